Source: an optimization exercise on an open RTL-to-GDS flow (aim: small area). Production flows keep margins and buffers that such runs may drop. Only simulation tests tie the RTL to the original design; equivalence was not proved. The runs stand in the order in which they began. Some may have run side by side, so a run need not build on the results above it, and the first need not be the original design. Not every run is shown, and edits may drop behaviour that the tests do not exercise. The clock cells of runs 7 to 10 and 12 come from the design's own scripts or RTL, not from TritonCTS. The flow treats the clock pin as an ideal source. Dropping or thinning the clock tree relies on that and would not hold on a real chip. Power is estimated from default activity; no workload was simulated.

### flow/design.v
module clk100hz (input logic clk, reset,
                output logic tick100);
localparam int W = 4;
logic [W-1:0] q;
assign tick100 = (q == '0);
always_ff @(posedge clk or posedge reset)
begin
    if (reset)
        q <= '0;
    else
        q <= q - 1'b1;
end
endmodule
module clk1hz(input logic clk, reset,
            output logic tick1);
localparam int W = 10;
logic [W-1:0] q;
assign tick1 = (q == '0);
always_ff @(posedge clk or posedge reset)
begin
    if (reset)
        q <= '0;
    else
        q <= q - 1'b1;
end
endmodule
module d_ff(output logic [3:0] q,
            input logic clk, reset, enable,
            input logic [3:0] d);
always_ff @ (posedge clk or posedge reset)
begin
    if (reset)
        q <= 4'b0000;
    else begin
    if (enable)
            q <= d;
            end
end
endmodule
module alpha_shift(input logic clk, reset, direction,
                input logic [3:0] q0, q1, q2, q3, q4, q5, q6, q7, q8,
                output logic [3:0] y, 
                output logic [2:0] x);
logic tick100, tick1;
clk100hz DUT1 (
    .clk(clk),
    .reset(reset),
    .tick100(tick100)
);
clk1hz DUT2 (
    .clk(clk),
    .reset(reset),
    .tick1(tick1)
);
logic [2:0] ff0_q, ff0_d, ff1_q, ff1_d, ff2_q, ff2_d, ff3_q, ff3_d, ff4_q, ff4_d, ff5_q, ff5_d;
logic [2:0] ff6_q, ff6_d, ff7_q, ff7_d, ff8_q, ff8_d, ff9_q, ff9_d;
logic [2:0] ff10_q, ff10_d, ff11_q, ff11_d, ff12_q, ff12_d, ff13_q, ff13_d, ff14_q, ff14_d, ff15_q, ff15_d;
always_comb ff0_d = 3'd0;
always_ff@(posedge clk or posedge reset)
begin
    if (reset) begin
        ff0_q <= 3'd0;
    end
    else if (tick100) begin
        ff0_q <= ff0_d;
    end
end
always_comb ff1_d = ff1_q + 1;
always_ff@(posedge clk or posedge reset)
begin
    if (reset) begin
        ff1_q <= 3'd0;
    end
    else if (tick100) begin
        if (ff1_q == 3'd1) begin
            ff1_q <= 3'd0; end
        else begin
            ff1_q <= ff1_d; end
    end
end
always_comb ff2_d = ff2_q + 1;
always_ff@(posedge clk or posedge reset)
begin
    if (reset) begin
        ff2_q <= 3'd0;
    end
    else if (tick100) begin
        if (ff2_q == 3'd2) begin
            ff2_q <= 3'd0; end
        else begin
            ff2_q <= ff2_d; end
    end
end
always_comb ff3_d = ff3_q + 1;
always_ff@(posedge clk or posedge reset)
begin
    if (reset) begin
        ff3_q <= 3'd0;
    end
    else if (tick100) begin
        if (ff3_q == 3'd3) begin
            ff3_q <= 3'd0; end
        else begin
            ff3_q <= ff3_d; end
    end
end
always_comb ff4_d = ff4_q + 1;
always_ff@(posedge clk or posedge reset)
begin
    if (reset) begin
        ff4_q <= 3'd0;
    end
    else if (tick100) begin
        if (ff4_q == 3'd4) begin
            ff4_q <= 3'd0; end
        else begin
            ff4_q <= ff4_d; end
    end
end
always_comb ff5_d = ff5_q + 1;
always_ff@(posedge clk or posedge reset)
begin
    if (reset) begin
        ff5_q <= 3'd0;
    end
    else if (tick100) begin
        if (ff5_q == 3'd5) begin
            ff5_q <= 3'd0; end
        else begin
            ff5_q <= ff5_d; end
    end
end
always_comb ff6_d = ff6_q + 1;
always_ff@(posedge clk or posedge reset)
begin
    if (reset) begin
        ff6_q <= 3'd0;
    end
    else if (tick100) begin
        if (ff6_q == 3'd6) begin
            ff6_q <= 3'd0; end
        else begin
            ff6_q <= ff6_d; end
    end
end
always_comb ff7_d = ff7_q + 1;
always_ff@(posedge clk or posedge reset)
begin
    if (reset) begin
        ff7_q <= 3'd0;
    end
    else if (tick100) begin
        ff7_q <= ff7_d; end
end
always_comb ff8_d = ff8_q + 1;
always_ff@(posedge clk or posedge reset)
begin
    if (reset) begin
        ff8_q <= 3'd0;
    end
    else if (tick100) begin
        ff8_q <= ff8_d; end
end
always_comb ff9_d = ff9_q + 1;
always_ff@(posedge clk or posedge reset)
begin
    if (reset) begin
        ff9_q <= 3'd1;
    end
    else if (tick100) begin
        if (ff9_q == 3'd7) begin
            ff9_q <= 3'd1; end
        else begin
            ff9_q <= ff9_d; end
    end
end
always_comb ff10_d = ff10_q + 1;
always_ff@(posedge clk or posedge reset)
begin
    if (reset) begin
        ff10_q <= 3'd2;
    end
    else if (tick100) begin
        if (ff10_q == 3'd7) begin
            ff10_q <= 3'd2; end
        else begin
            ff10_q <= ff10_d; end
    end
end
always_comb ff11_d = ff11_q + 1;
always_ff@(posedge clk or posedge reset)
begin
    if (reset) begin
        ff11_q <= 3'd3;
    end
    else if (tick100) begin
        if (ff11_q == 3'd7) begin
            ff11_q <= 3'd3; end
        else begin
            ff11_q <= ff11_d; end
    end
end
always_comb ff12_d = ff12_q + 1;
always_ff@(posedge clk or posedge reset)
begin
    if (reset) begin
        ff12_q <= 3'd4;
    end
    else if (tick100) begin
        if (ff12_q == 3'd7) begin
            ff12_q <= 3'd4; end
        else begin
            ff12_q <= ff12_d; end
    end
end
always_comb ff13_d = ff13_q + 1;
always_ff@(posedge clk or posedge reset)
begin
    if (reset) begin
        ff13_q <= 3'd5;
    end
    else if (tick100) begin
        if (ff13_q == 3'd7) begin
            ff13_q <= 3'd5; end
        else begin
            ff13_q <= ff13_d; end
    end
end
always_comb ff14_d = ff14_q + 1;
always_ff@(posedge clk or posedge reset)
begin
    if (reset) begin
        ff14_q <= 3'd6;
    end
    else if (tick100) begin
        if (ff14_q == 3'd7) begin
            ff14_q <= 3'd6; end
        else begin
            ff14_q <= ff14_d; end
    end
end
always_comb ff15_d = 3'd7;
always_ff@(posedge clk or posedge reset)
begin
    if (reset) begin
        ff15_q <= 3'd7;
    end
    else if (tick100) begin
        ff15_q <= ff15_d;
    end
end
logic [3:0] m0,m1,m2,m3,m4,m5,m6,m7,m8,m9,m10,m11,m12,m13,m14,m15;
always_comb begin
    case(ff0_q)
        3'b000: m0 = q0;
        default: m0 = 4'b0000;
    endcase
end
always_comb begin
    case(ff1_q)
        3'b000: m1 = q1;
        3'b001: m1 = q0;
        default: m1 = 4'b0000;
    endcase
end
always_comb begin
    case(ff2_q)
        3'b000: m2 = q2;
        3'b001: m2 = q1;
        3'b010: m2 = q0;
        default: m2 = 4'b0000;
    endcase
end
always_comb begin
    case(ff3_q)
        3'b000: m3 = q3;
        3'b001: m3 = q2;
        3'b010: m3 = q1;
        3'b011: m3 = q0;
        default: m3 = 4'b0000;
    endcase
end
always_comb begin
    case(ff4_q)
        3'b000: m4 = q4;
        3'b001: m4 = q3;
        3'b010: m4 = q2;
        3'b011: m4 = q1;
        3'b100: m4 = q0;
        default: m4 = 4'b0000;
    endcase
end
always_comb begin
    case(ff5_q)
        3'b000: m5 = q5;
        3'b001: m5 = q4;
        3'b010: m5 = q3;
        3'b011: m5 = q2;
        3'b100: m5 = q1;
        3'b101: m5 = q0;
        default: m5 = 4'b0000;
    endcase
end
always_comb begin
    case(ff6_q)
        3'b000: m6 = q6;
        3'b001: m6 = q5;
        3'b010: m6 = q4;
        3'b011: m6 = q3;
        3'b100: m6 = q2;
        3'b101: m6 = q1;
        3'b110: m6 = q0;
        default: m6 = 4'b0000;
    endcase
end
always_comb begin
    case(ff7_q)
        3'b000: m7 = q7;
        3'b001: m7 = q6;
        3'b010: m7 = q5;
        3'b011: m7 = q4;
        3'b100: m7 = q3;
        3'b101: m7 = q2;
        3'b110: m7 = q1;
        3'b111: m7 = q0;
        default: m7 = 4'b0000;
    endcase
end
always_comb begin
    case(ff8_q)
        3'b000: m8 = q8;
        3'b001: m8 = q7;
        3'b010: m8 = q6;
        3'b011: m8 = q5;
        3'b100: m8 = q4;
        3'b101: m8 = q3;
        3'b110: m8 = q2;
        3'b111: m8 = q1;
        default: m8 = 4'b0000;
    endcase
end
always_comb begin
    case(ff9_q)
        3'b001: m9 = q8;
        3'b010: m9 = q7;
        3'b011: m9 = q6;
        3'b100: m9 = q5;
        3'b101: m9 = q4;
        3'b110: m9 = q3;
        3'b111: m9 = q2;
        default: m9 = 4'b0000;
    endcase
end
always_comb begin
    case(ff10_q)
        3'b010: m10 = q8;
        3'b011: m10 = q7;
        3'b100: m10 = q6;
        3'b101: m10 = q5;
        3'b110: m10 = q4;
        3'b111: m10 = q3;
        default: m10 = 4'b0000;
    endcase
end
always_comb begin
    case(ff11_q)
        3'b011: m11 = q8;
        3'b100: m11 = q7;
        3'b101: m11 = q6;
        3'b110: m11 = q5;
        3'b111: m11 = q4;
        default: m11 = 4'b0000;
    endcase
end
always_comb begin
    case(ff12_q)
        3'b100: m12 = q8;
        3'b101: m12 = q7;
        3'b110: m12 = q6;
        3'b111: m12 = q5;
        default: m12 = 4'b0000;
    endcase
end
always_comb begin
    case(ff13_q)
        3'b101: m13 = q8;
        3'b110: m13 = q7;
        3'b111: m13 = q6;
        default: m13 = 4'b0000;
    endcase
end
always_comb begin
    case(ff14_q)
        3'b110: m14 = q8;
        3'b111: m14 = q7;
        default: m14 = 4'b0000;
    endcase
end
always_comb begin
    case(ff15_q)
        3'b111: m15 = q8;
        default: m15 = 4'b0000;
    endcase
end
logic [3:0] counter_d, counter_q;
always_comb counter_d = counter_q + 1;
always_ff@(posedge clk or posedge reset)
begin
    if (reset) begin
        counter_q <= 4'd0;
    end
    else if (tick1) begin
        counter_q <= counter_d; end
end
logic [3:0] sub_d, sub_q;
always_comb sub_d = sub_q - 1;
always_ff@(posedge clk or posedge reset)
begin
    if (reset) begin
        sub_q <= 4'd15;
    end
    else if (tick1) begin
        if (sub_q == 4'd0) begin
            sub_q <= 4'd15; end
        else begin
            sub_q <= sub_d; end 
    end
end
logic [3:0] s;
always_comb begin
    if (direction) s = sub_q;
    else s = counter_q;
end
always_comb begin
    case(s)
        4'b0000:y = m0;
        4'b0001:y = m1;
        4'b0010:y = m2;
        4'b0011:y = m3;
        4'b0100:y = m4;
        4'b0101:y = m5;
        4'b0110:y = m6;
        4'b0111:y = m7;
        4'b1000:y = m8;
        4'b1001:y = m9;
        4'b1010:y = m10;
        4'b1011:y = m11;
        4'b1100:y = m12;
        4'b1101:y = m13;
        4'b1110:y = m14;
        4'b1111:y = m15;
        default: y = 4'b0000;
    endcase
end 
always_comb begin
    case(s)
        4'b0000:x = ff0_q;
        4'b0001:x = ff1_q;
        4'b0010:x = ff2_q;
        4'b0011:x = ff3_q;
        4'b0100:x = ff4_q;
        4'b0101:x = ff5_q;
        4'b0110:x = ff6_q;
        4'b0111:x = ff7_q;
        4'b1000:x = ff8_q;
        4'b1001:x = ff9_q;
        4'b1010:x = ff10_q;
        4'b1011:x = ff11_q;
        4'b1100:x = ff12_q;
        4'b1101:x = ff13_q;
        4'b1110:x = ff14_q;
        4'b1111:x = ff15_q;
        default: x = 3'b000;
    endcase
end 
endmodule
module lab8 (input logic [3:0] num, 
        input [3:0] sel,
        input logic write, reset, clk, direction,
        output logic an0, an1, an2, an3, an4, an5, an6, an7,
        output logic segA, segB, segC, segD, segE, segF, segG);
logic tick100, tick1;
logic en0, en1, en2, en3, en4, en5, en6, en7, en8;
logic [3:0] q0, q1, q2, q3, q4, q5, q6, q7, q8;
logic [4:0] lion;
logic [8:0] cubs;
logic [3:0] y;
logic [2:0] x;
clk100hz DUT1 (
    .clk(clk),
    .reset(reset),
    .tick100(tick100)
);
clk1hz DUT2 (
    .clk(clk),
    .reset(reset),
    .tick1(tick1)
);
always_comb
begin
    lion[4] = write;
    lion[3] = sel[3];
    lion[2] = sel[2];
    lion[1] = sel[1];
    lion[0] = sel[0];
end
always_comb
begin
    en0 = cubs[8];
    en1 = cubs[7];
    en2 = cubs[6];
    en3 = cubs[5];
    en4 = cubs[4];
    en5 = cubs[3];
    en6 = cubs[2];
    en7 = cubs[1];
    en8 = cubs[0];
end
always_comb begin
    if (!lion[4]) cubs = 9'b000000000;
    else case(lion)
        5'b10000: cubs = 9'b100000000;
        5'b10001: cubs = 9'b010000000;
        5'b10010: cubs = 9'b001000000;
        5'b10011: cubs = 9'b000100000;
        5'b10100: cubs = 9'b000010000;
        5'b10101: cubs = 9'b000001000;
        5'b10110: cubs = 9'b000000100;
        5'b10111: cubs = 9'b000000010;
        5'b11000: cubs = 9'b000000001;
        default: cubs = 9'b000000000;
    endcase
end
d_ff ff0 (
    .q (q0),
    .clk (clk),
    .reset (reset),
    .enable (en0 & tick100),
    .d (num)
);
d_ff ff1 (
    .q (q1),
    .clk (clk),
    .reset (reset),
    .enable (en1 & tick100),
    .d (num)
);
d_ff ff2 (
    .q (q2),
    .clk (clk),
    .reset (reset),
    .enable (en2 & tick100),
    .d (num)
);
d_ff ff3 (
    .q (q3),
    .clk (clk),
    .reset (reset),
    .enable (en3 & tick100),
    .d (num)
);
d_ff ff4 (
    .q (q4),
    .clk (clk),
    .reset (reset),
    .enable (en4 & tick100),
    .d (num)
);
d_ff ff5 (
    .q (q5),
    .clk (clk),
    .reset (reset),
    .enable (en5 & tick100),
    .d (num)
);
d_ff ff6 (
    .q (q6),
    .clk (clk),
    .reset (reset),
    .enable (en6 & tick100),
    .d (num)
);
d_ff ff7 (
    .q (q7),
    .clk (clk),
    .reset (reset),
    .enable (en7 & tick100),
    .d (num)
);
d_ff ff8 (
    .q (q8),
    .clk (clk),
    .reset (reset),
    .enable (en8 & tick100),
    .d (num)
);
alpha_shift CAT (
    .clk(clk),
    .reset(reset),
    .direction(direction),
    .y(y),
    .x(x),
    .q0(q0),
    .q1(q1),
    .q2(q2),
    .q3(q3),
    .q4(q4),
    .q5(q5),
    .q6(q6),
    .q7(q7),
    .q8(q8)
);
logic [3:0] bb;
always_comb begin
    case (sel)
        4'b0000:bb = q0;
        4'b0001:bb = q1;
        4'b0010:bb = q2;
        4'b0011:bb = q3;
        4'b0100:bb = q4;
        4'b0101:bb = q5;
        4'b0110:bb = q6;
        4'b0111:bb = q7;
        4'b1000:bb = q8;
        default: bb = 4'b0000;
    endcase
end
logic [3:0] h;
always_comb begin
    case(write)
        1'b0 : h = y;
        1'b1 : h = bb;
    endcase
end
logic [2:0] d;
logic [2:0] amma;
always_comb begin
    amma[2] = sel[2];
    amma[1] = sel[1];
    amma[0] = sel[0];
end
always_comb begin
    if (write) d = amma;
    else d = x;
end
logic [6:0] sara;
always_comb
begin
    segA = sara[6];
    segB = sara[5];
    segC = sara[4];
    segD = sara[3];
    segE = sara[2];
    segF = sara[1];
    segG = sara[0];
end
always_comb begin
    case (h)
        4'b0000: sara = 7'b0000001;
        4'b0001: sara = 7'b1001111;
        4'b0010: sara = 7'b0010010;
        4'b0011: sara = 7'b0000110;
        4'b0100: sara = 7'b1001100;
        4'b0101: sara = 7'b0100100;
        4'b0110: sara = 7'b0100000;
        4'b0111: sara = 7'b0001111;
        4'b1000: sara = 7'b0000000;
        4'b1001: sara = 7'b0000100;
        4'b1010: sara = 7'b0001000;
        4'b1011: sara = 7'b1100000;
        4'b1100: sara = 7'b0110001;
        4'b1101: sara = 7'b1000010;
        4'b1110: sara = 7'b0110000;
        4'b1111: sara = 7'b0111000;
    endcase
end
logic [7:0] zulfi;
always_comb
begin
    an0 = zulfi[7];
    an1 = zulfi[6];
    an2 = zulfi[5];
    an3 = zulfi[4];
    an4 = zulfi[3];
    an5 = zulfi[2];
    an6 = zulfi[1];
    an7 = zulfi[0];
end
always_comb begin
    case (d)
        3'b000: zulfi = 8'b01111111;
        3'b001: zulfi = 8'b10111111;
        3'b010: zulfi = 8'b11011111;
        3'b011: zulfi = 8'b11101111;
        3'b100: zulfi = 8'b11110111;
        3'b101: zulfi = 8'b11111011;
        3'b110: zulfi = 8'b11111101;
        3'b111: zulfi = 8'b11111110;
        default: zulfi = 8'b00000000;
    endcase
end
endmodule
### flow/run.sh
#!/bin/bash
# synth_recipe.tcl (not shown) runs the flow's synth.tcl, then flattens the netlist and writes it again
# the make line also repeats each setting of config.mk as NAME=value (left out here)
make -C /OpenROAD-flow-scripts/flow DESIGN_CONFIG=/design/flow/config.mk WORK_HOME=/design/flow/orfs CLKGATE_MAP_FILE= SYNTH_SCRIPT=/design/flow/synth_recipe.tcl finish
### flow/config.mk
export PLATFORM = sky130hd
export DESIGN_NAME = lab8
export DESIGN_NICKNAME = lab8
export VERILOG_FILES = /design/flow/design.v
export SDC_FILE = /design/flow/constraint.sdc
export NUM_CORES = 4
export LEC_CHECK = 0
export CAP_MARGIN = 20
export CORE_MARGIN = 2
export CORE_UTILIZATION = 30
export SLEW_MARGIN = 20
### flow/constraint.sdc
create_clock -name core_clock -period 10.0 [get_ports {clk}]
set_input_delay 2.0000 -clock core_clock [delete_from_list [all_inputs] [get_ports {clk}]]
set_output_delay 2.0000 -clock core_clock [all_outputs]
set_load 0.01 [all_outputs]
==> parameters.txt, run 1 <==
Parameter                              Value

Cells and area
  Commonest non-fill, non-tap cell in the layout    dfrtp_1
  Fraction of final layout cells with drive strength greater than 1    0.131
  Register Area    0.00262 sq mm
  Area growth from synthesis to final layout    7.40%
  Net total in the final layout    985
  Antenna Cells    0
  Most frequent cells in the layout    dfrtp_1, nand2_1, ha_1
  Filler cell count in the final layout    2,950
  Area of combinational cells with multiple inputs    0.00554 sq mm
  Final Instance Area    0.00943 sq mm
  Final standard cell count with taps included and fillers excluded    1,298

Logic synthesis
  Net count after synthesis    1,038
  Count of flip-flops with a built-in enable after synthesis    0
  Synth top area cells    dfrtp_1, ha_1, mux2_2
  Synthesized flop and latch total    104
  YS warnings    5
  Proportion of synthesized flip-flops having asynchronous set or reset    1.00
  Most used flip-flop cell after synthesis    dfrtp_1
  Synthesized instance count    962
  Cell type with the highest aggregate area in the netlist    dfrtp_1
  Sequential fraction of the synthesis area    0.298
  Number of distinct standard cells referenced by the synthesized netlist    86
  Syn avg cell area    9.12 sq um
  Combined area of all synthesized cells    0.00878 sq mm
  Area share of the largest cell type after synthesis    0.259

Run
  Reported max-cap violation count    0

Floorplanning
  Initial core utilization    0.305
  Vert. Die Dim    175 microns
  Width of the chip    175 microns
  Std-Cell Core Area    0.0288 sq mm
  Boundary pin count    27
  Die area    0.0306 sq mm
  Placement Rows    62

Global routing
  Total grt overflow    0
  Total global-route track usage    0.191
  Number of antenna violations at the first check in global routing    0
  Via count of the first global-routing pass    7,415
  Wire length of the first global-routing pass    45.3 mm
  Pin count of the biggest net entering global routing    66

Run status
  Outcome  no timing/DRC/antenna violations

Detailed routing
  Post-route ant nets    0
  Vias    7,846
  Detailed Routing Iterations Pass 1    9
  WL/cell    22.9 microns
  # DRC    0
  Via density per instance    6.04
  Final WL    29.7 mm
  Initial drt markers    1,143

Setup path
  Arrival time of the worst setup path    6280 ps
  Crit path kind    in -> out
  Sort of element at the end of the critical path    output pin
  Startpoint Class    input port
  Crit path required time    8000 ps
  Max Fanout on Critical Path    25

Place
  Global placement routability congestion    0.982
  Cell total after placement    1,282
  HPWL after DPL    20.8 mm
  Area after DPL    0.00912 sq mm
  Count of input and output buffers    26

Clock network
  Clock transition at the registers of the reported paths    90 ps
  TritonCTS clock tree    done
  CTS Hold Buffers Added    0
  CTS resizes    0
  Clock buffer depth    2
  Clk latency of the worst-skew pair    360 ps
  Clock Root Buffer    clkbuf_16
  Max H-tree Level    3
  CTS Buf Count    9
  Number of clock sinks seen by CTS    104
  # Post-CTS Setup Buffers    0

Timing
  Max-slew headroom at the worst pin    0.341
  Final setup violating endpoints    0
  Highest attainable clock frequency    121 MHz
  Pin slew with the least headroom to its limit    989 ps
  Number of failing hold endpoints at the final stage    0
  Period minus WS final    8280 ps
  Unrepaired setup endpoints after global routing    false
  Setup TNS    0 ps
  Final critical-path share of the clock period    0.828
  Max Transition Viols Final    0
  Worst clock skew on the final layout    9.34 ps

Power and ir drop
  Leakage power of the design    3.89 nW
  Total power divided by cell area    98.6 mW/mm^2
  Worst voltage drop across the vdd grid    0.0000756 V
  Overall Power    929 uW

Worst hold path
  Worst hold-check path type    reg -> reg
[through the flow]
step	hold WS, ps	utilization	setup slack, ps
2_1_floorplan	412	-	3660
3_3_place_gp	426	0.317	1920
3_5_place_dp	446	0.317	1830
4_1_cts	459	0.327	1800
5_1_grt	472	0.327	1440
6_report	448	0.327	1720
[Yosys cell counts, drive strengths merged (11+ instances only)]
library cell  instances
ha                   64
inv                  55
nor2                 42
mux2                 61
buf                  30
a221oi               22
a22o                 33
dfrtp                91
a222oi               27
mux2i                23
nand2                74
o21ai                52
nor3                 17
nand2b               11
a21oi                38
a22oi                24
nand3                25
xnor2                11
clkbuf               62
dfstp                13
[worst max-delay path, stage by stage]
cell             delay, ps
clkdlybuf4s50_1        780
or3b_2                 640
nand2_2                300
o211ai_1               240
o21ai_0                370
nor4_1                 120
a21oi_1                800
or3b_1                 420
o211a_1                130
clkdlybuf4s50_1        470
[state kept, by name, indices dropped and copies added (netlist names), 4 cells and up]
name / count
CAT.DUT1.q: 4
CAT.DUT2.q: 10
CAT.counter_q: 4
CAT.sub_q: 4
DUT1.q: 4
ff0.q: 4
ff1.q: 4
ff2.q: 4
ff3.q: 4
ff4.q: 4
ff5.q: 4
ff6.q: 4
ff7.q: 4
ff8.q: 4
[routing by layer]
metal | up-vias | track usage | part of all wire
li1 | 3514 | - | -
met5 | - | 0 | 0
met1 | 3845 | 0.257 | 0.43
met2 | 404 | 0.287 | 0.44
met3 | 83 | 0.0498 | 0.092
met4 | 0 | 0.0885 | 0.037
[final timing paths]
kind	start	end	slack (ps)	cells past startpoint
min	DUT1.q[0]	DUT1.q[0]	450	1
max in group asynchronous	reset	ff3.q[3]	6720	3
min in group asynchronous	reset	CAT.DUT2.q[1]	2010	2
min reg2reg	DUT1.q[0]	DUT1.q[0]	450	1
max	direction	segA	1720	10
max reg2reg	DUT1.q[0]	ff2.q[3]	7340	6
[logic make-up after synthesis]
family                     Yosys count  synth area share
adders and majority gates           64            0.0912
AOI/OAI and AO/OA                  286             0.245
and+or+nand+nor                    250             0.154
buffers and inverters              147            0.0707
muxes                               90             0.120
xor gates and xnor gates            21            0.0210
DFF                                104             0.298
[cell type report]
cell class	instances	area share
flip-flops and latches	104	0.278
clock inverters	7	0.00850
well taps	384	0.0510
multi-input cells	711	0.587
inverters	55	0.0222
clock buffers	9	0.0239
repair buffers	28	0.0292
[power breakdown]
group	switching (mW)	internal [mW]	total, mW
Combinational	0.0543	0.0455	0.0998
Clock	0.196	0.180	0.377
Sequential	0.0275	0.425	0.453
Total	0.278	0.651	0.929
==> run 2: changes to the inputs <==
==> flow/design.v (replaced) <==
module lab8 (input logic [3:0] num,
        input [3:0] sel,
        input logic write, reset, clk, direction,
        output logic an0, an1, an2, an3, an4, an5, an6, an7,
        output logic segA, segB, segC, segD, segE, segF, segG);
logic [9:0] D;
always_ff @(posedge clk or posedge reset)
    if (reset) D <= '0;
    else       D <= D - 1'b1;
wire tick100 = (D[3:0] == 4'd0);
wire tick1   = tick100 & (D[9:4] == 6'd0);
logic [1:0] r3;
logic [2:0] r5, r7;
always_ff @(posedge clk or posedge reset)
    if (reset) begin
        r3 <= '0; r5 <= '0; r7 <= '0;
    end else if (tick100) begin
        r3 <= (r3 == 2'd2) ? 2'd0 : r3 + 1'b1;
        r5 <= (r5 == 3'd4) ? 3'd0 : r5 + 1'b1;
        r7 <= (r7 == 3'd6) ? 3'd0 : r7 + 1'b1;
    end
logic [3:0] C;
always_ff @(posedge clk or posedge reset)
    if (reset)      C <= '0;
    else if (tick1) C <= C + 1'b1;
logic [3:0] Q [0:8];
always_ff @(posedge clk or posedge reset)
    if (reset) begin
        for (int i = 0; i < 9; i++) Q[i] <= '0;
    end else if (tick100 & write) begin
        for (int i = 0; i < 8; i++)
            if (sel == 4'(i)) Q[i] <= num;
        if (sel[3]) Q[8] <= num;
    end
wire [2:0] t8 = 3'd0 - D[6:4];                   
logic [2:0] m6;                                   
always_comb
    case ({r3, t8[0]})
        3'b000: m6 = 3'd0;
        3'b001: m6 = 3'd3;
        3'b010: m6 = 3'd4;
        3'b011: m6 = 3'd1;
        3'b100: m6 = 3'd2;
        3'b101: m6 = 3'd5;
        default: m6 = 3'd0;
    endcase
wire [2:0] u = C[2:0] ^ {3{C[3]}};
wire s3 = C[3] ^ direction;
logic [2:0] r;
always_comb
    case (u)
        3'd0: r = 3'd0;
        3'd1: r = {2'b0, t8[0]};
        3'd2: r = {1'b0, r3};
        3'd3: r = {1'b0, t8[1:0]};
        3'd4: r = r5;
        3'd5: r = m6;
        3'd6: r = r7;
        default: r = t8;
    endcase
wire [2:0] v = u - r;
logic [2:0] d, idx;
logic idx8;
always_comb
    if (write) begin
        d = sel[2:0]; idx = sel[2:0]; idx8 = sel[3];
    end else if (!s3) begin
        d = r; idx = v; idx8 = 1'b0;
    end else begin
        d = ~v; idx = 3'd0 - r; idx8 = (r == 3'd0);
    end
wire [3:0] h = idx8 ? Q[8] : Q[idx];
logic [6:0] seg;
always_comb
    case (h)
        4'h0: seg = 7'b0000001;
        4'h1: seg = 7'b1001111;
        4'h2: seg = 7'b0010010;
        4'h3: seg = 7'b0000110;
        4'h4: seg = 7'b1001100;
        4'h5: seg = 7'b0100100;
        4'h6: seg = 7'b0100000;
        4'h7: seg = 7'b0001111;
        4'h8: seg = 7'b0000000;
        4'h9: seg = 7'b0000100;
        4'hA: seg = 7'b0001000;
        4'hB: seg = 7'b1100000;
        4'hC: seg = 7'b0110001;
        4'hD: seg = 7'b1000010;
        4'hE: seg = 7'b0110000;
        default: seg = 7'b0111000;
    endcase
assign {segA, segB, segC, segD, segE, segF, segG} = seg;
wire [7:0] an = ~(8'd1 << d);
assign {an7, an6, an5, an4, an3, an2, an1, an0} = an;
endmodule
--- a/flow/config.mk
+++ b/flow/config.mk
@@ -5,7 +5,8 @@
 export SDC_FILE = /design/flow/constraint.sdc
 export NUM_CORES = 4
 export LEC_CHECK = 0
+export ABC_AREA = 1
 export CAP_MARGIN = 20
 export CORE_MARGIN = 2
-export CORE_UTILIZATION = 30
+export CORE_UTILIZATION = 60
 export SLEW_MARGIN = 20
==> parameters.txt, run 2 <==
Parameter                              Value

Run status
  Outcome  no timing/DRC/antenna violations (unchanged)

Cells and area
  Antenna Cells    0 (unchanged)
  Commonest non-fill, non-tap cell in the layout    nand2_1 (was dfrtp_1)
  Fraction of final layout cells with drive strength greater than 1    0.139 (was 0.131)
  Top reg by flops    Q (was CAT.DUT2.q)
  Filler cell count in the final layout    496 (was 2,950)
  Most frequent cells in the layout    nand2_1, dfrtp_1, inv_1 (was dfrtp_1, nand2_1, ha_1)
  Largest register FFs    36 (was 10)
  Largest registers ranked by flip-flop count    Q: 36 flops, D: 10 flops, C: 4 flops
  Net total in the final layout    562 (was 985)
  Area growth from synthesis to final layout    15.7% (was 7.40%)

Floorplanning
  Width of the chip    83.2 microns (was 175 microns)
  Boundary pin count    27 (unchanged)
  Vert. Die Dim    83.2 microns (was 175 microns)
  Placement Rows    28 (was 62)
  Die area    0.00693 sq mm (was 0.0306 sq mm)
  Std-Cell Core Area    0.00599 sq mm (was 0.0288 sq mm)
  Initial core utilization    0.629 (was 0.305)

Place
  Count of input and output buffers    26 (unchanged)
  Global placement routability congestion    0.890 (was 0.982)
  HPWL after DPL    6.13 mm (was 20.8 mm)

Logic synthesis
  Most frequent cell after synthesis    nand2_1 (was dfrtp_1)
  Synthesized flop and latch total    58 (was 104)
  Synthesized-area fraction occupied by and/or/nand/nor cells    0.345 (was 0.154)
  Complex-gate fraction of the synthesized area    0.115 (was 0.245)
  Proportion of synthesized flip-flops having asynchronous set or reset    1.00 (unchanged)
  Post-Synth Adder-Cell Area    0.0585 (was 0.0912)
  Sequential fraction of the synthesis area    0.385 (was 0.298)
  Cell type with the highest aggregate area in the netlist    dfrtp_1 (unchanged)
  Number of distinct standard cells referenced by the synthesized netlist    39 (was 86)
  YS warnings    2 (was 5)
  Synth top area cells    dfrtp_1, nand2_1, inv_1 (was dfrtp_1, ha_1, mux2_2)
  Count of flip-flops with a built-in enable after synthesis    0 (unchanged)
  Most used flip-flop cell after synthesis    dfrtp_1 (unchanged)
  Area share of the largest cell type after synthesis    0.385 (was 0.259)
  Synthesized instance count    496 (was 962)
  Multiplexer share of the synthesized area    0 (was 0.120)
  Dominant combinational cell family by area after synthesis    simple AND/OR/NAND/NOR gates (was compound AO/OA/AOI/OAI gates)
  Combined area of all synthesized cells    0.00377 sq mm (was 0.00878 sq mm)
  Net count after synthesis    525 (was 1,038)
  XOR/XNOR Fraction of Synth Area    0.0256 (was 0.0210)
  Most instantiated cells after synthesis    nand2_1, dfrtp_1, inv_1 (was dfrtp_1, nand2_1, ha_1)
  Syn avg cell area    7.60 sq um (was 9.12 sq um)

Power and ir drop
  Total power divided by cell area    142 mW/mm^2 (was 98.6 mW/mm^2)
  Worst voltage drop across the vdd grid    0.000118 V (was 0.0000756 V)
  Overall Power    619 uW (was 929 uW)
  Leakage power of the design    2.19 nW (was 3.89 nW)

Clock network
  Max H-tree Level    3 (unchanged)
  # Post-CTS Setup Buffers    0 (unchanged)
  Clock transition at the registers of the reported paths    70 ps (was 90 ps)
  CTS Hold Buffers Added    0 (unchanged)
  CTS resizes    0 (unchanged)
  Number of clock sinks seen by CTS    58 (was 104)
  CTS Buf Count    9 (unchanged)
  Clock buffer depth    2 (unchanged)
  TritonCTS clock tree    done (unchanged)
  Clock Root Buffer    clkbuf_8 (was clkbuf_16)
  Clk latency of the worst-skew pair    340 ps (was 360 ps)

Timing
  Setup TNS    0 ps (unchanged)
  Highest attainable clock frequency    140 MHz (was 121 MHz)
  Pin slew with the least headroom to its limit    860 ps (was 989 ps)
  Final critical-path share of the clock period    0.716 (was 0.828)
  Worst clock skew on the final layout    13.3 ps (was 9.34 ps)
  Final setup violating endpoints    0 (unchanged)
  Period minus WS final    7160 ps (was 8280 ps)
  Unrepaired setup endpoints after global routing    false (unchanged)
  Number of failing hold endpoints at the final stage    0 (unchanged)
  Max Transition Viols Final    0 (unchanged)
  Max-slew headroom at the worst pin    0.422 (was 0.341)

Detailed routing
  Final WL    8.37 mm (was 29.7 mm)
  Initial drt markers    384 (was 1,143)
  Detailed Routing Iterations Pass 1    6 (was 9)
  Vias    3,276 (was 7,846)
  # DRC    0 (unchanged)
  Post-route ant nets    0 (unchanged)
  Via density per instance    5.34 (was 6.04)
  WL/cell    13.7 microns (was 22.9 microns)

Worst hold path
  Worst hold-check path type    reg -> reg (unchanged)
  Hold-critical path depth    1 (unchanged)

Global routing
  Number of antenna violations at the first check in global routing    0 (unchanged)
  Wire length of the first global-routing pass    14.1 mm (was 45.3 mm)
  Via count of the first global-routing pass    3,052 (was 7,415)
  Total grt overflow    0 (unchanged)
  Pin count of the biggest net entering global routing    59 (was 66)
  Total global-route track usage    0.253 (was 0.191)

Setup path
  Sort of element at the end of the critical path    output pin (unchanged)
  Crit path kind    reg -> out (was in -> out)
  Max Fanout on Critical Path    15 (was 25)
  Arrival time of the worst setup path    5160 ps (was 6280 ps)
  Crit path required time    8000 ps (about the same)
  Register-to-Register Setup Slack    7760 ps (was 7340 ps)
  Number of cells traversed by the worst register-to-register path    8 (was 6)
  Startpoint Class    register (was input port)

Run
  Reported max-cap violation count    0 (unchanged)
==> run 2: cell count changes in the layout (fill, tap and decap cells not counted), sizes merged, moves of 27 or more <==
cell | before | now
nand2 | 74 | 153
mux2 | 61 | 0
ha | 64 | 16
a22o | 33 | 0
dfrtp | 91 | 58
a222oi | 27 | 0
==> run 2: final cells by class <==
cell class                      instances  area (sq um)  share of cell area
Clock buffer                            9           124              0.0284
Clock inverter                          7           116              0.0267
Inverter                               62           243              0.0557
Multi-Input combinational cell        373          2050               0.470
Sequential cell                        58          1450               0.333
Tap cell                               75          93.8              0.0215
Timing Repair Buffer                   29           283              0.0649
==> run 2: final timing paths <==
kind	startpoint	endpoint
max	D[4]	segA
min	D[0]	D[0]
max reg2reg	D[0]	Q[5][1]
min reg2reg	D[0]	D[0]
max in group asynchronous	reset	Q[4][1]
min in group asynchronous	reset	r5[1]
==> run 2: kinds of logic (layout without fill, tap and decap cells) <==
family	after synthesis	in the layout
buffers and inverters	65	107
adder cells (fa/ha/maj)	17	17
XOR/XNOR	11	11
AO/OA/AOI/OAI	73	73
AND/OR/NAND/NOR	272	272
flip-flops	58	58
==> run 2: stage by stage <==
stage	instance area, sq um	cells	setup slack [ps]	hold WS, ps	utilization
floorplan	3770	496	4050	397	-
global placement	4120	597	2900	412	0.687
detailed placement	4120	597	2860	424	0.688
CTS	4360	613	2840	433	0.728
global route	4360	613	2410	456	0.728
finish	4360	613	2840	428	0.728
==> run 2: worst max-delay path: stages, from the launching register on <==
cell,delay (ps)
dfrtp_1,470
inv_1,150
ha_1,340
and3_1,200
a2111oi_1,780
fa_1,330
xor2_1,190
nand3_1,140
nand2_2,120
nand2_4,70
nand2_4,90
nand2_4,120
nand2_1,180
nand2_1,90
nor2_2,120
nand2_2,90
a21boi_0,240
ha_1,280
nand3_1,120
nand2_1,80
nand2_1,50
nand2_1,50
clkdlybuf4s50_1,520
==> run 2: power by group <==
group | total [mW] | switching (mW) | internal (mW)
clock network | 0.264 | 0.0990 | 0.165
registers | 0.249 | 0.00521 | 0.244
logic | 0.105 | 0.0628 | 0.0424
==> run 2: metal layers <==
metal,vias to the layer above,track usage,part of all wire
met5,-,0,0
met1,1491,0.358,0.48
li1,1672,-,-
met4,0,0.0671,0.016
met2,100,0.407,0.46
met3,13,0.0408,0.046
==> run 3: changes to the inputs <==
==> flow/flow/run.sh (new file) <==
#!/bin/bash
# Own layout flow: the standard flow (standard.sh, ORFS) with
#  - synthesis through flow/synth.tcl (area-only ABC script, no adder
#    extraction, smallest drive strengths), registers unchanged;
#  - port buffers of the smallest buffer cell;
#  - a clock tree of small clock buffers without dummy loads.
# Each step's full output goes to a log file in this folder.
set -euo pipefail
W=$(pwd)
export MYFLOW=$W/flow
sed "s#SYNTH_SCRIPT=[^ ]*#SYNTH_SCRIPT=$W/flow/synth.tcl#" standard.sh > own_standard.sh
grep -q "SYNTH_SCRIPT=$W/flow/synth.tcl" own_standard.sh
KNOBS=(
  "ADDER_MAP_FILE="
  "BUFFER_PORTS_ARGS=-buffer_cell sky130_fd_sc_hd__buf_1"
  "CTS_ARGS=-sink_clustering_enable -repair_clock_nets -dont_use_dummy_load -root_buf sky130_fd_sc_hd__clkbuf_4 -buf_list sky130_fd_sc_hd__clkbuf_4 -sink_clustering_size 20 -sink_clustering_max_diameter 60"
)
bash own_standard.sh "${KNOBS[@]}" synth > log_synth.txt 2>&1
bash own_standard.sh "${KNOBS[@]}" floorplan > log_floorplan.txt 2>&1
bash own_standard.sh "${KNOBS[@]}" place > log_place.txt 2>&1
bash own_standard.sh "${KNOBS[@]}" cts > log_cts.txt 2>&1
bash own_standard.sh "${KNOBS[@]}" finish > log_finish.txt 2>&1
test -f out/final.def
==> flow/flow/area.abc (new file) <==
strash; &get -n; &deepsyn -T 20; &put; dch -f; map -a; topo
==> flow/flow/downsize.tcl (new file) <==
chtype -map sky130_fd_sc_hd__a2111o_2 sky130_fd_sc_hd__a2111o_1
chtype -map sky130_fd_sc_hd__a2111o_4 sky130_fd_sc_hd__a2111o_1
chtype -map sky130_fd_sc_hd__a2111oi_1 sky130_fd_sc_hd__a2111oi_0
chtype -map sky130_fd_sc_hd__a2111oi_2 sky130_fd_sc_hd__a2111oi_0
chtype -map sky130_fd_sc_hd__a2111oi_4 sky130_fd_sc_hd__a2111oi_0
chtype -map sky130_fd_sc_hd__a211o_2 sky130_fd_sc_hd__a211o_1
chtype -map sky130_fd_sc_hd__a211o_4 sky130_fd_sc_hd__a211o_1
chtype -map sky130_fd_sc_hd__a211oi_2 sky130_fd_sc_hd__a211oi_1
chtype -map sky130_fd_sc_hd__a211oi_4 sky130_fd_sc_hd__a211oi_1
chtype -map sky130_fd_sc_hd__a21bo_4 sky130_fd_sc_hd__a21bo_1
chtype -map sky130_fd_sc_hd__a21boi_2 sky130_fd_sc_hd__a21boi_0
chtype -map sky130_fd_sc_hd__a21boi_4 sky130_fd_sc_hd__a21boi_0
chtype -map sky130_fd_sc_hd__a21o_2 sky130_fd_sc_hd__a21o_1
chtype -map sky130_fd_sc_hd__a21o_4 sky130_fd_sc_hd__a21o_1
chtype -map sky130_fd_sc_hd__a21oi_2 sky130_fd_sc_hd__a21oi_1
chtype -map sky130_fd_sc_hd__a21oi_4 sky130_fd_sc_hd__a21oi_1
chtype -map sky130_fd_sc_hd__a221o_2 sky130_fd_sc_hd__a221o_1
chtype -map sky130_fd_sc_hd__a221o_4 sky130_fd_sc_hd__a221o_1
chtype -map sky130_fd_sc_hd__a221oi_2 sky130_fd_sc_hd__a221oi_1
chtype -map sky130_fd_sc_hd__a221oi_4 sky130_fd_sc_hd__a221oi_1
chtype -map sky130_fd_sc_hd__a22o_2 sky130_fd_sc_hd__a22o_1
chtype -map sky130_fd_sc_hd__a22o_4 sky130_fd_sc_hd__a22o_1
chtype -map sky130_fd_sc_hd__a22oi_2 sky130_fd_sc_hd__a22oi_1
chtype -map sky130_fd_sc_hd__a22oi_4 sky130_fd_sc_hd__a22oi_1
chtype -map sky130_fd_sc_hd__a2bb2o_2 sky130_fd_sc_hd__a2bb2o_1
chtype -map sky130_fd_sc_hd__a2bb2o_4 sky130_fd_sc_hd__a2bb2o_1
chtype -map sky130_fd_sc_hd__a2bb2oi_2 sky130_fd_sc_hd__a2bb2oi_1
chtype -map sky130_fd_sc_hd__a2bb2oi_4 sky130_fd_sc_hd__a2bb2oi_1
chtype -map sky130_fd_sc_hd__a311o_2 sky130_fd_sc_hd__a311o_1
chtype -map sky130_fd_sc_hd__a311o_4 sky130_fd_sc_hd__a311o_1
chtype -map sky130_fd_sc_hd__a311oi_2 sky130_fd_sc_hd__a311oi_1
chtype -map sky130_fd_sc_hd__a311oi_4 sky130_fd_sc_hd__a311oi_1
chtype -map sky130_fd_sc_hd__a31o_4 sky130_fd_sc_hd__a31o_1
chtype -map sky130_fd_sc_hd__a31oi_2 sky130_fd_sc_hd__a31oi_1
chtype -map sky130_fd_sc_hd__a31oi_4 sky130_fd_sc_hd__a31oi_1
chtype -map sky130_fd_sc_hd__a32o_2 sky130_fd_sc_hd__a32o_1
chtype -map sky130_fd_sc_hd__a32o_4 sky130_fd_sc_hd__a32o_1
chtype -map sky130_fd_sc_hd__a32oi_2 sky130_fd_sc_hd__a32oi_1
chtype -map sky130_fd_sc_hd__a32oi_4 sky130_fd_sc_hd__a32oi_1
chtype -map sky130_fd_sc_hd__a41o_2 sky130_fd_sc_hd__a41o_1
chtype -map sky130_fd_sc_hd__a41o_4 sky130_fd_sc_hd__a41o_1
chtype -map sky130_fd_sc_hd__a41oi_2 sky130_fd_sc_hd__a41oi_1
chtype -map sky130_fd_sc_hd__a41oi_4 sky130_fd_sc_hd__a41oi_1
chtype -map sky130_fd_sc_hd__and2_2 sky130_fd_sc_hd__and2_0
chtype -map sky130_fd_sc_hd__and2_4 sky130_fd_sc_hd__and2_0
chtype -map sky130_fd_sc_hd__and2b_2 sky130_fd_sc_hd__and2b_1
chtype -map sky130_fd_sc_hd__and2b_4 sky130_fd_sc_hd__and2b_1
chtype -map sky130_fd_sc_hd__and3_2 sky130_fd_sc_hd__and3_1
chtype -map sky130_fd_sc_hd__and3_4 sky130_fd_sc_hd__and3_1
chtype -map sky130_fd_sc_hd__and3b_2 sky130_fd_sc_hd__and3b_1
chtype -map sky130_fd_sc_hd__and3b_4 sky130_fd_sc_hd__and3b_1
chtype -map sky130_fd_sc_hd__and4_2 sky130_fd_sc_hd__and4_1
chtype -map sky130_fd_sc_hd__and4_4 sky130_fd_sc_hd__and4_1
chtype -map sky130_fd_sc_hd__and4b_2 sky130_fd_sc_hd__and4b_1
chtype -map sky130_fd_sc_hd__and4b_4 sky130_fd_sc_hd__and4b_1
chtype -map sky130_fd_sc_hd__and4bb_4 sky130_fd_sc_hd__and4bb_1
chtype -map sky130_fd_sc_hd__fa_2 sky130_fd_sc_hd__fa_1
chtype -map sky130_fd_sc_hd__fa_4 sky130_fd_sc_hd__fa_1
chtype -map sky130_fd_sc_hd__ha_2 sky130_fd_sc_hd__ha_1
chtype -map sky130_fd_sc_hd__ha_4 sky130_fd_sc_hd__ha_1
chtype -map sky130_fd_sc_hd__inv_4 sky130_fd_sc_hd__inv_1
chtype -map sky130_fd_sc_hd__inv_6 sky130_fd_sc_hd__inv_1
chtype -map sky130_fd_sc_hd__inv_8 sky130_fd_sc_hd__inv_1
chtype -map sky130_fd_sc_hd__inv_12 sky130_fd_sc_hd__inv_1
chtype -map sky130_fd_sc_hd__inv_16 sky130_fd_sc_hd__inv_1
chtype -map sky130_fd_sc_hd__maj3_2 sky130_fd_sc_hd__maj3_1
chtype -map sky130_fd_sc_hd__maj3_4 sky130_fd_sc_hd__maj3_1
chtype -map sky130_fd_sc_hd__mux2_4 sky130_fd_sc_hd__mux2_1
chtype -map sky130_fd_sc_hd__mux2_8 sky130_fd_sc_hd__mux2_1
chtype -map sky130_fd_sc_hd__mux2i_2 sky130_fd_sc_hd__mux2i_1
chtype -map sky130_fd_sc_hd__mux2i_4 sky130_fd_sc_hd__mux2i_1
chtype -map sky130_fd_sc_hd__mux4_4 sky130_fd_sc_hd__mux4_2
chtype -map sky130_fd_sc_hd__mux4_1 sky130_fd_sc_hd__mux4_2
chtype -map sky130_fd_sc_hd__nand2_2 sky130_fd_sc_hd__nand2_1
chtype -map sky130_fd_sc_hd__nand2_4 sky130_fd_sc_hd__nand2_1
chtype -map sky130_fd_sc_hd__nand2_8 sky130_fd_sc_hd__nand2_1
chtype -map sky130_fd_sc_hd__nand2b_2 sky130_fd_sc_hd__nand2b_1
chtype -map sky130_fd_sc_hd__nand2b_4 sky130_fd_sc_hd__nand2b_1
chtype -map sky130_fd_sc_hd__nand3_2 sky130_fd_sc_hd__nand3_1
chtype -map sky130_fd_sc_hd__nand3_4 sky130_fd_sc_hd__nand3_1
chtype -map sky130_fd_sc_hd__nand3b_2 sky130_fd_sc_hd__nand3b_1
chtype -map sky130_fd_sc_hd__nand3b_4 sky130_fd_sc_hd__nand3b_1
chtype -map sky130_fd_sc_hd__nand4_2 sky130_fd_sc_hd__nand4_1
chtype -map sky130_fd_sc_hd__nand4_4 sky130_fd_sc_hd__nand4_1
chtype -map sky130_fd_sc_hd__nand4b_2 sky130_fd_sc_hd__nand4b_1
chtype -map sky130_fd_sc_hd__nand4b_4 sky130_fd_sc_hd__nand4b_1
chtype -map sky130_fd_sc_hd__nand4bb_2 sky130_fd_sc_hd__nand4bb_1
chtype -map sky130_fd_sc_hd__nand4bb_4 sky130_fd_sc_hd__nand4bb_1
chtype -map sky130_fd_sc_hd__nor2_2 sky130_fd_sc_hd__nor2_1
chtype -map sky130_fd_sc_hd__nor2_4 sky130_fd_sc_hd__nor2_1
chtype -map sky130_fd_sc_hd__nor2_8 sky130_fd_sc_hd__nor2_1
chtype -map sky130_fd_sc_hd__nor2b_2 sky130_fd_sc_hd__nor2b_1
chtype -map sky130_fd_sc_hd__nor2b_4 sky130_fd_sc_hd__nor2b_1
chtype -map sky130_fd_sc_hd__nor3_2 sky130_fd_sc_hd__nor3_1
chtype -map sky130_fd_sc_hd__nor3_4 sky130_fd_sc_hd__nor3_1
chtype -map sky130_fd_sc_hd__nor3b_2 sky130_fd_sc_hd__nor3b_1
chtype -map sky130_fd_sc_hd__nor3b_4 sky130_fd_sc_hd__nor3b_1
chtype -map sky130_fd_sc_hd__nor4_2 sky130_fd_sc_hd__nor4_1
chtype -map sky130_fd_sc_hd__nor4_4 sky130_fd_sc_hd__nor4_1
chtype -map sky130_fd_sc_hd__nor4b_2 sky130_fd_sc_hd__nor4b_1
chtype -map sky130_fd_sc_hd__nor4b_4 sky130_fd_sc_hd__nor4b_1
chtype -map sky130_fd_sc_hd__nor4bb_2 sky130_fd_sc_hd__nor4bb_1
chtype -map sky130_fd_sc_hd__nor4bb_4 sky130_fd_sc_hd__nor4bb_1
chtype -map sky130_fd_sc_hd__o2111a_2 sky130_fd_sc_hd__o2111a_1
chtype -map sky130_fd_sc_hd__o2111a_4 sky130_fd_sc_hd__o2111a_1
chtype -map sky130_fd_sc_hd__o2111ai_2 sky130_fd_sc_hd__o2111ai_1
chtype -map sky130_fd_sc_hd__o2111ai_4 sky130_fd_sc_hd__o2111ai_1
chtype -map sky130_fd_sc_hd__o211a_4 sky130_fd_sc_hd__o211a_1
chtype -map sky130_fd_sc_hd__o211ai_2 sky130_fd_sc_hd__o211ai_1
chtype -map sky130_fd_sc_hd__o211ai_4 sky130_fd_sc_hd__o211ai_1
chtype -map sky130_fd_sc_hd__o21a_2 sky130_fd_sc_hd__o21a_1
chtype -map sky130_fd_sc_hd__o21a_4 sky130_fd_sc_hd__o21a_1
chtype -map sky130_fd_sc_hd__o21ai_2 sky130_fd_sc_hd__o21ai_0
chtype -map sky130_fd_sc_hd__o21ai_4 sky130_fd_sc_hd__o21ai_0
chtype -map sky130_fd_sc_hd__o21ba_4 sky130_fd_sc_hd__o21ba_1
chtype -map sky130_fd_sc_hd__o21bai_2 sky130_fd_sc_hd__o21bai_1
chtype -map sky130_fd_sc_hd__o21bai_4 sky130_fd_sc_hd__o21bai_1
chtype -map sky130_fd_sc_hd__o221a_4 sky130_fd_sc_hd__o221a_1
chtype -map sky130_fd_sc_hd__o221ai_2 sky130_fd_sc_hd__o221ai_1
chtype -map sky130_fd_sc_hd__o221ai_4 sky130_fd_sc_hd__o221ai_1
chtype -map sky130_fd_sc_hd__o22a_2 sky130_fd_sc_hd__o22a_1
chtype -map sky130_fd_sc_hd__o22a_4 sky130_fd_sc_hd__o22a_1
chtype -map sky130_fd_sc_hd__o22ai_2 sky130_fd_sc_hd__o22ai_1
chtype -map sky130_fd_sc_hd__o22ai_4 sky130_fd_sc_hd__o22ai_1
chtype -map sky130_fd_sc_hd__o2bb2a_2 sky130_fd_sc_hd__o2bb2a_1
chtype -map sky130_fd_sc_hd__o2bb2a_4 sky130_fd_sc_hd__o2bb2a_1
chtype -map sky130_fd_sc_hd__o2bb2ai_2 sky130_fd_sc_hd__o2bb2ai_1
chtype -map sky130_fd_sc_hd__o2bb2ai_4 sky130_fd_sc_hd__o2bb2ai_1
chtype -map sky130_fd_sc_hd__o311a_2 sky130_fd_sc_hd__o311a_1
chtype -map sky130_fd_sc_hd__o311a_4 sky130_fd_sc_hd__o311a_1
chtype -map sky130_fd_sc_hd__o311ai_2 sky130_fd_sc_hd__o311ai_0
chtype -map sky130_fd_sc_hd__o311ai_4 sky130_fd_sc_hd__o311ai_0
chtype -map sky130_fd_sc_hd__o31a_2 sky130_fd_sc_hd__o31a_1
chtype -map sky130_fd_sc_hd__o31a_4 sky130_fd_sc_hd__o31a_1
chtype -map sky130_fd_sc_hd__o31ai_2 sky130_fd_sc_hd__o31ai_1
chtype -map sky130_fd_sc_hd__o31ai_4 sky130_fd_sc_hd__o31ai_1
chtype -map sky130_fd_sc_hd__o32a_2 sky130_fd_sc_hd__o32a_1
chtype -map sky130_fd_sc_hd__o32a_4 sky130_fd_sc_hd__o32a_1
chtype -map sky130_fd_sc_hd__o32ai_2 sky130_fd_sc_hd__o32ai_1
chtype -map sky130_fd_sc_hd__o32ai_4 sky130_fd_sc_hd__o32ai_1
chtype -map sky130_fd_sc_hd__o41a_2 sky130_fd_sc_hd__o41a_1
chtype -map sky130_fd_sc_hd__o41a_4 sky130_fd_sc_hd__o41a_1
chtype -map sky130_fd_sc_hd__o41ai_2 sky130_fd_sc_hd__o41ai_1
chtype -map sky130_fd_sc_hd__o41ai_4 sky130_fd_sc_hd__o41ai_1
chtype -map sky130_fd_sc_hd__or2_4 sky130_fd_sc_hd__or2_0
chtype -map sky130_fd_sc_hd__or2b_2 sky130_fd_sc_hd__or2b_1
chtype -map sky130_fd_sc_hd__or2b_4 sky130_fd_sc_hd__or2b_1
chtype -map sky130_fd_sc_hd__or3_2 sky130_fd_sc_hd__or3_1
chtype -map sky130_fd_sc_hd__or3_4 sky130_fd_sc_hd__or3_1
chtype -map sky130_fd_sc_hd__or3b_4 sky130_fd_sc_hd__or3b_1
chtype -map sky130_fd_sc_hd__or4_2 sky130_fd_sc_hd__or4_1
chtype -map sky130_fd_sc_hd__or4_4 sky130_fd_sc_hd__or4_1
chtype -map sky130_fd_sc_hd__or4b_4 sky130_fd_sc_hd__or4b_1
chtype -map sky130_fd_sc_hd__or4bb_2 sky130_fd_sc_hd__or4bb_1
chtype -map sky130_fd_sc_hd__or4bb_4 sky130_fd_sc_hd__or4bb_1
chtype -map sky130_fd_sc_hd__sdlclkp_2 sky130_fd_sc_hd__sdlclkp_1
chtype -map sky130_fd_sc_hd__sdlclkp_4 sky130_fd_sc_hd__sdlclkp_1
chtype -map sky130_fd_sc_hd__xnor2_2 sky130_fd_sc_hd__xnor2_1
chtype -map sky130_fd_sc_hd__xnor2_4 sky130_fd_sc_hd__xnor2_1
chtype -map sky130_fd_sc_hd__xnor3_2 sky130_fd_sc_hd__xnor3_1
chtype -map sky130_fd_sc_hd__xnor3_4 sky130_fd_sc_hd__xnor3_1
chtype -map sky130_fd_sc_hd__xor2_2 sky130_fd_sc_hd__xor2_1
chtype -map sky130_fd_sc_hd__xor2_4 sky130_fd_sc_hd__xor2_1
chtype -map sky130_fd_sc_hd__xor3_2 sky130_fd_sc_hd__xor3_1
chtype -map sky130_fd_sc_hd__xor3_4 sky130_fd_sc_hd__xor3_1
==> flow/flow/synth.tcl (new file) <==
proc abc {args} {
    set i [lsearch -exact $args -script]
    if {$i >= 0} {
        set args [lreplace $args $i [expr {$i + 1}] -script $::env(MYFLOW)/area.abc]
    }
    yosys abc {*}$args
}
source $::env(MYFLOW)/../synth_recipe.tcl
source $::env(MYFLOW)/downsize.tcl
opt_clean -purge
tee -o $::env(REPORTS_DIR)/synth_stat_own.txt stat -liberty [string trim $::env(LIB_FILES)]
# left out here: write 1_2_yosys.v
==> flow/standard.sh (new file) <==
#!/bin/bash
# synth_recipe.tcl (not shown) runs the flow's synth.tcl, then flattens the netlist and writes it again
# the make line also repeats each setting of config.mk as NAME=value (left out here)
make -C /OpenROAD-flow-scripts/flow DESIGN_CONFIG=/design/flow/config.mk WORK_HOME=/design/flow/orfs CLKGATE_MAP_FILE= SYNTH_SCRIPT=/design/flow/synth_recipe.tcl "${@:-finish}"
--- a/flow/config.mk
+++ b/flow/config.mk
@@ -5,7 +5,6 @@
 export SDC_FILE = /design/flow/constraint.sdc
 export NUM_CORES = 4
 export LEC_CHECK = 0
-export ABC_AREA = 1
 export CAP_MARGIN = 20
 export CORE_MARGIN = 2
 export CORE_UTILIZATION = 60
removed: flow/run.sh
==> parameters.txt, run 3 <==
Parameter                              Value

Run status
  Outcome  no timing/DRC/antenna violations (unchanged)

Cells and area
  Top reg by flops    Q (unchanged)
  Area growth from synthesis to final layout    8.50% (was 15.7%)
  Commonest non-fill, non-tap cell in the layout    nand2_1 (unchanged)
  Area of combinational cells with multiple inputs    0.00135 sq mm (was 0.00205 sq mm)
  Largest registers ranked by flip-flop count    Q: 36 flops, D: 10 flops, C: 4 flops (unchanged)
  Register Area    0.00145 sq mm (unchanged)
  Largest register FFs    36 (unchanged)
  Filler cell count in the final layout    478 (was 496)
  Antenna Cells    0 (unchanged)
  Final Instance Area    0.00332 sq mm (was 0.00436 sq mm)
  Most frequent cells in the layout    nand2_1, clkinv_1, nor2_1 (was nand2_1, dfrtp_1, inv_1)
  Fraction of final layout cells with drive strength greater than 1    0.0423 (was 0.139)
  Net total in the final layout    463 (was 562)

Setup path
  Register-to-Register Setup Slack    6800 ps (was 7760 ps)
  Startpoint Class    input port (was register)
  Arrival time of the worst setup path    5340 ps (was 5160 ps)
  Crit path max-delay family    simple AND/OR/NAND/NOR gates (unchanged)
  Crit-path slowest cell    nor2_1 (was a2111oi_1)
  Most prevalent standard cell on the critical path    clkinv_1 (was nand2_1)
  Cells traversed along the worst timing path    buf_1, or2_2, nand2_1, clkinv_1, o21ai_0, xor2_1, nand2_1, nand2_1, clkinv_1, nor2_1, clkinv_1, o22ai_1, o21ai_0, o21ai_0, o311ai_0, o21ai_0, clkinv_1, nor2_1, clkinv_1, a21oi_1, nand2_1, nand3_1, buf_1 (was inv_1, ha_1, and3_1, a2111oi_1, fa_1, xor2_1, nand3_1, nand2_2, nand2_4, nand2_4, nand2_4, nand2_1, nand2_1, nor2_2, nand2_2, a21boi_0, ha_1, nand3_1, nand2_1, nand2_1, nand2_1, clkdlybuf4s50_1)
  Max Fanout on Critical Path    7 (was 15)
  Critical path buffer and inverter count    7 (was 2)
  Biggest cell delay along the critical path    380 ps (was 780 ps)
  Crit path kind    in -> out (was reg -> out)
  Crit path required time    8000 ps (about the same)
  Sort of element at the end of the critical path    output pin (unchanged)

Logic synthesis
  Number of distinct standard cells referenced by the synthesized netlist    25 (was 39)
  Combined area of all synthesized cells    0.00306 sq mm (was 0.00377 sq mm)
  Area share of the largest cell type after synthesis    0.474 (was 0.385)
  Most frequent cell after synthesis    nand2_1 (unchanged)
  Synthesized instance count    413 (was 496)
  Syn avg cell area    7.42 sq um (was 7.60 sq um)
  Synthesized flop and latch total    58 (unchanged)
  YS warnings    2 (unchanged)
  Sequential fraction of the synthesis area    0.474 (was 0.385)
  Synth top area cells    dfrtp_1, nand2_1, clkinv_1 (was dfrtp_1, nand2_1, inv_1)
  Most instantiated cells after synthesis    nand2_1, clkinv_1, nor2_1 (was nand2_1, dfrtp_1, inv_1)
  Count of flip-flops with a built-in enable after synthesis    0 (unchanged)
  Cell type with the highest aggregate area in the netlist    dfrtp_1 (unchanged)
  Net count after synthesis    425 (was 525)
  Proportion of synthesized flip-flops having asynchronous set or reset    1.00 (unchanged)
  Most used flip-flop cell after synthesis    dfrtp_1 (unchanged)

Detailed routing
  Vias    2,727 (was 3,276)
  Via density per instance    5.25 (was 5.34)
  Detailed Routing Iterations Pass 1    4 (was 6)
  Initial drt markers    175 (was 384)
  WL/cell    13.0 microns (was 13.7 microns)
  Final WL    6.76 mm (was 8.37 mm)
  Post-route ant nets    0 (unchanged)
  # DRC    0 (unchanged)

Floorplanning
  Width of the chip    75.5 microns (was 83.2 microns)
  Std-Cell Core Area    0.00501 sq mm (was 0.00599 sq mm)
  Placement Rows    26 (was 28)
  Boundary pin count    27 (unchanged)
  Vert. Die Dim    75.5 microns (was 83.2 microns)
  Die area    0.00569 sq mm (was 0.00693 sq mm)
  Initial core utilization    0.611 (was 0.629)

Power and ir drop
  Total power divided by cell area    133 mW/mm^2 (was 142 mW/mm^2)
  Worst voltage drop across the vdd grid    0.000107 V (was 0.000118 V)
  Leakage power of the design    1.40 nW (was 2.19 nW)

Global routing
  Via count of the first global-routing pass    2,250 (was 3,052)
  Pin count of the biggest net entering global routing    59 (unchanged)
  Wire length of the first global-routing pass    10.9 mm (was 14.1 mm)
  Number of antenna violations at the first check in global routing    0 (unchanged)
  Met1 usage    0.413 (was 0.358)
  Global-route met2 utilization    0.340 (was 0.407)
  Met3 track demand over resource    0.0542 (was 0.0408)
  GRT busiest layer    met1 (was met2)
  Total global-route track usage    0.260 (was 0.253)
  Total grt overflow    0 (unchanged)

Timing
  Worst clock skew on the final layout    44.5 ps (was 13.3 ps)
  Pin slew with the least headroom to its limit    716 ps (was 860 ps)
  Unrepaired setup endpoints after global routing    false (unchanged)
  Setup TNS    0 ps (unchanged)
  Max-slew headroom at the worst pin    0.522 (was 0.422)
  Final setup violating endpoints    0 (unchanged)
  Period minus WS final    7340 ps (was 7160 ps)
  Final critical-path share of the clock period    0.734 (was 0.716)
  Highest attainable clock frequency    136 MHz (was 140 MHz)
  Number of failing hold endpoints at the final stage    0 (unchanged)
  Max Transition Viols Final    0 (unchanged)

Worst hold path
  Worst hold-check path type    reg -> reg (unchanged)

Clock network
  CTS Buf Count    9 (unchanged)
  Max H-tree Level    3 (unchanged)
  Clock Root Buffer    clkbuf_4 (was clkbuf_8)
  Clock buffer depth    2 (unchanged)
  Number of clock sinks seen by CTS    58 (unchanged)
  CTS Hold Buffers Added    0 (unchanged)
  TritonCTS clock tree    done (unchanged)
  Clock transition at the registers of the reported paths    100 ps (was 70 ps)
  # Post-CTS Setup Buffers    0 (unchanged)
  Clk latency of the worst-skew pair    410 ps (was 340 ps)
  CTS resizes    0 (unchanged)

Place
  Count of input and output buffers    26 (unchanged)
  Area after DPL    0.00326 sq mm (was 0.00412 sq mm)
  Global placement routability congestion    0.968 (was 0.890)
  HPWL after DPL    5.09 mm (was 6.13 mm)

Run
  Reported max-cap violation count    0 (unchanged)
-- run 3: layer usage --
| metal | part of all wire | vias to the layer above |
|---|---|---|
| li1 | - | 1419 |
| met1 | 0.52 | 1219 |
| met2 | 0.41 | 75 |
| met3 | 0.058 | 14 |
| met4 | 0.019 | 0 |
| met5 | 0 | - |
-- run 3: worst paths after layout --
check                      startpoint      end  cells past startpoint
max                         direction     segD                     23
min                              D[0]     D[0]                      1
max reg2reg                      D[0]     C[3]                     17
min reg2reg                      D[0]     D[0]                      1
max in group asynchronous       reset  Q[8][2]                      3
min in group asynchronous       reset     D[0]                      3
-- run 3: power by group --
group	switching (mW)	internal [mW]
Combinational	0.0539	0.0256
Clock	0.0730	0.0416
Sequential	0.00476	0.245
Total	0.132	0.312
-- run 3: kinds of logic after synthesis --
logic type / Yosys count / synth area share
xor+xnor: 6 / 0.0172
mux: 5 / 0.0184
flops: 58 / 0.474
compound gates: 93 / 0.172
simple gates: 181 / 0.232
buf+inv: 70 / 0.0858
-- run 3: layout make-up --
class | count | area share
well taps | 70 | 0.0264
flip-flops and latches | 58 | 0.437
inverters | 70 | 0.0791
repair buffers | 27 | 0.0316
multi-input cells | 285 | 0.406
clock buffers | 9 | 0.0203
-- run 3: per-stage QoR --
stage / util / worst slack, ps / hold WS (ps) / instances / power, mW
floorplan: - / 3340 / 443 / 413 / 0.309
detailed placement: 0.650 / 2710 / 462 / 510 / 0.333
CTS: 0.663 / 2700 / 488 / 519 / 0.447
global route: 0.663 / 2170 / 514 / 519 / 0.470
finish: 0.663 / 2660 / 482 / 519 / 0.443
global placement: 0.650 / 2880 / 457 / 510 / 0.331
==> run 4: changes to the inputs <==
--- a/flow/design.v
+++ b/flow/design.v
@@ -23,15 +23,6 @@
 always_ff @(posedge clk or posedge reset)
     if (reset)      C <= '0;
     else if (tick1) C <= C + 1'b1;
-logic [3:0] Q [0:8];
-always_ff @(posedge clk or posedge reset)
-    if (reset) begin
-        for (int i = 0; i < 9; i++) Q[i] <= '0;
-    end else if (tick100 & write) begin
-        for (int i = 0; i < 8; i++)
-            if (sel == 4'(i)) Q[i] <= num;
-        if (sel[3]) Q[8] <= num;
-    end
 wire [2:0] t8 = 3'd0 - D[6:4];                   
 logic [2:0] m6;                                   
 always_comb
@@ -69,7 +60,8 @@
     end else begin
         d = ~v; idx = 3'd0 - r; idx8 = (r == 3'd0);
     end
-wire [3:0] h = idx8 ? Q[8] : Q[idx];
+logic [3:0] h;
+assign h = idx8 ? Q[8] : Q[idx];
 logic [6:0] seg;
 always_comb
     case (h)
@@ -93,4 +85,15 @@
 assign {segA, segB, segC, segD, segE, segF, segG} = seg;
 wire [7:0] an = ~(8'd1 << d);
 assign {an7, an6, an5, an4, an3, an2, an1, an0} = an;
+logic [3:0] Q [0:8];
+wire wr = tick100 & write;
+always_ff @(posedge clk or posedge reset)
+    if (reset) begin
+        for (int i = 0; i < 9; i++) Q[i] <= '0;
+    end else if (wr) begin
+        if (!an[0] && !sel[3]) Q[0] <= num;
+        for (int i = 1; i < 8; i++)
+            if (!an[i]) Q[i] <= num;
+        if (sel[3]) Q[8] <= num;
+    end
 endmodule
==> flow/flow/area1.abc (new file) <==
strash; &get -n; &fraig -x; &put; dc2; dc2; dc2; &get -n; &dch -f; &nf -R 1000; &put
==> flow/flow/area2.abc (new file) <==
strash; &get -n; &fraig -x; &put; dc2; dc2; dc2; &get -n; &dch -f; &nf -p -R 1000; &put
==> flow/flow/area3.abc (new file) <==
strash; &get -n; &fraig -x; &put; dc2; resub -K 8 -N 2; dc2; resub -K 10 -N 2; dc2; &get -n; &dch -f; &nf -R 1000; &put
==> flow/flow/area4.abc (new file) <==
strash; dch -f; map -a; topo; strash; dch -f; map -a; topo
==> flow/flow/area5.abc (new file) <==
strash; balance; resub -K 6; rewrite; resub -K 6 -N 2; refactor; resub -K 8; balance; resub -K 8 -N 2; rewrite; resub -K 10; rewrite -z; resub -K 10 -N 2; balance; resub -K 12; refactor -z; resub -K 12 -N 2; rewrite -z; balance; dch -f; map -a; topo
==> flow/flow/area6.abc (new file) <==
strash; dc2; dc2; dch -f; map -a; topo
==> flow/flow/synth.tcl (replaced) <==
proc abc {args} {
    # ORFS hands ABC the clock period in ns where ABC reads ps; give it the
    # period in ps so that the mapping aims at area, not at an unreachable delay.
    set i [lsearch -exact $args -D]
    if {$i >= 0} {
        set args [lreplace $args $i [expr {$i + 1}] -D [expr {int(1000 * ([info exists ::env(FLOW_PERIOD_NS)] ? $::env(FLOW_PERIOD_NS) : 10))}]]
    }
    set i [lsearch -exact $args -script]
    set args [lreplace $args $i [expr {$i + 1}]]
    set lib [string trim $::env(LIB_FILES)]
    # Map with each area script in turn and keep the smallest result.
    yosys design -save pre_abc
    set best ""
    set best_area 1e18
    foreach script [lsort [glob $::env(MYFLOW)/area*.abc]] {
        yosys design -load pre_abc
        yosys abc -script $script {*}$args
        set st [yosys tee -q -s result.string stat -liberty $lib]
        if {[regexp {Chip area for module[^:]*:\s*([0-9.]+)} $st -> area]} {
            puts "ABC script [file tail $script]: area $area"
            if {$area < $best_area} {
                set best_area $area
                set best $script
            }
        }
    }
    puts "ABC script chosen: [file tail $best] (area $best_area)"
    yosys design -load pre_abc
    yosys abc -script $best {*}$args
}
source $::env(MYFLOW)/../synth_recipe.tcl
source $::env(MYFLOW)/downsize.tcl
opt_clean -purge
tee -o $::env(REPORTS_DIR)/synth_stat_own.txt stat -liberty [string trim $::env(LIB_FILES)]
# left out here: write 1_2_yosys.v
removed: flow/flow/area.abc
==> parameters.txt, run 4 <==
Parameter                              Value

Detailed routing
  Routed length on met2    2.82 mm (was 2.75 mm)
  WL/cell    13.2 microns (was 13.0 microns)
  # DRC    0 (unchanged)
  Met1 Routed Length    3.19 mm (was 3.48 mm)
  Post-route ant nets    0 (unchanged)
  Via density per instance    5.50 (was 5.25)
  Detailed Routing Iterations Pass 1    5 (was 4)
  Vias    2,722 (was 2,727)
  Topmost layer with routed signal wires    met4 (unchanged)
  Initial drt markers    271 (was 175)
  Final WL    6.56 mm (was 6.76 mm)
  Met3 layer wire length in the routed design    394 microns (was 395 microns)

Global routing
  Pin count of the biggest net entering global routing    59 (unchanged)
  Number of antenna violations at the first check in global routing    0 (unchanged)
  Via count of the first global-routing pass    2,443 (was 2,250)
  Total grt overflow    0 (unchanged)
  Total global-route track usage    0.269 (was 0.260)
  Wire length of the first global-routing pass    11.2 mm (was 10.9 mm)

Timing
  Setup TNS    0 ps (unchanged)
  Pin slew with the least headroom to its limit    879 ps (was 716 ps)
  Unrepaired setup endpoints after global routing    false (unchanged)
  Final setup violating endpoints    0 (unchanged)
  Number of failing hold endpoints at the final stage    0 (unchanged)
  Period minus WS final    7320 ps (was 7340 ps)
  PnR worst setup slack    2680 ps (was 2660 ps)
  Final critical-path share of the clock period    0.732 (was 0.734)
  Highest attainable clock frequency    137 MHz (was 136 MHz)
  Max Transition Viols Final    0 (unchanged)
  Worst clock skew on the final layout    36.5 ps (was 44.5 ps)
  Max-slew headroom at the worst pin    0.406 (was 0.522)

Setup path
  Startpoint Class    register (was input port)
  Crit path required time    8000 ps (about the same)
  Worst reg2reg path endpoint    Q[4][2] (was C[3])
  Launching point of the worst reg2reg path    C[3] (was D[0])
  Most prevalent standard cell on the critical path    clkinv_1 (unchanged)
  Crit-path slowest cell    dfrtp_1 (was nor2_1)
  Arrival time of the worst setup path    5320 ps (was 5340 ps)
  Number of cells traversed by the worst register-to-register path    15 (was 17)
  Sort of element at the end of the critical path    output pin (unchanged)
  Max Fanout on Critical Path    8 (was 7)
  Biggest cell delay along the critical path    470 ps (was 380 ps)
  Crit path kind    reg -> out (was in -> out)
  Cells traversed along the worst timing path    xor2_1, clkinv_1, nor2_1, clkinv_1, nor4_1, a21oi_1, nand4_1, clkinv_1, nand2_1, nand2_1, o21ai_0, xor2_1, nand2_1, o211ai_1, o21ai_0, clkinv_1, a32o_1, a2111oi_0, o21bai_1, clkinv_1, o21ai_0, o211ai_1, a21oi_1, buf_1 (was buf_1, or2_2, nand2_1, clkinv_1, o21ai_0, xor2_1, nand2_1, nand2_1, clkinv_1, nor2_1, clkinv_1, o22ai_1, o21ai_0, o21ai_0, o311ai_0, o21ai_0, clkinv_1, nor2_1, clkinv_1, a21oi_1, nand2_1, nand3_1, buf_1)
  Register-to-Register Setup Slack    6210 ps (was 6800 ps)

Clock network
  # Post-CTS Setup Buffers    0 (unchanged)
  CTS Hold Buffers Added    0 (unchanged)
  Number of clock sinks seen by CTS    58 (unchanged)
  Clk latency of the worst-skew pair    410 ps (about the same)
  CTS Buf Count    9 (unchanged)
  Clock transition at the registers of the reported paths    90 ps (was 100 ps)
  Max H-tree Level    3 (unchanged)
  TritonCTS clock tree    done (unchanged)
  Clock buffer depth    2 (unchanged)
  Clock Root Buffer    clkbuf_4 (unchanged)
  CTS resizes    0 (unchanged)

Cells and area
  Net total in the final layout    442 (was 463)
  Fraction of final layout cells with drive strength greater than 1    0.0280 (was 0.0423)
  Filler cell count in the final layout    448 (was 478)
  Register Area    0.00145 sq mm (unchanged)
  Final Instance Area    0.00325 sq mm (was 0.00332 sq mm)
  Most frequent cells in the layout    nand2_1, nor2_1, dfrtp_1 (was nand2_1, clkinv_1, nor2_1)
  Top reg by flops    Q (unchanged)
  Antenna Cells    0 (unchanged)
  Area growth from synthesis to final layout    8.79% (was 8.50%)
  Largest register FFs    36 (unchanged)
  Final cell utilization of the core    0.684 (was 0.663)
  Largest registers ranked by flip-flop count    Q: 36 flops, D: 10 flops, C: 4 flops (unchanged)
  Commonest non-fill, non-tap cell in the layout    nand2_1 (unchanged)
  Area of combinational cells with multiple inputs    0.00137 sq mm (was 0.00135 sq mm)

Run
  Reported max-cap violation count    0 (unchanged)

Floorplanning
  Die area    0.00556 sq mm (was 0.00569 sq mm)
  Vert. Die Dim    74.6 microns (was 75.5 microns)
  Initial core utilization    0.628 (was 0.611)
  Boundary pin count    27 (unchanged)
  Width of the chip    74.6 microns (was 75.5 microns)
  Std-Cell Core Area    0.00475 sq mm (was 0.00501 sq mm)
  Placement Rows    25 (was 26)

Worst hold path
  Critical hold path startpoint    D[0] (unchanged)
  Worst hold-check path type    reg -> reg (unchanged)
  Hold-critical path endpoint    D[0] (unchanged)
  Hold-critical path depth    1 (unchanged)

Logic synthesis
  Net count after synthesis    404 (was 425)
  Most instantiated cells after synthesis    nand2_1, nor2_1, dfrtp_1 (was nand2_1, clkinv_1, nor2_1)
  Area share of the largest cell type after synthesis    0.486 (was 0.474)
  Count of flip-flops with a built-in enable after synthesis    0 (unchanged)
  Most frequent cell after synthesis    nand2_1 (unchanged)
  Proportion of synthesized flip-flops having asynchronous set or reset    1.00 (unchanged)
  Cell type with the highest aggregate area in the netlist    dfrtp_1 (unchanged)
  Synthesized instance count    392 (was 413)
  Synth top area cells    dfrtp_1, nand2_1, nor2_1 (was dfrtp_1, nand2_1, clkinv_1)
  Synthesized flop and latch total    58 (unchanged)
  Sequential fraction of the synthesis area    0.486 (was 0.474)
  YS warnings    2 (unchanged)
  Number of distinct standard cells referenced by the synthesized netlist    24 (was 25)
  Most used flip-flop cell after synthesis    dfrtp_1 (unchanged)
  Combined area of all synthesized cells    0.00299 sq mm (was 0.00306 sq mm)
  Syn avg cell area    7.62 sq um (was 7.42 sq um)

Place
  HPWL after DPL    4.92 mm (was 5.09 mm)
  Area after DPL    0.00318 sq mm (was 0.00326 sq mm)
  Worst slack, placed    2830 ps (was 2710 ps)
  Global placement routability congestion    0.893 (was 0.968)
  Count of input and output buffers    26 (unchanged)

Run status
  Outcome  no timing/DRC/antenna violations (unchanged)

Power and ir drop
  Leakage power of the design    1.40 nW (about the same)
  Worst voltage drop across the vdd grid    0.000100 V (was 0.000107 V)
  Total power divided by cell area    137 mW/mm^2 (was 133 mW/mm^2)
  Overall Power    445 uW (was 443 uW)
[run 4: worst max-delay path by stage]
stage	startpoint	endpoint	slack [ps]	depth (start not counted)
2_1_floorplan	direction	segF	3450	14
3_3_place_gp	direction	segF	2900	16
3_5_place_dp	direction	segF	2830	16
4_1_cts	C[3]	segF	2740	24
5_1_grt	C[3]	segF	1990	26
6_report	C[3]	segF	2680	24
[run 4: cell families (layout without fill, tap and decap cells)]
| group | count (synthesis) | count (layout) | share of synthesized area |
|---|---|---|---|
| flops | 58 | 58 | 0.486 |
| xor+xnor | 10 | 10 | 0.0293 |
| compound gates | 94 | 94 | 0.187 |
| buf+inv | 47 | 83 | 0.0590 |
| simple gates | 183 | 183 | 0.239 |
[run 4: report_power, final]
part           leakage, nW  switching [mW]  internal [mW]
logic                0.635          0.0495         0.0239
clock network       0.0414          0.0719         0.0417
registers            0.719         0.00891          0.249
total                 1.40           0.130          0.315
[run 4: critical path: cells and delay by family, from the launching register on]
family,cells,cell delay (ps)
AO/OA/AOI/OAI,10,2150
buffers and inverters,6,1120
AND/OR/NAND/NOR,6,790
flip-flops,1,470
XOR/XNOR,2,400
[run 4: metrics by stage]
step	instances	hold WS (ps)
floorplan	392	443
finish	495	473
global placement	486	456
detailed placement	486	457
CTS	495	478
global route	495	501
[run 4: metal layers]
| layer | vias to the layer above | global-route usage |
|---|---|---|
| met5 | - | 0 |
| met4 | 0 | 0.109 |
| met3 | 14 | 0.0556 |
| met2 | 92 | 0.402 |
| met1 | 1232 | 0.383 |
| li1 | 1384 | - |
[run 4: area by class of cell]
class	instances	share of cell area
repair buffers	27	0.0323
inverters	47	0.0543
well taps	67	0.0258
multi-input cells	287	0.420
clock buffers	9	0.0208
flip-flops and latches	58	0.446
==> run 5: changes to the inputs <==
--- a/flow/design.v
+++ b/flow/design.v
@@ -61,7 +61,7 @@
         d = ~v; idx = 3'd0 - r; idx8 = (r == 3'd0);
     end
 logic [3:0] h;
-assign h = idx8 ? Q[8] : Q[idx];
+assign h = reset ? 4'd0 : (idx8 ? Q[8] : Q[idx]);
 logic [6:0] seg;
 always_comb
     case (h)
@@ -87,13 +87,11 @@
 assign {an7, an6, an5, an4, an3, an2, an1, an0} = an;
 logic [3:0] Q [0:8];
 wire wr = tick100 & write;
-always_ff @(posedge clk or posedge reset)
-    if (reset) begin
-        for (int i = 0; i < 9; i++) Q[i] <= '0;
-    end else if (wr) begin
-        if (!an[0] && !sel[3]) Q[0] <= num;
-        for (int i = 1; i < 8; i++)
-            if (!an[i]) Q[i] <= num;
-        if (sel[3]) Q[8] <= num;
-    end
+wire [3:0] wdata = reset ? 4'd0 : num;
+always_ff @(posedge clk) begin
+    if (reset || (wr && !an[0] && !sel[3])) Q[0] <= wdata;
+    for (int i = 1; i < 8; i++)
+        if (reset || (wr && !an[i])) Q[i] <= wdata;
+    if (reset || (wr && sel[3])) Q[8] <= wdata;
+end
 endmodule
==> flow/flow/clock.tcl (new file) <==
# PRE_CTS_TCL hook: the clock tree by hand. The clock port drives
# MY_CLK_GROUPS buffers of type MY_CLK_BUF, each placed at the centre of a
# group of nearby flip-flops and driving their clock pins (groups by k-means
# on the flip-flops' places). TritonCTS is then skipped; the rest of ORFS's
# CTS step (placement legalisation, timing repair) runs as usual.
set db [ord::get_db]
set block [ord::get_db_block]
set master [$db findMaster $::env(MY_CLK_BUF)]
set k $::env(MY_CLK_GROUPS)
set clknet [[$block findBTerm clk] getNet]
set sinks {}
foreach it [$clknet getITerms] {
    set loc [[$it getInst] getLocation]
    lappend sinks [list $it [lindex $loc 0] [lindex $loc 1]]
}
set sinks [lsort -real -index 1 $sinks]
set n [llength $sinks]
# start: k groups by x order, then k-means
set centres {}
for {set g 0} {$g < $k} {incr g} {
    set s [lindex $sinks [expr {int(($g + 0.5) * $n / $k)}]]
    lappend centres [list [lindex $s 1] [lindex $s 2]]
}
for {set iter 0} {$iter < 20} {incr iter} {
    set members {}
    for {set g 0} {$g < $k} {incr g} { lappend members {} }
    foreach s $sinks {
        set best 0
        set bd 1e30
        for {set g 0} {$g < $k} {incr g} {
            set c [lindex $centres $g]
            set d [expr {abs([lindex $s 1] - [lindex $c 0]) + abs([lindex $s 2] - [lindex $c 1])}]
            if {$d < $bd} { set bd $d; set best $g }
        }
        lset members $best [concat [lindex $members $best] [list $s]]
    }
    set centres {}
    for {set g 0} {$g < $k} {incr g} {
        set sx 0.0; set sy 0.0; set m [llength [lindex $members $g]]
        foreach s [lindex $members $g] { set sx [expr {$sx + [lindex $s 1]}]; set sy [expr {$sy + [lindex $s 2]}] }
        if {$m > 0} { lappend centres [list [expr {$sx / $m}] [expr {$sy / $m}]] } else { lappend centres {0 0} }
    }
}
for {set g 0} {$g < $k} {incr g} {
    set ms [lindex $members $g]
    if {[llength $ms] == 0} { continue }
    set inst [odb::dbInst_create $block $master "clkbuf_own_$g"]
    set net [odb::dbNet_create $block "clknet_own_$g"]
    $net setSigType CLOCK
    [$inst findITerm A] connect $clknet
    [$inst findITerm X] connect $net
    foreach s $ms {
        set it [lindex $s 0]
        $it disconnect
        $it connect $net
    }
    set c [lindex $centres $g]
    $inst setLocation [expr {int([lindex $c 0])}] [expr {int([lindex $c 1])}]
    $inst setPlacementStatus PLACED
    puts "clock buffer clkbuf_own_$g drives [llength $ms] flip-flops"
}
$clknet setSigType CLOCK
global_connect
rename clock_tree_synthesis ""
proc clock_tree_synthesis {args} {
    puts "TritonCTS skipped: clock tree made by hand in clock.tcl"
    set_propagated_clock [all_clocks]
}
==> parameters.txt, run 5 <==
Parameter                              Value

Setup path
  Number of cells traversed by the worst register-to-register path    14 (was 15)
  Register-to-Register Setup Slack    5620 ps (was 6210 ps)
  Arrival time of the worst setup path    5350 ps (was 5320 ps)
  Crit path required time    8000 ps (about the same)
  Crit path kind    in -> out (was reg -> out)
  Startpoint Class    input port (was register)
  Max Fanout on Critical Path    5 (was 8)
  Sort of element at the end of the critical path    output pin (unchanged)

Global routing
  Number of antenna violations at the first check in global routing    0 (unchanged)
  Total global-route track usage    0.242 (was 0.269)
  Via count of the first global-routing pass    1,991 (was 2,443)
  Wire length of the first global-routing pass    9.48 mm (was 11.2 mm)
  Pin count of the biggest net entering global routing    34 (was 59)
  Total grt overflow    0 (unchanged)

Clock network
  Clk latency of the worst-skew pair    410 ps (about the same)
  TritonCTS clock tree    done (unchanged)
  # Post-CTS Setup Buffers    0 (unchanged)
  CTS resizes    0 (unchanged)
  Clock transition at the registers of the reported paths    70 ps (was 90 ps)
  CTS Hold Buffers Added    0 (unchanged)
  CTS Buf Count    9 (unchanged)
  Number of clock sinks seen by CTS    58 (unchanged)

Power and ir drop
  Total power divided by cell area    142 mW/mm^2 (was 137 mW/mm^2)
  Leakage power of the design    1.11 nW (was 1.40 nW)
  Overall Power    434 uW (was 445 uW)
  Worst voltage drop across the vdd grid    0.0000973 V (was 0.000100 V)

Floorplanning
  Boundary pin count    27 (unchanged)
  Std-Cell Core Area    0.00444 sq mm (was 0.00475 sq mm)
  Initial core utilization    0.633 (was 0.628)
  Vert. Die Dim    72.5 microns (was 74.6 microns)
  Width of the chip    72.5 microns (was 74.6 microns)
  Placement Rows    24 (was 25)
  Die area    0.00525 sq mm (was 0.00556 sq mm)

Worst hold path
  Worst hold-check path type    reg -> reg (unchanged)
  Hold-critical path depth    1 (unchanged)

Place
  Count of input and output buffers    26 (unchanged)
  HPWL after DPL    4.18 mm (was 4.92 mm)
  Worst slack, placed    2690 ps (was 2830 ps)
  Global placement routability congestion    0.954 (was 0.893)
  Area after DPL    0.00299 sq mm (was 0.00318 sq mm)

Cells and area
  Largest registers ranked by flip-flop count    Q: 36 flops, D: 10 flops, C: 4 flops (unchanged)
  Most frequent cells in the layout    edfxtp_1, nand2_1, nor2_1 (was nand2_1, nor2_1, dfrtp_1)
  Antenna Cells    0 (unchanged)
  Fraction of final layout cells with drive strength greater than 1    0.0396 (was 0.0280)
  Area growth from synthesis to final layout    8.67% (was 8.79%)
  Largest register FFs    36 (unchanged)
  Final Instance Area    0.00306 sq mm (was 0.00325 sq mm)
  Top reg by flops    Q (unchanged)
  Net total in the final layout    317 (was 442)

Logic synthesis
  Most instantiated cells after synthesis    edfxtp_1, nand2_1, nor2_1 (was nand2_1, nor2_1, dfrtp_1)
  Synthesized flop and latch total    58 (unchanged)
  Synthesized instance count    267 (was 392)
  Cell type with the highest aggregate area in the netlist    edfxtp_1 (was dfrtp_1)
  Combined area of all synthesized cells    0.00281 sq mm (was 0.00299 sq mm)
  Synth top area cells    edfxtp_1, dfrtp_1, nand2_1 (was dfrtp_1, nand2_1, nor2_1)
  Proportion of synthesized flip-flops having asynchronous set or reset    0.379 (was 1.00)
  Sequential fraction of the synthesis area    0.580 (was 0.486)
  YS warnings    2 (unchanged)
  Count of flip-flops with a built-in enable after synthesis    36 (was 0)
  Number of distinct standard cells referenced by the synthesized netlist    35 (was 24)
  Net count after synthesis    279 (was 404)
  Most used flip-flop cell after synthesis    edfxtp_1 (was dfrtp_1)
  Area share of the largest cell type after synthesis    0.384 (was 0.486)
  Syn avg cell area    10.5 sq um (was 7.62 sq um)

Timing
  Highest attainable clock frequency    136 MHz (was 137 MHz)
  Setup TNS    0 ps (unchanged)
  Worst clock skew on the final layout    29.8 ps (was 36.5 ps)
  Max-slew headroom at the worst pin    0.468 (was 0.406)
  Final critical-path share of the clock period    0.735 (was 0.732)
  Pin slew with the least headroom to its limit    792 ps (was 879 ps)
  Unrepaired setup endpoints after global routing    false (unchanged)
  Number of failing hold endpoints at the final stage    0 (unchanged)
  Max Transition Viols Final    0 (unchanged)
  PnR worst setup slack    2650 ps (was 2680 ps)
  Period minus WS final    7350 ps (was 7320 ps)
  Final worst hold slack    461 ps (was 473 ps)
  Final setup violating endpoints    0 (unchanged)

Run
  Reported max-cap violation count    0 (unchanged)

Detailed routing
  Detailed Routing Iterations Pass 1    6 (was 5)
  WL/cell    16.1 microns (was 13.2 microns)
  Final WL    5.72 mm (was 6.56 mm)
  Post-route ant nets    0 (unchanged)
  Initial drt markers    236 (was 271)
  Vias    2,192 (was 2,722)
  # DRC    0 (unchanged)
  Via density per instance    6.17 (was 5.50)

Run status
  Outcome  no timing/DRC/antenna violations (unchanged)
-- run 5: final cells by class, without the clock buffers --
class,count,area (sq um)
Sequential cell,58,1630
Fill cell,351,1390
Multi-Input combinational cell,202,1160
Timing Repair Buffer,27,105
Tap cell,52,65.1
Inverter,7,26.3
-- run 5: per-stage QoR --
stage	util	instances
2_1_floorplan	-	267
4_1_cts	0.688	355
3_3_place_gp	0.673	346
5_1_grt	0.688	355
6_report	0.688	355
3_5_place_dp	0.673	346
-- run 5: cells by family after synthesis --
family,count (synthesis),synth area share
simple gates,111,0.182
compound gates,69,0.160
flops,58,0.580
xor+xnor,21,0.0654
buf+inv,7,0.00934
mux,1,0.00356
-- run 5: worst paths after layout --
path,start,endpoint
max in group asynchronous,reset,r7[2]
min reg2reg,D[8],D[8]
min in group asynchronous,reset,C[0]
max,direction,segF
max reg2reg,C[3],Q[4][1]
min,D[8],D[8]
-- run 5: layer usage --
| layer | GRT usage | part of all wire | up-vias |
|---|---|---|---|
| met5 | 0 | 0 | - |
| met4 | 0.0967 | 0.017 | 0 |
| met3 | 0.0667 | 0.086 | 13 |
| met2 | 0.327 | 0.41 | 107 |
| met1 | 0.372 | 0.49 | 1008 |
| li1 | - | - | 1064 |
-- run 5: where the power goes --
part           switching [mW]  leakage [nW]  internal, mW  total [mW]
combinational          0.0349         0.450        0.0156      0.0505
sequential            0.00348         0.614         0.266       0.270
clock                  0.0720        0.0414        0.0417       0.114
-- run 5: worst max-delay path: stages --
cell and delay [ps]:
buf_1 80, xor2_1 270, nand2b_1 170, or3_1 360
nor3_1 200, a211oi_1 90, and2_0 240, nor2_1 300
a22oi_1 110, a41oi_1 290, o221a_1 310, clkinv_1 160
nor3_1 310, o32ai_1 140, a21oi_1 150, buf_1 160
==> run 6: changes to the inputs <==
--- a/flow/design.v
+++ b/flow/design.v
@@ -4,14 +4,14 @@
         output logic an0, an1, an2, an3, an4, an5, an6, an7,
         output logic segA, segB, segC, segD, segE, segF, segG);
 logic [9:0] D;
-always_ff @(posedge clk or posedge reset)
+always_ff @(posedge clk)
     if (reset) D <= '0;
     else       D <= D - 1'b1;
 wire tick100 = (D[3:0] == 4'd0);
 wire tick1   = tick100 & (D[9:4] == 6'd0);
 logic [1:0] r3;
 logic [2:0] r5, r7;
-always_ff @(posedge clk or posedge reset)
+always_ff @(posedge clk)
     if (reset) begin
         r3 <= '0; r5 <= '0; r7 <= '0;
     end else if (tick100) begin
@@ -20,7 +20,7 @@
         r7 <= (r7 == 3'd6) ? 3'd0 : r7 + 1'b1;
     end
 logic [3:0] C;
-always_ff @(posedge clk or posedge reset)
+always_ff @(posedge clk)
     if (reset)      C <= '0;
     else if (tick1) C <= C + 1'b1;
 wire [2:0] t8 = 3'd0 - D[6:4];                   
@@ -35,8 +35,8 @@
         3'b101: m6 = 3'd5;
         default: m6 = 3'd0;
     endcase
-wire [2:0] u = C[2:0] ^ {3{C[3]}};
-wire s3 = C[3] ^ direction;
+wire [2:0] u = reset ? 3'd0 : C[2:0] ^ {3{C[3]}};
+wire s3 = (C[3] & ~reset) ^ direction;
 logic [2:0] r;
 always_comb
     case (u)
==> flow/flow/area10.abc (new file) <==
strash; &get -n; &fraig -x; &put; dc2; dc2; &get -n; &synch2; &put; dc2; &get -n; &dch -f; &nf -R 1000; &put
==> flow/flow/area7.abc (new file) <==
strash; &get -n; &fraig -x; &put; dc2; resub -K 8 -N 2; dc2; resub -K 10 -N 2; dc2; resub -K 12 -N 2; dc2; &get -n; &dch -f; &nf -R 1000; &put
==> flow/flow/area8.abc (new file) <==
strash; &get -n; &fraig -x; &put; dc2; resub -K 8 -N 2; dc2; resub -K 10 -N 2; dc2; dch -f; map -a; topo
==> flow/flow/area9.abc (new file) <==
strash; balance; resub -K 6; rewrite; resub -K 6 -N 2; refactor; resub -K 8; balance; resub -K 8 -N 2; rewrite; resub -K 10; rewrite -z; resub -K 10 -N 2; balance; resub -K 12; refactor -z; resub -K 12 -N 2; rewrite -z; balance; &get -n; &dch -f; &nf -R 1000; &put
==> parameters.txt, run 6 <==
Parameter                              Value

Detailed routing
  Initial drt markers    176 (was 236)
  Via density per instance    6.22 (was 6.17)
  # DRC    0 (unchanged)
  Post-route ant nets    0 (unchanged)
  WL/cell    16.2 microns (was 16.1 microns)
  Detailed Routing Iterations Pass 1    5 (was 6)
  Vias    2,244 (was 2,192)
  Final WL    5.84 mm (was 5.72 mm)

Cells and area
  Antenna Cells    0 (unchanged)
  Final cell utilization of the core    0.684 (was 0.688)
  Top reg by flops    Q (unchanged)
  Net total in the final layout    323 (was 317)
  Most frequent cells in the layout    edfxtp_1, nand2_1, nor2_1 (unchanged)
  Largest register FFs    36 (unchanged)
  Fraction of final layout cells with drive strength greater than 1    0.0356 (was 0.0396)
  Largest registers ranked by flip-flop count    Q: 36 flops, D: 10 flops, C: 4 flops (unchanged)
  Area growth from synthesis to final layout    8.91% (was 8.67%)

Power and ir drop
  Worst voltage drop across the vdd grid    0.000108 V (was 0.0000973 V)
  Net switching fraction of the power    0.294 (was 0.254)
  Overall Power    510 uW (was 434 uW)
  Cell-internal power    360 uW (was 324 uW)
  Switching component of the power    150 uW (was 110 uW)
  Leakage power of the design    1.03 nW (was 1.11 nW)
  Part of the power in registers    0.580 (was 0.622)
  Relative contribution of the clock network to total power    0.218 (was 0.262)
  Power share of the combinational group    0.202 (was 0.116)
  Total power divided by cell area    170 mW/mm^2 (was 142 mW/mm^2)

Logic synthesis
  Cell type with the highest aggregate area in the netlist    edfxtp_1 (unchanged)
  Synth top area cells    edfxtp_1, dfxtp_1, nand2_1 (was edfxtp_1, dfrtp_1, nand2_1)
  Number of distinct standard cells referenced by the synthesized netlist    35 (unchanged)
  Most used flip-flop cell after synthesis    edfxtp_1 (unchanged)
  Net count after synthesis    284 (was 279)
  Synthesized instance count    272 (was 267)
  Synthesized flop and latch total    58 (unchanged)
  Most instantiated cells after synthesis    edfxtp_1, nand2_1, nor2_1 (unchanged)
  Syn avg cell area    10.1 sq um (was 10.5 sq um)
  Combined area of all synthesized cells    0.00275 sq mm (was 0.00281 sq mm)
  Proportion of synthesized flip-flops having asynchronous set or reset    0 (was 0.379)
  Area share of the largest cell type after synthesis    0.393 (was 0.384)
  Sequential fraction of the synthesis area    0.553 (was 0.580)
  Count of flip-flops with a built-in enable after synthesis    36 (unchanged)
  YS warnings    2 (unchanged)

Global routing
  Global-route met2 utilization    0.418 (was 0.327)
  Wire length of the first global-routing pass    9.55 mm (was 9.48 mm)
  GRT busiest layer    met2 (was met1)
  Pin count of the biggest net entering global routing    28 (was 34)
  Met3 track demand over resource    0.0802 (was 0.0667)
  Met1 usage    0.310 (was 0.372)
  Via count of the first global-routing pass    2,047 (was 1,991)
  Total grt overflow    0 (unchanged)
  Number of antenna violations at the first check in global routing    0 (unchanged)
  Total global-route track usage    0.252 (was 0.242)

Clock network
  CTS Hold Buffers Added    0 (unchanged)
  CTS resizes    0 (unchanged)
  Clock transition at the registers of the reported paths    70 ps (about the same)
  # Post-CTS Setup Buffers    0 (unchanged)
  Number of clock sinks seen by CTS    58 (unchanged)
  TritonCTS clock tree    done (unchanged)
  Clk latency of the worst-skew pair    390 ps (was 410 ps)
  CTS Buf Count    9 (unchanged)

Floorplanning
  Width of the chip    71.7 microns (was 72.5 microns)
  Std-Cell Core Area    0.00438 sq mm (was 0.00444 sq mm)
  Die area    0.00515 sq mm (was 0.00525 sq mm)
  Boundary pin count    27 (unchanged)
  Initial core utilization    0.628 (was 0.633)
  Placement Rows    24 (unchanged)
  Vert. Die Dim    71.7 microns (was 72.5 microns)

Setup path
  Worst reg2reg path endpoint    Q[7][1] (was Q[4][1])
  Number of cells traversed by the worst register-to-register path    13 (was 14)
  Most prevalent standard cell on the critical path    o21ai_0
  Biggest cell delay along the critical path    550 ps (was 360 ps)
  Arrival time of the worst setup path    7070 ps (was 5350 ps)
  Crit path required time    8000 ps (about the same)
  Sort of element at the end of the critical path    output pin (unchanged)
  Register-to-Register Setup Slack    6120 ps (was 5620 ps)
  Startpoint Class    input port (unchanged)
  Max Fanout on Critical Path    27 (was 5)
  Crit path kind    in -> out (unchanged)
  Crit-path slowest cell    o21ai_0 (was or3_1)
  Launching point of the worst reg2reg path    C[3] (unchanged)
  Cells traversed along the worst timing path    buf_1, buf_4, clkinv_1, nand2_1, nor2_1, o21ai_0, a21oi_1, a221oi_1, nand2_1, o21ai_0, o22ai_1, xnor2_1, o21ai_0, nor3b_1, a222oi_1, a31o_1, a31oi_1, clkinv_1, o21ai_0, nand3_1, o221ai_1, buf_1 (was buf_1, xor2_1, nand2b_1, or3_1, nor3_1, a211oi_1, and2_0, nor2_1, a22oi_1, a41oi_1, o221a_1, clkinv_1, nor3_1, o32ai_1, a21oi_1, buf_1)

Timing
  Number of failing hold endpoints at the final stage    0 (unchanged)
  Worst clock skew on the final layout    25.7 ps (was 29.8 ps)
  Max Transition Viols Final    0 (unchanged)
  Pin slew with the least headroom to its limit    811 ps (was 792 ps)
  Highest attainable clock frequency    110 MHz (was 136 MHz)
  Final worst hold slack    474 ps (was 461 ps)
  Final critical-path share of the clock period    0.907 (was 0.735)
  Max-slew headroom at the worst pin    0.455 (was 0.468)
  Period minus WS final    9070 ps (was 7350 ps)
  Setup TNS    0 ps (unchanged)
  Unrepaired setup endpoints after global routing    false (unchanged)
  PnR worst setup slack    927 ps (was 2650 ps)
  Final setup violating endpoints    0 (unchanged)

Place
  Worst slack, placed    1050 ps (was 2690 ps)
  Global placement routability congestion    0.962 (was 0.954)
  Count of input and output buffers    26 (unchanged)
  HPWL after DPL    4.27 mm (was 4.18 mm)

Run
  Reported max-cap violation count    0 (unchanged)

Worst hold path
  Hold-critical path depth    1 (unchanged)
  Hold-critical path endpoint    D[0] (was D[8])
  Worst hold-check path type    reg -> reg (unchanged)
  Critical hold path startpoint    D[0] (was D[8])

Run status
  Outcome  no timing/DRC/antenna violations (unchanged)
## run 6: cell types whose count changed after synthesis, moves of 4 or more
cell	before	now
a211oi_1	1	5
clkinv_1	7	2
dfrtp_1	22	0
dfxtp_1	0	22
nand2b_1	11	7
nand3_1	9	3
nor2b_1	5	13
o21a_1	1	5
## run 6: logic make-up after synthesis
group                     after synthesis  share of synthesized area
buffers and inverters                   2                    0.00273
and+or+nand+nor                       116                      0.201
xor gates and xnor gates               16                     0.0509
AOI/OAI and AO/OA                      80                      0.192
DFF                                    58                      0.553
## run 6: worst max-delay path, delay by kind of cell
family	cells	cell delay, ps
simple gates	5	1200
compound gates	11	2550
xor+xnor	1	160
buf+inv	5	1140
## run 6: how the worst max path moves through the flow
stage               startpoint    to  slack (ps)  cells after the start
finish                   reset  segD         930                     22
global route             reset  segD         270                     22
CTS                      reset  segD        1050                     22
detailed placement       reset  segD        1050                     22
global placement         reset  segD        1320                     22
floorplan                reset  segF        2390                     18
## run 6: metrics by stage
step | cell area (sq um) | cells
finish | 3000 | 361
global placement | 2930 | 352
global route | 3000 | 361
CTS | 3000 | 361
floorplan | 2750 | 272
detailed placement | 2930 | 352
## run 6: layout make-up, without the clock buffers
type                    instances  area, sq um
flip-flops and latches         58         1520
fillers                       350         1390
well taps                      52         65.1
inverters                       2         7.51
multi-input cells             212         1220
repair buffers                 28          113
## run 6: layer usage
metal	up-vias	routed length (microns)
met2	85	2880
met4	0	121
met3	11	342
li1	1108	-
met5	-	0
met1	1040	2490
## run 6: power by group through the flow
stage	Sequential [mW]	Clock, mW	Combinational (mW)
floorplan	0.296	0	0.0763
finish	0.296	0.111	0.103
CTS	0.296	0.114	0.103
detailed placement	0.301	0	0.102
global placement	0.301	0	0.101
global route	0.299	0.124	0.117
==> run 7: changes to the inputs <==
--- a/flow/flow/run.sh
+++ b/flow/flow/run.sh
@@ -3,7 +3,8 @@
 #  - synthesis through flow/synth.tcl (area-only ABC script, no adder
 #    extraction, smallest drive strengths), registers unchanged;
 #  - port buffers of the smallest buffer cell;
-#  - a clock tree of small clock buffers without dummy loads.
+#  - a clock tree made by hand (clock.tcl): the clock port drives four
+#    clock buffers, each driving a group of nearby flip-flops.
 # Each step's full output goes to a log file in this folder.
 set -euo pipefail
 W=$(pwd)
@@ -13,8 +14,10 @@
 KNOBS=(
   "ADDER_MAP_FILE="
   "BUFFER_PORTS_ARGS=-buffer_cell sky130_fd_sc_hd__buf_1"
-  "CTS_ARGS=-sink_clustering_enable -repair_clock_nets -dont_use_dummy_load -root_buf sky130_fd_sc_hd__clkbuf_4 -buf_list sky130_fd_sc_hd__clkbuf_4 -sink_clustering_size 20 -sink_clustering_max_diameter 60"
+  "PRE_CTS_TCL=$W/flow/clock.tcl"
 )
+export MY_CLK_BUF=sky130_fd_sc_hd__clkbuf_8
+export MY_CLK_GROUPS=4
 bash own_standard.sh "${KNOBS[@]}" synth > log_synth.txt 2>&1
 bash own_standard.sh "${KNOBS[@]}" floorplan > log_floorplan.txt 2>&1
 bash own_standard.sh "${KNOBS[@]}" place > log_place.txt 2>&1
removed: flow/flow/area10.abc
==> parameters.txt, run 7 <==
Parameter                              Value

Run status
  Outcome  no timing/DRC/antenna violations (unchanged)

Setup path
  Max Fanout on Critical Path    26 (was 27)
  Launching point of the worst reg2reg path    C[3] (unchanged)
  Arrival time of the worst setup path    6460 ps (was 7070 ps)
  Worst reg2reg path endpoint    Q[6][0] (was Q[7][1])
  Cells traversed along the worst timing path    buf_1, buf_4, or2_0, nor3_1, a221oi_1, nand2_1, o21ai_0, o22ai_1, xnor2_1, o21ai_0, nor3b_1, a222oi_1, a31o_1, a31oi_1, clkinv_1, o21ai_0, nand3_1, o221ai_1, buf_1 (was buf_1, buf_4, clkinv_1, nand2_1, nor2_1, o21ai_0, a21oi_1, a221oi_1, nand2_1, o21ai_0, o22ai_1, xnor2_1, o21ai_0, nor3b_1, a222oi_1, a31o_1, a31oi_1, clkinv_1, o21ai_0, nand3_1, o221ai_1, buf_1)
  Crit path kind    in -> out (unchanged)
  Startpoint Class    input port (unchanged)
  Sort of element at the end of the critical path    output pin (unchanged)
  Most prevalent standard cell on the critical path    o21ai_0 (unchanged)
  Number of cells traversed by the worst register-to-register path    13 (unchanged)
  Biggest cell delay along the critical path    560 ps (was 550 ps)
  Crit path required time    8000 ps (about the same)
  Register-to-Register Setup Slack    6270 ps (was 6120 ps)
  Crit-path slowest cell    o21ai_0 (unchanged)

Clock network
  CTS resizes    0 (unchanged)
  # Post-CTS Setup Buffers    0 (unchanged)
  Clock transition at the registers of the reported paths    100 ps (was 70 ps)
  Clk latency of the worst-skew pair    150 ps (was 390 ps)
  CTS Hold Buffers Added    0 (unchanged)

Worst hold path
  Worst hold-check path type    reg -> reg (unchanged)
  Hold-critical path endpoint    D[0] (unchanged)
  Critical hold path startpoint    D[0] (unchanged)
  Hold-critical path depth    1 (unchanged)

Logic synthesis
  Net count after synthesis    284 (unchanged)
  Cell type with the highest aggregate area in the netlist    edfxtp_1 (unchanged)
  Proportion of synthesized flip-flops having asynchronous set or reset    0 (unchanged)
  Sequential fraction of the synthesis area    0.553 (unchanged)
  Synthesized flop and latch total    58 (unchanged)
  Synthesized instance count    272 (unchanged)
  Syn avg cell area    10.1 sq um (unchanged)
  YS warnings    2 (unchanged)
  Synth top area cells    edfxtp_1, dfxtp_1, nand2_1 (unchanged)
  Most used flip-flop cell after synthesis    edfxtp_1 (unchanged)
  Combined area of all synthesized cells    0.00275 sq mm (unchanged)
  Area share of the largest cell type after synthesis    0.393 (unchanged)
  Count of flip-flops with a built-in enable after synthesis    36 (unchanged)
  Most instantiated cells after synthesis    edfxtp_1, nand2_1, nor2_1 (unchanged)
  Number of distinct standard cells referenced by the synthesized netlist    35 (unchanged)

Timing
  Worst clock skew on the final layout    35.1 ps (was 25.7 ps)
  Pin slew with the least headroom to its limit    760 ps (was 811 ps)
  Number of failing hold endpoints at the final stage    0 (unchanged)
  Final critical-path share of the clock period    0.846 (was 0.907)
  Setup TNS    0 ps (unchanged)
  Max Transition Viols Final    0 (unchanged)
  Final setup violating endpoints    0 (unchanged)
  Unrepaired setup endpoints after global routing    false (unchanged)
  Period minus WS final    8460 ps (was 9070 ps)
  Max-slew headroom at the worst pin    0.491 (was 0.455)
  Highest attainable clock frequency    118 MHz (was 110 MHz)

Cells and area
  Net total in the final layout    319 (was 323)
  Most frequent cells in the layout    edfxtp_1, nand2_1, nor2_1 (unchanged)
  Largest register FFs    36 (unchanged)
  Filler cell count in the final layout    359 (was 350)
  Top reg by flops    Q (unchanged)
  Largest registers ranked by flip-flop count    Q: 36 flops, D: 10 flops, C: 4 flops (unchanged)
  Antenna Cells    0 (unchanged)
  Area growth from synthesis to final layout    8.73% (was 8.91%)
  Fraction of final layout cells with drive strength greater than 1    0.0230 (was 0.0356)

Floorplanning
  Boundary pin count    27 (unchanged)
  Initial core utilization    0.628 (unchanged)
  Std-Cell Core Area    0.00438 sq mm (unchanged)
  Vert. Die Dim    71.7 microns (unchanged)
  Die area    0.00515 sq mm (unchanged)
  Width of the chip    71.7 microns (unchanged)
  Placement Rows    24 (unchanged)

Global routing
  Total global-route track usage    0.222 (was 0.252)
  Pin count of the biggest net entering global routing    27 (was 28)
  Via count of the first global-routing pass    1,961 (was 2,047)
  Wire length of the first global-routing pass    9.29 mm (was 9.55 mm)
  Number of antenna violations at the first check in global routing    0 (unchanged)
  Total grt overflow    0 (unchanged)

Detailed routing
  # DRC    0 (unchanged)
  Post-route ant nets    0 (unchanged)
  Final WL    5.59 mm (was 5.84 mm)
  Initial drt markers    124 (was 176)
  Via density per instance    6.01 (was 6.22)
  Detailed Routing Iterations Pass 1    4 (was 5)
  WL/cell    15.7 microns (was 16.2 microns)
  Vias    2,145 (was 2,244)

Place
  Count of input and output buffers    26 (unchanged)
  HPWL after DPL    4.32 mm (was 4.27 mm)
  Global placement routability congestion    0.993 (was 0.962)

Power and ir drop
  Total power divided by cell area    163 mW/mm^2 (was 170 mW/mm^2)
  Leakage power of the design    1.02 nW (was 1.03 nW)
  Worst voltage drop across the vdd grid    0.000120 V (was 0.000108 V)
  Overall Power    489 uW (was 510 uW)

Run
  Reported max-cap violation count    0 (unchanged)
==> run 7: cell counts after synthesis <==
Identical to the previous run, type by type.
==> run 7: worst max-delay path by stage <==
stage	slack [ps]	start	end	depth (start not counted)
6_report	1540	reset	segD	19
5_1_grt	940	reset	segA	19
4_1_cts	1610	reset	segD	19
2_1_floorplan	2390	reset	segF	18
3_5_place_dp	1620	reset	segD	19
3_3_place_gp	1800	reset	segD	19
==> run 7: kinds of logic after synthesis <==
| logic type | synth area share |
|---|---|
| xor gates and xnor gates | 0.0509 |
| AOI/OAI and AO/OA | 0.192 |
| and+or+nand+nor | 0.201 |
| buffers and inverters | 0.00273 |
| DFF | 0.553 |
==> run 7: power breakdown <==
part	internal (mW)	switching, mW
clock	0.0368	0.0534
sequential	0.279	0.0172
combinational	0.0400	0.0629
total	0.356	0.133
==> run 7: metal layers <==
layer | wire, microns | GRT usage
met5 | 0 | 0
met4 | 94 | 0.0335
met3 | 194 | 0.00985
met2 | 2830 | 0.414
met1 | 2470 | 0.293
==> run 7: cell type report <==
| class | instances | area [sq um] | area share |
|---|---|---|---|
| plain buffers | 4 | 55.1 | 0.0184 |
| inverters | 2 | 7.51 | 0.00251 |
| multi-input cells | 212 | 1220 | 0.409 |
| flip-flops and latches | 58 | 1520 | 0.508 |
| well taps | 52 | 65.1 | 0.0217 |
| repair buffers | 29 | 120 | 0.0401 |
==> run 7: critical path, delay by kind of cell <==
kind	cells	cell delay, ps
AO/OA/AOI/OAI	9	2400
XOR/XNOR	1	160
buffers and inverters	4	770
AND/OR/NAND/NOR	5	1140
==> run 7: metrics by stage <==
| stage | hold WS, ps | instances | worst slack, ps | util | area [sq um] |
|---|---|---|---|---|---|
| finish | 472 | 357 | 1540 | 0.683 | 2990 |
| global route | 501 | 357 | 943 | 0.683 | 2990 |
| CTS | 478 | 357 | 1610 | 0.683 | 2990 |
| detailed placement | 454 | 353 | 1620 | 0.670 | 2940 |
| global placement | 440 | 353 | 1800 | 0.670 | 2940 |
| floorplan | 428 | 272 | 2390 | - | 2750 |
==> run 8: changes to the inputs <==
--- a/flow/design.v
+++ b/flow/design.v
@@ -3,12 +3,12 @@
         input logic write, reset, clk, direction,
         output logic an0, an1, an2, an3, an4, an5, an6, an7,
         output logic segA, segB, segC, segD, segE, segF, segG);
-logic [9:0] D;
+logic [9:0] E;
 always_ff @(posedge clk)
-    if (reset) D <= '0;
-    else       D <= D - 1'b1;
-wire tick100 = (D[3:0] == 4'd0);
-wire tick1   = tick100 & (D[9:4] == 6'd0);
+    if (reset) E <= 10'b1111110000;
+    else       E <= E - 1'b1;
+wire tick100 = (E[3:0] == 4'd0);
+wire tick1   = tick100 & (E[9:4] == 6'b111111);
 logic [1:0] r3;
 logic [2:0] r5, r7;
 always_ff @(posedge clk)
@@ -23,7 +23,8 @@
 always_ff @(posedge clk)
     if (reset)      C <= '0;
     else if (tick1) C <= C + 1'b1;
-wire [2:0] t8 = 3'd0 - D[6:4];                   
+logic [3:0] Q [0:8];
+wire [2:0] t8 = ~E[6:4];                         
 logic [2:0] m6;                                   
 always_comb
     case ({r3, t8[0]})
@@ -60,8 +61,7 @@
     end else begin
         d = ~v; idx = 3'd0 - r; idx8 = (r == 3'd0);
     end
-logic [3:0] h;
-assign h = reset ? 4'd0 : (idx8 ? Q[8] : Q[idx]);
+wire [3:0] h = reset ? 4'd0 : (idx8 ? Q[8] : Q[{1'b0, idx}]);
 logic [6:0] seg;
 always_comb
     case (h)
@@ -85,7 +85,6 @@
 assign {segA, segB, segC, segD, segE, segF, segG} = seg;
 wire [7:0] an = ~(8'd1 << d);
 assign {an7, an6, an5, an4, an3, an2, an1, an0} = an;
-logic [3:0] Q [0:8];
 wire wr = tick100 & write;
 wire [3:0] wdata = reset ? 4'd0 : num;
 always_ff @(posedge clk) begin
--- a/flow/config.mk
+++ b/flow/config.mk
@@ -8,4 +8,5 @@
 export CAP_MARGIN = 20
 export CORE_MARGIN = 2
 export CORE_UTILIZATION = 60
+export GPL_TIMING_DRIVEN = 0
 export SLEW_MARGIN = 20
==> parameters.txt, run 8 <==
Parameter                              Value

Run status
  Outcome  no timing/DRC/antenna violations (unchanged)

Detailed routing
  WL/cell    16.5 microns (was 15.7 microns)
  Via density per instance    6.15 (was 6.01)
  Vias    2,176 (was 2,145)
  Post-route ant nets    0 (unchanged)
  Initial drt markers    244 (was 124)
  Final WL    5.84 mm (was 5.59 mm)
  Detailed Routing Iterations Pass 1    7 (was 4)
  # DRC    0 (unchanged)

Cells and area
  Area growth from synthesis to final layout    8.07% (was 8.73%)
  Antenna Cells    0 (unchanged)
  Final Instance Area    0.00295 sq mm (was 0.00299 sq mm)
  Most frequent cells in the layout    nand2_1, edfxtp_1, buf_1 (was edfxtp_1, nand2_1, nor2_1)
  Net total in the final layout    316 (was 319)
  Fraction of final layout cells with drive strength greater than 1    0.0199 (was 0.0230)
  Largest register FFs    36 (unchanged)
  Largest registers ranked by flip-flop count    Q: 36 flops, E: 10 flops, C: 4 flops (was Q: 36 flops, D: 10 flops, C: 4 flops)
  Top reg by flops    Q (unchanged)
  Final standard cell count with taps included and fillers excluded    354 (was 357)
  Commonest non-fill, non-tap cell in the layout    nand2_1

Timing
  Setup TNS    0 ps (unchanged)
  Worst clock skew on the final layout    39.4 ps (was 35.1 ps)
  Final setup violating endpoints    0 (unchanged)
  PnR worst setup slack    749 ps (was 1540 ps)
  Unrepaired setup endpoints after global routing    false (unchanged)
  Period minus WS final    9250 ps (was 8460 ps)
  Pin slew with the least headroom to its limit    964 ps (was 760 ps)
  Number of failing hold endpoints at the final stage    0 (unchanged)
  Max-slew headroom at the worst pin    0.355 (was 0.491)
  Max Transition Viols Final    0 (unchanged)
  Final critical-path share of the clock period    0.925 (was 0.846)
  Highest attainable clock frequency    108 MHz (was 118 MHz)

Worst hold path
  Critical hold path startpoint    E[0] (was D[0])
  Hold-critical path depth    1 (unchanged)
  Worst hold-check path type    reg -> reg (unchanged)
  Hold-critical path endpoint    E[0] (was D[0])

Setup path
  Register-to-Register Setup Slack    6250 ps (was 6270 ps)
  Arrival time of the worst setup path    7250 ps (was 6460 ps)
  Biggest cell delay along the critical path    510 ps (was 560 ps)
  Sort of element at the end of the critical path    output pin (unchanged)
  Launching point of the worst reg2reg path    C[3] (unchanged)
  Crit path max-delay family    compound AO/OA/AOI/OAI gates (unchanged)
  Number of cells traversed by the worst register-to-register path    15 (was 13)
  Crit path required time    8000 ps (about the same)
  Worst reg2reg path endpoint    Q[2][0] (was Q[6][0])
  Most prevalent standard cell on the critical path    nand2_1 (was o21ai_0)
  Crit path kind    in -> out (unchanged)
  Launch point of the worst path    reset (unchanged)
  Cells traversed along the worst timing path    clkbuf_2, clkinv_2, nand2_1, nor2_1, a32oi_1, nand2_1, a21oi_1, o31ai_1, or3_1, nand2_1, o21ai_0, xor2_1, o21ai_1, nor3b_1, a22oi_1, a41o_1, a31oi_1, clkinv_1, and2_0, or2_0, a31oi_1, o21ai_0, buf_1 (was buf_1, buf_4, or2_0, nor3_1, a221oi_1, nand2_1, o21ai_0, o22ai_1, xnor2_1, o21ai_0, nor3b_1, a222oi_1, a31o_1, a31oi_1, clkinv_1, o21ai_0, nand3_1, o221ai_1, buf_1)
  Total stage count of the critical path    23 (was 19)
  Critical path buffer and inverter count    4 (unchanged)
  Startpoint Class    input port (unchanged)
  Crit-path slowest cell    nor3b_1 (was o21ai_0)
  Max Fanout on Critical Path    24 (was 26)

Power and ir drop
  Switching component of the power    126 uW (was 133 uW)
  Relative contribution of the clock network to total power    0.198 (was 0.184)
  Worst voltage drop across the vdd grid    0.000114 V (was 0.000120 V)
  Total power divided by cell area    158 mW/mm^2 (was 163 mW/mm^2)
  Cell-internal power    341 uW (was 356 uW)
  Net switching fraction of the power    0.269 (was 0.273)
  Part of the power in registers    0.613 (was 0.605)
  Power share of the combinational group    0.189 (was 0.210)
  Leakage power of the design    1.03 nW (was 1.02 nW)
  Overall Power    466 uW (was 489 uW)

Logic synthesis
  Synthesized instance count    272 (unchanged)
  Sequential fraction of the synthesis area    0.558 (was 0.553)
  Synth top area cells    edfxtp_1, dfxtp_1, nand2_1 (unchanged)
  Area share of the largest cell type after synthesis    0.396 (was 0.393)
  Dominant combinational cell family by area after synthesis    simple AND/OR/NAND/NOR gates (unchanged)
  Syn avg cell area    10.0 sq um (was 10.1 sq um)
  Count of flip-flops with a built-in enable after synthesis    36 (unchanged)
  Cell type with the highest aggregate area in the netlist    edfxtp_1 (unchanged)
  Synthesized-area fraction occupied by and/or/nand/nor cells    0.208 (was 0.201)
  Complex-gate fraction of the synthesized area    0.192 (about the same)
  Net count after synthesis    284 (unchanged)
  Most frequent cell after synthesis    nand2_1
  XOR/XNOR Fraction of Synth Area    0.0353 (was 0.0509)
  Synthesized flop and latch total    58 (unchanged)
  Post-Synth Adder-Cell Area    0 (unchanged)
  YS warnings    2 (unchanged)
  Most used flip-flop cell after synthesis    edfxtp_1 (unchanged)
  Proportion of synthesized flip-flops having asynchronous set or reset    0 (unchanged)
  Combined area of all synthesized cells    0.00273 sq mm (was 0.00275 sq mm)
  Multiplexer share of the synthesized area    0 (unchanged)
  Number of distinct standard cells referenced by the synthesized netlist    38 (was 35)
  Most instantiated cells after synthesis    nand2_1, edfxtp_1, o21ai_0 (was edfxtp_1, nand2_1, nor2_1)

Floorplanning
  Width of the chip    71.4 microns (was 71.7 microns)
  Placement Rows    24 (unchanged)
  Die area    0.00510 sq mm (was 0.00515 sq mm)
  Vert. Die Dim    71.4 microns (was 71.7 microns)
  Initial core utilization    0.626 (was 0.628)
  Std-Cell Core Area    0.00435 sq mm (was 0.00438 sq mm)
  Boundary pin count    27 (unchanged)

Clock network
  # Post-CTS Setup Buffers    0 (unchanged)
  Clk latency of the worst-skew pair    170 ps (was 150 ps)
  Clock transition at the registers of the reported paths    110 ps (was 100 ps)

Place
  HPWL after DPL    4.39 mm (was 4.32 mm)
  Count of input and output buffers    26 (unchanged)
  Cell total after placement    350 (was 353)
  Worst slack, placed    -317 ps (was 1620 ps)
  Global placement routability congestion    0.886 (was 0.993)
  Area after DPL    0.00289 sq mm (was 0.00294 sq mm)

Global routing
  Via count of the first global-routing pass    2,038 (was 1,961)
  Total grt overflow    0 (unchanged)
  Wire length of the first global-routing pass    9.83 mm (was 9.29 mm)
  Pin count of the biggest net entering global routing    25 (was 27)
  Total global-route track usage    0.239 (was 0.222)
  Number of antenna violations at the first check in global routing    0 (unchanged)

Run
  Reported max-cap violation count    0 (unchanged)
-- run 8: changes by cell type after synthesis, sizes merged, moves of 3 or more --
cell | previous run | this run
nor2 | 30 | 21
nand3 | 3 | 9
nand2 | 36 | 40
nand2b | 7 | 3
o21ai | 21 | 25
or3 | 1 | 5
xnor2 | 9 | 5
a211oi | 5 | 2
and3 | 3 | 6
clkinv | 2 | 5
o211ai | 3 | 0
o21a | 5 | 2
-- run 8: layout make-up --
cell class              count  area [sq um]
multi-input cells         209          1190
flip-flops and latches     58          1520
well taps                  52          65.1
fillers                   330          1410
inverters                   5          20.0
repair buffers             26          98.8
plain buffers               4          55.1
-- run 8: cells by family (layout without fill, tap and decap cells) --
family | count (synthesis) | count (layout)
AND/OR/NAND/NOR | 118 | 118
buffers and inverters | 5 | 35
XOR/XNOR | 11 | 11
flip-flops | 58 | 58
AO/OA/AOI/OAI | 80 | 80
-- run 8: metal layers --
layer,vias up,GRT usage,part of all wire,wire [microns]
li1,1103,-,-,-
met1,1016,0.334,0.45,2640
met2,52,0.422,0.49,2860
met3,5,0.0197,0.048,282
met4,0,0.0314,0.0096,56
met5,-,0,0,0
-- run 8: worst max path at each step --
stage	slack, ps	endpoint
after global placement	-300	segD
after detailed placement	-320	segD
after CTS	90	segD
after global routing	140	segD
after floorplan	1880	segF
final	750	segD
-- run 8: what timing repair did --
item	4_1_cts	5_1_grt
gates resized for setup	2	2
hold buffers	0	0
setup endpoints to repair	7	7
hold endpoints to repair	0	0
-- run 8: through the flow --
stage                     utilization  hold slack [ps]
final                           0.677              472
after global routing            0.677              508
after CTS                       0.678              476
after detailed placement        0.664              448
after global placement          0.664              440
after floorplan                     -              428
-- run 8: power by group through the flow --
stage	clock [mW]	sequential (mW)	combinational, mW
global route	0.100	0.288	0.0999
global placement	0	0.291	0.0858
floorplan	0	0.287	0.0630
finish	0.0921	0.286	0.0882
detailed placement	0	0.291	0.0879
CTS	0.0933	0.286	0.0884
==> run 9: changes to the inputs <==
--- a/flow/flow/run.sh
+++ b/flow/flow/run.sh
@@ -17,7 +17,7 @@
   "PRE_CTS_TCL=$W/flow/clock.tcl"
 )
 export MY_CLK_BUF=sky130_fd_sc_hd__clkbuf_8
-export MY_CLK_GROUPS=4
+export MY_CLK_GROUPS=3
 bash own_standard.sh "${KNOBS[@]}" synth > log_synth.txt 2>&1
 bash own_standard.sh "${KNOBS[@]}" floorplan > log_floorplan.txt 2>&1
 bash own_standard.sh "${KNOBS[@]}" place > log_place.txt 2>&1
--- a/flow/config.mk
+++ b/flow/config.mk
@@ -7,6 +7,6 @@
 export LEC_CHECK = 0
 export CAP_MARGIN = 20
 export CORE_MARGIN = 2
-export CORE_UTILIZATION = 60
+export CORE_UTILIZATION = 75
 export GPL_TIMING_DRIVEN = 0
 export SLEW_MARGIN = 20
==> parameters.txt, run 9 <==
Parameter                              Value

Power and ir drop
  Leakage power of the design    1.02 nW (was 1.03 nW)
  Worst voltage drop across the vdd grid    0.000147 V (was 0.000114 V)
  Total power divided by cell area    157 mW/mm^2 (was 158 mW/mm^2)
  Overall Power    458 uW (was 466 uW)

Setup path
  Crit path max-delay family    compound AO/OA/AOI/OAI gates (unchanged)
  Worst reg2reg path endpoint    Q[1][3] (was Q[2][0])
  Launching point of the worst reg2reg path    C[3] (unchanged)
  Register-to-Register Setup Slack    6210 ps (was 6250 ps)
  Arrival time of the worst setup path    7400 ps (was 7250 ps)
  Cells traversed along the worst timing path    clkbuf_2, clkinv_2, nand2_1, nor2_1, a32oi_1, nand2_1, a21oi_1, o31ai_1, or3_1, nand2_1, o21ai_0, xor2_1, o21ai_1, nor3b_1, a22oi_1, a41o_1, a31oi_1, clkinv_1, and2_0, or2_0, a31oi_1, o21ai_0, buf_1 (unchanged)
  Most prevalent standard cell on the critical path    nand2_1 (unchanged)
  Sort of element at the end of the critical path    output pin (unchanged)
  Crit path required time    8000 ps (about the same)
  Biggest cell delay along the critical path    570 ps (was 510 ps)
  Startpoint Class    input port (unchanged)
  Crit-path slowest cell    nor3b_1 (unchanged)
  Critical path buffer and inverter count    4 (unchanged)
  Max Fanout on Critical Path    24 (unchanged)
  Number of cells traversed by the worst register-to-register path    14 (was 15)
  Crit path kind    in -> out (unchanged)

Detailed routing
  # DRC    0 (unchanged)
  Vias    2,313 (was 2,176)
  Final WL    6.06 mm (was 5.84 mm)
  Initial drt markers    281 (was 244)
  Detailed Routing Iterations Pass 1    8 (was 7)
  Via density per instance    6.67 (was 6.15)
  WL/cell    17.5 microns (was 16.5 microns)
  Post-route ant nets    0 (unchanged)

Logic synthesis
  Most frequent cell after synthesis    nand2_1 (unchanged)
  Proportion of synthesized flip-flops having asynchronous set or reset    0 (unchanged)
  Complex-gate fraction of the synthesized area    0.192 (unchanged)
  YS warnings    2 (unchanged)
  XOR/XNOR Fraction of Synth Area    0.0353 (unchanged)
  Net count after synthesis    284 (unchanged)
  Count of flip-flops with a built-in enable after synthesis    36 (unchanged)
  Multiplexer share of the synthesized area    0 (unchanged)
  Area share of the largest cell type after synthesis    0.396 (unchanged)
  Synthesized-area fraction occupied by and/or/nand/nor cells    0.208 (unchanged)
  Most used flip-flop cell after synthesis    edfxtp_1 (unchanged)
  Synth top area cells    edfxtp_1, dfxtp_1, nand2_1 (unchanged)
  Combined area of all synthesized cells    0.00273 sq mm (unchanged)
  Sequential fraction of the synthesis area    0.558 (unchanged)
  Most instantiated cells after synthesis    nand2_1, edfxtp_1, o21ai_0 (unchanged)
  Number of distinct standard cells referenced by the synthesized netlist    38 (unchanged)
  Post-Synth Adder-Cell Area    0 (unchanged)
  Dominant combinational cell family by area after synthesis    simple AND/OR/NAND/NOR gates (unchanged)
  Synthesized flop and latch total    58 (unchanged)
  Syn avg cell area    10.0 sq um (unchanged)
  Cell type with the highest aggregate area in the netlist    edfxtp_1 (unchanged)
  Synthesized instance count    272 (unchanged)

Cells and area
  Largest register FFs    36 (unchanged)
  Most frequent cells in the layout    nand2_1, edfxtp_1, buf_1 (unchanged)
  Commonest non-fill, non-tap cell in the layout    nand2_1 (unchanged)
  Fraction of final layout cells with drive strength greater than 1    0.0166 (was 0.0199)
  Area growth from synthesis to final layout    7.29% (was 8.07%)
  Top reg by flops    Q (unchanged)
  Filler cell count in the final layout    200 (was 330)
  Net total in the final layout    315 (was 316)
  Register Area    0.00152 sq mm (unchanged)
  Area of combinational cells with multiple inputs    0.00119 sq mm (unchanged)
  Antenna Cells    0 (unchanged)
  Largest registers ranked by flip-flop count    Q: 36 flops, E: 10 flops, C: 4 flops (unchanged)

Global routing
  GRT busiest layer    met2 (unchanged)
  Total global-route track usage    0.302 (was 0.239)
  Number of antenna violations at the first check in global routing    0 (unchanged)
  Met3 track demand over resource    0.0176 (was 0.0197)
  Via count of the first global-routing pass    2,074 (was 2,038)
  Global-route met2 utilization    0.570 (was 0.422)
  Total grt overflow    0 (unchanged)
  Wire length of the first global-routing pass    9.78 mm (was 9.83 mm)
  Met1 usage    0.393 (was 0.334)
  Pin count of the biggest net entering global routing    25 (unchanged)

Timing
  Max-slew headroom at the worst pin    0.285 (was 0.355)
  Unrepaired setup endpoints after global routing    false (unchanged)
  Final critical-path share of the clock period    0.940 (was 0.925)
  Number of failing hold endpoints at the final stage    0 (unchanged)
  Max Transition Viols Final    0 (unchanged)
  Worst clock skew on the final layout    11.8 ps (was 39.4 ps)
  Final worst hold slack    466 ps (was 472 ps)
  Highest attainable clock frequency    106 MHz (was 108 MHz)
  Pin slew with the least headroom to its limit    1070 ps (was 964 ps)
  Period minus WS final    9400 ps (was 9250 ps)
  Final setup violating endpoints    0 (unchanged)

Clock network
  # Post-CTS Setup Buffers    0 (unchanged)
  Clock transition at the registers of the reported paths    110 ps (about the same)
  Clk latency of the worst-skew pair    170 ps (about the same)

Floorplanning
  Std-Cell Core Area    0.00342 sq mm (was 0.00435 sq mm)
  Boundary pin count    27 (unchanged)
  Initial core utilization    0.799 (was 0.626)
  Vert. Die Dim    64.3 microns (was 71.4 microns)
  Die area    0.00414 sq mm (was 0.00510 sq mm)
  Placement Rows    21 (was 24)
  Width of the chip    64.3 microns (was 71.4 microns)

Worst hold path
  Critical hold path startpoint    E[0] (unchanged)
  Worst hold-check path type    reg -> reg (unchanged)
  Hold-critical path depth    1 (unchanged)
  Hold-critical path endpoint    E[0] (unchanged)

Place
  Global placement routability congestion    0.943 (was 0.886)
  HPWL after DPL    4.42 mm (was 4.39 mm)
  Count of input and output buffers    26 (unchanged)

Run
  Reported max-cap violation count    0 (unchanged)

Run status
  Outcome  no timing/DRC/antenna violations (unchanged)
-- run 9: cell count changes in the layout (fill, tap and decap cells not counted) --
| cell | before | now |
|---|---|---|
| clkbuf_8 | 4 | 3 |
-- run 9: cell type report --
type / instances / share of cell area
timing repair buffer: 26 / 0.0338
multi-input combinational: 209 / 0.406
tap: 46 / 0.0197
buffer: 3 / 0.0141
sequential: 58 / 0.520
inverter: 5 / 0.00684
-- run 9: through the flow --
stage                     TNS (ps)  utilization  area (sq um)  instances  setup slack, ps
after detailed placement     -1870        0.844          2880        344             -428
after CTS                        0        0.858          2930        347             6.57
after global routing             0        0.857          2930        347             32.5
final                            0        0.857          2930        347              597
after global placement        -513        0.844          2880        344             -190
after floorplan                  0            -          2730        272             1880
-- run 9: timing repair --
item / CTS / global route
hold buffers: 0 / 0
setup endpoints to repair: 7 / 7
resized for setup: 2 / 2
-- run 9: worst max path at each step --
stage / from / end / cells after the start
global placement: reset / segD / 23
global route: reset / segD / 23
finish: reset / segD / 23
floorplan: reset / segF / 21
CTS: reset / segD / 23
detailed placement: reset / segD / 23
-- run 9: routing by layer --
| layer | wire length [microns] | vias up | share of wire |
|---|---|---|---|
| li1 | - | 1091 | - |
| met1 | 2380 | 1099 | 0.39 |
| met2 | 3170 | 111 | 0.52 |
| met3 | 435 | 12 | 0.072 |
| met4 | 75 | 0 | 0.012 |
| met5 | 0 | - | 0 |
-- run 9: logic make-up (layout without fill, tap and decap cells) --
kind of cell | Yosys count | in the layout
flip-flops | 58 | 58
XOR/XNOR | 11 | 11
AO/OA/AOI/OAI | 80 | 80
buffers and inverters | 5 | 34
AND/OR/NAND/NOR | 118 | 118
-- run 9: power by group --
group | total, mW | internal [mW] | switching, mW
Clock | 0.0816 | 0.0280 | 0.0536
Sequential | 0.286 | 0.274 | 0.0121
Combinational | 0.0911 | 0.0300 | 0.0611
==> run 10: changes to the inputs <==
--- a/flow/flow/run.sh
+++ b/flow/flow/run.sh
@@ -3,7 +3,7 @@
 #  - synthesis through flow/synth.tcl (area-only ABC script, no adder
 #    extraction, smallest drive strengths), registers unchanged;
 #  - port buffers of the smallest buffer cell;
-#  - a clock tree made by hand (clock.tcl): the clock port drives four
+#  - a clock tree made by hand (clock.tcl): the clock port drives three
 #    clock buffers, each driving a group of nearby flip-flops.
 # Each step's full output goes to a log file in this folder.
 set -euo pipefail
==> parameters.txt, run 10 <==
Parameter                              Value

Logic synthesis
  Count of flip-flops with a built-in enable after synthesis    36 (unchanged)
  Syn avg cell area    10.0 sq um (unchanged)
  Synthesized instance count    272 (unchanged)
  Synth top area cells    edfxtp_1, dfxtp_1, nand2_1 (unchanged)
  Area share of the largest cell type after synthesis    0.396 (unchanged)
  Net count after synthesis    284 (unchanged)
  YS warnings    2 (unchanged)
  Proportion of synthesized flip-flops having asynchronous set or reset    0 (unchanged)
  Combined area of all synthesized cells    0.00273 sq mm (unchanged)
  Cell type with the highest aggregate area in the netlist    edfxtp_1 (unchanged)
  Most used flip-flop cell after synthesis    edfxtp_1 (unchanged)
  Most frequent cell after synthesis    nand2_1 (unchanged)
  Sequential fraction of the synthesis area    0.558 (unchanged)
  Number of distinct standard cells referenced by the synthesized netlist    38 (unchanged)
  Most instantiated cells after synthesis    nand2_1, edfxtp_1, o21ai_0 (unchanged)
  Synthesized flop and latch total    58 (unchanged)

Power and ir drop
  Power share of the combinational group    0.199 (about the same)
  Overall Power    458 uW (unchanged)
  Total power divided by cell area    157 mW/mm^2 (unchanged)
  Net switching fraction of the power    0.276 (unchanged)
  Relative contribution of the clock network to total power    0.178 (about the same)
  Cell-internal power    332 uW (unchanged)
  Leakage power of the design    1.02 nW (unchanged)
  Switching component of the power    127 uW (unchanged)
  Worst voltage drop across the vdd grid    0.000147 V (unchanged)
  Part of the power in registers    0.623 (about the same)

Cells and area
  Largest registers ranked by flip-flop count    Q: 36 flops, E: 10 flops, C: 4 flops (unchanged)
  Net total in the final layout    315 (unchanged)
  Area growth from synthesis to final layout    7.29% (unchanged)
  Fraction of final layout cells with drive strength greater than 1    0.0166 (unchanged)
  Final cell utilization of the core    0.857 (unchanged)
  Final Instance Area    0.00293 sq mm (unchanged)
  Commonest non-fill, non-tap cell in the layout    nand2_1 (unchanged)
  Largest register FFs    36 (unchanged)
  Most frequent cells in the layout    nand2_1, edfxtp_1, buf_1 (unchanged)
  Top reg by flops    Q (unchanged)
  Final standard cell count with taps included and fillers excluded    347 (unchanged)
  Antenna Cells    0 (unchanged)

Detailed routing
  Final WL    6.06 mm (unchanged)
  Post-route ant nets    0 (unchanged)
  # DRC    0 (unchanged)
  Via density per instance    6.67 (unchanged)
  Vias    2,313 (unchanged)
  Initial drt markers    281 (unchanged)
  Detailed Routing Iterations Pass 1    8 (unchanged)
  WL/cell    17.5 microns (unchanged)

Setup path
  Crit path to    segD (unchanged)
  Startpoint Class    input port (unchanged)
  Launch point of the worst path    reset (unchanged)
  Sort of element at the end of the critical path    output pin (unchanged)
  Crit path required time    8000 ps (about the same)
  Crit path kind    in -> out (unchanged)
  Arrival time of the worst setup path    7400 ps (about the same)
  Launching point of the worst reg2reg path    C[3] (unchanged)
  Max Fanout on Critical Path    24 (unchanged)
  Worst reg2reg path endpoint    Q[1][3] (unchanged)
  Number of cells traversed by the worst register-to-register path    14 (unchanged)
  Register-to-Register Setup Slack    6210 ps (about the same)

Floorplanning
  Width of the chip    64.3 microns (unchanged)
  Boundary pin count    27 (unchanged)
  Vert. Die Dim    64.3 microns (unchanged)
  Initial core utilization    0.799 (unchanged)
  Placement Rows    21 (unchanged)
  Die area    0.00414 sq mm (unchanged)
  Std-Cell Core Area    0.00342 sq mm (unchanged)

Place
  Worst slack, placed    -428 ps (unchanged)
  Cell total after placement    344 (unchanged)
  Count of input and output buffers    26 (unchanged)
  Global placement routability congestion    0.943 (unchanged)
  HPWL after DPL    4.42 mm (unchanged)
  Area after DPL    0.00288 sq mm (unchanged)

Run
  Reported max-cap violation count    0 (unchanged)

Run status
  Outcome  no timing/DRC/antenna violations (unchanged)

Timing
  PnR worst setup slack    597 ps (unchanged)
  Setup TNS    0 ps (unchanged)
  Max-slew headroom at the worst pin    0.285 (unchanged)
  Highest attainable clock frequency    106 MHz (unchanged)
  Final worst hold slack    466 ps (unchanged)
  Final critical-path share of the clock period    0.940 (unchanged)
  Unrepaired setup endpoints after global routing    false (unchanged)
  Pin slew with the least headroom to its limit    1070 ps (unchanged)
  Final setup violating endpoints    0 (unchanged)
  Max Transition Viols Final    0 (unchanged)
  Period minus WS final    9400 ps (unchanged)
  Worst clock skew on the final layout    11.8 ps (unchanged)
  Number of failing hold endpoints at the final stage    0 (unchanged)

Worst hold path
  Worst hold-check path type    reg -> reg (unchanged)

Global routing
  Pin count of the biggest net entering global routing    25 (unchanged)
  Wire length of the first global-routing pass    9.78 mm (unchanged)
  Number of antenna violations at the first check in global routing    0 (unchanged)
  Via count of the first global-routing pass    2,074 (unchanged)
  Total global-route track usage    0.302 (unchanged)
  Total grt overflow    0 (unchanged)

Clock network
  Clock transition at the registers of the reported paths    110 ps (about the same)
  CTS Hold Buffers Added    0 (unchanged)
  Clk latency of the worst-skew pair    170 ps (about the same)
run 10: worst max-delay path, cell delays in order:
cell and delay [ps]:
clkbuf_2 390, clkinv_2 390, nand2_1 260, nor2_1 70, a32oi_1 210, nand2_1 90
a21oi_1 120, o31ai_1 150, or3_1 360, nand2_1 110, o21ai_0 90, xor2_1 180
o21ai_1 450, nor3b_1 570, a22oi_1 150, a41o_1 310, a31oi_1 330, clkinv_1 200
and2_0 240, or2_0 260, a31oi_1 180, o21ai_0 110, buf_1 160
run 10: what timing repair did:
item | 4_1_cts | 5_1_grt
buffers inserted | 0 | 0
hold endpoints to repair | 0 | 0
resized for setup | 2 | 2
endpoints found under the setup margin | 7 | 7
run 10: how the worst min path moves through the flow:
stage,from,endpoint,slack [ps],depth (start not counted)
after floorplan,E[0],E[0],430,1
after detailed placement,E[0],E[0],450,1
after global placement,E[0],E[0],440,1
after CTS,E[0],E[0],470,1
final,E[0],E[0],470,1
after global routing,E[0],E[0],500,1
run 10: cell families (layout without fill, tap and decap cells):
family                 Yosys count  in the layout  share of synthesized area
AO/OA/AOI/OAI                   80             80                      0.192
XOR/XNOR                        11             11                     0.0353
AND/OR/NAND/NOR                118            118                      0.208
flip-flops                      58             58                      0.558
buffers and inverters            5             34                    0.00688
run 10: area by class of cell:
class / count / area (sq um)
sequential: 58 / 1520
multi-input combinational: 209 / 1190
fill: 200 / 489
timing repair buffer: 26 / 98.8
tap: 46 / 57.6
buffer: 3 / 41.3
inverter: 5 / 20.0
run 10: routing by layer:
| metal | track usage | part of all wire | vias up |
|---|---|---|---|
| met1 | 0.393 | 0.39 | 1099 |
| met5 | 0 | 0 | - |
| met4 | 0.0372 | 0.012 | 0 |
| met2 | 0.570 | 0.52 | 111 |
| li1 | - | - | 1091 |
| met3 | 0.0176 | 0.072 | 12 |
run 10: power groups by stage:
stage	sequential, mW	clock [mW]	combinational (mW)
floorplan	0.287	0	0.0630
CTS	0.286	0.0813	0.0899
finish	0.286	0.0816	0.0911
global route	0.288	0.0906	0.100
detailed placement	0.291	0	0.0891
global placement	0.290	0	0.0842
==> run 11: changes to the inputs <==
--- a/flow/flow/run.sh
+++ b/flow/flow/run.sh
@@ -3,8 +3,7 @@
 #  - synthesis through flow/synth.tcl (area-only ABC script, no adder
 #    extraction, smallest drive strengths), registers unchanged;
 #  - port buffers of the smallest buffer cell;
-#  - a clock tree made by hand (clock.tcl): the clock port drives three
-#    clock buffers, each driving a group of nearby flip-flops.
+#  - a clock tree of small clock buffers without dummy loads.
 # Each step's full output goes to a log file in this folder.
 set -euo pipefail
 W=$(pwd)
@@ -14,10 +13,8 @@
 KNOBS=(
   "ADDER_MAP_FILE="
   "BUFFER_PORTS_ARGS=-buffer_cell sky130_fd_sc_hd__buf_1"
-  "PRE_CTS_TCL=$W/flow/clock.tcl"
+  "CTS_ARGS=-sink_clustering_enable -repair_clock_nets -dont_use_dummy_load -root_buf sky130_fd_sc_hd__clkbuf_4 -buf_list sky130_fd_sc_hd__clkbuf_4 -sink_clustering_size 20 -sink_clustering_max_diameter 60"
 )
-export MY_CLK_BUF=sky130_fd_sc_hd__clkbuf_8
-export MY_CLK_GROUPS=3
 bash own_standard.sh "${KNOBS[@]}" synth > log_synth.txt 2>&1
 bash own_standard.sh "${KNOBS[@]}" floorplan > log_floorplan.txt 2>&1
 bash own_standard.sh "${KNOBS[@]}" place > log_place.txt 2>&1
==> flow/flow/area10.abc (new file) <==
strash; &get -n; &fraig -x; &put; dc2; resub -K 8 -N 2; dc2; resub -K 10 -N 2; dc2; resub -K 12 -N 2; dc2; dch -f; amap; topo
==> flow/flow/area11.abc (new file) <==
strash; &get -n; &fraig -x; &put; dc2; resub -K 8 -N 2; dc2; resub -K 10 -N 2; dc2; resub -K 12 -N 2; dc2; dch -f; amap -F 10 -A 30; topo
==> flow/flow/area12.abc (new file) <==
strash; &get -n; &fraig -x; &put; dc2; resub -K 8 -N 2; dc2; resub -K 10 -N 2; dc2; resub -K 12 -N 2; dc2; &get -n; &dch -f; &nf -R 1000; &put; &get -n; &dch -f; &nf -R 1000; &put
==> flow/flow/area13.abc (new file) <==
strash; &get -n; &fraig -x; &put; dc2; resub -K 8 -N 2; dc2; resub -K 10 -N 2; dc2; resub -K 12 -N 2; dc2; &get -n; &dch -f; &nf -R 2000 -E 100; &put
removed: flow/flow/clock.tcl
==> parameters.txt, run 11 <==
Parameter                              Value

Run status
  Outcome  no timing/DRC/antenna violations (unchanged)

Power and ir drop
  Worst voltage drop across the vdd grid    0.000128 V (was 0.000147 V)
  Power share of the combinational group    0.178 (was 0.199)
  Total power divided by cell area    165 mW/mm^2 (was 157 mW/mm^2)
  Leakage power of the design    0.959 nW (was 1.02 nW)
  Part of the power in registers    0.587 (was 0.623)
  Overall Power    480 uW (was 458 uW)
  Switching component of the power    141 uW (was 127 uW)
  Relative contribution of the clock network to total power    0.236 (was 0.178)
  Net switching fraction of the power    0.294 (was 0.276)
  Cell-internal power    339 uW (was 332 uW)

Setup path
  Crit path required time    8000 ps (about the same)
  Startpoint Class    input port (unchanged)
  Register-to-Register Setup Slack    5730 ps (was 6210 ps)
  Crit-path slowest cell    a222oi_1 (was nor3b_1)
  Crit path max-delay family    compound AO/OA/AOI/OAI gates (unchanged)
  Launching point of the worst reg2reg path    C[3] (unchanged)
  Sort of element at the end of the critical path    output pin (unchanged)
  Number of cells traversed by the worst register-to-register path    12 (was 14)
  Biggest cell delay along the critical path    420 ps (was 570 ps)
  Arrival time of the worst setup path    7190 ps (was 7400 ps)
  Critical path buffer and inverter count    8 (was 4)
  Crit path kind    in -> out (unchanged)
  Max Fanout on Critical Path    23 (was 24)
  Worst reg2reg path endpoint    Q[0][2] (was Q[1][3])

Floorplanning
  Boundary pin count    27 (unchanged)
  Std-Cell Core Area    0.00339 sq mm (was 0.00342 sq mm)
  Vert. Die Dim    63.9 microns (was 64.3 microns)
  Width of the chip    63.9 microns (was 64.3 microns)
  Initial core utilization    0.793 (was 0.799)
  Die area    0.00408 sq mm (was 0.00414 sq mm)
  Placement Rows    21 (unchanged)

Global routing
  Number of antenna violations at the first check in global routing    0 (unchanged)
  Via count of the first global-routing pass    2,363 (was 2,074)
  Total grt overflow    0 (unchanged)
  Wire length of the first global-routing pass    11.1 mm (was 9.78 mm)
  Total global-route track usage    0.364 (was 0.302)
  Pin count of the biggest net entering global routing    24 (was 25)

Logic synthesis
  Most instantiated cells after synthesis    nor2_1, edfxtp_1, clkinv_1 (was nand2_1, edfxtp_1, o21ai_0)
  Synthesized flop and latch total    58 (unchanged)
  Combined area of all synthesized cells    0.00269 sq mm (was 0.00273 sq mm)
  Cell type with the highest aggregate area in the netlist    edfxtp_1 (unchanged)
  Number of distinct standard cells referenced by the synthesized netlist    31 (was 38)
  Most frequent cell after synthesis    nor2_1 (was nand2_1)
  Most used flip-flop cell after synthesis    edfxtp_1 (unchanged)
  Synthesized instance count    280 (was 272)
  YS warnings    2 (unchanged)
  Net count after synthesis    292 (was 284)
  Proportion of synthesized flip-flops having asynchronous set or reset    0 (unchanged)
  Syn avg cell area    9.60 sq um (was 10.0 sq um)
  Sequential fraction of the synthesis area    0.566 (was 0.558)
  Count of flip-flops with a built-in enable after synthesis    36 (unchanged)
  Area share of the largest cell type after synthesis    0.402 (was 0.396)
  Synth top area cells    edfxtp_1, dfxtp_1, o21ai_0 (was edfxtp_1, dfxtp_1, nand2_1)

Timing
  Final setup violating endpoints    0 (unchanged)
  Period minus WS final    9190 ps (was 9400 ps)
  Pin slew with the least headroom to its limit    798 ps (was 1070 ps)
  Worst clock skew on the final layout    29.5 ps (was 11.8 ps)
  Highest attainable clock frequency    109 MHz (was 106 MHz)
  Unrepaired setup endpoints after global routing    false (unchanged)
  Final worst hold slack    449 ps (was 466 ps)
  Max Transition Viols Final    0 (unchanged)
  Final critical-path share of the clock period    0.919 (was 0.940)
  Max-slew headroom at the worst pin    0.462 (was 0.285)
  Number of failing hold endpoints at the final stage    0 (unchanged)

Run
  Reported max-cap violation count    0 (unchanged)

Worst hold path
  Critical hold path startpoint    E[0] (unchanged)
  Worst hold-check path type    reg -> reg (unchanged)
  Hold-critical path depth    1 (unchanged)
  Hold-critical path endpoint    E[0] (unchanged)

Clock network
  CTS Buf Count    9
  Number of clock sinks seen by CTS    58
  Max H-tree Level    3
  Clock buffer depth    2
  CTS Hold Buffers Added    0 (unchanged)
  # Post-CTS Setup Buffers    0 (unchanged)
  Clock transition at the registers of the reported paths    80 ps (was 110 ps)
  Clock Root Buffer    clkbuf_4
  CTS resizes    1 (was 2)
  TritonCTS clock tree    done
  Clk latency of the worst-skew pair    400 ps (was 170 ps)

Cells and area
  Net total in the final layout    329 (was 315)
  Most frequent cells in the layout    nor2_1, edfxtp_1, clkinv_1 (was nand2_1, edfxtp_1, buf_1)
  Largest register FFs    36 (unchanged)
  Final Instance Area    0.00291 sq mm (was 0.00293 sq mm)
  Largest registers ranked by flip-flop count    Q: 36 flops, E: 10 flops, C: 4 flops (unchanged)
  Final standard cell count with taps included and fillers excluded    361 (was 347)
  Area growth from synthesis to final layout    8.43% (was 7.29%)
  Antenna Cells    0 (unchanged)
  Top reg by flops    Q (unchanged)
  Filler cell count in the final layout    181 (was 200)
  Commonest non-fill, non-tap cell in the layout    nor2_1 (was nand2_1)
  Final cell utilization of the core    0.860 (was 0.857)
  Fraction of final layout cells with drive strength greater than 1    0.0349 (was 0.0166)

Detailed routing
  WL/cell    18.6 microns (was 17.5 microns)
  Detailed Routing Iterations Pass 1    6 (was 8)
  Via density per instance    6.78 (was 6.67)
  Post-route ant nets    0 (unchanged)
  # DRC    0 (unchanged)
  Vias    2,449 (was 2,313)
  Initial drt markers    410 (was 281)
  Final WL    6.70 mm (was 6.06 mm)

Place
  Global placement routability congestion    0.897 (was 0.943)
  Count of input and output buffers    26 (unchanged)
  Cell total after placement    352 (was 344)
  HPWL after DPL    4.62 mm (was 4.42 mm)
  Area after DPL    0.00284 sq mm (was 0.00288 sq mm)
[run 11: cell types whose count changed in the layout (fill, tap and decap cells not counted), moves of 6 or more]
cell      before  now
xor2_1         6    0
and3_1         6    0
clkbuf_4       0    9
clkinv_1       4   30
nand2_1       40   23
a22oi_1        8    2
and2_0         6    0
o22ai_1        0    6
o211ai_1       0    6
nor2_1        21   38
[run 11: layout make-up]
type	instances	area, sq um	area share
Clock buffer	9	67.6	0.0232
Tap cell	46	57.6	0.0198
Sequential cell	58	1520	0.522
Multi-Input combinational cell	191	1050	0.360
Inverter	31	119	0.0408
Timing Repair Buffer	26	98.8	0.0339
[run 11: through the flow]
stage / setup TNS (ps) / setup WS (ps)
floorplan: 0 / 2020
global placement: 0 / 84.6
detailed placement: -58.8 / -58.8
CTS: 0 / 211
global route: 0 / 254
finish: 0 / 814
[run 11: per-layer routing]
metal	global-route usage	wire [microns]	vias up
met3	0.0616	560	33
met1	0.427	2440	1112
met2	0.639	3430	177
met4	0.185	266	0
li1	-	-	1127
met5	0	0	-
[run 11: worst register-to-register path, cell delays in order, from the launching register on]
cell      delay [ps]
dfxtp_1          440
clkinv_1         160
o22ai_1          330
or2_0            230
nor3_1           120
a22o_1           270
a21oi_1          130
o211ai_1         220
o21bai_1         260
o21ai_0          140
a222oi_1         630
nand3_1          290
o31ai_1          700
[run 11: worst max-delay path by stage]
stage	cells after the start	slack, ps	to	startpoint
finish	28	810	segF	reset
global route	28	250	segF	reset
CTS	28	210	segF	reset
detailed placement	28	-60	segF	reset
global placement	28	80	segF	reset
floorplan	26	2020	segF	reset
[run 11: power by group through the flow]
stage                     combinational (mW)  sequential (mW)  clock (mW)
final                                 0.0853            0.282       0.113
after global routing                  0.0936            0.283       0.121
after CTS                             0.0827            0.281       0.112
after detailed placement              0.0810            0.286           0
after global placement                0.0765            0.285           0
after floorplan                       0.0568            0.283           0
[run 11: cells by family after synthesis]
logic type	after synthesis	share of synthesized area
buffers and inverters	31	0.0433
flip-flops	58	0.566
AO/OA/AOI/OAI	96	0.235
AND/OR/NAND/NOR	95	0.155
==> run 12: changes to the inputs <==
--- a/flow/flow/run.sh
+++ b/flow/flow/run.sh
@@ -3,7 +3,8 @@
 #  - synthesis through flow/synth.tcl (area-only ABC script, no adder
 #    extraction, smallest drive strengths), registers unchanged;
 #  - port buffers of the smallest buffer cell;
-#  - a clock tree of small clock buffers without dummy loads.
+#  - a clock tree made by hand (clock.tcl): the clock port drives four
+#    clock buffers, each driving a group of nearby flip-flops.
 # Each step's full output goes to a log file in this folder.
 set -euo pipefail
 W=$(pwd)
@@ -13,8 +14,10 @@
 KNOBS=(
   "ADDER_MAP_FILE="
   "BUFFER_PORTS_ARGS=-buffer_cell sky130_fd_sc_hd__buf_1"
-  "CTS_ARGS=-sink_clustering_enable -repair_clock_nets -dont_use_dummy_load -root_buf sky130_fd_sc_hd__clkbuf_4 -buf_list sky130_fd_sc_hd__clkbuf_4 -sink_clustering_size 20 -sink_clustering_max_diameter 60"
+  "PRE_CTS_TCL=$W/flow/clock.tcl"
 )
+export MY_CLK_BUF=sky130_fd_sc_hd__clkbuf_8
+export MY_CLK_GROUPS=4
 bash own_standard.sh "${KNOBS[@]}" synth > log_synth.txt 2>&1
 bash own_standard.sh "${KNOBS[@]}" floorplan > log_floorplan.txt 2>&1
 bash own_standard.sh "${KNOBS[@]}" place > log_place.txt 2>&1
==> flow/flow/clock.tcl: back to that of run 5 <==
==> parameters.txt, run 12 <==
Parameter                              Value

Run status
  Outcome  no timing/DRC/antenna violations (unchanged)

Timing
  Pin slew with the least headroom to its limit    874 ps (was 798 ps)
  Period minus WS final    9370 ps (was 9190 ps)
  Final setup violating endpoints    0 (unchanged)
  Final worst hold slack    450 ps (was 449 ps)
  Number of failing hold endpoints at the final stage    0 (unchanged)
  Worst clock skew on the final layout    2.15 ps (was 29.5 ps)
  Setup TNS    0 ps (unchanged)
  Highest attainable clock frequency    107 MHz (was 109 MHz)
  Unrepaired setup endpoints after global routing    false (unchanged)
  Max Transition Viols Final    0 (unchanged)
  Final critical-path share of the clock period    0.937 (was 0.919)
  Max-slew headroom at the worst pin    0.410 (was 0.462)

Power and ir drop
  Leakage power of the design    0.945 nW (was 0.959 nW)
  Total power divided by cell area    157 mW/mm^2 (was 165 mW/mm^2)
  Cell-internal power    334 uW (was 339 uW)
  Relative contribution of the clock network to total power    0.202 (was 0.236)
  Power share of the combinational group    0.182 (was 0.178)
  Net switching fraction of the power    0.268 (was 0.294)
  Switching component of the power    122 uW (was 141 uW)
  Part of the power in registers    0.616 (was 0.587)
  Worst voltage drop across the vdd grid    0.000136 V (was 0.000128 V)

Logic synthesis
  Area share of the largest cell type after synthesis    0.402 (unchanged)
  Proportion of synthesized flip-flops having asynchronous set or reset    0 (unchanged)
  Combined area of all synthesized cells    0.00269 sq mm (unchanged)
  Synth top area cells    edfxtp_1, dfxtp_1, o21ai_0 (unchanged)
  Net count after synthesis    292 (unchanged)
  YS warnings    2 (unchanged)
  Multiplexer share of the synthesized area    0 (unchanged)
  XOR/XNOR Fraction of Synth Area    0 (unchanged)
  Number of distinct standard cells referenced by the synthesized netlist    31 (unchanged)
  Sequential fraction of the synthesis area    0.566 (unchanged)
  Dominant combinational cell family by area after synthesis    compound AO/OA/AOI/OAI gates (unchanged)
  Most used flip-flop cell after synthesis    edfxtp_1 (unchanged)
  Most instantiated cells after synthesis    nor2_1, edfxtp_1, clkinv_1 (unchanged)
  Post-Synth Adder-Cell Area    0 (unchanged)
  Most frequent cell after synthesis    nor2_1 (unchanged)
  Count of flip-flops with a built-in enable after synthesis    36 (unchanged)
  Synthesized instance count    280 (unchanged)
  Complex-gate fraction of the synthesized area    0.235 (unchanged)
  Syn avg cell area    9.60 sq um (unchanged)
  Synthesized flop and latch total    58 (unchanged)
  Cell type with the highest aggregate area in the netlist    edfxtp_1 (unchanged)
  Synthesized-area fraction occupied by and/or/nand/nor cells    0.155 (unchanged)

Cells and area
  Net total in the final layout    324 (was 329)
  Fraction of final layout cells with drive strength greater than 1    0.0194 (was 0.0349)
  Area growth from synthesis to final layout    7.91% (was 8.43%)
  Largest register FFs    36 (unchanged)
  Top reg by flops    Q (unchanged)
  Most frequent cells in the layout    nor2_1, edfxtp_1, clkinv_1 (unchanged)
  Commonest non-fill, non-tap cell in the layout    nor2_1 (unchanged)
  Largest registers ranked by flip-flop count    Q: 36 flops, E: 10 flops, C: 4 flops (unchanged)
  Final standard cell count with taps included and fillers excluded    356 (was 361)
  Antenna Cells    0 (unchanged)

Global routing
  Via count of the first global-routing pass    2,263 (was 2,363)
  Number of antenna violations at the first check in global routing    0 (unchanged)
  Total global-route track usage    0.324 (was 0.364)
  Pin count of the biggest net entering global routing    24 (unchanged)
  Total grt overflow    0 (unchanged)
  Wire length of the first global-routing pass    10.4 mm (was 11.1 mm)

Floorplanning
  Std-Cell Core Area    0.00339 sq mm (unchanged)
  Boundary pin count    27 (unchanged)
  Die area    0.00408 sq mm (unchanged)
  Placement Rows    21 (unchanged)
  Initial core utilization    0.793 (unchanged)
  Width of the chip    63.9 microns (unchanged)
  Vert. Die Dim    63.9 microns (unchanged)

Detailed routing
  Post-route ant nets    0 (unchanged)
  Vias    2,355 (was 2,449)
  # DRC    0 (unchanged)
  Initial drt markers    304 (was 410)
  Via density per instance    6.62 (was 6.78)
  Final WL    6.26 mm (was 6.70 mm)
  WL/cell    17.6 microns (was 18.6 microns)
  Detailed Routing Iterations Pass 1    5 (was 6)

Clock network
  Clk latency of the worst-skew pair    150 ps (was 400 ps)
  Clock transition at the registers of the reported paths    90 ps (was 80 ps)
  # Post-CTS Setup Buffers    0 (unchanged)

Setup path
  Max Fanout on Critical Path    23 (unchanged)
  Biggest cell delay along the critical path    420 ps (about the same)
  Number of cells traversed by the worst register-to-register path    12 (unchanged)
  Crit path kind    in -> out (unchanged)
  Crit path required time    8000 ps (about the same)
  Sort of element at the end of the critical path    output pin (unchanged)
  Arrival time of the worst setup path    7370 ps (was 7190 ps)
  Register-to-Register Setup Slack    5760 ps (was 5730 ps)
  Crit-path slowest cell    a222oi_1 (unchanged)
  Startpoint Class    input port (unchanged)

Run
  Reported max-cap violation count    0 (unchanged)

Worst hold path
  Hold-critical path depth    1 (unchanged)
  Worst hold-check path type    reg -> reg (unchanged)

Place
  Count of input and output buffers    26 (unchanged)
  Cell total after placement    352 (unchanged)
  HPWL after DPL    4.62 mm (unchanged)
  Global placement routability congestion    0.897 (unchanged)
==> run 12: repair_timing <==
action	4_1_cts	5_1_grt
resized for setup	1	2
endpoints found under the hold margin	0	0
hold buffers	0	0
cloned	0	0
setup endpoints to repair	1	7
==> run 12: per-layer routing <==
metal,vias up,track usage,part of all wire
li1,1105,-,-
met1,1095,0.423,0.38
met2,129,0.578,0.52
met3,26,0.0176,0.064
met4,0,0.109,0.037
met5,-,0,0
==> run 12: path summary, 6_finish.rpt <==
check	start	endpoint
max reg2reg	C[3]	Q[0][0]
min reg2reg	E[0]	E[0]
min	E[0]	E[0]
max	reset	segF
==> run 12: cells by family (layout without fill, tap and decap cells) <==
kind of cell,count (synthesis),in the layout
AOI/OAI and AO/OA,96,96
buffers and inverters,31,61
DFF,58,58
and+or+nand+nor,95,95
==> run 12: stage by stage <==
step / power, mW / worst slack, ps / instance area, sq um / utilization
final: 0.456 / 627 / 2900 / 0.856
after global routing: 0.476 / 61.7 / 2900 / 0.856
after CTS: 0.454 / 229 / 2900 / 0.855
after detailed placement: 0.367 / -58.8 / 2840 / 0.839
after global placement: 0.362 / 84.6 / 2840 / 0.839
after floorplan: 0.340 / 2020 / 2690 / -
==> run 12: power groups by stage <==
stage / clock network [mW] / registers [mW] / logic, mW
floorplan: 0 / 0.283 / 0.0568
global placement: 0 / 0.285 / 0.0765
detailed placement: 0 / 0.286 / 0.0810
CTS: 0.0913 / 0.281 / 0.0815
global route: 0.101 / 0.283 / 0.0915
finish: 0.0919 / 0.281 / 0.0831
==> run 12: area by class of cell <==
type,count,area [sq um]
fillers,178,489
inverters,31,118
well taps,46,57.6
flip-flops and latches,58,1520
multi-input cells,191,1050
plain buffers,4,55.1
repair buffers,26,98.8
==> run 12: critical path, delay by kind of cell <==
family / cells / cell delay [ps]
AOI/OAI and AO/OA: 10 / 1950
and+or+nand+nor: 10 / 1720
buffers and inverters: 8 / 1700

## separate check: timing with driven ports
No port has a modelled driver above. Below, the same layouts with a new extraction and two added sets of constraints.
Step 1, drivers: a clkbuf_16 drives clk and a buf_2 each remaining input, both assumed.
Step 2 moves the port delays by t, midway between the first and last clock arrival at a register: inputs arrive t later, outputs are due t later. That takes back most of the time a late clock gives input paths.
Slacks: ideal / step 1 / step 2; pairs: ideal / step 1.
run	shift t [ns]	setup WS [ns]	cell pins on the clock port's net
run 1	0.411	1.716 / 1.677 / 1.677	1
run 2	0.366	2.841 / 2.799 / 2.799	1
run 3	0.411	2.658 / 2.627 / 2.627	1
run 4	0.416	2.684 / 2.657 / 2.768	1
run 5	0.419	2.654 / 2.630 / 2.630	1
run 6	0.406	0.927 / 0.906 / 0.906	1
run 7	0.194	1.539 / 1.518 / 1.518	4
run 8	0.206	0.749 / 0.727 / 0.727	4
run 9	0.210	0.597 / 0.574 / 0.574	3
run 10	0.210	0.597 / 0.574 / 0.574	3
run 11	0.406	0.814 / 0.792 / 0.792	1
run 12	0.202	0.627 / 0.605 / 0.605	4
After both steps every run listed still meets setup and hold. For run 2, which loses most, drivers alone change the setup slack by -0.042 ns; drivers and shift together by -0.042 ns.
